This design comes from an exercise in tuning for small area, a short achievable clock period and few clock cycles per item on the open sky130 flow, not from production work.
RTL that was checked went through simulation tests only; none was proved equivalent to the original.
The runs stand in the order in which they began. Some may have run side by side, so a run need not build on the results above it, and the first need not be the original design.
The series may have gaps, and a smaller design here may also do less where the tests do not look.
For runs 2 to 9 and 11 to 13, only the layout was checked, not whether the RTL still works.

`design/flow/run.sh`:
```
#!/bin/bash
# synth_recipe.tcl (not shown) runs the flow's synth.tcl, then flattens the netlist and writes it again
# the make line also repeats each setting of config.mk as NAME=value (left out here)
make -C /OpenROAD-flow-scripts/flow DESIGN_CONFIG=/design/flow/config.mk WORK_HOME=/design/flow/orfs CLKGATE_MAP_FILE= SYNTH_SCRIPT=/design/flow/synth_recipe.tcl finish
```
`design/flow/design.v`:
```
`timescale 1ns / 1ps
module div_xy(did,      
            div,      
            quo,             
            rem,             
            error            
);
    parameter M=25;                  
  parameter N=10;                  
input [M:0] did;
   input [N:0] div;
       output [M:0] quo;
       output [M:0] rem;
   output error;
   reg [M:0] quo;
   reg [M:0] rem;
   reg error;
   integer i;              
   always @(did or div)                
  begin
  quo=0;
  rem=0;                          
  if(div==0)
     error=1;                     
     else if(did==0)
          begin                     
              rem=div;
              quo=0;
              error=0;
           end
          else
          begin
              error=0;
           for (i=M+1;i>0;i=i-1)  
           begin
             rem={rem[M-1:0],did[i-1]};  
             quo=quo<<1;    
           if(rem>=div)    
     begin
  quo=quo+1;  
    rem=rem-div;   
    end
  end
          end
  end                                 
  endmodule
`timescale 1ns / 1ps
module div_z(did,      
				 div,      
				 quo,             
				 rem,             
				 error            
);
    parameter M=25;                  
  parameter N=8;                  
input [M:0] did;
 input [N:0] div;
     output [M:0] quo;
     output [M:0] rem;
 output error;
 reg [M:0] quo;
 reg [M:0] rem;
 reg error;
 integer i;              
 always @(did or div)                
begin
quo=0;
rem=0;                          
if(div==0)
   error=1;                     
   else if(did==0)
        begin                     
            rem=div;
            quo=0;
            error=0;
         end
        else
        begin
            error=0;
         for (i=M+1;i>0;i=i-1)  
         begin
           rem={rem[M-1:0],did[i-1]};  
           quo=quo<<1;    
         if(rem>=div)    
   begin
quo=quo+1;  
  rem=rem-div;   
  end
end
        end
end                                 
endmodule
`timescale 1ns / 1ps
module seg_plan(clk,rst,start,ox,oy,oz,dx,dy,dz,mod,v_con,n,
                done,dirx,diry,dirz,disx,disy,disz,vx,vy,vz);
parameter xy_limit=11,
z_limit=9,
vxy_limit=26,
vz_limit=26;
input clk;
input rst;
input start;
input [xy_limit-1:0] ox,oy,dx,dy;
input [z_limit-1:0] oz,dz;
input mod;
input [3:0] v_con;
input [3:0] n;
output reg done;
output reg dirx,diry,dirz;
output reg [xy_limit-1:0] disx,disy;
output reg [z_limit-1:0] disz;
output reg [vxy_limit-1:0] vx,vy;
output reg [vz_limit-1:0] vz;
reg [xy_limit-1:0] ox_r,oy_r,dx_r,dy_r;
reg [z_limit-1:0] oz_r,dz_r;
reg mod_r;
reg [3:0] v_con_r,n_r;
reg busy;
wire dirx_t,diry_t,dirz_t;
wire [xy_limit-1:0] disx_t,disy_t;
wire [z_limit-1:0] disz_t;
wire stab_x,stab_y,stab_z,stab_vz;
wire big_x,big_y;
wire [xy_limit-1:0] max_xy;
wire [xy_limit-1:0] divr_xy;
wire [z_limit-1:0] divr_z;
wire [vxy_limit-1:0] mul_xy;
wire [vz_limit-1:0] mul_z;
wire [vxy_limit-1:0] quo_xy,res_xy;
wire [vz_limit-1:0] quo_z,res_z;
wire error_xy,error_z;
wire [vxy_limit-1:0] vx_t,vy_t;
wire [vz_limit-1:0] vz_t;
reg [vxy_limit-1:0] vv;
assign dirx_t=(dx_r>ox_r)?1:0;
assign diry_t=(dy_r>oy_r)?1:0;
assign dirz_t=(dz_r>oz_r)?1:0;
assign disx_t=(dirx_t==1)?(dx_r-ox_r):(ox_r-dx_r);
assign disy_t=(diry_t==1)?(dy_r-oy_r):(oy_r-dy_r);
assign disz_t=(dirz_t==1)?(dz_r-oz_r):(oz_r-dz_r);
assign stab_x=(ox_r==dx_r)?1:0;
assign stab_y=(oy_r==dy_r)?1:0;
assign stab_z=(oz_r==dz_r)?1:0;
assign stab_vz=stab_z||(stab_x&&stab_y);
assign big_x=(disx_t>=disy_t)?1:0;
assign big_y=(disy_t>=disx_t)?1:0;
assign max_xy=(big_x==1)?disx_t:disy_t;
assign mul_xy=(big_x==1)?vv*disx_t:vv*disy_t;
assign divr_xy=(big_y==1)?disx_t:disy_t;
assign mul_z=vv*max_xy;
assign divr_z=disz_t;
assign vx_t=(stab_x==1)?vv:((big_x==1)?vv:quo_xy+1);
assign vy_t=(stab_y==1)?vv:((big_y==1)?vv:quo_xy+1);
assign vz_t=(stab_vz==1)?10000:quo_z+1;
always @(*)
begin
    if(mod_r==0)
    begin
        case(v_con_r)
        4'd1:vv=25000;
        4'd2:vv=21000;
        4'd3:vv=18000;
        4'd4:vv=15000;
        4'd5:vv=12000;
        4'd6:vv=10000;
        4'd7:vv=9000;
        4'd8:vv=8000;
        4'd9:vv=7000;
        4'd10:vv=6000;
        4'd11:vv=5000;
        4'd12:vv=4500;
        4'd13:vv=4000;
        4'd14:vv=3500;
        4'd15:vv=3000;
        default:vv=30000;
        endcase
    end
    else
    begin
        case(n_r)
        4'd1:vv=5000;
        4'd2:vv=10000;
        4'd3:vv=15000;
        4'd4:vv=20000;
        4'd5:vv=25000;
        4'd6:vv=30000;
        4'd7:vv=35000;
        4'd8:vv=40000;
        4'd9:vv=45000;
        4'd10:vv=50000;
        4'd11:vv=55000;
        4'd12:vv=60000;
        4'd13:vv=65000;
        4'd14:vv=70000;
        4'd15:vv=75000;
        default:vv=80000;
        endcase
    end
end
div_xy u_div_xy(
.did(mul_xy),
.div(divr_xy),
.quo(quo_xy),
.rem(res_xy),
.error(error_xy)
);
div_z u_div_z(
.did(mul_z),
.div(divr_z),
.quo(quo_z),
.rem(res_z),
.error(error_z)
);
always @(posedge clk)
begin
    if(start)
    begin
        ox_r<=ox;
        oy_r<=oy;
        oz_r<=oz;
        dx_r<=dx;
        dy_r<=dy;
        dz_r<=dz;
        mod_r<=mod;
        v_con_r<=v_con;
        n_r<=n;
    end
    dirx<=dirx_t;
    diry<=diry_t;
    dirz<=dirz_t;
    disx<=disx_t;
    disy<=disy_t;
    disz<=disz_t;
    vx<=vx_t;
    vy<=vy_t;
    vz<=vz_t;
end
always @(posedge clk)
begin
    if(rst)
    begin
        busy<=0;
        done<=0;
    end
    else
    begin
        busy<=start;
        done<=busy;
    end
end
endmodule
```
`design/flow/config.mk`:
```
export PLATFORM = sky130hd
export DESIGN_NAME = seg_plan
export DESIGN_NICKNAME = seg_plan
export VERILOG_FILES = /design/flow/design.v
export SDC_FILE = /design/flow/constraint.sdc
export NUM_CORES = 4
export LEC_CHECK = 0
export CAP_MARGIN = 20
export CORE_MARGIN = 2
export CORE_UTILIZATION = 40
export SLEW_MARGIN = 20
```
`design/flow/constraint.sdc`:
```
create_clock -name core_clock -period 100.0 [get_ports {clk}]
set_input_delay 20.0000 -clock core_clock [delete_from_list [all_inputs] [get_ports {clk}]]
set_output_delay 20.0000 -clock core_clock [all_outputs]
set_load 0.01 [all_outputs]
```
==> flow_metrics.env, run 1 <==
export IMPL_grt_max_degree=68
export IMPL_syn_area_sq_mm=0.0799
export IMPL_dp_hpwl_um=224000
export IMPL_critical_path_slowest_cell="or3_4"
export IMPL_slew_headroom=0.183
export IMPL_fmax_ghz=0.0107
export IMPL_fin_area_sq_mm=0.0866
export IMPL_async_flop_share=0
export IMPL_wl_um=281000
export IMPL_setup_viol=0
export IMPL_syn_area_per_cell_sq_um=7.48
export IMPL_r2r_setup_slack_ps=6870
export IMPL_insertion_delay_ps=720
export IMPL_start_util=0.401
export IMPL_max_cap_viol_count=0
export IMPL_final_common_cell="nand2_1"
export IMPL_grtUsageMet1=0.343
export IMPL_critPathCaptureType="flop"
export IMPL_grt_pass1_wl_um=443000
export IMPL_fin_util=0.435
export IMPL_ys_ff_latch=212
export IMPL_maxSlewViolCount=0
export IMPL_reg2reg_from="oy_r[1]"
export IMPL_cpPeakStageDelay_ps=600
export IMPL_viasPerCell=6.09
export IMPL_required_ps=100530
export IMPL_first_pass_iters=6
export IMPL_drc=0
export IMPL_grt_pass1_vias=79100
export IMPL_clock_skew_ps=82.5
export IMPL_worstHoldPathType="reg2reg"
export IMPL_nets=11900
export IMPL_syn_num_nets=11900
export IMPL_whs_path_depth=1
export IMPL_fill_cells=20200
export IMPL_ys_types=180
export IMPL_final_cell_mix="1001 x nand2_1, 978 x nor2_1, 781 x inv_1"
export IMPL_core_area_sq_mm=0.199
export IMPL_syn_inst=10700
export IMPL_crit_fanout=64
export IMPL_crit_top_cell="a21o_1"
export IMPL_min_from="busy"
export IMPL_regArea_sq_mm=0.00495
export IMPL_die_y_um=451
export IMPL_ys_warn_count=3
export IMPL_worst_setup_path_start_kind="flop"
export IMPL_synth_seq_area_share=0.0620
export IMPL_cts_hold_buf=0
export IMPL_ys_flop_type="dfxtp_1"
export IMPL_dpl_cell_area_sq_mm=0.0846
export IMPL_drtAntennaViolNets=0
export IMPL_fin_cells=13400
export IMPL_post_drt_wl_per_cell_um=21.0
export IMPL_place_inst=13300
export IMPL_hold_viol_final=0
export IMPL_synth_edff_count=71
export IMPL_grt_antenna_before_repair=5
export IMPL_fin_crit_sh=0.931
export IMPL_path_class="reg2reg"
export IMPL_numCtsBuffers=31
export IMPL_area_growth_pct=8.36
export IMPL_use_met2=0.452
export IMPL_portBuffers=186
export IMPL_vias=81600
export IMPL_grtUsageTotal=0.265
export IMPL_gp_congestion=0.956
export IMPL_dieArea_sq_mm=0.203
export IMPL_status="timing/DRC/antenna clean"
export IMPL_std_cell_rows=164
export IMPL_tritoncts="built"
export IMPL_worstHoldEndpoint="done"
export IMPL_worst_pin_slew_ps=1200
export IMPL_use_met3=0.0266
export IMPL_multi_input_area_sq_mm=0.0710
export IMPL_fin_crit_ps=93130
export IMPL_r2r_end="vz[20]"
export IMPL_io_pins=187
export IMPL_arrival_ps=93660
export IMPL_drive_gt1_frac=0.0823
export IMPL_htreeDepth=1
export IMPL_path_clk_slew_ps=60
export IMPL_reg2reg_depth=413
export IMPL_drtIter0Drc=6816
export IMPL_finalSetupTns_ps=0
export IMPL_cts_root_buffer_cell="clkbuf_16"
export IMPL_grt_overflow=0
export IMPL_grt_busiest_layer="met2"
export IMPL_die_x_um=451
export IMPL_cts_sinks=212
export IMPL_clock_tree_buffer_depth=3
## synth_stat cells, types with 32 or more instances
master     instances  area share
a211oi_1          80      0.0075
a21o_1           402       0.038
a21oi_1          744       0.047
a31oi_1           89      0.0070
and2_1           152       0.012
and3_1            94      0.0074
and4_1            53      0.0058
buf_2            103      0.0065
buf_4             44      0.0041
clkbuf_1         181      0.0085
dfxtp_1          141       0.035
edfxtp_1          71       0.027
fa_1             399        0.10
ha_1             754        0.12
inv_1            783       0.037
mux2_2           138       0.019
mux2i_1          160       0.020
nand2_1         1012       0.048
nand2b_1         206       0.016
nand3_1          284       0.018
nand4_1          207       0.016
nor2_1           988       0.046
nor2b_1          133       0.010
nor3_1           261       0.016
nor4_1           105      0.0082
o2111ai_1         32      0.0035
o211ai_1          83      0.0078
o21a_1            69      0.0065
o21ai_0          485       0.030
o21ai_1           83      0.0052
o21bai_1         106       0.010
o22ai_1           40      0.0031
o31a_1            40      0.0044
o31ai_1          108       0.010
or2_1             32      0.0025
or2_2             45      0.0035
or3_1            113      0.0088
or4_1             41      0.0039
xnor2_1          522       0.057
xor2_1           271       0.030
## worst max path at each step
stage,endpoint,from,slack (ps),cells past startpoint
2_1_floorplan,vz[20],ox_r[2],12820,458
3_3_place_gp,vz[20],dx_r[0],-1880,399
3_5_place_dp,vz[20],dx_r[0],-2640,400
4_1_cts,vz[20],ox_r[2],90,405
5_1_grt,vz[22],oy_r[1],-110,415
6_report,vz[20],oy_r[1],6870,413
## area by class of cell
class | count | area share
Clock buffer | 38 | 0.0101
Sequential cell | 212 | 0.0572
Clock inverter | 20 | 0.00280
Multi-Input combinational cell | 9312 | 0.820
Tap cell | 2656 | 0.0384
Timing Repair Buffer | 361 | 0.0371
Inverter | 796 | 0.0346
Antenna cell | 3 | 0.0000867
## logic make-up after synthesis
group | Yosys count | share of synthesized area
adders and majority gates | 1154 | 0.218
muxes | 312 | 0.0419
xor gates and xnor gates | 811 | 0.0909
AOI/OAI and AO/OA | 3026 | 0.266
buffers and inverters | 1160 | 0.0592
and+or+nand+nor | 4005 | 0.262
DFF | 212 | 0.0620
## metal layers
metal / part of all wire / up-vias
met5: 0.000092 / -
met4: 0.041 / 4
met3: 0.058 / 516
met2: 0.47 / 2792
met1: 0.43 / 39400
li1: - / 38900
## metrics by stage
step	worst slack (ps)	hold WS [ps]
3_5_place_dp	-2640	428
6_report	6870	436
4_1_cts	89.9	443
5_1_grt	-109	455
3_3_place_gp	-1880	418
2_1_floorplan	12820	414
## critical path, delay by kind of cell, from the launching register on
kind	cells	cell delay [ps]
mux	17	4620
flops	1	410
buf+inv	21	4010
simple gates	140	29760
fa+ha+maj	37	12490
xor+xnor	3	610
compound gates	195	40800
## repair_timing
| item | CTS | global route |
|---|---|---|
| resized for setup | 17 | 97 |
| endpoints found under the setup margin | 26 | 78 |
| pin swaps | 1 | 12 |
| gates cloned | 0 | 4 |
| buffers inserted | 2 | 43 |
Testbench counts, summed over its fixed seeds: cycles 9,608, items 4,800.
Power of run 1 is left out: the tool's default activity adds up to more than one toggle a clock period on the data nets, which glitch-free logic cannot reach.
==> inputs of run 2 (changes only) <==
==> design/flow/design.v (replaced) <==
`timescale 1ns / 1ps
module seg_plan(clk,rst,start,ox,oy,oz,dx,dy,dz,mod,v_con,n,
                done,dirx,diry,dirz,disx,disy,disz,vx,vy,vz);
parameter S = 7;                   
localparam K = (26 + S - 1) / S;   
parameter KMIN = K - 1;            
input clk;
input rst;
input start;
input [10:0] ox,oy,dx,dy;
input [8:0] oz,dz;
input mod;
input [3:0] v_con;
input [3:0] n;
output reg done;
output reg dirx,diry,dirz;
output [10:0] disx,disy;
output [8:0] disz;
output [25:0] vx,vy,vz;
reg [10:0] ax,ay,bx,by;
reg [8:0] az,bz;
reg m_r;
reg [3:0] s_r;
reg [25:0] qxy,qz;       
reg minx,miny,needz_r;
reg setup;
reg [2:0] cnt;
assign disx=ax;
assign disy=ay;
assign disz=az;
reg [16:0] vv;
reg [7:0] c;
always @(*)
begin
    if(m_r==0)
    begin
        case(s_r)
        4'd1:c=50;
        4'd2:c=42;
        4'd3:c=36;
        4'd4:c=30;
        4'd5:c=24;
        4'd6:c=20;
        4'd7:c=18;
        4'd8:c=16;
        4'd9:c=14;
        4'd10:c=12;
        4'd11:c=10;
        4'd12:c=9;
        4'd13:c=8;
        4'd14:c=7;
        4'd15:c=6;
        default:c=60;
        endcase
    end
    else
    begin
        if(s_r==0) c=160;
        else c=s_r*10;
    end
end
always @(*)
begin
    if(m_r==0)
    begin
        case(s_r)
        4'd1:vv=25000;
        4'd2:vv=21000;
        4'd3:vv=18000;
        4'd4:vv=15000;
        4'd5:vv=12000;
        4'd6:vv=10000;
        4'd7:vv=9000;
        4'd8:vv=8000;
        4'd9:vv=7000;
        4'd10:vv=6000;
        4'd11:vv=5000;
        4'd12:vv=4500;
        4'd13:vv=4000;
        4'd14:vv=3500;
        4'd15:vv=3000;
        default:vv=30000;
        endcase
    end
    else
    begin
        if(s_r==0) vv=80000;
        else vv=s_r*5000;
    end
end
assign vx=minx?qxy:{9'd0,vv};
assign vy=miny?qxy:{9'd0,vv};
assign vz=needz_r?qz:26'd10000;
wire [11:0] ux={1'b0,ax}-{1'b0,bx};
wire [11:0] uy={1'b0,ay}-{1'b0,by};
wire [9:0] uz={1'b0,az}-{1'b0,bz};
wire dirx_t=ux[11];
wire diry_t=uy[11];
wire dirz_t=uz[9];
wire [10:0] disx_t=(ux[10:0]^{11{dirx_t}})+dirx_t;
wire [10:0] disy_t=(uy[10:0]^{11{diry_t}})+diry_t;
wire [8:0] disz_t=(uz[8:0]^{9{dirz_t}})+dirz_t;
wire bigx=(disx_t>=disy_t);
wire [10:0] mx=bigx?disx_t:disy_t;
wire [10:0] mn=bigx?disy_t:disx_t;
wire [18:0] cm=c*mx;
wire [23:0] p_hi=(cm<<7)-(cm<<1)-cm;
wire [25:0] P={p_hi,2'b00};
wire needx=(mn!=0)&&(disx_t!=disy_t);
wire needz=(disz_t!=0)&&!((disx_t==0)&&(disy_t==0));
reg [2:0] k_t;
reg [25:0] d0;
reg [10:0] r0xy;
reg [8:0] r0z;
integer k,j;
always @(*)
begin
    k_t=K;
    d0=P>>(S*K-26);
    r0xy=0;
    r0z=0;
    for(k=K-1;k>=KMIN;k=k-1)
    begin
        j=26-S*k;
        if((!needx||((P>>(26-j))<mn))&&(!needz||((P>>(26-j))<disz_t)))
        begin
            k_t=k;
            d0=P<<j;
            r0xy=P>>(26-j);
            r0z=P>>(26-j);
        end
    end
end
function [11:0] rstep;    
    input [10:0] r;
    input b;
    input [10:0] d;
    reg [11:0] t;
    reg [12:0] bo;
    reg q;
    integer m;
    begin
        t={r,b};
        bo[0]=1'b0;
        for(m=0;m<11;m=m+1)
            bo[m+1]=(~t[m]&d[m])|(~t[m]&bo[m])|(d[m]&bo[m]);
        bo[12]=~t[11]&bo[11];
        q=~bo[12];
        for(m=0;m<11;m=m+1)
            rstep[m]=t[m]^(q&(d[m]^bo[m]));
        rstep[11]=q;
    end
endfunction
function [9:0] rstepz;    
    input [8:0] r;
    input b;
    input [8:0] d;
    reg [9:0] t;
    reg [10:0] bo;
    reg q;
    integer m;
    begin
        t={r,b};
        bo[0]=1'b0;
        for(m=0;m<9;m=m+1)
            bo[m+1]=(~t[m]&d[m])|(~t[m]&bo[m])|(d[m]&bo[m]);
        bo[10]=~t[9]&bo[9];
        q=~bo[10];
        for(m=0;m<9;m=m+1)
            rstepz[m]=t[m]^(q&(d[m]^bo[m]));
        rstepz[9]=q;
    end
endfunction
reg [10:0] rxy_n;
reg [8:0] rz_n;
reg [25:0] qxy_n,qz_n;
reg [11:0] sxy;
reg [9:0] sz;
integer i;
always @(*)
begin
    rxy_n=bx;
    qxy_n=qxy;
    rz_n=bz;
    qz_n=qz;
    for(i=0;i<S;i=i+1)
    begin
        sxy=rstep(rxy_n,qxy_n[25],by);
        rxy_n=sxy[10:0];
        qxy_n={qxy_n[24:0],sxy[11]};
        sz=rstepz(rz_n,qz_n[25],az);
        rz_n=sz[8:0];
        qz_n={qz_n[24:0],sz[9]};
    end
    qxy_n=qxy_n+(cnt==1);
    qz_n=qz_n+(cnt==1);
end
always @(posedge clk)
begin
    if(start)
    begin
        ax<=ox;
        ay<=oy;
        az<=oz;
        bx<=dx;
        by<=dy;
        bz<=dz;
        m_r<=mod;
        s_r<=mod?n:v_con;
    end
    else if(setup)
    begin
        dirx<=dirx_t;
        diry<=diry_t;
        dirz<=dirz_t;
        ax<=disx_t;
        ay<=disy_t;
        az<=disz_t;
        by<=mn;
        bx<=r0xy;
        bz<=r0z;
        minx<=needx&&!bigx;
        miny<=needx&&bigx;
        needz_r<=needz;
    end
    else
    begin
        bx<=rxy_n;
        bz<=rz_n;
    end
    if(setup)
    begin
        qxy<=d0;
        qz<=d0;
    end
    else
    begin
        qxy<=qxy_n;
        qz<=qz_n;
    end
end
always @(posedge clk)
begin
    if(rst)
    begin
        setup<=0;
        cnt<=0;
        done<=0;
    end
    else
    begin
        setup<=start;
        done<=0;
        if(setup)
        begin
            if(needx||needz)
                cnt<=k_t;
            else
                done<=1;
        end
        else if(cnt!=0)
        begin
            cnt<=cnt-1;
            if(cnt==1)
                done<=1;
        end
    end
end
endmodule
==> flow_metrics.env, run 2 <==
export IMPL_path_buf_inv=2
export IMPL_synth_seq_area_share=0.141
export IMPL_ys_flop_type="dfxtp_1"
export IMPL_numCtsBuffers=17
export IMPL_dieArea_sq_mm=0.0632
export IMPL_cts_repair_resized=0
export IMPL_critical_path_slowest_cell="nor2_1"
export IMPL_grt_max_degree=61
export IMPL_cts_hold_buf=0
export IMPL_die_y_um=251
export IMPL_finalSetupTns_ps=0
export IMPL_core_area_sq_mm=0.0605
export IMPL_portBuffers=186
export IMPL_final_cell_mix="305 x nand2_1, 279 x ha_1, 260 x nor2_1"
export IMPL_grt_overflow=0
export IMPL_std_cell_rows=90
export IMPL_fin_crit_ps=49260
export IMPL_synth_edff_count=53
export IMPL_clock_tree_buffer_depth=2
export IMPL_grt_pass1_vias=23800
export IMPL_ys_ff_latch=146
export IMPL_cp_depth=214
export IMPL_yosysMostFrequentCell="nand2_1"
export IMPL_slew_headroom=0.228
export IMPL_max_cap_viol_count=0
export IMPL_drc=0
export IMPL_drive_gt1_frac=0.0733
export IMPL_arrival_ps=49690
export IMPL_min_from="cnt[1]"
export IMPL_htreeDepth=4
export IMPL_grtUsageTotal=0.284
export IMPL_ys_types=130
export IMPL_required_ps=100430
export IMPL_path_class="reg2reg"
export IMPL_ys_warn_count=1
export IMPL_post_drt_wl_per_cell_um=22.5
export IMPL_async_flop_share=0
export IMPL_reg2reg_from="by[0]"
export IMPL_area_growth_pct=13.1
export IMPL_r2r_setup_slack_ps=50740
export IMPL_fmax_ghz=0.0203
export IMPL_crit_top_cell="ha_1"
export IMPL_status="timing/DRC/antenna clean"
export IMPL_tritoncts="built"
export IMPL_vias=24400
export IMPL_final_common_cell="nand2_1"
export IMPL_fill_cells=5957
export IMPL_ys_top_cells_by_area="ha_1 14%, dfxtp_1 7.6%, edfxtp_1 6.5%"
export IMPL_cp_endpoint="qxy[22]"
export IMPL_grt_pass1_wl_um=139000
export IMPL_cts_sinks=146
export IMPL_dp_hpwl_um=72600
export IMPL_path_clk_slew_ps=80
export IMPL_gp_congestion=0.949
export IMPL_grt_antenna_before_repair=2
export IMPL_fin_area_sq_mm=0.0277
export IMPL_worst_pin_slew_ps=1150
export IMPL_syn_inst=3107
export IMPL_yosys_top_cells_count="305 x nand2_1, 279 x ha_1, 260 x nor2_1"
export IMPL_reg2reg_depth=214
export IMPL_viasPerCell=6.04
export IMPL_syn_area_per_cell_sq_um=7.88
export IMPL_setup_viol=0
export IMPL_worstSetupStartpoint="by[0]"
export IMPL_worst_setup_path_start_kind="flop"
export IMPL_insertion_delay_ps=520
export IMPL_holdWs_ps=505
export IMPL_wl_um=90500
export IMPL_r2r_end="qxy[22]"
export IMPL_cpPeakStageDelay_ps=740
export IMPL_syn_num_nets=3533
export IMPL_crit_fanout=15
export IMPL_synth_top_area_cell="ha_1"
export IMPL_postCtsSetupBuffers=0
export IMPL_netlist_area_leader_share=0.143
export IMPL_path_delay_family="simple AND/OR/NAND/NOR gates"
export IMPL_nets=3660
export IMPL_fin_crit_sh=0.493
export IMPL_cts_root_buffer_cell="clkbuf_16"
export IMPL_syn_area_sq_mm=0.0245
export IMPL_regArea_sq_mm=0.00345
export IMPL_clock_skew_ps=23.4
export IMPL_drtIter0Drc=2081
export IMPL_drtAntennaViolNets=0
export IMPL_maxSlewViolCount=0
export IMPL_first_pass_iters=6
export IMPL_hold_viol_final=0
export IMPL_worstHoldPathType="reg2reg"
export IMPL_dpl_cell_area_sq_mm=0.0271
export IMPL_io_pins=187
export IMPL_start_util=0.405
export IMPL_rsz0062_at_grt="no"
export IMPL_die_x_um=251
export IMPL_critPathCaptureType="flop"
export IMPL_multi_input_area_sq_mm=0.0197
-- run 2: stage by stage --
stage	setup slack (ps)	utilization	cells
after floorplan	58200	-	3107
after global placement	53420	0.447	3995
after detailed placement	51720	0.447	3995
after CTS	51540	0.457	4027
after global routing	47450	0.458	4029
final	50740	0.458	4030
-- run 2: kinds of logic (layout without fill, tap and decap cells) --
group,Yosys count,in the layout,synth area share
adder cells (fa/ha/maj),352,352,0.202
XOR/XNOR,240,240,0.0883
AND/OR/NAND/NOR,1162,1162,0.241
buffers and inverters,331,471,0.0544
other,0,1,0
multiplexers,84,84,0.0364
flip-flops,146,146,0.141
AO/OA/AOI/OAI,792,792,0.236
-- run 2: worst min path at each step --
stage               slack [ps]  depth (start not counted)  endpoint
floorplan                  470                          2    cnt[1]
global placement           480                          2    cnt[1]
detailed placement         480                          2    cnt[1]
CTS                        490                          2    cnt[1]
global route               560                          2    cnt[1]
finish                     510                          2    cnt[1]
-- run 2: metal layers --
metal / global-route usage / vias up / share of wire
met4: 0.0956 / 0 / 0.032
met1: 0.387 / 11800 / 0.45
li1: - / 11400 / -
met3: 0.0449 / 161 / 0.071
met5: 0 / - / 0
met2: 0.457 / 976 / 0.45
-- run 2: layout make-up --
class                   instances  share of cell area
diodes                          1           0.0000904
clock buffers                  17              0.0154
clock inverters                15             0.00646
inverters                     222              0.0301
multi-input cells            2630               0.712
flip-flops and latches        146               0.125
well taps                     782              0.0353
repair buffers                217              0.0761
-- run 2: worst reg2reg max path, delay by kind of cell (launching register included) --
kind	cells	cell delay, ps
buffers and inverters	2	140
AND/OR/NAND/NOR	96	24310
adder cells (fa/ha/maj)	49	10670
AO/OA/AOI/OAI	62	12330
multiplexers	2	380
flip-flops	1	610
XOR/XNOR	3	770
Power of run 2 is left out for the same reason.
==> inputs of run 3 (changes only) <==
--- a/design/flow/design.v
+++ b/design/flow/design.v
@@ -26,4 +26,5 @@
 reg setup;
 reg [2:0] cnt;
+reg [16:0] vv_r;         
 assign disx=ax;
 assign disy=ay;
@@ -89,6 +90,6 @@
     end
 end
-assign vx=minx?qxy:{9'd0,vv};
-assign vy=miny?qxy:{9'd0,vv};
+assign vx=minx?qxy:{9'd0,vv_r};
+assign vy=miny?qxy:{9'd0,vv_r};
 assign vz=needz_r?qz:26'd10000;
 wire [11:0] ux={1'b0,ax}-{1'b0,bx};
@@ -137,17 +138,8 @@
     input [10:0] d;
     reg [11:0] t;
-    reg [12:0] bo;
-    reg q;
-    integer m;
     begin
         t={r,b};
-        bo[0]=1'b0;
-        for(m=0;m<11;m=m+1)
-            bo[m+1]=(~t[m]&d[m])|(~t[m]&bo[m])|(d[m]&bo[m]);
-        bo[12]=~t[11]&bo[11];
-        q=~bo[12];
-        for(m=0;m<11;m=m+1)
-            rstep[m]=t[m]^(q&(d[m]^bo[m]));
-        rstep[11]=q;
+        rstep[11]=(t>={1'b0,d});
+        rstep[10:0]=rstep[11]?(t-d):t[10:0];
     end
 endfunction
@@ -157,17 +149,8 @@
     input [8:0] d;
     reg [9:0] t;
-    reg [10:0] bo;
-    reg q;
-    integer m;
     begin
         t={r,b};
-        bo[0]=1'b0;
-        for(m=0;m<9;m=m+1)
-            bo[m+1]=(~t[m]&d[m])|(~t[m]&bo[m])|(d[m]&bo[m]);
-        bo[10]=~t[9]&bo[9];
-        q=~bo[10];
-        for(m=0;m<9;m=m+1)
-            rstepz[m]=t[m]^(q&(d[m]^bo[m]));
-        rstepz[9]=q;
+        rstepz[9]=(t>={1'b0,d});
+        rstepz[8:0]=rstepz[9]?(t-d):t[8:0];
     end
 endfunction
@@ -196,7 +179,9 @@
     qz_n=qz_n+(cnt==1);
 end
+wire busy=setup||(cnt!=0);
 always @(posedge clk)
 begin
-    if(start)
+    vv_r<=vv;
+    if(!busy)
     begin
         ax<=ox;
==> flow_metrics.env, run 3 <==
export IMPL_status="timing/DRC/antenna clean"
export IMPL_fin_crit_ps=22510
export IMPL_viasPerCell=5.76
export IMPL_grt_busiest_layer="met2"
export IMPL_syn_inst=2977
export IMPL_rsz0062_at_grt="no"
export IMPL_ys_flop_type="dfxtp_1"
export IMPL_maxSlewViolCount=0
export IMPL_synthAdderAreaFrac=0.228
export IMPL_synth_seq_area_share=0.158
export IMPL_start_util=0.403
export IMPL_use_met3=0.0333
export IMPL_die_x_um=247
export IMPL_ys_warn_count=1
export IMPL_yosys_area_share_simple=0.196
export IMPL_grtUsageTotal=0.257
export IMPL_grtUsageMet1=0.324
export IMPL_required_ps=80000
export IMPL_final_cell_mix="292 x ha_1, 288 x nor2_1, 260 x inv_1"
export IMPL_syn_area_per_cell_sq_um=7.96
export IMPL_core_area_sq_mm=0.0588
export IMPL_finalSetupTns_ps=0
export IMPL_synth_top_family_by_area="adder cells"
export IMPL_clock_skew_ps=15.1
export IMPL_tritoncts="built"
export IMPL_wl_um=79600
export IMPL_synth_top_area_cell="ha_1"
export IMPL_first_pass_iters=5
export IMPL_vias=22500
export IMPL_crit_fanout=26
export IMPL_arrival_ps=2510
export IMPL_muxShareOfSynthArea=0.0584
export IMPL_slew_headroom=0.273
export IMPL_cpPeakStageDelay_ps=1070
export IMPL_ys_types=112
export IMPL_cts_repair_resized=0
export IMPL_std_cell_rows=89
export IMPL_fin_crit_sh=0.225
export IMPL_use_met2=0.441
export IMPL_drc=0
export IMPL_syn_area_sq_mm=0.0237
export IMPL_hold_viol_final=0
export IMPL_dp_hpwl_um=64000
export IMPL_postCtsSetupBuffers=0
export IMPL_dieArea_sq_mm=0.0612
export IMPL_path_clk_slew_ps=70
export IMPL_nets=3570
export IMPL_synth_compound_area_share=0.215
export IMPL_grt_max_degree=87
export IMPL_max_cap_viol_count=0
export IMPL_gp_congestion=0.930
export IMPL_worstHoldPathType="reg2reg"
export IMPL_htreeDepth=4
export IMPL_yosys_top_cells_count="292 x ha_1, 288 x nor2_1, 262 x inv_1"
export IMPL_worst_setup_path_start_kind="flop"
export IMPL_setup_viol=0
export IMPL_drive_gt1_frac=0.0607
export IMPL_grt_overflow=0
export IMPL_critPathCaptureType="output port"
export IMPL_area_growth_pct=13.9
export IMPL_crit_chain="mux2_2, clkdlybuf4s50_1"
export IMPL_syn_num_nets=3430
export IMPL_io_pins=187
export IMPL_post_drt_wl_per_cell_um=20.4
export IMPL_netlist_area_leader_share=0.154
export IMPL_insertion_delay_ps=500
export IMPL_grt_pass1_vias=21900
export IMPL_portBuffers=186
export IMPL_path_class="reg2out"
export IMPL_fmax_ghz=0.0444
export IMPL_worst_pin_slew_ps=1090
export IMPL_cts_hold_buf=0
export IMPL_numCtsBuffers=17
export IMPL_synth_xor_area_frac=0.0854
export IMPL_fin_area_sq_mm=0.0270
export IMPL_async_flop_share=0
export IMPL_critical_path_slowest_cell="edfxtp_1"
export IMPL_synth_edff_count=53
export IMPL_path_delay_family="flip-flops"
export IMPL_path_buf_inv=1
export IMPL_cts_sinks=161
export IMPL_grt_antenna_before_repair=0
export IMPL_ys_ff_latch=161
export IMPL_yosysMostFrequentCell="ha_1"
export IMPL_die_y_um=247
export IMPL_final_common_cell="ha_1"
export IMPL_grt_pass1_wl_um=122000
export IMPL_dpl_cell_area_sq_mm=0.0263
export IMPL_drtIter0Drc=1524
export IMPL_drtAntennaViolNets=0
export IMPL_cts_root_buffer_cell="clkbuf_16"
export IMPL_diodes=0
export IMPL_clock_tree_buffer_depth=2
export IMPL_top_regs="qxy (26), qz (26), vv_r (15)"
export IMPL_ys_top_cells_by_area="ha_1 15%, dfxtp_1 9.1%, fa_1 7.4%"
## run 3: cell types whose count changed after synthesis, sizes merged, moves of 20 or more
cell,delta
or3,-30
o21a,-20
inv,+44
nor4,-29
a21o,+37
o21bai,-43
nor3,-52
nand2,-67
a21boi,-26
or2,-24
a21oi,+81
nor2,+27
nand2b,-23
mux2,+36
## run 3: kinds of logic after synthesis
group | count (synthesis)
xor gates and xnor gates | 231
adders and majority gates | 379
buffers and inverters | 357
muxes | 127
and+or+nand+nor | 951
AOI/OAI and AO/OA | 771
DFF | 161
## run 3: final cells by class
cell class	count	area (sq um)
tap	773	967
inverter	268	1010
timing repair buffer	210	2040
clock inverter	13	188
fill	5796	31800
clock buffer	19	464
multi-input combinational	2459	18600
sequential	161	3760
## run 3: tightest hold or removal path, delay by kind of cell, from the launching register on
family                 cells  cell delay (ps)
DFF                        1              300
buffers and inverters      1               50
AOI/OAI and AO/OA          1               60
## run 3: stage by stage
step | setup WS [ps] | std cells | hold WS (ps) | util
after floorplan | 78400 | 2977 | 415 | -
after global placement | 77790 | 3871 | 456 | 0.448
after detailed placement | 77700 | 3871 | 465 | 0.448
after CTS | 77460 | 3903 | 475 | 0.459
after global routing | 76480 | 3903 | 490 | 0.459
final | 77490 | 3903 | 472 | 0.459
## run 3: final timing paths
path | start | to | slack (ps) | cells past startpoint
max | miny | vy[12] | 77490 | 2
min | flop | vv_r[6] | 470 | 2
max reg2reg | by[8] | qxy[20] | 78220 | 79
min reg2reg | flop | vv_r[6] | 470 | 2
## run 3: layer usage
| metal | part of all wire | up-vias |
|---|---|---|
| li1 | - | 10900 |
| met1 | 0.43 | 10800 |
| met2 | 0.48 | 705 |
| met3 | 0.051 | 145 |
| met4 | 0.038 | 0 |
| met5 | 0 | - |
Power of run 3 is left out for the same reason.
==> inputs of run 4 (changes only) <==
--- a/design/flow/design.v
+++ b/design/flow/design.v
@@ -17,14 +17,12 @@
 output [10:0] disx,disy;
 output [8:0] disz;
-output [25:0] vx,vy,vz;
+output reg [25:0] vx,vy,vz;
 reg [10:0] ax,ay,bx,by;
 reg [8:0] az,bz;
 reg m_r;
 reg [3:0] s_r;
-reg [25:0] qxy,qz;       
 reg minx,miny,needz_r;
 reg setup;
 reg [2:0] cnt;
-reg [16:0] vv_r;         
 assign disx=ax;
 assign disy=ay;
@@ -90,7 +88,4 @@
     end
 end
-assign vx=minx?qxy:{9'd0,vv_r};
-assign vy=miny?qxy:{9'd0,vv_r};
-assign vz=needz_r?qz:26'd10000;
 wire [11:0] ux={1'b0,ax}-{1'b0,bx};
 wire [11:0] uy={1'b0,ay}-{1'b0,by};
@@ -155,7 +150,9 @@
     end
 endfunction
+wire last=(cnt==1);
+wire [25:0] qxy=minx?vx:vy;
 reg [10:0] rxy_n;
 reg [8:0] rz_n;
-reg [25:0] qxy_n,qz_n;
+reg [S-1:0] qlo_xy,qlo_z;
 reg [11:0] sxy;
 reg [9:0] sz;
@@ -164,23 +161,28 @@
 begin
     rxy_n=bx;
-    qxy_n=qxy;
     rz_n=bz;
-    qz_n=qz;
     for(i=0;i<S;i=i+1)
     begin
-        sxy=rstep(rxy_n,qxy_n[25],by);
+        sxy=rstep(rxy_n,qxy[25-i],by);
         rxy_n=sxy[10:0];
-        qxy_n={qxy_n[24:0],sxy[11]};
-        sz=rstepz(rz_n,qz_n[25],az);
+        qlo_xy[S-1-i]=sxy[11];
+        sz=rstepz(rz_n,vz[25-i],az);
         rz_n=sz[8:0];
-        qz_n={qz_n[24:0],sz[9]};
-    end
-    qxy_n=qxy_n+(cnt==1);
-    qz_n=qz_n+(cnt==1);
-end
+        qlo_z[S-1-i]=sz[9];
+    end
+end
+wire [25-S:0] hxy=qxy[25-S:0];
+wire [25-S:0] hz=vz[25-S:0];
+wire [25-S:0] hxy_inc=hxy+1;
+wire [25-S:0] hz_inc=hz+1;
+wire [S-1:0] lxy_inc=qlo_xy+last;
+wire [S-1:0] lz_inc=qlo_z+last;
+wire cxy=last&&(&qlo_xy);
+wire cz=last&&(&qlo_z);
+wire [25:0] qxy_n={cxy?hxy_inc:hxy,lxy_inc};
+wire [25:0] qz_n={cz?hz_inc:hz,lz_inc};
 wire busy=setup||(cnt!=0);
 always @(posedge clk)
 begin
-    vv_r<=vv;
     if(!busy)
     begin
@@ -216,11 +218,13 @@
     if(setup)
     begin
-        qxy<=d0;
-        qz<=d0;
-    end
-    else
-    begin
-        qxy<=qxy_n;
-        qz<=qz_n;
+        vx<=(needx&&!bigx)?d0:{9'd0,vv};
+        vy<=(needx&&bigx)?d0:{9'd0,vv};
+        vz<=needz?d0:26'd10000;
+    end
+    else
+    begin
+        vx<=minx?qxy_n:{9'd0,vv};
+        vy<=miny?qxy_n:{9'd0,vv};
+        vz<=needz_r?qz_n:26'd10000;
     end
 end
--- a/design/flow/config.mk
+++ b/design/flow/config.mk
@@ -8,4 +8,4 @@
 export CAP_MARGIN = 20
 export CORE_MARGIN = 2
-export CORE_UTILIZATION = 40
+export CORE_UTILIZATION = 70
 export SLEW_MARGIN = 20
==> flow_metrics.env, run 4 <==
export IMPL_core_area_sq_mm=0.0347
export IMPL_tritoncts="built"
export IMPL_yosys_area_share_simple=0.186
export IMPL_synthAdderAreaFrac=0.219
export IMPL_drive_gt1_frac=0.0580
export IMPL_ys_flop_type="dfxtp_1"
export IMPL_clock_tree_buffer_depth=2
export IMPL_top_layer="met5"
export IMPL_cts_sinks=172
export IMPL_die_y_um=192
export IMPL_syn_num_nets=3562
export IMPL_max_cap_viol_count=0
export IMPL_ys_types=111
export IMPL_syn_area_sq_mm=0.0248
export IMPL_die_x_um=192
export IMPL_numCtsBuffers=17
export IMPL_post_drt_wl_per_cell_um=23.0
export IMPL_drt_met1_wl_um=31500
export IMPL_synth_xor_area_frac=0.0802
export IMPL_multi_input_area_sq_mm=0.0194
export IMPL_netlist_area_leader_share=0.148
export IMPL_syn_area_per_cell_sq_um=7.97
export IMPL_std_cell_rows=68
export IMPL_grt_pass1_vias=24600
export IMPL_ys_ff_latch=172
export IMPL_worstHoldPathType="reg2reg"
export IMPL_ys_warn_count=1
export IMPL_worst_pin_slew_ps=1070
export IMPL_portBuffers=186
export IMPL_crit_fanout=18
export IMPL_synth_edff_count=53
export IMPL_io_pins=187
export IMPL_postCtsSetupBuffers=0
export IMPL_setup_viol=0
export IMPL_grt_overflow=0
export IMPL_fin_crit_sh=0.219
export IMPL_dp_hpwl_um=66100
export IMPL_critPathCaptureType="flop"
export IMPL_fmax_ghz=0.0457
export IMPL_maxSlewViolCount=0
export IMPL_rsz0062_at_grt="no"
export IMPL_gp_congestion=1.04
export IMPL_fill_cells=2449
export IMPL_arrival_ps=22220
export IMPL_cts_repair_resized=0
export IMPL_ys_top_cells_by_area="ha_1 15%, dfxtp_1 9.6%, fa_1 7.0%"
export IMPL_synth_compound_area_share=0.241
export IMPL_muxShareOfSynthArea=0.0566
export IMPL_wl_um=84900
export IMPL_synth_top_family_by_area="compound AO/OA/AOI/OAI gates"
export IMPL_drc=0
export IMPL_start_util=0.714
export IMPL_syn_inst=3107
export IMPL_diodes=0
export IMPL_synth_top_area_cell="ha_1"
export IMPL_final_common_cell="ha_1"
export IMPL_grt_antenna_before_repair=1
export IMPL_final_cell_mix="294 x ha_1, 266 x nand2_1, 262 x nor2_1"
export IMPL_path_class="in2reg"
export IMPL_insertion_delay_ps=470
export IMPL_worst_setup_path_start_kind="primary input"
export IMPL_met2RoutedLength_um=37700
export IMPL_drtAntennaViolNets=0
export IMPL_dieArea_sq_mm=0.0369
export IMPL_grt_pass1_wl_um=131000
export IMPL_fin_crit_ps=21870
export IMPL_nets=3682
export IMPL_regArea_sq_mm=0.00398
export IMPL_top_regs="vx (26), vy (26), vz (26)"
export IMPL_wl_met3_um=10000
export IMPL_finalSetupTns_ps=0
export IMPL_drtIter0Drc=2790
export IMPL_cts_hold_buf=0
export IMPL_viasPerCell=6.93
export IMPL_slew_headroom=0.285
export IMPL_area_growth_pct=11.1
export IMPL_first_pass_iters=12
export IMPL_htreeDepth=4
export IMPL_required_ps=100350
export IMPL_hold_viol_final=0
export IMPL_yosys_top_cells_count="294 x ha_1, 266 x nand2_1, 262 x nor2_1"
export IMPL_async_flop_share=0
export IMPL_cts_root_buffer_cell="clkbuf_16"
export IMPL_clock_skew_ps=16.9
export IMPL_grt_max_degree=56
export IMPL_yosysMostFrequentCell="ha_1"
export IMPL_grtUsageTotal=0.455
export IMPL_vias=25600
export IMPL_status="timing/DRC/antenna clean"
export IMPL_path_clk_slew_ps=80
export IMPL_synth_seq_area_share=0.160
==> run 4: changes by cell type in the layout (fill, tap and decap cells not counted), sizes merged, moves of 14 or more <==
cell	delta
and2	-44
o22ai	+37
nor2	-27
nand2	+23
mux2i	+22
nor3	+21
o21ai	+20
mux2	-17
a21oi	-14
or3	+14
==> run 4: final cells by class <==
type                       instances  area share
clock inverter                    14     0.00632
tap                              455      0.0207
sequential                       172       0.144
inverter                         261      0.0356
clock buffer                      18      0.0160
timing repair buffer             200      0.0715
multi-input combinational       2575       0.706
==> run 4: worst max-delay path, stage by stage <==
cell and delay [ps]:
clkdlybuf4s50_1 620, mux2i_1 280, a21o_1 510, inv_1 220, nor2_1 240, nor3_1 70, a221o_1 270
==> run 4: path summary, 6_finish.rpt <==
check	from	endpoint	slack (ps)	cells past startpoint
max	mod	flop	78130	7
min reg2reg	cnt[0]	cnt[0]	530	1
max reg2reg	minx	vy[19]	78180	68
min	cnt[0]	cnt[0]	530	1
==> run 4: metal layers <==
| layer | track usage | up-vias |
|---|---|---|
| met2 | 0.730 | 1773 |
| met5 | 0 | - |
| met3 | 0.122 | 458 |
| met1 | 0.548 | 11900 |
| met4 | 0.266 | 2 |
| li1 | - | 11500 |
==> run 4: logic make-up after synthesis <==
kind of cell,Yosys count
compound gates,888
buf+inv,360
flops,172
mux,132
simple gates,947
fa+ha+maj,381
xor+xnor,227
==> run 4: metrics by stage <==
step / area (sq um) / util / hold WS, ps / cells / setup slack (ps)
after floorplan: 24800 / - / 471 / 3107 / 78400
after global placement: 26900 / 0.775 / 485 / 3663 / 77860
after detailed placement: 26900 / 0.775 / 511 / 3663 / 77700
after CTS: 27500 / 0.793 / 529 / 3695 / 78150
after global routing: 27500 / 0.793 / 553 / 3695 / 77180
final: 27500 / 0.793 / 534 / 3695 / 78130
Power of run 4 is left out for the same reason.
==> inputs of run 5 (changes only) <==
--- a/design/flow/config.mk
+++ b/design/flow/config.mk
@@ -8,4 +8,4 @@
 export CAP_MARGIN = 20
 export CORE_MARGIN = 2
-export CORE_UTILIZATION = 70
+export CORE_UTILIZATION = 40
 export SLEW_MARGIN = 20
==> flow_metrics.env, run 5 <==
export IMPL_grt_max_degree=58
export IMPL_rsz0062_at_grt="no"
export IMPL_ys_flop_type="dfxtp_1"
export IMPL_cpPeakStageDelay_ps=720
export IMPL_drtIter0Drc=1993
export IMPL_path_class="reg2out"
export IMPL_finalSetupTns_ps=0
export IMPL_ys_top_cells_by_area="ha_1 15%, dfxtp_1 9.6%, fa_1 7.0%"
export IMPL_syn_area_sq_mm=0.0248
export IMPL_grtUsageTotal=0.267
export IMPL_dieArea_sq_mm=0.0639
export IMPL_yosysMostFrequentCell="ha_1"
export IMPL_ys_warn_count=1
export IMPL_die_x_um=253
export IMPL_first_pass_iters=6
export IMPL_tritoncts="built"
export IMPL_fin_crit_sh=0.219
export IMPL_drc=0
export IMPL_worstHoldPathType="reg2reg"
export IMPL_grt_busiest_layer="met2"
export IMPL_clock_tree_buffer_depth=2
export IMPL_worst_pin_slew_ps=1040
export IMPL_status="timing/DRC/antenna clean"
export IMPL_syn_num_nets=3562
export IMPL_grt_overflow=0
export IMPL_slew_headroom=0.307
export IMPL_insertion_delay_ps=510
export IMPL_path_buf_inv=1
export IMPL_cts_sinks=172
export IMPL_synthAdderAreaFrac=0.219
export IMPL_dp_hpwl_um=68900
export IMPL_syn_inst=3107
export IMPL_synth_xor_area_frac=0.0802
export IMPL_cts_root_buffer_cell="clkbuf_16"
export IMPL_critPathCaptureType="output port"
export IMPL_grt_antenna_before_repair=4
export IMPL_grt_pass1_vias=22300
export IMPL_maxSlewViolCount=0
export IMPL_gp_congestion=0.945
export IMPL_synth_compound_area_share=0.241
export IMPL_fmax_ghz=0.0457
export IMPL_syn_area_per_cell_sq_um=7.97
export IMPL_drive_gt1_frac=0.0601
export IMPL_grtUsageMet1=0.363
export IMPL_yosys_area_share_simple=0.186
export IMPL_critical_path_slowest_cell="edfxtp_1"
export IMPL_required_ps=80000
export IMPL_grt_pass1_wl_um=131000
export IMPL_die_y_um=253
export IMPL_wl_um=85900
export IMPL_std_cell_rows=91
export IMPL_start_util=0.403
export IMPL_cts_hold_buf=0
export IMPL_htreeDepth=4
export IMPL_portBuffers=186
export IMPL_io_pins=187
export IMPL_synth_top_family_by_area="compound AO/OA/AOI/OAI gates"
export IMPL_final_common_cell="ha_1"
export IMPL_nets=3689
export IMPL_viasPerCell=5.88
export IMPL_crit_chain="clkdlybuf4s50_1"
export IMPL_drtAntennaViolNets=0
export IMPL_final_cell_mix="294 x ha_1, 265 x nand2_1, 262 x nor2_1"
export IMPL_synth_seq_area_share=0.160
export IMPL_use_met2=0.417
export IMPL_crit_fanout=9
export IMPL_hold_viol_final=0
export IMPL_arrival_ps=1870
export IMPL_worst_setup_path_start_kind="flop"
export IMPL_muxShareOfSynthArea=0.0566
export IMPL_numCtsBuffers=17
export IMPL_fin_crit_ps=21870
export IMPL_ys_ff_latch=172
export IMPL_path_delay_family="flip-flops"
export IMPL_setup_viol=0
export IMPL_fill_cells=6234
export IMPL_synth_edff_count=53
export IMPL_async_flop_share=0
export IMPL_top_regs="vx (26), vy (26), vz (26)"
export IMPL_path_clk_slew_ps=80
export IMPL_core_area_sq_mm=0.0615
export IMPL_synth_top_area_cell="ha_1"
export IMPL_netlist_area_leader_share=0.148
export IMPL_ys_types=111
export IMPL_cts_repair_resized=0
export IMPL_vias=23700
export IMPL_postCtsSetupBuffers=0
export IMPL_use_met3=0.0482
export IMPL_clock_skew_ps=20.4
export IMPL_max_cap_viol_count=0
export IMPL_area_growth_pct=13.0
export IMPL_yosys_top_cells_count="294 x ha_1, 266 x nand2_1, 262 x nor2_1"
export IMPL_post_drt_wl_per_cell_um=21.3
run 5: kinds of logic after synthesis:
family / count (synthesis)
flip-flops: 172
AO/OA/AOI/OAI: 888
AND/OR/NAND/NOR: 947
XOR/XNOR: 227
multiplexers: 132
buffers and inverters: 360
adder cells (fa/ha/maj): 381
run 5: path summary, 6_finish.rpt:
kind / startpoint / to / slack (ps) / cells after the start
min: cnt[1] / cnt[1] / 500 / 2
max reg2reg: minx / vx[17] / 78910 / 71
min reg2reg: cnt[1] / cnt[1] / 500 / 2
max: az[0] / disz[0] / 78130 / 1
run 5: area by class of cell:
cell class,count,area [sq um],area share
Clock buffer,18,439,0.0157
Timing Repair Buffer,207,2020,0.0722
Multi-Input combinational cell,2575,19400,0.694
Inverter,261,980,0.0350
Sequential cell,172,3980,0.142
Antenna cell,1,2.50,0.0000894
Clock inverter,14,168,0.00599
Tap cell,790,988,0.0353
run 5: through the flow:
step                      worst slack (ps)  area (sq um)  utilization  cells  hold slack [ps]
after global placement               77760         27400        0.445   4005              493
after CTS                            78120         28000        0.455   4037              501
after floorplan                      78400         24800            -   3107              471
after global routing                 77510         28000        0.455   4038              520
after detailed placement             77780         27400        0.445   4005              495
final                                78130         28000        0.455   4038              499
run 5: tightest hold or removal path: stages, from the launching register on:
cell and delay, ps:
dfxtp_1 310, nor2_1 90, a311oi_1 50
run 5: routing by layer:
| metal | up-vias | share of wire | wire [um] |
|---|---|---|---|
| met5 | - | 0.00034 | 29 |
| met4 | 4 | 0.038 | 3270 |
| met3 | 161 | 0.074 | 6330 |
| met2 | 850 | 0.44 | 38000 |
| met1 | 11200 | 0.45 | 38300 |
| li1 | 11500 | - | - |
Power of run 5 is left out for the same reason.
==> inputs of run 6 (changes only) <==
--- a/design/flow/design.v
+++ b/design/flow/design.v
@@ -29,33 +29,42 @@
 assign disz=az;
 reg [16:0] vv;
-reg [7:0] c;
-always @(*)
-begin
-    if(m_r==0)
-    begin
-        case(s_r)
-        4'd1:c=50;
-        4'd2:c=42;
-        4'd3:c=36;
-        4'd4:c=30;
-        4'd5:c=24;
-        4'd6:c=20;
-        4'd7:c=18;
-        4'd8:c=16;
-        4'd9:c=14;
-        4'd10:c=12;
-        4'd11:c=10;
-        4'd12:c=9;
-        4'd13:c=8;
-        4'd14:c=7;
-        4'd15:c=6;
-        default:c=60;
-        endcase
-    end
-    else
-    begin
-        if(s_r==0) c=160;
-        else c=s_r*10;
-    end
+reg [11:0] bd;
+always @(*)
+begin
+    case({m_r,s_r})
+        5'd0: bd=12'b001000101000;  
+        5'd1: bd=12'b001101000010;  
+        5'd2: bd=12'b000010010010;  
+        5'd3: bd=12'b000010001000;  
+        5'd4: bd=12'b000010000110;  
+        5'd5: bd=12'b000001010000;  
+        5'd6: bd=12'b000001001000;  
+        5'd7: bd=12'b000001000010;  
+        5'd8: bd=12'b000001000000;  
+        5'd9: bd=12'b000001000110;  
+        5'd10: bd=12'b000001101000;  
+        5'd11: bd=12'b000000010010;  
+        5'd12: bd=12'b000000010001;  
+        5'd13: bd=12'b000000010000;  
+        5'd14: bd=12'b000000010101;  
+        5'd15: bd=12'b000000001010;  
+        5'd16: bd=12'b010010000000;  
+        5'd17: bd=12'b000000010010;  
+        5'd18: bd=12'b000001001000;  
+        5'd19: bd=12'b000010000110;  
+        5'd20: bd=12'b000010010000;  
+        5'd21: bd=12'b001101000010;  
+        5'd22: bd=12'b001000101000;  
+        5'd23: bd=12'b001000001010;  
+        5'd24: bd=12'b001001000000;  
+        5'd25: bd=12'b001001010010;  
+        5'd26: bd=12'b001010001000;  
+        5'd27: bd=12'b010101000110;  
+        5'd28: bd=12'b010000110000;  
+        5'd29: bd=12'b010000000010;  
+        5'd30: bd=12'b010001101000;  
+        5'd31: bd=12'b010001001010;  
+        default: bd=12'b0;
+    endcase
 end
 always @(*)
@@ -100,6 +109,17 @@
 wire [10:0] mx=bigx?disx_t:disy_t;
 wire [10:0] mn=bigx?disy_t:disx_t;
-wire [18:0] cm=c*mx;
-wire [23:0] p_hi=(cm<<7)-(cm<<1)-cm;
+function [19:0] brow;
+    input [2:0] dg;
+    input [10:0] m;
+    input integer sh;
+    reg [11:0] mk;
+    begin
+        mk=dg[1]?{m,1'b0}:(dg[0]?{1'b0,m}:12'd0);
+        brow=({8'd0,mk}<<sh)^{20{dg[2]}};
+    end
+endfunction
+wire [19:0] cm_c={19'd0,bd[2]}+{19'd0,bd[5]}+{19'd0,bd[8]}+{19'd0,bd[11]};
+wire [19:0] cm=brow(bd[2:0],mx,0)+brow(bd[5:3],mx,2)+brow(bd[8:6],mx,4)+brow(bd[11:9],mx,6)+cm_c;
+wire [23:0] p_hi=({4'd0,cm}<<7)-({4'd0,cm}<<1)-{4'd0,cm};
 wire [25:0] P={p_hi,2'b00};
 wire needx=(mn!=0)&&(disx_t!=disy_t);
@@ -172,14 +192,28 @@
     end
 end
-wire [25-S:0] hxy=qxy[25-S:0];
-wire [25-S:0] hz=vz[25-S:0];
-wire [25-S:0] hxy_inc=hxy+1;
-wire [25-S:0] hz_inc=hz+1;
-wire [S-1:0] lxy_inc=qlo_xy+last;
-wire [S-1:0] lz_inc=qlo_z+last;
-wire cxy=last&&(&qlo_xy);
-wire cz=last&&(&qlo_z);
-wire [25:0] qxy_n={cxy?hxy_inc:hxy,lxy_inc};
-wire [25:0] qz_n={cz?hz_inc:hz,lz_inc};
+function [25:0] incq;
+    input [25-S:0] h;
+    input [S-1:0] l;
+    input cin;
+    reg [S-1:0] ml;
+    reg [25-S:0] mh;
+    reg ch;
+    integer m;
+    begin
+        for(m=0;m<S;m=m+1)
+        begin
+            ml=(1<<m)-1;
+            incq[m]=l[m]^(cin&(&(l|~ml)));
+        end
+        ch=cin&(&l);
+        for(m=0;m<=25-S;m=m+1)
+        begin
+            mh=(1<<m)-1;
+            incq[S+m]=h[m]^(ch&(&(h|~mh)));
+        end
+    end
+endfunction
+wire [25:0] qxy_n=incq(qxy[25-S:0],qlo_xy,last);
+wire [25:0] qz_n=incq(vz[25-S:0],qlo_z,last);
 wire busy=setup||(cnt!=0);
 always @(posedge clk)
==> design/flow/flow/run.sh (new file) <==
#!/bin/bash
# The standard layout, with the port buffers made from buf_1 cells
# (ORFS's default picks clkdlybuf4s50_1, a larger and slower delay cell).
export BUFFER_PORTS_ARGS="-buffer_cell sky130_fd_sc_hd__buf_1"
bash standard.sh > standard.log 2>&1
==> design/flow/standard.sh (new file) <==
#!/bin/bash
# synth_recipe.tcl (not shown) runs the flow's synth.tcl, then flattens the netlist and writes it again
# the make line also repeats each setting of config.mk as NAME=value (left out here)
make -C /OpenROAD-flow-scripts/flow DESIGN_CONFIG=/design/flow/config.mk WORK_HOME=/design/flow/orfs CLKGATE_MAP_FILE= SYNTH_SCRIPT=/design/flow/synth_recipe.tcl "${@:-finish}"
removed: design/flow/run.sh
==> flow_metrics.env, run 6 <==
export IMPL_fin_util=0.441
export IMPL_grtUsageTotal=0.255
export IMPL_dp_hpwl_um=63800
export IMPL_cts_sinks=180
export IMPL_area_growth_pct=8.52
export IMPL_dieArea_sq_mm=0.0621
export IMPL_reg2reg_depth=68
export IMPL_grt_antenna_before_repair=3
export IMPL_cts_root_buffer_cell="clkbuf_16"
export IMPL_async_flop_share=0
export IMPL_start_util=0.406
export IMPL_whs_path_depth=2
export IMPL_drc=0
export IMPL_fin_crit_sh=0.220
export IMPL_path_class="in2reg"
export IMPL_io_pins=187
export IMPL_arrival_ps=22400
export IMPL_fin_crit_ps=22010
export IMPL_ys_ff_latch=180
export IMPL_clock_skew_ps=25.0
export IMPL_syn_area_per_cell_sq_um=7.94
export IMPL_drtAntennaViolNets=0
export IMPL_r2r_end="vy[23]"
export IMPL_diodes=0
export IMPL_yosysMostFrequentCell="ha_1"
export IMPL_grt_overflow=0
export IMPL_synth_top_area_cell="ha_1"
export IMPL_core_area_sq_mm=0.0592
export IMPL_worstHoldEndpoint="cnt[1]"
export IMPL_gp_congestion=0.926
export IMPL_hold_viol_final=0
export IMPL_finalSetupTns_ps=0
export IMPL_grt_max_degree=60
export IMPL_critPathCaptureType="flop"
export IMPL_top_regs="vx (26), vy (26), vz (26)"
export IMPL_drtIter0Drc=1988
export IMPL_post_drt_wl_per_cell_um=20.4
export IMPL_syn_area_sq_mm=0.0241
export IMPL_viasPerCell=5.87
export IMPL_required_ps=100390
export IMPL_insertion_delay_ps=520
export IMPL_final_common_cell="ha_1"
export IMPL_reg2reg_from="minx"
export IMPL_postCtsSetupBuffers=0
export IMPL_slew_headroom=0.291
export IMPL_setup_viol=0
export IMPL_cts_hold_buf=0
export IMPL_worst_pin_slew_ps=1050
export IMPL_min_from="cnt[1]"
export IMPL_worstSetupStartpoint="mod"
export IMPL_wl_um=80600
export IMPL_die_y_um=249
export IMPL_grt_busiest_layer="met2"
export IMPL_use_met2=0.404
export IMPL_syn_num_nets=3440
export IMPL_grt_pass1_wl_um=124000
export IMPL_rsz0062_at_grt="no"
export IMPL_numCtsBuffers=17
export IMPL_grt_pass1_vias=21600
export IMPL_tritoncts="built"
export IMPL_grtUsageMet1=0.354
export IMPL_synth_edff_count=53
export IMPL_clock_tree_buffer_depth=2
export IMPL_syn_inst=3031
export IMPL_fill_cells=6148
export IMPL_use_met3=0.0392
export IMPL_ys_types=99
export IMPL_r2r_setup_slack_ps=79530
export IMPL_drive_gt1_frac=0.0546
export IMPL_worst_setup_path_start_kind="primary input"
export IMPL_portBuffers=186
export IMPL_netlist_area_leader_share=0.143
export IMPL_crit_fanout=22
export IMPL_final_cell_mix="275 x ha_1, 250 x nor2_1, 247 x a21oi_1"
export IMPL_vias=23100
export IMPL_die_x_um=249
export IMPL_worstHoldPathType="reg2reg"
export IMPL_yosys_top_cells_count="275 x ha_1, 251 x nor2_1, 247 x a21oi_1"
export IMPL_ys_top_cells_by_area="ha_1 14%, dfxtp_1 11%, xnor2_1 6.6%"
export IMPL_path_clk_slew_ps=80
export IMPL_cts_repair_resized=0
export IMPL_first_pass_iters=6
export IMPL_nets=3567
export IMPL_max_cap_viol_count=0
export IMPL_status="timing/DRC/antenna clean"
export IMPL_std_cell_rows=89
export IMPL_maxSlewViolCount=0
export IMPL_ys_warn_count=1
export IMPL_htreeDepth=4
export IMPL_fmax_ghz=0.0454
export IMPL_synth_seq_area_share=0.172
export IMPL_ys_flop_type="dfxtp_1"
-- run 6: cell count changes after synthesis, moves of 14 or more --
cell	previous run	this run
a22oi_1	7	47
ha_1	294	275
nand3_1	70	52
a21o_1	82	62
nand2_1	266	215
a22o_1	1	27
nor4_1	15	29
xor2_1	84	66
xnor2_1	143	182
fa_1	87	60
a21oi_1	212	247
inv_1	256	213
nor2b_1	43	58
-- run 6: final cells by class --
| class | instances | area (sq um) | share of cell area |
|---|---|---|---|
| clock inverter | 15 | 174 | 0.00666 |
| inverter | 218 | 818 | 0.0313 |
| clock buffer | 17 | 425 | 0.0163 |
| multi-input combinational | 2529 | 18700 | 0.716 |
| sequential | 180 | 4140 | 0.158 |
| tap | 773 | 967 | 0.0370 |
| timing repair buffer | 212 | 893 | 0.0342 |
-- run 6: cell families after synthesis --
kind of cell,synth area share
buffers and inverters,0.0520
AOI/OAI and AO/OA,0.250
DFF,0.172
xor gates and xnor gates,0.0924
muxes,0.0629
and+or+nand+nor,0.178
adders and majority gates,0.193
-- run 6: worst max-delay path, stage by stage --
cell	delay (ps)
buf_1	260
mux2i_1	270
a21o_1	640
inv_1	520
nor2_1	330
inv_1	100
o22ai_1	150
a22oi_1	110
-- run 6: how the worst max path moves through the flow --
stage / end / slack (ps) / cells after the start
5_1_grt: bd[1] / 77650 / 8
4_1_cts: bd[1] / 78020 / 8
3_5_place_dp: bd[1] / 77480 / 8
3_3_place_gp: bd[1] / 77450 / 8
2_1_floorplan: bd[4] / 77920 / 9
6_report: bd[1] / 77990 / 8
-- run 6: through the flow --
step	std cells	cell area (sq um)	hold WS, ps	worst slack (ps)
final	3944	26100	506	77990
after global placement	3912	25500	451	77450
after floorplan	3031	24100	437	77920
after global routing	3944	26100	531	77650
after CTS	3944	26100	516	78020
after detailed placement	3912	25500	494	77480
-- run 6: routing by layer --
metal / up-vias / part of all wire
met2: 795 / 0.44
met3: 111 / 0.069
met4: 6 / 0.026
met1: 10900 / 0.46
met5: - / 0.00042
li1: 11300 / -
Power of run 6 is left out for the same reason.
==> inputs of run 7 (changes only) <==
==> design/flow/run.sh (new file) <==
#!/bin/bash
# synth_recipe.tcl (not shown) runs the flow's synth.tcl, then flattens the netlist and writes it again
# the make line also repeats each setting of config.mk as NAME=value (left out here)
make -C /OpenROAD-flow-scripts/flow DESIGN_CONFIG=/design/flow/config.mk WORK_HOME=/design/flow/orfs CLKGATE_MAP_FILE= SYNTH_SCRIPT=/design/flow/synth_recipe.tcl finish
removed: design/flow/flow/run.sh
removed: design/flow/standard.sh
==> flow_metrics.env, run 7 <==
export IMPL_nets=3574
export IMPL_yosysMostFrequentCell="ha_1"
export IMPL_cts_root_buffer_cell="clkbuf_16"
export IMPL_final_common_cell="ha_1"
export IMPL_area_growth_pct=13.7
export IMPL_die_x_um=249
export IMPL_dpl_cell_area_sq_mm=0.0267
export IMPL_syn_num_nets=3440
export IMPL_htreeDepth=4
export IMPL_numCtsBuffers=17
export IMPL_path_clk_slew_ps=90
export IMPL_final_cell_mix="275 x ha_1, 251 x nor2_1, 247 x a21oi_1"
export IMPL_worst_pin_slew_ps=1020
export IMPL_ys_types=99
export IMPL_postCtsSetupBuffers=0
export IMPL_cts_repair_resized=0
export IMPL_clock_tree_buffer_depth=2
export IMPL_synth_seq_area_share=0.172
export IMPL_drc=0
export IMPL_finalSetupTns_ps=0
export IMPL_syn_inst=3031
export IMPL_fin_crit_sh=0.224
export IMPL_worst_setup_path_start_kind="primary input"
export IMPL_ys_top_cells_by_area="ha_1 14%, dfxtp_1 11%, xnor2_1 6.6%"
export IMPL_syn_area_sq_mm=0.0241
export IMPL_max_cap_viol_count=0
export IMPL_setup_viol=0
export IMPL_std_cell_rows=89
export IMPL_netlist_area_leader_share=0.143
export IMPL_synth_edff_count=53
export IMPL_rsz0062_at_grt="no"
export IMPL_tritoncts="built"
export IMPL_drive_gt1_frac=0.0563
export IMPL_fin_crit_ps=22410
export IMPL_grt_pass1_vias=23000
export IMPL_top_regs="vx (26), vy (26), vz (26)"
export IMPL_drtIter0Drc=2010
export IMPL_drtAntennaViolNets=0
export IMPL_ys_warn_count=1
export IMPL_viasPerCell=6.00
export IMPL_arrival_ps=22800
export IMPL_ys_ff_latch=180
export IMPL_portBuffers=186
export IMPL_path_class="in2reg"
export IMPL_required_ps=100390
export IMPL_fmax_ghz=0.0446
export IMPL_cts_sinks=180
export IMPL_first_pass_iters=6
export IMPL_gp_congestion=0.941
export IMPL_worstHoldPathType="reg2reg"
export IMPL_fin_cells=3951
export IMPL_slew_headroom=0.301
export IMPL_start_util=0.406
export IMPL_ys_flop_type="dfxtp_1"
export IMPL_io_pins=187
export IMPL_grt_max_degree=57
export IMPL_hold_viol_final=0
export IMPL_maxSlewViolCount=0
export IMPL_die_y_um=249
export IMPL_wl_um=86000
export IMPL_synth_top_area_cell="ha_1"
export IMPL_yosys_top_cells_count="275 x ha_1, 251 x nor2_1, 247 x a21oi_1"
export IMPL_clock_skew_ps=20.0
export IMPL_vias=23700
export IMPL_grt_pass1_wl_um=132000
export IMPL_insertion_delay_ps=520
export IMPL_post_drt_wl_per_cell_um=21.8
export IMPL_dieArea_sq_mm=0.0621
export IMPL_crit_fanout=22
export IMPL_grtUsageTotal=0.270
export IMPL_grt_overflow=0
export IMPL_place_inst=3919
export IMPL_fin_area_sq_mm=0.0274
export IMPL_async_flop_share=0
export IMPL_syn_area_per_cell_sq_um=7.94
export IMPL_diodes=0
export IMPL_status="timing/DRC/antenna clean"
export IMPL_cts_hold_buf=0
export IMPL_grt_antenna_before_repair=3
export IMPL_critPathCaptureType="flop"
export IMPL_dp_hpwl_um=68300
export IMPL_core_area_sq_mm=0.0592
run 7: cell counts after synthesis:
No cell type changed its count.
run 7: kinds of logic after synthesis:
logic type / count (synthesis) / synth area share
adders and majority gates: 335 / 0.193
DFF: 180 / 0.172
buffers and inverters: 322 / 0.0520
AOI/OAI and AO/OA: 923 / 0.250
muxes: 142 / 0.0629
xor gates and xnor gates: 250 / 0.0924
and+or+nand+nor: 879 / 0.178
run 7: worst max-delay path, cell delays in order:
cell and delay, ps:
clkdlybuf4s50_1 630, mux2i_1 310, a21o_1 630, inv_1 510, nor2_1 350, inv_1 100
o22ai_1 160, a22oi_1 110
run 7: through the flow:
step / setup WS (ps) / utilization / hold slack, ps
2_1_floorplan: 77920 / - / 437
3_3_place_gp: 77180 / 0.451 / 457
3_5_place_dp: 77080 / 0.451 / 516
4_1_cts: 77610 / 0.462 / 536
5_1_grt: 77330 / 0.462 / 590
6_report: 77590 / 0.462 / 534
run 7: cell type report:
cell class | instances | area (sq um)
clock buffers | 18 | 450
well taps | 773 | 967
clock inverters | 14 | 190
inverters | 218 | 818
multi-input cells | 2529 | 18700
flip-flops and latches | 180 | 4140
fillers | 5852 | 31900
repair buffers | 219 | 2110
run 7: routing by layer:
layer / routed length [um] / part of all wire / track usage
met5: 18 / 0.00021 / 0
met2: 38700 / 0.45 / 0.438
met3: 5610 / 0.065 / 0.0393
met1: 38700 / 0.45 / 0.363
met4: 2920 / 0.034 / 0.0990
run 7: path summary, 6_finish.rpt:
kind,start,end,slack [ps],cells past startpoint
worst max register to register,minx,vx[23],79410,66
worst min-delay path,cnt[1],cnt[1],530,2
worst max-delay path,mod,bd[1],77590,8
worst min register to register,cnt[1],cnt[1],530,2
Power of run 7 is left out for the same reason.
==> inputs of run 8 (changes only) <==
--- a/design/flow/design.v
+++ b/design/flow/design.v
@@ -29,43 +29,18 @@
 assign disz=az;
 reg [16:0] vv;
-reg [11:0] bd;
-always @(*)
-begin
-    case({m_r,s_r})
-        5'd0: bd=12'b001000101000;  
-        5'd1: bd=12'b001101000010;  
-        5'd2: bd=12'b000010010010;  
-        5'd3: bd=12'b000010001000;  
-        5'd4: bd=12'b000010000110;  
-        5'd5: bd=12'b000001010000;  
-        5'd6: bd=12'b000001001000;  
-        5'd7: bd=12'b000001000010;  
-        5'd8: bd=12'b000001000000;  
-        5'd9: bd=12'b000001000110;  
-        5'd10: bd=12'b000001101000;  
-        5'd11: bd=12'b000000010010;  
-        5'd12: bd=12'b000000010001;  
-        5'd13: bd=12'b000000010000;  
-        5'd14: bd=12'b000000010101;  
-        5'd15: bd=12'b000000001010;  
-        5'd16: bd=12'b010010000000;  
-        5'd17: bd=12'b000000010010;  
-        5'd18: bd=12'b000001001000;  
-        5'd19: bd=12'b000010000110;  
-        5'd20: bd=12'b000010010000;  
-        5'd21: bd=12'b001101000010;  
-        5'd22: bd=12'b001000101000;  
-        5'd23: bd=12'b001000001010;  
-        5'd24: bd=12'b001001000000;  
-        5'd25: bd=12'b001001010010;  
-        5'd26: bd=12'b001010001000;  
-        5'd27: bd=12'b010101000110;  
-        5'd28: bd=12'b010000110000;  
-        5'd29: bd=12'b010000000010;  
-        5'd30: bd=12'b010001101000;  
-        5'd31: bd=12'b010001001010;  
-        default: bd=12'b0;
-    endcase
-end
+wire [4:0] sel={m_r,s_r};
+wire [11:0] bd;
+assign bd[0]=(sel==5'd12)|(sel==5'd14);
+assign bd[1]=(sel==5'd1)|(sel==5'd2)|(sel==5'd4)|(sel==5'd7)|(sel==5'd9)|(sel==5'd11)|(sel==5'd15)|(sel==5'd17)|(sel==5'd19)|(sel==5'd21)|(sel==5'd23)|(sel==5'd25)|(sel==5'd27)|(sel==5'd29)|(sel==5'd31);
+assign bd[2]=(sel==5'd4)|(sel==5'd9)|(sel==5'd14)|(sel==5'd19)|(sel==5'd27);
+assign bd[3]=(sel==5'd0)|(sel==5'd3)|(sel==5'd6)|(sel==5'd10)|(sel==5'd15)|(sel==5'd18)|(sel==5'd22)|(sel==5'd23)|(sel==5'd26)|(sel==5'd30)|(sel==5'd31);
+assign bd[4]=(sel==5'd2)|(sel==5'd5)|(sel==5'd11)|(sel==5'd12)|(sel==5'd13)|(sel==5'd14)|(sel==5'd17)|(sel==5'd20)|(sel==5'd25)|(sel==5'd28);
+assign bd[5]=(sel==5'd0)|(sel==5'd10)|(sel==5'd22)|(sel==5'd28)|(sel==5'd30);
+assign bd[6]=(sel==5'd1)|(sel==5'd5)|(sel==5'd6)|(sel==5'd7)|(sel==5'd8)|(sel==5'd9)|(sel==5'd10)|(sel==5'd18)|(sel==5'd21)|(sel==5'd24)|(sel==5'd25)|(sel==5'd27)|(sel==5'd30)|(sel==5'd31);
+assign bd[7]=(sel==5'd2)|(sel==5'd3)|(sel==5'd4)|(sel==5'd16)|(sel==5'd19)|(sel==5'd20)|(sel==5'd26);
+assign bd[8]=(sel==5'd1)|(sel==5'd21)|(sel==5'd27);
+assign bd[9]=(sel==5'd0)|(sel==5'd1)|(sel==5'd21)|(sel==5'd22)|(sel==5'd23)|(sel==5'd24)|(sel==5'd25)|(sel==5'd26);
+assign bd[10]=(sel==5'd16)|(sel==5'd27)|(sel==5'd28)|(sel==5'd29)|(sel==5'd30)|(sel==5'd31);
+assign bd[11]=1'b0;
 always @(*)
 begin
@@ -171,5 +146,5 @@
 endfunction
 wire last=(cnt==1);
-wire [25:0] qxy=minx?vx:vy;
+wire [25:0] qxy=vx;
 reg [10:0] rxy_n;
 reg [8:0] rz_n;
@@ -252,12 +227,12 @@
     if(setup)
     begin
-        vx<=(needx&&!bigx)?d0:{9'd0,vv};
-        vy<=(needx&&bigx)?d0:{9'd0,vv};
+        vx<=needx?d0:{9'd0,vv};
+        vy<={9'd0,vv};
         vz<=needz?d0:26'd10000;
     end
     else
     begin
-        vx<=minx?qxy_n:{9'd0,vv};
-        vy<=miny?qxy_n:{9'd0,vv};
+        vx<=(last?minx:(minx||miny))?qxy_n:{9'd0,vv};
+        vy<=(last&&miny)?qxy_n:{9'd0,vv};
         vz<=needz_r?qz_n:26'd10000;
     end
==> design/flow/flow/run.sh (new file) <==
#!/bin/bash
# The standard layout, with the port buffers made from buf_1 cells
# (ORFS's default picks clkdlybuf4s50_1, a larger and slower delay cell).
export BUFFER_PORTS_ARGS="-buffer_cell sky130_fd_sc_hd__buf_1"
bash standard.sh > standard.log 2>&1
==> design/flow/standard.sh (new file) <==
#!/bin/bash
# synth_recipe.tcl (not shown) runs the flow's synth.tcl, then flattens the netlist and writes it again
# the make line also repeats each setting of config.mk as NAME=value (left out here)
make -C /OpenROAD-flow-scripts/flow DESIGN_CONFIG=/design/flow/config.mk WORK_HOME=/design/flow/orfs CLKGATE_MAP_FILE= SYNTH_SCRIPT=/design/flow/synth_recipe.tcl "${@:-finish}"
removed: design/flow/run.sh
==> flow_metrics.env, run 8 <==
export IMPL_die_y_um=249
export IMPL_path_buf_inv=1
export IMPL_std_cell_rows=89
export IMPL_status="timing/DRC/antenna clean"
export IMPL_worstHoldPathType="reg2reg"
export IMPL_fmax_ghz=0.0468
export IMPL_grt_overflow=0
export IMPL_drc=0
export IMPL_core_area_sq_mm=0.0591
export IMPL_final_common_cell="ha_1"
export IMPL_reg2reg_from="by[2]"
export IMPL_ys_types=110
export IMPL_syn_area_sq_mm=0.0240
export IMPL_clock_skew_ps=20.9
export IMPL_required_ps=80000
export IMPL_worstSetupStartpoint="az[0]"
export IMPL_io_pins=187
export IMPL_syn_num_nets=3431
export IMPL_syn_area_per_cell_sq_um=7.93
export IMPL_async_flop_share=0
export IMPL_syn_inst=3021
export IMPL_cts_hold_buf=0
export IMPL_synth_top_area_cell="ha_1"
export IMPL_grt_pass1_vias=22100
export IMPL_rsz0062_at_grt="no"
export IMPL_max_cap_viol_count=0
export IMPL_first_pass_iters=8
export IMPL_ys_top_cells_by_area="ha_1 14%, dfxtp_1 9.7%, edfxtp_1 6.6%"
export IMPL_drtAntennaViolNets=0
export IMPL_wl_um=85900
export IMPL_maxSlewViolCount=0
export IMPL_min_from="cnt[2]"
export IMPL_finalSetupTns_ps=0
export IMPL_yosys_top_cells_count="276 x ha_1, 238 x nor2_1, 235 x inv_1"
export IMPL_critPathCaptureType="output port"
export IMPL_path_class="reg2out"
export IMPL_synth_seq_area_share=0.163
export IMPL_worst_pin_slew_ps=1130
export IMPL_cts_root_buffer_cell="clkbuf_16"
export IMPL_slew_headroom=0.242
export IMPL_crit_chain="buf_1"
export IMPL_setup_viol=0
export IMPL_cts_repair_resized=0
export IMPL_die_x_um=249
export IMPL_grt_max_degree=55
export IMPL_netlist_area_leader_share=0.144
export IMPL_cpPeakStageDelay_ps=690
export IMPL_viasPerCell=6.00
export IMPL_path_clk_slew_ps=80
export IMPL_hold_viol_final=0
export IMPL_clock_tree_buffer_depth=2
export IMPL_top_regs="vx (26), vy (26), vz (26)"
export IMPL_ys_flop_type="dfxtp_1"
export IMPL_path_delay_family="flip-flops"
export IMPL_crit_fanout=9
export IMPL_numCtsBuffers=17
export IMPL_grt_pass1_wl_um=131000
export IMPL_arrival_ps=1390
export IMPL_drtIter0Drc=2107
export IMPL_nets=3576
export IMPL_fin_crit_sh=0.214
export IMPL_diodes=0
export IMPL_htreeDepth=4
export IMPL_reg2reg_depth=72
export IMPL_final_cell_mix="276 x ha_1, 238 x nor2_1, 234 x inv_1"
export IMPL_portBuffers=186
export IMPL_yosysMostFrequentCell="ha_1"
export IMPL_ys_warn_count=1
export IMPL_area_growth_pct=8.86
export IMPL_postCtsSetupBuffers=0
export IMPL_vias=23700
export IMPL_dp_hpwl_um=69300
export IMPL_worst_setup_path_start_kind="flop"
export IMPL_fill_cells=6105
export IMPL_whs_path_depth=2
export IMPL_synth_edff_count=53
export IMPL_grtUsageTotal=0.271
export IMPL_worstHoldEndpoint="cnt[2]"
export IMPL_post_drt_wl_per_cell_um=21.7
export IMPL_critical_path_slowest_cell="edfxtp_1"
export IMPL_dieArea_sq_mm=0.0619
export IMPL_r2r_end="vy[1]"
export IMPL_insertion_delay_ps=500
export IMPL_grt_antenna_before_repair=1
export IMPL_gp_congestion=0.973
export IMPL_cts_sinks=169
export IMPL_tritoncts="built"
export IMPL_drive_gt1_frac=0.0604
export IMPL_start_util=0.405
export IMPL_ys_ff_latch=169
export IMPL_r2r_setup_slack_ps=79110
export IMPL_fin_crit_ps=21390
==> run 8: changes by cell type in the layout (fill, tap and decap cells not counted), moves of 22 or more <==
cell	previous run	this run
buf_1	0	186
clkdlybuf4s50_1	186	0
a21oi_1	247	210
mux2i_1	77	43
a21o_1	62	85
a22o_1	27	5
o21ai_0	184	162
==> run 8: metrics by stage <==
step	hold slack, ps	util	cells	instance area, sq um	setup slack (ps)
after global placement	523	0.431	3918	25500	78230
final	541	0.441	3952	26100	78610
after floorplan	482	-	3021	24000	78510
after CTS	538	0.441	3950	26100	78630
after global routing	566	0.441	3952	26100	77910
after detailed placement	523	0.431	3918	25500	78230
==> run 8: logic make-up (layout without fill, tap and decap cells) <==
family,after synthesis,after routing,synth area share
multiplexers,92,92,0.0410
adder cells (fa/ha/maj),336,336,0.194
AO/OA/AOI/OAI,942,942,0.270
flip-flops,169,169,0.163
AND/OR/NAND/NOR,893,893,0.185
buffers and inverters,342,500,0.0567
XOR/XNOR,247,247,0.0903
==> run 8: metal layers <==
metal  up-vias  GRT usage  part of all wire
met1     11300      0.359              0.44
met2       859      0.442              0.45
met5         -          0                 0
met4         0     0.0959             0.035
li1      11400          -                 -
met3       139     0.0467             0.073
==> run 8: final cells by class <==
type                       instances  area [sq um]  share of cell area
tap                              773           967              0.0371
sequential                       169          3920               0.150
timing repair buffer             228          1030              0.0393
multi-input combinational       2510         18700               0.717
clock buffer                      19           444              0.0170
clock inverter                    13           140             0.00537
inverter                         240           901              0.0345
==> run 8: how the worst max path moves through the flow <==
| stage | endpoint | slack, ps | cells after the start |
|---|---|---|---|
| detailed placement | flop | 78230 | 7 |
| floorplan | flop | 78510 | 5 |
| global placement | flop | 78230 | 7 |
| CTS | disz[0] | 78630 | 1 |
| finish | disz[0] | 78610 | 1 |
| global route | vy[1] | 77910 | 74 |
Power of run 8 is left out for the same reason.
==> inputs of run 9 (changes only) <==
--- a/design/flow/design.v
+++ b/design/flow/design.v
@@ -28,5 +28,5 @@
 assign disy=ay;
 assign disz=az;
-reg [16:0] vv;
+wire [16:0] vv;
 wire [4:0] sel={m_r,s_r};
 wire [11:0] bd;
@@ -43,33 +43,21 @@
 assign bd[10]=(sel==5'd16)|(sel==5'd27)|(sel==5'd28)|(sel==5'd29)|(sel==5'd30)|(sel==5'd31);
 assign bd[11]=1'b0;
-always @(*)
-begin
-    if(m_r==0)
-    begin
-        case(s_r)
-        4'd1:vv=25000;
-        4'd2:vv=21000;
-        4'd3:vv=18000;
-        4'd4:vv=15000;
-        4'd5:vv=12000;
-        4'd6:vv=10000;
-        4'd7:vv=9000;
-        4'd8:vv=8000;
-        4'd9:vv=7000;
-        4'd10:vv=6000;
-        4'd11:vv=5000;
-        4'd12:vv=4500;
-        4'd13:vv=4000;
-        4'd14:vv=3500;
-        4'd15:vv=3000;
-        default:vv=30000;
-        endcase
-    end
-    else
-    begin
-        if(s_r==0) vv=80000;
-        else vv=s_r*5000;
-    end
-end
+assign vv[0]=1'b0;
+assign vv[1]=1'b0;
+assign vv[2]=(sel==5'd12)|(sel==5'd14);
+assign vv[3]=(sel==5'd1)|(sel==5'd2)|(sel==5'd4)|(sel==5'd7)|(sel==5'd9)|(sel==5'd11)|(sel==5'd14)|(sel==5'd15)|(sel==5'd17)|(sel==5'd19)|(sel==5'd21)|(sel==5'd23)|(sel==5'd25)|(sel==5'd27)|(sel==5'd29)|(sel==5'd31);
+assign vv[4]=(sel==5'd0)|(sel==5'd3)|(sel==5'd4)|(sel==5'd6)|(sel==5'd9)|(sel==5'd10)|(sel==5'd12)|(sel==5'd15)|(sel==5'd18)|(sel==5'd19)|(sel==5'd22)|(sel==5'd23)|(sel==5'd26)|(sel==5'd27)|(sel==5'd30)|(sel==5'd31);
+assign vv[5]=(sel==5'd0)|(sel==5'd1)|(sel==5'd5)|(sel==5'd7)|(sel==5'd10)|(sel==5'd13)|(sel==5'd14)|(sel==5'd15)|(sel==5'd20)|(sel==5'd21)|(sel==5'd22)|(sel==5'd23)|(sel==5'd28)|(sel==5'd29)|(sel==5'd30)|(sel==5'd31);
+assign vv[6]=(sel==5'd3)|(sel==5'd5)|(sel==5'd8)|(sel==5'd9)|(sel==5'd10)|(sel==5'd24)|(sel==5'd25)|(sel==5'd26)|(sel==5'd27)|(sel==5'd28)|(sel==5'd29)|(sel==5'd30)|(sel==5'd31);
+assign vv[7]=(sel==5'd1)|(sel==5'd4)|(sel==5'd5)|(sel==5'd11)|(sel==5'd12)|(sel==5'd13)|(sel==5'd14)|(sel==5'd15)|(sel==5'd16)|(sel==5'd17)|(sel==5'd19)|(sel==5'd21)|(sel==5'd23)|(sel==5'd25)|(sel==5'd27)|(sel==5'd29)|(sel==5'd31);
+assign vv[8]=(sel==5'd0)|(sel==5'd1)|(sel==5'd6)|(sel==5'd7)|(sel==5'd8)|(sel==5'd9)|(sel==5'd10)|(sel==5'd11)|(sel==5'd12)|(sel==5'd13)|(sel==5'd14)|(sel==5'd15)|(sel==5'd17)|(sel==5'd18)|(sel==5'd21)|(sel==5'd22)|(sel==5'd25)|(sel==5'd26)|(sel==5'd29)|(sel==5'd30);
+assign vv[9]=(sel==5'd2)|(sel==5'd3)|(sel==5'd4)|(sel==5'd5)|(sel==5'd6)|(sel==5'd7)|(sel==5'd8)|(sel==5'd9)|(sel==5'd10)|(sel==5'd11)|(sel==5'd13)|(sel==5'd15)|(sel==5'd17)|(sel==5'd18)|(sel==5'd19)|(sel==5'd20)|(sel==5'd25)|(sel==5'd26)|(sel==5'd27)|(sel==5'd28);
+assign vv[10]=(sel==5'd0)|(sel==5'd3)|(sel==5'd5)|(sel==5'd6)|(sel==5'd8)|(sel==5'd10)|(sel==5'd13)|(sel==5'd14)|(sel==5'd18)|(sel==5'd20)|(sel==5'd22)|(sel==5'd24)|(sel==5'd25)|(sel==5'd27)|(sel==5'd29)|(sel==5'd31);
+assign vv[11]=(sel==5'd4)|(sel==5'd5)|(sel==5'd8)|(sel==5'd9)|(sel==5'd13)|(sel==5'd14)|(sel==5'd15)|(sel==5'd16)|(sel==5'd19)|(sel==5'd20)|(sel==5'd23)|(sel==5'd24)|(sel==5'd25)|(sel==5'd28)|(sel==5'd29);
+assign vv[12]=(sel==5'd0)|(sel==5'd2)|(sel==5'd4)|(sel==5'd8)|(sel==5'd9)|(sel==5'd10)|(sel==5'd11)|(sel==5'd12)|(sel==5'd16)|(sel==5'd17)|(sel==5'd19)|(sel==5'd22)|(sel==5'd24)|(sel==5'd27)|(sel==5'd29)|(sel==5'd30);
+assign vv[13]=(sel==5'd0)|(sel==5'd1)|(sel==5'd4)|(sel==5'd5)|(sel==5'd6)|(sel==5'd7)|(sel==5'd16)|(sel==5'd18)|(sel==5'd19)|(sel==5'd21)|(sel==5'd22)|(sel==5'd25)|(sel==5'd28)|(sel==5'd29)|(sel==5'd31);
+assign vv[14]=(sel==5'd0)|(sel==5'd1)|(sel==5'd2)|(sel==5'd3)|(sel==5'd20)|(sel==5'd21)|(sel==5'd22)|(sel==5'd26)|(sel==5'd27)|(sel==5'd28)|(sel==5'd29);
+assign vv[15]=(sel==5'd23)|(sel==5'd24)|(sel==5'd25)|(sel==5'd26)|(sel==5'd27)|(sel==5'd28)|(sel==5'd29);
+assign vv[16]=(sel==5'd16)|(sel==5'd30)|(sel==5'd31);
 wire [11:0] ux={1'b0,ax}-{1'b0,bx};
 wire [11:0] uy={1'b0,ay}-{1'b0,by};
==> flow_metrics.env, run 9 <==
export IMPL_grt_overflow=0
export IMPL_cp_endpoint="disz[1]"
export IMPL_grt_pass1_wl_um=121000
export IMPL_drtAntennaViolNets=0
export IMPL_syn_num_nets=3176
export IMPL_final_common_cell="ha_1"
export IMPL_cp_depth=1
export IMPL_worst_pin_slew_ps=1060
export IMPL_yosys_top_cells_count="250 x ha_1, 240 x nor2_1, 215 x nand2_1"
export IMPL_core_area_sq_mm=0.0553
export IMPL_area_growth_pct=8.86
export IMPL_dpl_cell_area_sq_mm=0.0238
export IMPL_worstSetupStartpoint="az[1]"
export IMPL_fin_crit_ps=21410
export IMPL_nets=3303
export IMPL_die_x_um=241
export IMPL_cts_root_buffer_cell="clkbuf_16"
export IMPL_reg2reg_from="by[1]"
export IMPL_status="timing/DRC/antenna clean"
export IMPL_htreeDepth=4
export IMPL_worstHoldPathType="reg2reg"
export IMPL_final_cell_mix="250 x ha_1, 239 x nor2_1, 214 x nand2_1"
export IMPL_async_flop_share=0
export IMPL_setup_viol=0
export IMPL_cts_hold_buf=0
export IMPL_cts_repair_resized=0
export IMPL_start_util=0.405
export IMPL_first_pass_iters=5
export IMPL_finalSetupTns_ps=0
export IMPL_hold_viol_final=0
export IMPL_drtIter0Drc=1833
export IMPL_netlist_area_leader_share=0.140
export IMPL_worst_setup_path_start_kind="flop"
export IMPL_path_class="reg2out"
export IMPL_fin_area_sq_mm=0.0244
export IMPL_post_drt_wl_per_cell_um=21.7
export IMPL_arrival_ps=1410
export IMPL_slew_headroom=0.293
export IMPL_cpPeakStageDelay_ps=700
export IMPL_syn_area_per_cell_sq_um=8.02
export IMPL_reg2reg_depth=69
export IMPL_fin_crit_sh=0.214
export IMPL_portBuffers=186
export IMPL_clock_skew_ps=16.9
export IMPL_syn_inst=2795
export IMPL_synth_seq_area_share=0.163
export IMPL_dp_hpwl_um=63300
export IMPL_critPathCaptureType="output port"
export IMPL_maxSlewViolCount=0
export IMPL_path_clk_slew_ps=80
export IMPL_grt_antenna_before_repair=4
export IMPL_ys_top_cells_by_area="ha_1 14%, dfxtp_1 9.2%, edfxtp_1 7.1%"
export IMPL_top_regs="vx (26), vy (26), vz (26)"
export IMPL_postCtsSetupBuffers=0
export IMPL_syn_area_sq_mm=0.0224
export IMPL_grtUsageTotal=0.273
export IMPL_path_delay_family="flip-flops"
export IMPL_vias=21900
export IMPL_cts_sinks=156
export IMPL_fmax_ghz=0.0467
export IMPL_numCtsBuffers=17
export IMPL_ys_types=117
export IMPL_tritoncts="built"
export IMPL_rsz0062_at_grt="no"
export IMPL_critical_path_slowest_cell="edfxtp_1"
export IMPL_synth_edff_count=53
export IMPL_wl_um=79800
export IMPL_io_pins=187
export IMPL_r2r_end="vx[21]"
export IMPL_clock_tree_buffer_depth=2
export IMPL_crit_fanout=7
export IMPL_path_buf_inv=1
export IMPL_fill_cells=5628
export IMPL_required_ps=80000
export IMPL_ys_warn_count=1
export IMPL_ys_flop_type="dfxtp_1"
export IMPL_ys_ff_latch=156
export IMPL_drive_gt1_frac=0.0712
export IMPL_r2r_setup_slack_ps=78890
export IMPL_std_cell_rows=86
export IMPL_dieArea_sq_mm=0.0580
export IMPL_viasPerCell=5.93
export IMPL_insertion_delay_ps=510
export IMPL_gp_congestion=0.950
export IMPL_crit_chain="buf_1"
export IMPL_grt_max_degree=56
export IMPL_synth_top_area_cell="ha_1"
export IMPL_grt_pass1_vias=20800
export IMPL_max_cap_viol_count=0
export IMPL_die_y_um=241
export IMPL_drc=0
export IMPL_yosysMostFrequentCell="ha_1"
==> run 9: cell count changes in the layout (fill, tap and decap cells not counted), sizes merged, moves of 22 or more <==
cell,change
mux2,+25
a211oi,-22
a31oi,-24
ha,-26
inv,-38
a22oi,-27
mux2i,+25
o22ai,+31
==> run 9: final cells by class <==
type | count | area, sq um | share of cell area
Antenna cell | 4 | 10.0 | 0.000410
Multi-Input combinational cell | 2341 | 17600 | 0.721
Timing Repair Buffer | 207 | 856 | 0.0351
Tap cell | 748 | 936 | 0.0383
Inverter | 199 | 747 | 0.0306
Clock inverter | 14 | 169 | 0.00692
Sequential cell | 156 | 3650 | 0.150
Clock buffer | 18 | 450 | 0.0185
==> run 9: per-stage QoR <==
| step | setup WS (ps) | cells | hold slack, ps | util |
|---|---|---|---|---|
| final | 78590 | 3687 | 555 | 0.441 |
| after CTS | 78530 | 3683 | 540 | 0.441 |
| after global routing | 77520 | 3683 | 583 | 0.441 |
| after floorplan | 79440 | 2795 | 486 | - |
| after detailed placement | 79100 | 3651 | 529 | 0.430 |
| after global placement | 79100 | 3651 | 514 | 0.430 |
==> run 9: cell families after synthesis <==
group	after synthesis	share of synthesized area
compound gates	806	0.241
xor+xnor	257	0.101
fa+ha+maj	307	0.190
flops	156	0.163
mux	142	0.0684
buf+inv	298	0.0534
simple gates	829	0.183
==> run 9: worst min path at each step <==
stage | startpoint | endpoint | slack, ps | cells after the start
after detailed placement | cnt[1] | cnt[1] | 530 | 2
final | cnt[1] | cnt[1] | 560 | 2
after global routing | cnt[1] | cnt[1] | 580 | 2
after CTS | cnt[1] | cnt[1] | 540 | 2
after global placement | cnt[1] | cnt[1] | 510 | 2
after floorplan | cnt[1] | cnt[1] | 490 | 2
==> run 9: routing by layer <==
layer	GRT usage	part of all wire	up-vias
met2	0.432	0.45	784
li1	-	-	10500
met4	0.0948	0.033	4
met5	0	0.00034	-
met3	0.0492	0.071	129
met1	0.371	0.45	10500
Power of run 9 is left out for the same reason.
==> inputs of run 10 (changes only) <==
--- a/design/flow/design.v
+++ b/design/flow/design.v
@@ -116,8 +116,10 @@
     input [10:0] d;
     reg [11:0] t;
+    reg [12:0] u;
     begin
         t={r,b};
-        rstep[11]=(t>={1'b0,d});
-        rstep[10:0]=rstep[11]?(t-d):t[10:0];
+        u={1'b0,t}-{2'b0,d};
+        rstep[11]=~u[12];
+        rstep[10:0]=u[12]?t[10:0]:u[10:0];
     end
 endfunction
@@ -127,8 +129,10 @@
     input [8:0] d;
     reg [9:0] t;
+    reg [10:0] u;
     begin
         t={r,b};
-        rstepz[9]=(t>={1'b0,d});
-        rstepz[8:0]=rstepz[9]?(t-d):t[8:0];
+        u={1'b0,t}-{2'b0,d};
+        rstepz[9]=~u[10];
+        rstepz[8:0]=u[10]?t[8:0]:u[8:0];
     end
 endfunction
==> flow_metrics.env, run 10 <==
export IMPL_status="timing/DRC/antenna clean"
export IMPL_grt_pass1_wl_um=117000
export IMPL_start_util=0.404
export IMPL_ys_top_cells_by_area="ha_1 14%, dfxtp_1 9.5%, edfxtp_1 7.3%"
export IMPL_wl_um=75800
export IMPL_syn_inst=2730
export IMPL_worstSetupStartpoint="az[1]"
export IMPL_die_x_um=237
export IMPL_worst_setup_path_start_kind="flop"
export IMPL_path_clk_slew_ps=70
export IMPL_syn_area_sq_mm=0.0217
export IMPL_std_cell_rows=85
export IMPL_setup_viol=0
export IMPL_slew_headroom=0.304
export IMPL_area_growth_pct=9.00
export IMPL_ys_ff_latch=156
export IMPL_first_pass_iters=5
export IMPL_critPathCaptureType="output port"
export IMPL_dpl_cell_area_sq_mm=0.0231
export IMPL_ys_types=101
export IMPL_final_cell_mix="250 x nor2_1, 250 x ha_1, 208 x nand2_1"
export IMPL_fin_area_sq_mm=0.0237
export IMPL_viasPerCell=5.96
export IMPL_crit_fanout=8
export IMPL_vias=21300
export IMPL_io_pins=187
export IMPL_postCtsSetupBuffers=0
export IMPL_dp_hpwl_um=61200
export IMPL_die_y_um=237
export IMPL_clock_tree_buffer_depth=2
export IMPL_crit_chain="buf_1"
export IMPL_drc=0
export IMPL_yosys_top_cells_count="250 x ha_1, 250 x nor2_1, 208 x nand2_1"
export IMPL_drtAntennaViolNets=0
export IMPL_required_ps=80000
export IMPL_cts_hold_buf=0
export IMPL_grt_pass1_vias=20600
export IMPL_portBuffers=186
export IMPL_drive_gt1_frac=0.0623
export IMPL_ys_warn_count=1
export IMPL_hold_viol_final=0
export IMPL_grtUsageTotal=0.267
export IMPL_critical_path_slowest_cell="edfxtp_1"
export IMPL_grt_antenna_before_repair=0
export IMPL_finalSetupTns_ps=0
export IMPL_path_delay_family="flip-flops"
export IMPL_cts_root_buffer_cell="clkbuf_16"
export IMPL_min_from="cnt[2]"
export IMPL_insertion_delay_ps=510
export IMPL_core_area_sq_mm=0.0537
export IMPL_drtIter0Drc=1685
export IMPL_htreeDepth=4
export IMPL_cpPeakStageDelay_ps=690
export IMPL_synth_seq_area_share=0.168
export IMPL_top_regs="vx (26), vy (26), vz (26)"
export IMPL_ys_flop_type="dfxtp_1"
export IMPL_clock_skew_ps=24.8
export IMPL_maxSlewViolCount=0
export IMPL_worst_pin_slew_ps=1030
export IMPL_fin_crit_ps=21400
export IMPL_dieArea_sq_mm=0.0562
export IMPL_async_flop_share=0
export IMPL_synth_edff_count=53
export IMPL_numCtsBuffers=17
export IMPL_syn_area_per_cell_sq_um=7.96
export IMPL_holdWs_ps=504
export IMPL_path_buf_inv=1
export IMPL_grt_max_degree=58
export IMPL_cts_repair_resized=0
export IMPL_worstHoldPathType="reg2reg"
export IMPL_tritoncts="built"
export IMPL_nets=3242
export IMPL_grt_overflow=0
export IMPL_arrival_ps=1400
export IMPL_reg2reg_from="by[0]"
export IMPL_rsz0062_at_grt="no"
export IMPL_path_class="reg2out"
export IMPL_netlist_area_leader_share=0.144
export IMPL_fmax_ghz=0.0467
export IMPL_syn_num_nets=3111
export IMPL_max_cap_viol_count=0
export IMPL_post_drt_wl_per_cell_um=21.2
export IMPL_gp_congestion=0.925
export IMPL_cts_sinks=156
export IMPL_fin_crit_sh=0.214
export IMPL_synth_top_area_cell="ha_1"
run 10: cell count changes after synthesis, sizes merged, moves of 11 or more:
cell	previous run	this run
a21o	72	60
a21oi	208	196
inv	197	185
nand2b	39	50
nand4	39	18
nor2	240	251
o21ai	171	157
run 10: layout make-up:
cell class	count	area [sq um]
fillers	5341	30000
well taps	696	871
repair buffers	209	878
multi-input cells	2289	17000
inverters	188	707
clock buffers	17	425
diodes	1	2.50
flip-flops and latches	156	3650
clock inverters	15	170
run 10: path summary, 6_finish.rpt:
kind | to | slack (ps) | cells after the start
max | disz[1] | 78600 | 1
min | cnt[2] | 500 | 2
max reg2reg | vx[8] | 79500 | 77
min reg2reg | cnt[2] | 500 | 2
run 10: through the flow:
step / util / setup slack (ps) / cells
6_report: 0.441 / 78600 / 3571
3_3_place_gp: 0.429 / 79040 / 3537
4_1_cts: 0.440 / 78540 / 3569
3_5_place_dp: 0.429 / 79080 / 3537
2_1_floorplan: - / 79400 / 2730
5_1_grt: 0.441 / 77910 / 3570
run 10: kinds of logic (layout without fill, tap and decap cells):
| group | count (synthesis) | count (layout) | share of synthesized area |
|---|---|---|---|
| fa+ha+maj | 307 | 307 | 0.197 |
| simple gates | 850 | 850 | 0.196 |
| buf+inv | 285 | 429 | 0.0520 |
| flops | 156 | 156 | 0.168 |
| mux | 126 | 126 | 0.0620 |
| xor+xnor | 247 | 247 | 0.0996 |
| other cells | 0 | 1 | 0 |
| compound gates | 759 | 759 | 0.226 |
run 10: metal layers:
layer  routed length [um]  track usage  vias up
met5                    0            0        -
met4                 3600        0.128        0
met3                 5040       0.0462      158
met2                34800        0.438      800
met1                32300        0.339    10200
li1                     -            -    10200
Testbench counts for the RTL of run 10, summed over its fixed seeds: cycles 20,867, items 4,800.
Power of run 10 is left out for the same reason.
==> inputs of run 11 (changes only) <==
--- a/design/flow/design.v
+++ b/design/flow/design.v
@@ -18,5 +18,5 @@
 output [8:0] disz;
 output reg [25:0] vx,vy,vz;
-reg [10:0] ax,ay,bx,by;
+reg [10:0] ax,ay,bx;
 reg [8:0] az,bz;
 reg m_r;
@@ -61,5 +61,5 @@
 assign vv[16]=(sel==5'd16)|(sel==5'd30)|(sel==5'd31);
 wire [11:0] ux={1'b0,ax}-{1'b0,bx};
-wire [11:0] uy={1'b0,ay}-{1'b0,by};
+wire [11:0] uy={1'b0,ay}-{1'b0,vy[10:0]};
 wire [9:0] uz={1'b0,az}-{1'b0,bz};
 wire dirx_t=ux[11];
@@ -138,4 +138,5 @@
 endfunction
 wire last=(cnt==1);
+wire [10:0] dxy=minx?ax:ay;    
 wire [25:0] qxy=vx;
 reg [10:0] rxy_n;
@@ -151,5 +152,5 @@
     for(i=0;i<S;i=i+1)
     begin
-        sxy=rstep(rxy_n,qxy[25-i],by);
+        sxy=rstep(rxy_n,qxy[25-i],dxy);
         rxy_n=sxy[10:0];
         qlo_xy[S-1-i]=sxy[11];
@@ -192,5 +193,4 @@
         az<=oz;
         bx<=dx;
-        by<=dy;
         bz<=dz;
         m_r<=mod;
@@ -205,5 +205,4 @@
         ay<=disy_t;
         az<=disz_t;
-        by<=mn;
         bx<=r0xy;
         bz<=r0z;
@@ -227,4 +226,6 @@
         vx<=(last?minx:(minx||miny))?qxy_n:{9'd0,vv};
         vy<=(last&&miny)?qxy_n:{9'd0,vv};
+        if(!busy)
+            vy[10:0]<=dy;
         vz<=needz_r?qz_n:26'd10000;
     end
==> flow_metrics.env, run 11 <==
export IMPL_status="timing/DRC/antenna clean"
export IMPL_gp_congestion=0.944
export IMPL_r2r_end="vx[8]"
export IMPL_grt_antenna_before_repair=3
export IMPL_syn_area_sq_mm=0.0211
export IMPL_grt_max_degree=48
export IMPL_critical_path_slowest_cell="edfxtp_1"
export IMPL_reg2reg_from="minx"
export IMPL_first_pass_iters=5
export IMPL_core_area_sq_mm=0.0523
export IMPL_fmax_ghz=0.0470
export IMPL_std_cell_rows=84
export IMPL_nets=3216
export IMPL_slew_headroom=0.336
export IMPL_numCtsBuffers=17
export IMPL_cp_depth=1
export IMPL_async_flop_share=0
export IMPL_cts_sinks=145
export IMPL_post_drt_wl_per_cell_um=20.7
export IMPL_max_cap_viol_count=0
export IMPL_cts_repair_resized=0
export IMPL_path_class="reg2out"
export IMPL_dp_hpwl_um=59400
export IMPL_cts_root_buffer_cell="clkbuf_16"
export IMPL_vias=20700
export IMPL_drtAntennaViolNets=0
export IMPL_die_x_um=234
export IMPL_grt_pass1_wl_um=111000
export IMPL_top_regs="vx (26), vy (26), vz (26)"
export IMPL_postCtsSetupBuffers=0
export IMPL_grt_overflow=0
export IMPL_cpPeakStageDelay_ps=600
export IMPL_io_pins=187
export IMPL_cts_hold_buf=0
export IMPL_synth_edff_count=42
export IMPL_worst_pin_slew_ps=994
export IMPL_portBuffers=186
export IMPL_drc=0
export IMPL_crit_fanout=9
export IMPL_worstSetupStartpoint="az[0]"
export IMPL_tritoncts="built"
export IMPL_worst_setup_path_start_kind="flop"
export IMPL_fin_area_sq_mm=0.0231
export IMPL_setup_viol=0
export IMPL_path_clk_slew_ps=70
export IMPL_worstHoldPathType="reg2reg"
export IMPL_cp_endpoint="disz[0]"
export IMPL_rsz0062_at_grt="no"
export IMPL_hold_viol_final=0
export IMPL_ys_warn_count=1
export IMPL_yosysMostFrequentCell="ha_1"
export IMPL_grt_pass1_vias=19500
export IMPL_final_cell_mix="250 x ha_1, 228 x nand2_1, 223 x nor2_1"
export IMPL_yosys_top_cells_count="250 x ha_1, 228 x nand2_1, 223 x nor2_1"
export IMPL_path_delay_family="flip-flops"
export IMPL_path_buf_inv=1
export IMPL_grtUsageTotal=0.265
export IMPL_critPathCaptureType="output port"
export IMPL_syn_num_nets=3061
export IMPL_insertion_delay_ps=490
export IMPL_start_util=0.403
export IMPL_wl_um=73100
export IMPL_drtIter0Drc=1759
export IMPL_clock_skew_ps=19.2
export IMPL_ys_types=103
export IMPL_netlist_area_leader_share=0.148
export IMPL_synth_seq_area_share=0.158
export IMPL_ys_flop_type="dfxtp_1"
export IMPL_viasPerCell=5.86
export IMPL_required_ps=80000
export IMPL_arrival_ps=1270
export IMPL_drive_gt1_frac=0.0611
export IMPL_reg2reg_depth=79
export IMPL_fin_crit_sh=0.213
export IMPL_ys_ff_latch=145
export IMPL_fin_util=0.442
export IMPL_maxSlewViolCount=0
export IMPL_htreeDepth=4
export IMPL_whs_path_depth=2
export IMPL_r2r_setup_slack_ps=78790
export IMPL_clock_tree_buffer_depth=2
export IMPL_dieArea_sq_mm=0.0546
export IMPL_area_growth_pct=9.77
export IMPL_die_y_um=234
export IMPL_syn_area_per_cell_sq_um=7.87
export IMPL_fill_cells=5332
export IMPL_final_common_cell="ha_1"
export IMPL_crit_chain="buf_1"
export IMPL_dpl_cell_area_sq_mm=0.0226
export IMPL_ys_top_cells_by_area="ha_1 15%, dfxtp_1 9.8%, xnor2_1 6.1%"
export IMPL_fin_crit_ps=21270
export IMPL_synth_top_area_cell="ha_1"
export IMPL_syn_inst=2680
export IMPL_finalSetupTns_ps=0
[run 11: cell count changes after synthesis, moves of 20 or more]
cell,delta
o21ai_1,+21
inv_1,+20
nor2_1,-27
nand2_1,+20
xnor2_1,-28
a22oi_1,+33
o22ai_1,-35
[run 11: cells by family after synthesis]
| kind of cell | after synthesis | synth area share |
|---|---|---|
| flip-flops | 145 | 0.158 |
| multiplexers | 114 | 0.0580 |
| XOR/XNOR | 238 | 0.0989 |
| AND/OR/NAND/NOR | 785 | 0.179 |
| AO/OA/AOI/OAI | 795 | 0.250 |
| adder cells (fa/ha/maj) | 307 | 0.203 |
| buffers and inverters | 296 | 0.0539 |
[run 11: metrics by stage]
step / hold slack (ps) / setup WS (ps) / std cells
after CTS: 492 / 78680 / 3536
after global routing: 524 / 76990 / 3537
after detailed placement: 479 / 78940 / 3504
after global placement: 480 / 79190 / 3504
final: 501 / 78730 / 3537
after floorplan: 467 / 79320 / 2680
[run 11: layer usage]
metal | wire length [um] | track usage | share of wire
met2 | 33500 | 0.434 | 0.46
met4 | 3210 | 0.123 | 0.044
met5 | 13 | 0 | 0.00018
met1 | 32400 | 0.346 | 0.44
met3 | 3990 | 0.0320 | 0.055
[run 11: layout make-up]
type | count | area [sq um] | share of cell area
Timing Repair Buffer | 221 | 961 | 0.0415
Clock buffer | 19 | 453 | 0.0196
Sequential cell | 145 | 3320 | 0.144
Tap cell | 688 | 861 | 0.0372
Inverter | 211 | 792 | 0.0342
Clock inverter | 13 | 111 | 0.00481
Multi-Input combinational cell | 2239 | 16600 | 0.719
Antenna cell | 1 | 2.50 | 0.000108
[run 11: how the worst min path moves through the flow]
stage / start / to / slack, ps
6_report: cnt[1] / cnt[1] / 500
5_1_grt: cnt[1] / cnt[1] / 520
4_1_cts: cnt[1] / cnt[1] / 490
3_5_place_dp: cnt[1] / cnt[1] / 480
3_3_place_gp: cnt[1] / cnt[1] / 480
2_1_floorplan: cnt[1] / cnt[1] / 470
Power of run 11 is left out for the same reason.
==> inputs of run 12 (changes only) <==
--- a/design/flow/design.v
+++ b/design/flow/design.v
@@ -2,5 +2,5 @@
 module seg_plan(clk,rst,start,ox,oy,oz,dx,dy,dz,mod,v_con,n,
                 done,dirx,diry,dirz,disx,disy,disz,vx,vy,vz);
-parameter S = 7;                   
+parameter S = 9;                   
 localparam K = (26 + S - 1) / S;   
 parameter KMIN = K - 1;            
--- a/design/flow/config.mk
+++ b/design/flow/config.mk
@@ -6,4 +6,5 @@
 export NUM_CORES = 4
 export LEC_CHECK = 0
+export ABC_AREA = 1
 export CAP_MARGIN = 20
 export CORE_MARGIN = 2
==> flow_metrics.env, run 12 <==
export IMPL_numCtsBuffers=17
export IMPL_nets=4245
export IMPL_fill_cells=6490
export IMPL_clock_skew_ps=21.4
export IMPL_finalSetupTns_ps=0
export IMPL_setup_viol=0
export IMPL_worstHoldPathType="reg2reg"
export IMPL_netlist_area_leader_share=0.154
export IMPL_portBuffers=186
export IMPL_slew_headroom=0.343
export IMPL_viasPerCell=5.36
export IMPL_vias=24700
export IMPL_cts_sinks=145
export IMPL_cts_root_buffer_cell="clkbuf_16"
export IMPL_postCtsSetupBuffers=0
export IMPL_start_util=0.406
export IMPL_grt_max_degree=84
export IMPL_grt_overflow=0
export IMPL_grt_pass1_wl_um=132000
export IMPL_maxSlewViolCount=0
export IMPL_path_clk_slew_ps=80
export IMPL_std_cell_rows=89
export IMPL_status="timing/DRC/antenna clean"
export IMPL_hold_viol_final=0
export IMPL_ys_warn_count=1
export IMPL_tritoncts="built"
export IMPL_async_flop_share=0
export IMPL_worstHoldEndpoint="cnt[2]"
export IMPL_ys_flop_type="dfxtp_1"
export IMPL_syn_num_nets=4090
export IMPL_cts_repair_resized=0
export IMPL_path_buf_inv=20
export IMPL_fmax_ghz=0.0434
export IMPL_wl_um=86000
export IMPL_drc=0
export IMPL_path_class="reg2reg"
export IMPL_final_cell_mix="845 x nand2_1, 563 x inv_1, 296 x ha_1"
export IMPL_final_common_cell="nand2_1"
export IMPL_drtIter0Drc=1747
export IMPL_r2r_setup_slack_ps=76980
export IMPL_cts_hold_buf=0
export IMPL_drtAntennaViolNets=0
export IMPL_dp_hpwl_um=71200
export IMPL_grtUsageTotal=0.271
export IMPL_worstSetupStartpoint="minx"
export IMPL_insertion_delay_ps=470
export IMPL_regArea_sq_mm=0.00332
export IMPL_arrival_ps=23350
export IMPL_core_area_sq_mm=0.0592
export IMPL_yosysMostFrequentCell="nand2_1"
export IMPL_required_ps=100330
export IMPL_synth_top_area_cell="ha_1"
export IMPL_r2r_end="vx[10]"
export IMPL_reg2reg_from="minx"
export IMPL_top_regs="vx (26), vy (26), vz (26)"
export IMPL_htreeDepth=4
export IMPL_critical_path_slowest_cell="edfxtp_1"
export IMPL_io_pins=187
export IMPL_worst_pin_slew_ps=981
export IMPL_drive_gt1_frac=0.0489
export IMPL_fin_crit_ps=23020
export IMPL_whs_path_depth=2
export IMPL_yosys_top_cells_count="846 x nand2_1, 563 x inv_1, 296 x ha_1"
export IMPL_crit_fanout=33
export IMPL_die_x_um=249
export IMPL_ys_top_cells_by_area="ha_1 15%, nand2_1 13%, inv_1 8.8%"
export IMPL_synth_edff_count=42
export IMPL_dieArea_sq_mm=0.0621
export IMPL_ys_ff_latch=145
export IMPL_cpPeakStageDelay_ps=730
export IMPL_syn_inst=3659
export IMPL_syn_area_sq_mm=0.0240
export IMPL_first_pass_iters=5
export IMPL_gp_congestion=1.00
export IMPL_path_delay_family="compound AO/OA/AOI/OAI gates"
export IMPL_fin_area_sq_mm=0.0262
export IMPL_die_y_um=249
export IMPL_dpl_cell_area_sq_mm=0.0255
export IMPL_area_growth_pct=8.81
export IMPL_post_drt_wl_per_cell_um=18.7
export IMPL_grt_antenna_before_repair=4
export IMPL_synth_seq_area_share=0.138
export IMPL_critPathCaptureType="flop"
export IMPL_ys_types=69
export IMPL_min_from="cnt[2]"
export IMPL_max_cap_viol_count=0
export IMPL_syn_area_per_cell_sq_um=6.57
export IMPL_grt_pass1_vias=23200
export IMPL_fin_crit_sh=0.230
export IMPL_multi_input_area_sq_mm=0.0181
export IMPL_worst_setup_path_start_kind="flop"
export IMPL_rsz0062_at_grt="no"
export IMPL_diodes=0
export IMPL_clock_tree_buffer_depth=2
export IMPL_reg2reg_depth=119
run 12: final cells by class:
cell class / count / share of cell area
multi-input cells: 2850 / 0.694
flip-flops and latches: 145 / 0.127
inverters: 585 / 0.0842
well taps: 773 / 0.0370
repair buffers: 215 / 0.0350
clock buffers: 17 / 0.0163
clock inverters: 15 / 0.00684
run 12: how the worst max path moves through the flow:
stage	end	slack, ps	depth (start not counted)
3_5_place_dp	vx[10]	77150	123
6_report	vx[10]	76980	119
2_1_floorplan	disz[1]	79190	0
5_1_grt	vx[10]	74270	121
3_3_place_gp	vx[10]	77500	125
4_1_cts	vx[10]	77040	123
run 12: kinds of logic after synthesis:
logic type                 Yosys count  share of synthesized area
muxes                               14                    0.00604
DFF                                145                      0.138
xor gates and xnor gates           263                     0.0969
and+or+nand+nor                   1519                      0.285
buffers and inverters              664                      0.108
AOI/OAI and AO/OA                  697                      0.161
adders and majority gates          357                      0.205
run 12: worst register-to-register path: cells and delay by family (launching register included):
kind	cells	cell delay (ps)
and+or+nand+nor	41	5450
DFF	1	730
xor gates and xnor gates	1	90
buffers and inverters	20	2890
adders and majority gates	10	4250
AOI/OAI and AO/OA	47	9530
run 12: metrics by stage:
| stage | hold WS (ps) | utilization | worst slack, ps | cells |
|---|---|---|---|---|
| floorplan | 462 | - | 79190 | 3659 |
| global placement | 487 | 0.431 | 77500 | 4568 |
| detailed placement | 500 | 0.431 | 77150 | 4568 |
| CTS | 511 | 0.441 | 77040 | 4600 |
| global route | 559 | 0.441 | 74270 | 4600 |
| finish | 515 | 0.441 | 76980 | 4600 |
run 12: metal layers:
layer | part of all wire | vias up | track usage
met3 | 0.060 | 158 | 0.0288
met4 | 0.049 | 0 | 0.126
li1 | - | 12400 | -
met5 | 0 | - | 0
met2 | 0.46 | 756 | 0.451
met1 | 0.44 | 11300 | 0.353
Power of run 12 is left out for the same reason.
==> inputs of run 13 (changes only) <==
--- a/design/flow/config.mk
+++ b/design/flow/config.mk
@@ -6,5 +6,4 @@
 export NUM_CORES = 4
 export LEC_CHECK = 0
-export ABC_AREA = 1
 export CAP_MARGIN = 20
 export CORE_MARGIN = 2
==> flow_metrics.env, run 13 <==
export IMPL_muxShareOfSynthArea=0.0655
export IMPL_critical_path_slowest_cell="edfxtp_1"
export IMPL_worstHoldEndpoint="cnt[1]"
export IMPL_crit_top_cell="o21ai_0"
export IMPL_fin_crit_ps=27470
export IMPL_r2r_setup_slack_ps=72530
export IMPL_path_class="reg2reg"
export IMPL_synth_top_area_cell="ha_1"
export IMPL_grt_pass1_wl_um=128000
export IMPL_ys_ff_latch=145
export IMPL_netlist_area_leader_share=0.157
export IMPL_core_area_sq_mm=0.0587
export IMPL_tritoncts="built"
export IMPL_first_pass_iters=5
export IMPL_nets=3601
export IMPL_grtUsageTotal=0.273
export IMPL_htreeDepth=4
export IMPL_required_ps=100370
export IMPL_post_drt_wl_per_cell_um=21.3
export IMPL_hold_viol_final=0
export IMPL_setup_viol=0
export IMPL_fmax_ghz=0.0364
export IMPL_arrival_ps=27840
export IMPL_syn_inst=3030
export IMPL_ys_warn_count=1
export IMPL_yosysMostFrequentCell="ha_1"
export IMPL_maxSlewViolCount=0
export IMPL_synth_top_family_by_area="compound AO/OA/AOI/OAI gates"
export IMPL_cts_repair_resized=0
export IMPL_viasPerCell=5.93
export IMPL_drtIter0Drc=1985
export IMPL_synth_seq_area_share=0.141
export IMPL_vias=23500
export IMPL_wl_um=84400
export IMPL_std_cell_rows=89
export IMPL_syn_area_sq_mm=0.0236
export IMPL_final_common_cell="ha_1"
export IMPL_critPathCaptureType="flop"
export IMPL_yosys_area_share_simple=0.189
export IMPL_yosys_top_cells_count="296 x ha_1, 254 x nor2_1, 230 x inv_1"
export IMPL_top_regs="vx (26), vy (26), vz (26)"
export IMPL_syn_num_nets=3461
export IMPL_min_from="cnt[1]"
export IMPL_grt_antenna_before_repair=0
export IMPL_dieArea_sq_mm=0.0611
export IMPL_path_clk_slew_ps=80
export IMPL_portBuffers=186
export IMPL_reg2reg_depth=101
export IMPL_start_util=0.403
export IMPL_die_y_um=247
export IMPL_fill_cells=6093
export IMPL_async_flop_share=0
export IMPL_numCtsBuffers=17
export IMPL_insertion_delay_ps=480
export IMPL_cts_hold_buf=0
export IMPL_postCtsSetupBuffers=0
export IMPL_clock_tree_buffer_depth=2
export IMPL_dp_hpwl_um=68300
export IMPL_path_buf_inv=3
export IMPL_reg2reg_from="minx"
export IMPL_worst_pin_slew_ps=1190
export IMPL_grt_pass1_vias=21400
export IMPL_cts_sinks=145
export IMPL_worst_setup_path_start_kind="flop"
export IMPL_whs_path_depth=2
export IMPL_drtAntennaViolNets=0
export IMPL_syn_area_per_cell_sq_um=7.80
export IMPL_gp_congestion=0.970
export IMPL_synth_compound_area_share=0.247
export IMPL_fin_util=0.439
export IMPL_slew_headroom=0.205
export IMPL_ys_flop_type="dfxtp_1"
export IMPL_synth_edff_count=42
export IMPL_synth_xor_area_frac=0.0941
export IMPL_final_cell_mix="296 x ha_1, 253 x nor2_1, 229 x inv_1"
export IMPL_area_growth_pct=9.05
export IMPL_r2r_end="vx[9]"
export IMPL_fin_area_sq_mm=0.0258
export IMPL_max_cap_viol_count=0
export IMPL_rsz0062_at_grt="no"
export IMPL_ys_types=102
export IMPL_worstHoldPathType="reg2reg"
export IMPL_crit_fanout=29
export IMPL_fin_crit_sh=0.275
export IMPL_drc=0
export IMPL_regArea_sq_mm=0.00332
export IMPL_cts_root_buffer_cell="clkbuf_16"
export IMPL_diodes=0
export IMPL_clock_skew_ps=26.0
export IMPL_grt_max_degree=49
export IMPL_synthAdderAreaFrac=0.208
export IMPL_path_delay_family="compound AO/OA/AOI/OAI gates"
export IMPL_grt_overflow=0
export IMPL_drive_gt1_frac=0.0641
export IMPL_finalSetupTns_ps=0
export IMPL_dpl_cell_area_sq_mm=0.0252
export IMPL_status="timing/DRC/antenna clean"
export IMPL_io_pins=187
export IMPL_multi_input_area_sq_mm=0.0190
export IMPL_cpPeakStageDelay_ps=780
export IMPL_die_x_um=247
export IMPL_ys_top_cells_by_area="ha_1 16%, dfxtp_1 8.7%, xnor2_1 6.4%"
## run 13: layer usage
layer | GRT usage | up-vias | routed length, um
li1 | - | 11300 | -
met1 | 0.401 | 11100 | 39700
met2 | 0.409 | 963 | 35400
met3 | 0.0441 | 117 | 7090
met4 | 0.0684 | 0 | 2210
met5 | 0 | - | 0
## run 13: tightest hold or removal path, stage by stage (launching register included)
cell	delay (ps)
dfxtp_1	310
nor2_1	100
a311oi_1	60
## run 13: worst max-delay path by stage
stage	startpoint	end	cells past startpoint	slack (ps)
after floorplan	minx	vx[9]	115	76390
after global placement	minx	vx[22]	100	73250
after detailed placement	minx	vx[22]	99	72580
after CTS	minx	vx[22]	99	72460
final	minx	vx[9]	101	72530
after global routing	minx	vy[10]	102	70330
## run 13: final cells by class
| class | count | share of cell area |
|---|---|---|
| inverters | 234 | 0.0341 |
| multi-input cells | 2552 | 0.739 |
| well taps | 773 | 0.0375 |
| repair buffers | 220 | 0.0369 |
| flip-flops and latches | 145 | 0.129 |
| clock inverters | 15 | 0.00738 |
| clock buffers | 17 | 0.0165 |
## run 13: kinds of logic after synthesis
group,Yosys count
XOR/XNOR,254
adder cells (fa/ha/maj),357
flip-flops,145
AO/OA/AOI/OAI,879
buffers and inverters,333
multiplexers,145
AND/OR/NAND/NOR,917
## run 13: per-stage QoR
stage / hold WS, ps / worst slack [ps] / cells
3_3_place_gp: 489 / 73250 / 3923
5_1_grt: 566 / 70330 / 3956
4_1_cts: 514 / 72460 / 3955
6_report: 513 / 72530 / 3956
2_1_floorplan: 471 / 76390 / 3030
3_5_place_dp: 500 / 72580 / 3923
Power of run 13 is left out for the same reason.
==> inputs of run 14 (changes only) <==
--- a/design/flow/design.v
+++ b/design/flow/design.v
@@ -2,5 +2,5 @@
 module seg_plan(clk,rst,start,ox,oy,oz,dx,dy,dz,mod,v_con,n,
                 done,dirx,diry,dirz,disx,disy,disz,vx,vy,vz);
-parameter S = 9;                   
+parameter S = 7;                   
 localparam K = (26 + S - 1) / S;   
 parameter KMIN = K - 1;            
@@ -138,5 +138,5 @@
 endfunction
 wire last=(cnt==1);
-wire [10:0] dxy=minx?ax:ay;    
+wire [10:0] dxy=vy[10:0];    
 wire [25:0] qxy=vx;
 reg [10:0] rxy_n;
@@ -219,5 +219,5 @@
     begin
         vx<=needx?d0:{9'd0,vv};
-        vy<={9'd0,vv};
+        vy<={9'd0,vv[16:11],(needx||needz)?mn:vv[10:0]};
         vz<=needz?d0:26'd10000;
     end
@@ -225,6 +225,7 @@
     begin
         vx<=(last?minx:(minx||miny))?qxy_n:{9'd0,vv};
-        vy<=(last&&miny)?qxy_n:{9'd0,vv};
-        if(!busy)
+        if(last)
+            vy<=miny?qxy_n:{9'd0,vv};
+        else if(!busy)
             vy[10:0]<=dy;
         vz<=needz_r?qz_n:26'd10000;
==> flow_metrics.env, run 14 <==
export IMPL_status="timing/DRC/antenna clean"
export IMPL_final_common_cell="ha_1"
export IMPL_drive_gt1_frac=0.0588
export IMPL_fmax_ghz=0.0467
export IMPL_maxSlewViolCount=0
export IMPL_crit_fanout=7
export IMPL_post_drt_wl_per_cell_um=21.8
export IMPL_ys_top_cells_by_area="ha_1 15%, edfxtp_1 8.3%, dfxtp_1 8.1%"
export IMPL_dp_hpwl_um=61900
export IMPL_dieArea_sq_mm=0.0551
export IMPL_wl_um=76500
export IMPL_grtUsageTotal=0.268
export IMPL_start_util=0.405
export IMPL_core_area_sq_mm=0.0526
export IMPL_grt_max_degree=51
export IMPL_nets=3190
export IMPL_first_pass_iters=5
export IMPL_worstHoldPathType="reg2reg"
export IMPL_insertion_delay_ps=500
export IMPL_path_delay_family="flip-flops"
export IMPL_ys_warn_count=1
export IMPL_vias=21000
export IMPL_rsz0062_at_grt="no"
export IMPL_cts_hold_buf=0
export IMPL_syn_area_sq_mm=0.0213
export IMPL_syn_area_per_cell_sq_um=7.98
export IMPL_diodes=0
export IMPL_drtAntennaViolNets=0
export IMPL_yosys_top_cells_count="250 x ha_1, 228 x nor2_1, 211 x inv_1"
export IMPL_grt_overflow=0
export IMPL_required_ps=80000
export IMPL_syn_num_nets=3048
export IMPL_io_pins=187
export IMPL_critical_path_slowest_cell="edfxtp_1"
export IMPL_synth_seq_area_share=0.164
export IMPL_arrival_ps=1420
export IMPL_htreeDepth=4
export IMPL_tritoncts="built"
export IMPL_fin_crit_sh=0.214
export IMPL_gp_congestion=0.960
export IMPL_fin_crit_ps=21420
export IMPL_final_cell_mix="250 x ha_1, 227 x nor2_1, 210 x inv_1"
export IMPL_synth_top_area_cell="ha_1"
export IMPL_finalSetupTns_ps=0
export IMPL_postCtsSetupBuffers=0
export IMPL_crit_chain="buf_1"
export IMPL_syn_inst=2667
export IMPL_viasPerCell=5.98
export IMPL_area_growth_pct=9.53
export IMPL_top_regs="vx (26), vy (26), vz (26)"
export IMPL_yosysMostFrequentCell="ha_1"
export IMPL_cpPeakStageDelay_ps=720
export IMPL_grt_pass1_vias=19800
export IMPL_numCtsBuffers=17
export IMPL_setup_viol=0
export IMPL_die_y_um=235
export IMPL_cts_sinks=145
export IMPL_grt_antenna_before_repair=4
export IMPL_grt_pass1_wl_um=115000
export IMPL_portBuffers=186
export IMPL_drc=0
export IMPL_cts_root_buffer_cell="clkbuf_16"
export IMPL_clock_skew_ps=19.2
export IMPL_max_cap_viol_count=0
export IMPL_ys_flop_type="dfxtp_1"
export IMPL_synth_edff_count=59
export IMPL_path_buf_inv=1
export IMPL_slew_headroom=0.239
export IMPL_netlist_area_leader_share=0.147
export IMPL_clock_tree_buffer_depth=2
export IMPL_std_cell_rows=84
export IMPL_worst_setup_path_start_kind="flop"
export IMPL_hold_viol_final=0
export IMPL_ys_types=87
export IMPL_path_class="reg2out"
export IMPL_die_x_um=235
export IMPL_cts_repair_resized=0
export IMPL_worst_pin_slew_ps=1140
export IMPL_ys_ff_latch=145
export IMPL_async_flop_share=0
export IMPL_path_clk_slew_ps=70
export IMPL_drtIter0Drc=1689
export IMPL_critPathCaptureType="output port"
==> run 14: area by class of cell <==
cell class                      count  area, sq um
Fill cell                        5313        29200
Tap cell                          688          861
Timing Repair Buffer              212          893
Clock inverter                     10         86.3
Sequential cell                   145         3490
Multi-Input combinational cell   2215        16700
Clock buffer                       21          493
Inverter                          218          818
==> run 14: logic make-up after synthesis <==
family / synth area share
simple gates: 0.172
buf+inv: 0.0546
flops: 0.164
fa+ha+maj: 0.201
compound gates: 0.250
xor+xnor: 0.0996
mux: 0.0598
==> run 14: through the flow <==
step / utilization / setup WS, ps / instance area [sq um] / hold slack [ps] / std cells
3_3_place_gp: 0.433 / 79080 / 22700 / 440 / 3478
4_1_cts: 0.444 / 78550 / 23300 / 473 / 3509
5_1_grt: 0.444 / 77700 / 23300 / 508 / 3509
2_1_floorplan: - / 79210 / 21300 / 487 / 2667
6_report: 0.444 / 78580 / 23300 / 465 / 3509
3_5_place_dp: 0.433 / 79090 / 22700 / 454 / 3478
==> run 14: metal layers <==
metal | vias to the layer above | part of all wire | track usage
li1 | 10000 | - | -
met1 | 10000 | 0.45 | 0.366
met2 | 798 | 0.45 | 0.426
met3 | 134 | 0.070 | 0.0409
met4 | 2 | 0.032 | 0.0995
met5 | - | 0.00024 | 0
==> run 14: worst paths after layout <==
| path | end | cells after the start | slack [ps] | from |
|---|---|---|---|---|
| worst max-delay path | disz[1] | 1 | 78580 | az[1] |
| worst min-delay path | vy[19] | 2 | 460 | vy[19] |
| worst max register to register | vy[8] | 75 | 79110 | vy[9] |
| worst min register to register | vy[19] | 2 | 460 | vy[19] |
==> run 14: worst min-delay path, stage by stage (launching register included) <==
cell,delay [ps]
dfxtp_1,330
nand2_1,50
o21ai_0,50
Testbench counts for the RTL of run 14, summed over its fixed seeds: cycles 20,867, items 4,800.
Power of run 14 is left out for the same reason.
==> inputs of run 15 (changes only) <==
--- a/design/flow/config.mk
+++ b/design/flow/config.mk
@@ -9,3 +9,5 @@
 export CORE_MARGIN = 2
 export CORE_UTILIZATION = 40
+export CTS_BUF_LIST = sky130_fd_sc_hd__clkbuf_8
+export CTS_CLUSTER_SIZE = 40
 export SLEW_MARGIN = 20
==> flow_metrics.env, run 15 <==
export IMPL_r2r_setup_slack_ps=79050
export IMPL_worstHoldPathType="reg2reg"
export IMPL_maxSlewViolCount=0
export IMPL_core_area_sq_mm=0.0526
export IMPL_dieArea_sq_mm=0.0551
export IMPL_critical_path_slowest_cell="edfxtp_1"
export IMPL_holdWs_ps=470
export IMPL_std_cell_rows=84
export IMPL_fin_crit_sh=0.215
export IMPL_drive_gt1_frac=0.0588
export IMPL_dp_hpwl_um=61900
export IMPL_fin_area_sq_mm=0.0231
export IMPL_fin_crit_ps=21480
export IMPL_numCtsBuffers=17
export IMPL_wl_um=76400
export IMPL_grtUsageTotal=0.268
export IMPL_ys_flop_type="dfxtp_1"
export IMPL_grt_pass1_vias=19800
export IMPL_htreeDepth=4
export IMPL_min_from="vy[19]"
export IMPL_whs_path_depth=2
export IMPL_cpPeakStageDelay_ps=710
export IMPL_insertion_delay_ps=570
export IMPL_rsz0062_at_grt="no"
export IMPL_crit_chain="buf_1"
export IMPL_grt_pass1_wl_um=115000
export IMPL_yosys_top_cells_count="250 x ha_1, 228 x nor2_1, 211 x inv_1"
export IMPL_worstHoldEndpoint="vy[19]"
export IMPL_netlist_area_leader_share=0.147
export IMPL_ys_types=87
export IMPL_syn_area_per_cell_sq_um=7.98
export IMPL_postCtsSetupBuffers=0
export IMPL_portBuffers=186
export IMPL_drc=0
export IMPL_ys_top_cells_by_area="ha_1 15%, edfxtp_1 8.3%, dfxtp_1 8.1%"
export IMPL_die_y_um=235
export IMPL_worst_pin_slew_ps=1090
export IMPL_clock_tree_buffer_depth=2
export IMPL_required_ps=80000
export IMPL_cts_repair_resized=0
export IMPL_path_clk_slew_ps=90
export IMPL_ys_warn_count=1
export IMPL_async_flop_share=0
export IMPL_area_growth_pct=8.69
export IMPL_grt_max_degree=51
export IMPL_path_buf_inv=1
export IMPL_vias=21100
export IMPL_dpl_cell_area_sq_mm=0.0227
export IMPL_worst_setup_path_start_kind="flop"
export IMPL_syn_num_nets=3048
export IMPL_status="timing/DRC/antenna clean"
export IMPL_synth_seq_area_share=0.164
export IMPL_drtAntennaViolNets=0
export IMPL_top_regs="vx (26), vy (26), vz (26)"
export IMPL_drtIter0Drc=1725
export IMPL_post_drt_wl_per_cell_um=21.8
export IMPL_synth_edff_count=59
export IMPL_path_class="reg2out"
export IMPL_viasPerCell=6.00
export IMPL_die_x_um=235
export IMPL_syn_area_sq_mm=0.0213
export IMPL_cts_hold_buf=0
export IMPL_slew_headroom=0.269
export IMPL_nets=3190
export IMPL_tritoncts="built"
export IMPL_start_util=0.405
export IMPL_cts_root_buffer_cell="clkbuf_8"
export IMPL_max_cap_viol_count=0
export IMPL_finalSetupTns_ps=0
export IMPL_gp_congestion=0.960
export IMPL_synth_top_area_cell="ha_1"
export IMPL_grt_antenna_before_repair=4
export IMPL_r2r_end="vy[8]"
export IMPL_first_pass_iters=6
export IMPL_final_common_cell="ha_1"
export IMPL_yosysMostFrequentCell="ha_1"
export IMPL_setup_viol=0
export IMPL_path_delay_family="flip-flops"
export IMPL_hold_viol_final=0
export IMPL_fmax_ghz=0.0465
export IMPL_cts_sinks=145
export IMPL_final_cell_mix="250 x ha_1, 227 x nor2_1, 211 x inv_1"
export IMPL_io_pins=187
export IMPL_clock_skew_ps=26.8
export IMPL_crit_fanout=7
export IMPL_reg2reg_from="vy[9]"
export IMPL_reg2reg_depth=75
export IMPL_ys_ff_latch=145
export IMPL_grt_overflow=0
export IMPL_syn_inst=2667
export IMPL_critPathCaptureType="output port"
export IMPL_arrival_ps=1480
[run 15: cell counts after synthesis]
Identical to the previous run, type by type.
[run 15: layout make-up]
class	count	area, sq um
timing repair buffer	212	893
clock inverter	13	150
antenna	1	2.50
tap	688	861
clock buffer	18	248
fill	5335	29400
inverter	218	818
multi-input combinational	2215	16700
sequential	145	3490
[run 15: per-stage QoR]
step / worst slack [ps] / utilization / cells
CTS: 78450 / 0.440 / 3509
global route: 77730 / 0.440 / 3510
finish: 78520 / 0.440 / 3510
floorplan: 79210 / - / 2667
global placement: 79080 / 0.433 / 3478
detailed placement: 79090 / 0.433 / 3478
[run 15: logic make-up after synthesis]
logic type      count (synthesis)  share of synthesized area
compound gates                791                      0.250
simple gates                  756                      0.172
buf+inv                       307                     0.0546
fa+ha+maj                     307                      0.201
xor+xnor                      242                     0.0996
flops                         145                      0.164
mux                           119                     0.0598
[run 15: how the worst max path moves through the flow]
stage	start	to	slack (ps)	cells after the start
5_1_grt	vy[9]	vy[8]	77730	75
3_3_place_gp	dz[0]	bz[0]	79080	4
6_report	az[1]	disz[1]	78520	1
3_5_place_dp	az[1]	disz[1]	79090	1
2_1_floorplan	dz[0]	bz[0]	79210	3
4_1_cts	az[1]	disz[1]	78450	1
[run 15: per-layer routing]
metal | global-route usage | up-vias | routed length [um]
li1 | - | 10000 | -
met3 | 0.0443 | 130 | 5360
met2 | 0.426 | 785 | 34500
met4 | 0.0942 | 0 | 2360
met5 | 0 | - | 0
met1 | 0.366 | 10100 | 34200
Power of run 15 is left out for the same reason.
==> inputs of run 16 (changes only) <==
--- a/design/flow/config.mk
+++ b/design/flow/config.mk
@@ -10,4 +10,4 @@
 export CORE_UTILIZATION = 40
 export CTS_BUF_LIST = sky130_fd_sc_hd__clkbuf_8
-export CTS_CLUSTER_SIZE = 40
+export CTS_CLUSTER_SIZE = 60
 export SLEW_MARGIN = 20
==> flow_metrics.env, run 16 <==
export IMPL_numCtsBuffers=17
export IMPL_yosys_top_cells_count="250 x ha_1, 228 x nor2_1, 211 x inv_1"
export IMPL_hold_viol_final=0
export IMPL_grt_pass1_wl_um=115000
export IMPL_fin_crit_ps=21480
export IMPL_r2r_setup_slack_ps=79050
export IMPL_syn_inst=2667
export IMPL_arrival_ps=1480
export IMPL_std_cell_rows=84
export IMPL_reg2reg_depth=75
export IMPL_fin_crit_sh=0.215
export IMPL_maxSlewViolCount=0
export IMPL_critical_path_slowest_cell="edfxtp_1"
export IMPL_dieArea_sq_mm=0.0551
export IMPL_drtAntennaViolNets=0
export IMPL_die_y_um=235
export IMPL_fill_cells=5335
export IMPL_cpPeakStageDelay_ps=710
export IMPL_synth_edff_count=59
export IMPL_first_pass_iters=6
export IMPL_path_clk_slew_ps=90
export IMPL_insertion_delay_ps=570
export IMPL_vias=21100
export IMPL_finalSetupTns_ps=0
export IMPL_yosysMostFrequentCell="ha_1"
export IMPL_path_class="reg2out"
export IMPL_whs_path_depth=2
export IMPL_io_pins=187
export IMPL_fmax_ghz=0.0465
export IMPL_start_util=0.405
export IMPL_synth_seq_area_share=0.164
export IMPL_r2r_end="vy[8]"
export IMPL_wl_um=76400
export IMPL_cts_hold_buf=0
export IMPL_area_growth_pct=8.69
export IMPL_viasPerCell=6.00
export IMPL_drive_gt1_frac=0.0588
export IMPL_worstHoldPathType="reg2reg"
export IMPL_syn_num_nets=3048
export IMPL_grt_pass1_vias=19800
export IMPL_max_cap_viol_count=0
export IMPL_clock_tree_buffer_depth=2
export IMPL_netlist_area_leader_share=0.147
export IMPL_tritoncts="built"
export IMPL_final_cell_mix="250 x ha_1, 227 x nor2_1, 211 x inv_1"
export IMPL_cts_repair_resized=0
export IMPL_path_buf_inv=1
export IMPL_holdWs_ps=470
export IMPL_async_flop_share=0
export IMPL_die_x_um=235
export IMPL_ys_ff_latch=145
export IMPL_worst_setup_path_start_kind="flop"
export IMPL_cts_root_buffer_cell="clkbuf_8"
export IMPL_grt_antenna_before_repair=4
export IMPL_portBuffers=186
export IMPL_ys_warn_count=1
export IMPL_core_area_sq_mm=0.0526
export IMPL_min_from="vy[19]"
export IMPL_synth_top_area_cell="ha_1"
export IMPL_gp_congestion=0.960
export IMPL_ys_types=87
export IMPL_grt_max_degree=51
export IMPL_status="timing/DRC/antenna clean"
export IMPL_final_common_cell="ha_1"
export IMPL_required_ps=80000
export IMPL_slew_headroom=0.269
export IMPL_postCtsSetupBuffers=0
export IMPL_setup_viol=0
export IMPL_clock_skew_ps=26.8
export IMPL_dp_hpwl_um=61900
export IMPL_htreeDepth=4
export IMPL_ys_flop_type="dfxtp_1"
export IMPL_reg2reg_from="vy[9]"
export IMPL_syn_area_sq_mm=0.0213
export IMPL_grt_overflow=0
export IMPL_drtIter0Drc=1725
export IMPL_ys_top_cells_by_area="ha_1 15%, edfxtp_1 8.3%, dfxtp_1 8.1%"
export IMPL_grtUsageTotal=0.268
export IMPL_syn_area_per_cell_sq_um=7.98
export IMPL_worstHoldEndpoint="vy[19]"
export IMPL_crit_fanout=7
export IMPL_critPathCaptureType="output port"
export IMPL_path_delay_family="flip-flops"
export IMPL_drc=0
export IMPL_cts_sinks=145
export IMPL_worst_pin_slew_ps=1090
export IMPL_crit_chain="buf_1"
export IMPL_nets=3190
export IMPL_rsz0062_at_grt="no"
export IMPL_post_drt_wl_per_cell_um=21.8
export IMPL_top_regs="vx (26), vy (26), vz (26)"
## run 16: cell counts after synthesis
Identical to the previous run, type by type.
## run 16: kinds of logic after synthesis
kind of cell	count (synthesis)	synth area share
AO/OA/AOI/OAI	791	0.250
flip-flops	145	0.164
XOR/XNOR	242	0.0996
AND/OR/NAND/NOR	756	0.172
buffers and inverters	307	0.0546
multiplexers	119	0.0598
adder cells (fa/ha/maj)	307	0.201
## run 16: per-layer routing
metal,track usage,vias to the layer above,share of wire
met5,0,-,0
li1,-,10000,-
met1,0.366,10100,0.45
met2,0.426,785,0.45
met4,0.0942,0,0.031
met3,0.0443,130,0.070
## run 16: worst max-delay path by stage
stage / start / to / slack, ps / cells past startpoint
final: az[1] / disz[1] / 78520 / 1
after global routing: vy[9] / vy[8] / 77730 / 75
after CTS: az[1] / disz[1] / 78450 / 1
after detailed placement: az[1] / disz[1] / 79090 / 1
after global placement: dz[0] / bz[0] / 79080 / 4
after floorplan: dz[0] / bz[0] / 79210 / 3
## run 16: per-stage QoR
step | utilization | setup WS (ps) | std cells | cell area (sq um)
after detailed placement | 0.433 | 79090 | 3478 | 22700
final | 0.440 | 78520 | 3510 | 23100
after floorplan | - | 79210 | 2667 | 21300
after global placement | 0.433 | 79080 | 3478 | 22700
after global routing | 0.440 | 77730 | 3510 | 23100
after CTS | 0.440 | 78450 | 3509 | 23100
## run 16: cell type report
type	instances	area (sq um)	share of cell area
inverters	218	818	0.0354
clock buffers	18	248	0.0107
diodes	1	2.50	0.000108
multi-input cells	2215	16700	0.720
well taps	688	861	0.0372
repair buffers	212	893	0.0386
flip-flops and latches	145	3490	0.151
clock inverters	13	150	0.00649
Power of run 16 is left out for the same reason.
==> inputs of run 17 (changes only) <==
--- a/design/flow/config.mk
+++ b/design/flow/config.mk
@@ -9,5 +9,5 @@
 export CORE_MARGIN = 2
 export CORE_UTILIZATION = 40
-export CTS_BUF_LIST = sky130_fd_sc_hd__clkbuf_8
-export CTS_CLUSTER_SIZE = 60
+export CTS_BUF_LIST = sky130_fd_sc_hd__clkbuf_4 sky130_fd_sc_hd__clkbuf_8
+export CTS_CLUSTER_SIZE = 40
 export SLEW_MARGIN = 20
==> flow_metrics.env, run 17 <==
export IMPL_hold_viol_final=0
export IMPL_maxSlewViolCount=0
export IMPL_die_y_um=235
export IMPL_dp_hpwl_um=61900
export IMPL_ys_flop_type="dfxtp_1"
export IMPL_die_x_um=235
export IMPL_cts_root_buffer_cell="clkbuf_8"
export IMPL_reg2reg_depth=75
export IMPL_viasPerCell=6.00
export IMPL_worstHoldPathType="reg2reg"
export IMPL_dieArea_sq_mm=0.0551
export IMPL_start_util=0.405
export IMPL_crit_fanout=7
export IMPL_clock_tree_buffer_depth=2
export IMPL_path_delay_family="flip-flops"
export IMPL_critical_path_slowest_cell="edfxtp_1"
export IMPL_max_cap_viol_count=0
export IMPL_min_from="vy[19]"
export IMPL_gp_congestion=0.960
export IMPL_cts_hold_buf=0
export IMPL_grt_overflow=0
export IMPL_tritoncts="built"
export IMPL_cts_repair_resized=0
export IMPL_area_growth_pct=8.71
export IMPL_vias=21100
export IMPL_fin_crit_ps=21480
export IMPL_numCtsBuffers=17
export IMPL_yosys_top_cells_count="250 x ha_1, 228 x nor2_1, 211 x inv_1"
export IMPL_arrival_ps=1480
export IMPL_syn_inst=2667
export IMPL_synth_edff_count=59
export IMPL_drtIter0Drc=1726
export IMPL_ys_types=87
export IMPL_wl_um=76500
export IMPL_netlist_area_leader_share=0.147
export IMPL_ys_ff_latch=145
export IMPL_setup_viol=0
export IMPL_r2r_setup_slack_ps=79050
export IMPL_core_area_sq_mm=0.0526
export IMPL_path_class="reg2out"
export IMPL_first_pass_iters=6
export IMPL_grt_pass1_vias=19800
export IMPL_top_regs="vx (26), vy (26), vz (26)"
export IMPL_critPathCaptureType="output port"
export IMPL_io_pins=187
export IMPL_fmax_ghz=0.0466
export IMPL_required_ps=80000
export IMPL_path_buf_inv=1
export IMPL_syn_area_sq_mm=0.0213
export IMPL_std_cell_rows=84
export IMPL_nets=3190
export IMPL_ys_warn_count=1
export IMPL_cts_sinks=145
export IMPL_postCtsSetupBuffers=0
export IMPL_final_common_cell="ha_1"
export IMPL_slew_headroom=0.270
export IMPL_drc=0
export IMPL_cpPeakStageDelay_ps=710
export IMPL_synth_top_area_cell="ha_1"
export IMPL_insertion_delay_ps=570
export IMPL_grt_pass1_wl_um=115000
export IMPL_post_drt_wl_per_cell_um=21.8
export IMPL_finalSetupTns_ps=0
export IMPL_fin_crit_sh=0.215
export IMPL_drtAntennaViolNets=0
export IMPL_htreeDepth=4
export IMPL_grt_antenna_before_repair=4
export IMPL_crit_chain="buf_1"
export IMPL_r2r_end="vy[8]"
export IMPL_rsz0062_at_grt="no"
export IMPL_worst_pin_slew_ps=1090
export IMPL_worstHoldEndpoint="vy[19]"
export IMPL_path_clk_slew_ps=90
export IMPL_whs_path_depth=2
export IMPL_syn_area_per_cell_sq_um=7.98
export IMPL_drive_gt1_frac=0.0592
export IMPL_syn_num_nets=3048
export IMPL_ys_top_cells_by_area="ha_1 15%, edfxtp_1 8.3%, dfxtp_1 8.1%"
export IMPL_grt_max_degree=51
export IMPL_reg2reg_from="vy[9]"
export IMPL_grtUsageTotal=0.268
export IMPL_clock_skew_ps=26.8
export IMPL_synth_seq_area_share=0.164
export IMPL_yosysMostFrequentCell="ha_1"
export IMPL_worst_setup_path_start_kind="flop"
export IMPL_final_cell_mix="250 x ha_1, 227 x nor2_1, 210 x inv_1"
export IMPL_status="timing/DRC/antenna clean"
export IMPL_async_flop_share=0
export IMPL_portBuffers=186
## run 17: changes by cell type in the layout (fill, tap and decap cells not counted)
| cell | change |
|---|---|
| clkbuf_4 | +1 |
| inv_1 | -1 |
## run 17: area by class of cell
cell class	instances	area (sq um)
Tap cell	688	861
Clock buffer	19	255
Inverter	218	818
Clock inverter	12	146
Sequential cell	145	3490
Fill cell	5333	29400
Timing Repair Buffer	212	893
Antenna cell	1	2.50
Multi-Input combinational cell	2215	16700
## run 17: layer usage
metal	vias up	GRT usage	part of all wire
met5	-	0	0
met4	0	0.0942	0.031
met3	127	0.0443	0.070
met2	787	0.426	0.45
met1	10100	0.366	0.45
li1	10000	-	-
## run 17: how the worst max path moves through the flow
stage / endpoint / depth (start not counted) / slack [ps] / from
after CTS: disz[1] / 1 / 78450 / az[1]
after global routing: vy[8] / 75 / 77730 / vy[9]
final: disz[1] / 1 / 78520 / az[1]
after detailed placement: disz[1] / 1 / 79090 / az[1]
after floorplan: bz[0] / 3 / 79210 / dz[0]
after global placement: bz[0] / 4 / 79080 / dz[0]
## run 17: per-stage QoR
stage | worst slack (ps) | utilization | area, sq um | hold WS (ps) | std cells
after floorplan | 79210 | - | 21300 | 487 | 2667
after global placement | 79080 | 0.433 | 22700 | 440 | 3478
after detailed placement | 79090 | 0.433 | 22700 | 454 | 3478
after CTS | 78450 | 0.440 | 23100 | 478 | 3509
after global routing | 77730 | 0.440 | 23100 | 512 | 3510
final | 78520 | 0.440 | 23100 | 470 | 3510
## run 17: cells by family after synthesis
logic type	share of synthesized area
compound gates	0.250
xor+xnor	0.0996
fa+ha+maj	0.201
buf+inv	0.0546
flops	0.164
mux	0.0598
simple gates	0.172
## run 17: worst min-delay path: cells and delay by family (launching register included)
| family | cells | cell delay (ps) |
|---|---|---|
| simple gates | 1 | 50 |
| compound gates | 1 | 50 |
| flops | 1 | 340 |
Power of run 17 is left out for the same reason.

-- static timing again, ports no longer ideal --
The flow's constraints put no driver on any port. The routed layouts listed below were extracted and timed again, unchanged, in two steps. Step 1 (the two cells are an assumption about what drives the block):
set clk [get_ports {clk}]
set_driving_cell -lib_cell sky130_fd_sc_hd__clkbuf_16 $clk
set_driving_cell -lib_cell sky130_fd_sc_hd__buf_2 [delete_from_list [all_inputs] $clk]
Step 2, shift: input delay + t, output delay - t, t = (earliest + latest rising clock arrival at the registers) / 2. This alone moves slack from input paths to output paths. Slacks: ideal ports / drivers / drivers and shift; pairs: ideal ports / drivers.
run	shift t [ns]	setup slack, ns	hold WS [ns]	clock arrival spread, ns	pins driven straight from the clock port
run 1	0.755	6.869 / 6.869 / 6.869	0.436 / 0.436 / 0.436	0.083 / 0.084	1
run 2	0.570	50.738 / 50.738 / 50.738	0.505 / 0.505 / 0.505	0.024 / 0.023	1
run 3	0.555	77.493 / 77.433 / 77.672	0.472 / 0.472 / 0.472	0.015 / 0.015	1
run 4	0.524	78.130 / 78.112 / 77.637	0.534 / 0.534 / 0.534	0.017 / 0.017	1
run 5	0.571	78.133 / 78.067 / 77.758	0.499 / 0.499 / 0.499	0.021 / 0.021	1
run 6	0.570	77.989 / 78.033 / 77.463	0.506 / 0.506 / 0.506	0.025 / 0.025	1
run 7	0.568	77.592 / 77.627 / 77.059	0.534 / 0.534 / 0.534	0.021 / 0.020	1
run 8	0.548	78.613 / 78.559 / 78.206	0.541 / 0.541 / 0.541	0.021 / 0.021	1
run 9	0.557	78.593 / 78.534 / 78.887	0.555 / 0.555 / 0.555	0.017 / 0.017	1
run 10	0.550	78.602 / 78.548 / 79.055	0.504 / 0.504 / 0.504	0.025 / 0.025	1
run 11	0.530	78.726 / 78.672 / 78.790	0.501 / 0.501 / 0.501	0.019 / 0.019	1
run 12	0.516	76.981 / 76.981 / 76.981	0.515 / 0.515 / 0.515	0.021 / 0.022	1
run 13	0.529	72.534 / 72.534 / 72.534	0.513 / 0.513 / 0.513	0.026 / 0.026	1
run 14	0.542	78.584 / 78.530 / 79.071	0.465 / 0.465 / 0.465	0.019 / 0.019	1
run 15	0.607	78.517 / 78.465 / 79.050	0.470 / 0.470 / 0.470	0.027 / 0.027	1
run 16	0.607	78.517 / 78.465 / 79.050	0.470 / 0.470 / 0.470	0.027 / 0.027	1
run 17	0.608	78.518 / 78.466 / 79.055	0.470 / 0.470 / 0.470	0.027 / 0.028	1
After both steps every run listed still meets setup and hold. The setup slack of run 7, which loses most, moves by +0.035 ns with the drivers and by -0.533 ns with both steps.
